Background: an optimization exercise with open tools, aiming at small area, a short achievable clock period and few clock cycles. Do not read the settings as production practice.
At most, simulation tests tie the RTL to the original design; equivalence was not proved.
Order is by start time. A run may have started before the one above it ended, and the first run may already hold edits.
The series may have gaps, and a smaller design here may also do less where the tests do not look.
Only the layout flow was run in runs 1 to 4; the RTL was not checked for function there.
Power and IR drop assume default switching activity.

===== flow/run.sh =====
#!/bin/bash
# synth_recipe.tcl (not shown) runs the flow's synth.tcl, then flattens the netlist and writes it again
# the make line also repeats each setting of config.mk as NAME=value (left out here)
make -C /OpenROAD-flow-scripts/flow DESIGN_CONFIG=/design/flow/config.mk WORK_HOME=/design/flow/orfs CLKGATE_MAP_FILE= SYNTH_SCRIPT=/design/flow/synth_recipe.tcl finish

===== flow/config.mk =====
export PLATFORM = sky130hd
export DESIGN_NAME = gemm_accelerator_top_nxnxn
export DESIGN_NICKNAME = gemm_accelerator_top_nxnxn
export VERILOG_FILES = /design/flow/design.v
export SDC_FILE = /design/flow/constraint.sdc
export NUM_CORES = 4
export LEC_CHECK = 0
export CAP_MARGIN = 20
export CORE_MARGIN = 2
export CORE_UTILIZATION = 40
export SLEW_MARGIN = 20

===== flow/constraint.sdc =====
create_clock -name core_clock -period 10.0 [get_ports {clk_i}]
set_input_delay 2.0000 -clock core_clock [delete_from_list [all_inputs] [get_ports {clk_i}]]
set_output_delay 2.0000 -clock core_clock [all_outputs]
set_load 0.01 [all_outputs]

===== flow/design.v =====
module ceiling_counter #(
  parameter int Width      = 8,
  parameter int HasCeiling = 1
) (
  input  logic             clk_i,
  input  logic             rst_ni,        
  input  logic             tick_i,
  input  logic             clear_i,       
  input  logic [Width-1:0] ceiling_i,
  output logic [Width-1:0] count_o,
  output logic             last_value_o
);
  always_ff @(posedge clk_i or negedge rst_ni) begin
    if (!rst_ni) begin
      count_o <= '0;
    end else if (clear_i) begin
      count_o <= '0;
    end else if (tick_i) begin
      if (HasCeiling) begin
        if (count_o < (ceiling_i - 1'b1))
          count_o <= count_o + 1'b1;
        else count_o <= '0;
      end else begin
        count_o <= count_o + 1'b1;
      end
    end
  end
  always_comb begin
    if (HasCeiling) begin
      last_value_o = (count_o == (ceiling_i - 1'b1)) && tick_i;
    end else begin
      last_value_o = (&count_o) && tick_i;
    end
  end
endmodule
module register_chain #(
  parameter int Depth     = 3,
  parameter int DataWidth = 8
)(
  input  logic                     clk_i,
  input  logic                     rst_ni,
  input  logic [DataWidth-1:0]     data_in_i,
  output logic [DataWidth-1:0]     data_out_o
);
  logic [DataWidth-1:0] registers [0:Depth-1];
  always_ff @(posedge clk_i or negedge rst_ni) begin
    if (!rst_ni) begin
      for (int i = 0; i < Depth; i++) begin
        registers[i] <= '0;
      end
    end else begin
      registers[0] <= data_in_i;
      for (int i = 1; i < Depth; i++) begin
        registers[i] <= registers[i-1];
      end
    end
  end
  assign data_out_o = registers[Depth-1];
endmodule
module general_mac_pe #(
  parameter int unsigned InDataWidth  = 8,
  parameter int unsigned NumInputs    = 1,
  parameter int unsigned OutDataWidth = 32
)(
  input  logic clk_i,
  input  logic rst_ni,
  input  logic signed [NumInputs-1:0][InDataWidth-1:0] a_i,
  input  logic signed [NumInputs-1:0][InDataWidth-1:0] b_i,
  input  logic a_valid_i,
  input  logic b_valid_i,
  input  logic [1:0] acc_mux_sel,
  input  logic signed [OutDataWidth-1:0] acc_north,
  input  logic signed [OutDataWidth-1:0] acc_west,
  output logic signed [NumInputs-1:0][InDataWidth-1:0] a_o_east,
  output logic signed [NumInputs-1:0][InDataWidth-1:0] b_o_south,
  output logic signed [OutDataWidth-1:0] acc_east,
  output logic signed [OutDataWidth-1:0] acc_south
);
  logic acc_valid;
  logic signed [NumInputs-1:0][InDataWidth-1:0] regA, regB;
  logic signed [OutDataWidth-1:0] mult_result;
  logic signed [OutDataWidth-1:0] acc_mux_in, c_o, accumulation_result;
  logic [1:0] reg_mux_sel;
  logic acc_clr_i;
  assign acc_south = c_o;
  assign acc_east  = c_o;
  assign a_o_east  = regA;
  assign b_o_south = regB;
  always_ff @(posedge clk_i or negedge rst_ni) begin
    if (!rst_ni) begin
      regA <= '0;
      regB <= '0;
    end else begin
      if(a_valid_i)
        regA <= a_i;
      else
        regA <= '0;
      if(b_valid_i)
        regB <= b_i;
      else
        regB <= '0;
    end
  end
  always_comb begin
    mult_result = '0;
    for (int i = 0; i < NumInputs; i++) begin
      mult_result += $signed(regA[i]) * $signed(regB[i]);
    end
  end
  always_comb begin
    accumulation_result = mult_result + c_o;
  end
  always_ff @(posedge clk_i or negedge rst_ni) begin
    if (!rst_ni) begin
      c_o <= '0;
    end else if (acc_valid) begin
      c_o <= acc_mux_in;
    end else if (acc_clr_i) begin
      c_o <= '0;
    end else begin
      c_o <= c_o;
    end
  end
  always_comb begin
    case (acc_mux_sel)
      2'b00: begin 
        acc_mux_in = accumulation_result;  
        acc_clr_i  =  0;
        acc_valid  =  1;
      end
      2'b01: begin
        acc_mux_in = acc_north;  
        acc_clr_i  =  0;
        acc_valid  =  1;
      end
      2'b10: begin
        acc_mux_in = acc_west;   
        acc_clr_i  =  0;
        acc_valid  =  1;
      end
      2'b11: begin
        acc_mux_in = '0;         
        acc_clr_i  =  1;         
        acc_valid  =  0;
      end
      default: begin
        acc_mux_in = '0;
        acc_clr_i  =  0;         
        acc_valid  =  0;
      end
    endcase
  end
endmodule
module gemm_systolic_array_top #(
  parameter int unsigned numInputs = 4,
  parameter int unsigned dataWidth_I = 8,
  parameter int unsigned dataWidth_O = 32
) (
  input  logic                            clk_i,
  input  logic                            rst_ni,
  input  logic                            valid_data,
  input  logic signed [numInputs-1:0][dataWidth_I-1:0] sram_a_rdata_i,
  input  logic signed [numInputs-1:0][dataWidth_I-1:0] sram_b_rdata_i,  
  input  logic        [1:0]               acc_mux_sel,
  output logic signed [numInputs-1:0][dataWidth_O-1:0] sram_c_wdata_o,
  output logic                            done_o
);
  genvar m, k, n, connect_iter;
  logic busy;
  logic signed [4-1:0][4-1:0][dataWidth_I-1:0]  a_i;
  logic signed [4-1:0][4-1:0][dataWidth_I-1:0]  b_i;
  logic signed [4-1:0][4-1:0][dataWidth_I-1:0]  a_o_east;
  logic signed [4-1:0][4-1:0][dataWidth_I-1:0]  b_o_south;
  logic signed [4-1:0][4-1:0][dataWidth_O-1:0] acc_north;  
  logic signed [4-1:0][4-1:0][dataWidth_O-1:0] acc_west;   
  logic signed [4-1:0][4-1:0][dataWidth_O-1:0] acc_east;   
  logic signed [4-1:0][4-1:0][dataWidth_O-1:0] acc_south;  
  logic [1:0] reg_mux_sel;
  assign reg_mux_sel = acc_mux_sel;
  always_comb begin
    for (int i = 0; i < numInputs; i++) begin
      if(reg_mux_sel == 2'b01)
          sram_c_wdata_o[i] = acc_south[4-1][i];
      else if (reg_mux_sel == 2'b10)
          sram_c_wdata_o[i] = acc_east[i][4-1];
      else begin 
        sram_c_wdata_o[i] = '0;
      end
    end
  end
  logic [dataWidth_O-1:0] dbg_out_c_1;
  logic [dataWidth_O-1:0] dbg_out_c_2;
  logic [dataWidth_O-1:0] dbg_out_c_3;
  logic [dataWidth_O-1:0] dbg_out_c_4;
  assign dbg_out_c_1 = sram_c_wdata_o[0];
  assign dbg_out_c_2 = sram_c_wdata_o[1];
  assign dbg_out_c_3 = sram_c_wdata_o[2];
  assign dbg_out_c_4 = sram_c_wdata_o[3];
  for(connect_iter = 0; connect_iter < 4; connect_iter++) begin : connect_a_b
    for(n = 0; n < 4; n++) begin : connect_a
      if (connect_iter == 0) begin
        assign b_i[connect_iter][n] = sram_b_rdata_i[n];  
      end else begin
        assign b_i[connect_iter][n] = b_o_south[connect_iter-1][n];  
      end
    end
    for(m = 0; m < 4; m++) begin : connect_b
      if (connect_iter == 0) begin
        assign a_i[m][connect_iter] = sram_a_rdata_i[m];  
      end else begin
        assign a_i[m][connect_iter] = a_o_east[m][connect_iter-1];  
      end
    end
  end
  for(connect_iter = 0; connect_iter < 4; connect_iter++) begin : connect_acc
    for(n = 0; n < 4; n++) begin : connect_acc_north
      if (connect_iter == 0) begin
        assign acc_north[connect_iter][n] = acc_south[0][n];  
      end else begin
        assign acc_north[connect_iter][n] = acc_south[connect_iter-1][n];  
      end
    end
    for(m = 0; m < 4; m++) begin : connect_acc_east
      if (connect_iter == 0) begin
        assign acc_west[m][connect_iter] = acc_east[0][m];  
      end else begin
        assign acc_west[m][connect_iter] = acc_east[m][connect_iter-1];  
      end
    end
  end
  for (m = 0; m < 4; m++) begin : gem_mac_pe_m
    for (n = 0; n < 4; n++) begin : gem_mac_pe_n
        general_mac_pe #(
        .InDataWidth  ( dataWidth_I            ),
        .NumInputs    ( 1                      ),
        .OutDataWidth ( dataWidth_O           )
      ) i_mac_pe (
        .clk_i        ( clk_i                  ),
        .rst_ni       ( rst_ni                 ),
        .a_i          ( a_i[m][n]              ),
        .b_i          ( b_i[m][n]              ),
        .a_valid_i    ( valid_data             ),
        .b_valid_i    ( valid_data             ),
        .acc_north    ( acc_north[m][n]        ),
        .acc_mux_sel  ( reg_mux_sel            ),
        .acc_west     ( acc_west[m][n]         ),
        .a_o_east     ( a_o_east[m][n]         ),
        .b_o_south    ( b_o_south[m][n]        ),
        .acc_east     ( acc_east[m][n]         ),
        .acc_south    ( acc_south[m][n]        )
      );
    end
  end
endmodule
module gemm_accelerator_top_nxnxn #(
  parameter int unsigned InDataWidth      = 8,
  parameter int unsigned OutDataWidth     = 32,
  parameter int unsigned AddrWidth        = 16,
  parameter int unsigned SizeAddrWidth    = 8,
  parameter int unsigned NumKernels       = 2,
  parameter int unsigned NumParallelLanes = 4
) (
  input  logic                            clk_i,
  input  logic                            rst_ni,
  input  logic                            start_i,
  output logic                            done_o,
  input  logic        [SizeAddrWidth-1:0] M_size_i,
  input  logic        [SizeAddrWidth-1:0] K_size_i,
  input  logic        [SizeAddrWidth-1:0] N_size_i,
  output logic        [    AddrWidth-1:0] sram_a_addr_o,
  output logic        [    AddrWidth-1:0] sram_b_addr_o,
  output logic        [    AddrWidth-1:0] sram_c_addr_o,
  input  logic signed [InDataWidth*NumParallelLanes-1:0]              sram_a_rdata_i, 
  input  logic signed [InDataWidth*NumKernels*NumParallelLanes-1:0]   sram_b_rdata_i,
  output logic signed [OutDataWidth*NumKernels*NumParallelLanes-1:0]  sram_c_wdata_o,
  output logic                            sram_c_we_o
);
  logic signed [NumParallelLanes-1:0][InDataWidth-1:0]  sram_a_unpacked;  
  logic signed [NumKernels-1:0][NumParallelLanes-1:0][InDataWidth-1:0]  sram_b_packed;
  logic signed [NumKernels-1:0][NumParallelLanes-1:0][OutDataWidth-1:0] sram_c_packed;
  always_comb begin
    for (int n = 0; n < NumParallelLanes; n++) begin
      sram_a_unpacked[n] = sram_a_rdata_i[(n + 1)*InDataWidth-1 -: InDataWidth];
    end
  end
  always_comb begin
    for (int k = 0; k < NumKernels; k++) begin
      for (int n = 0; n < NumParallelLanes; n++) begin
        sram_b_packed[k][n] = sram_b_rdata_i[((k*NumParallelLanes) + n + 1)*InDataWidth-1 -: InDataWidth];
      end
    end
  end
  always_comb begin
    for (int k = 0; k < NumKernels; k++) begin
      for (int n = 0; n < NumParallelLanes; n++) begin
        sram_c_wdata_o[((k*NumParallelLanes) + n + 1)*OutDataWidth-1 -: OutDataWidth] = sram_c_packed[k][n];
      end
    end
  end
  logic tick_k, tick_n, tick_m;
  logic done_k, done_n, done_m;
  logic [SizeAddrWidth-1:0] count_k, count_n, count_m;
  ceiling_counter #(
    .Width      ( SizeAddrWidth ),
    .HasCeiling ( 1 )
  ) i_cnt_k (
    .clk_i      ( clk_i ),
    .rst_ni     ( rst_ni ),
    .clear_i    ( start_i ),
    .tick_i     ( tick_k ),
    .ceiling_i  ( K_size_i ), 
    .count_o    ( count_k ),
    .last_value_o ( done_k )
  );
  ceiling_counter #(
    .Width      ( SizeAddrWidth ),
    .HasCeiling ( 1 )
  ) i_cnt_n (
    .clk_i      ( clk_i ),
    .rst_ni     ( rst_ni ),
    .clear_i    ( start_i ),
    .tick_i     ( done_k ),  
    .ceiling_i  ( N_size_i>>$clog2(NumParallelLanes*NumKernels) ),  
    .count_o    ( count_n ),
    .last_value_o ( done_n )
  );
  logic done_last;
  ceiling_counter #(
    .Width      ( SizeAddrWidth ),
    .HasCeiling ( 1 )
  ) i_cnt_m (
    .clk_i      ( clk_i ),
    .rst_ni     ( rst_ni ),
    .clear_i    ( start_i ),
    .tick_i     ( done_n ),
    .ceiling_i  ( M_size_i>>2 ),  
    .count_o    ( count_m ),
    .last_value_o ( done_last )  
  );
  typedef enum logic [2:0] {
    IDLE,
    START_KERNELS,
    K_FILL,
    K_FLOOD,
    K_FLUSH,
    K_FLOOD_LAST,
    K_FLUSH_LAST,
    DONE
  } state_t;
  state_t current_state, next_state;
  logic   start_kernels_comb;  
  logic   all_kernels_done;    
  logic signed [NumParallelLanes-1:0][InDataWidth-1:0]  skewed_data_a;  
  logic signed [NumKernels-1:0][NumParallelLanes-1:0][InDataWidth-1:0]  skewed_data_b;
  logic signed [NumParallelLanes-1:0][InDataWidth-1:0] a_data;
  logic signed [NumKernels-1:0][NumParallelLanes-1:0][InDataWidth-1:0] b_data;
  assign a_data = (current_state == K_FILL) ? sram_a_unpacked : '0;
  genvar i, j;
  generate
    for (i = 0; i < NumParallelLanes; i++) begin : gen_skew_a
      if ( i == 0 ) begin
        assign skewed_data_a[0] = a_data[0];
      end else begin
        register_chain #(
          .Depth    (i),
          .DataWidth(InDataWidth)
        ) i_reg_chain_a (
          .clk_i      ( clk_i ),
          .rst_ni     ( rst_ni ),
          .data_in_i  ( a_data[i] ),
          .data_out_o ( skewed_data_a[i] )
        );
      end
    end
  endgenerate
  logic        [1:0]               control_pe;
  logic                             valid_data;
  logic        [NumKernels-1:0]     sub_done;
  logic        [NumKernels-1:0]     all_weights_sent;
  logic        [NumKernels-1:0]     done_pe;
  generate
    for (i = 0; i < NumKernels; i++) begin : gen_kernels
      assign b_data[i] = (current_state == K_FILL) ? sram_b_packed[i] : '0;
      for (j = 0; j < NumParallelLanes; j++) begin : gen_lanes
        if ( j == 0 ) begin
          assign skewed_data_b[i][0] = b_data[i][0];
        end else begin
          register_chain #(
            .Depth    (j),
            .DataWidth(InDataWidth)
          ) i_reg_chain_b (
            .clk_i      ( clk_i ),
            .rst_ni     ( rst_ni ),
            .data_in_i  ( b_data[i][j] ),
            .data_out_o ( skewed_data_b[i][j] )
          );
        end
      end
      gemm_systolic_array_top #(
        .numInputs      ( NumParallelLanes ),
        .dataWidth_I    ( InDataWidth      ),
        .dataWidth_O    ( OutDataWidth     )
      ) i_systolic_array (
        .clk_i          ( clk_i            ),
        .rst_ni         ( rst_ni           ),
        .valid_data     ( valid_data       ),
        .acc_mux_sel    ( control_pe       ),  
        .sram_a_rdata_i ( skewed_data_a    ),
        .sram_b_rdata_i ( skewed_data_b[i]    ),
        .sram_c_wdata_o ( sram_c_packed[i]   ),
        .done_o         ( done_pe[i]          )
      );  
    end
  endgenerate
  logic [2:0] wait_flooding;
  logic [1:0] wait_flushing;  logic [1:0] offset_c_sram;
  assign offset_c_sram = wait_flushing; 
  always_ff @(posedge clk_i or negedge rst_ni) begin
    if (!rst_ni) current_state <= IDLE;
    else         current_state <= next_state;
  end
  always_comb begin
    next_state = current_state;
    case (current_state)
      IDLE:begin
        if (start_i) next_state = START_KERNELS;
      end 
      START_KERNELS: begin
          next_state = K_FILL;
      end
      K_FILL: begin
        if (done_last) next_state = K_FLOOD_LAST;  
        else begin
          if (done_k) next_state = K_FLOOD;  
        end
      end
      K_FLOOD: begin
        if (wait_flooding >= 3'd6) next_state = K_FLUSH;
      end
      K_FLUSH: begin
        if (wait_flushing == 0) next_state = START_KERNELS;
      end
      K_FLOOD_LAST: begin
        if (wait_flooding >= 3'd6) next_state = K_FLUSH_LAST;
      end
      K_FLUSH_LAST: begin
        if (wait_flushing == 0) next_state = DONE;
      end
      DONE: begin
        next_state = IDLE;
      end
      default: 
        next_state = IDLE;
    endcase
  end
  always_comb begin
    valid_data  = 1'b0;
    done_o      = 1'b0;
    control_pe  = 2'b11;  
    sram_c_we_o = 1'b0; 
    tick_k      = 1'b0;
    case (current_state)
      IDLE: begin
        control_pe = 2'b11;  
      end
      START_KERNELS: begin
        control_pe = 2'b11;  
      end
      K_FILL: begin
        tick_k = 1'b1;
        valid_data = 1'b1;
        control_pe = 2'b00;  
      end
      K_FLOOD, K_FLOOD_LAST: begin
        valid_data = 1'b1;
        control_pe = 2'b00;  
      end
      K_FLUSH, K_FLUSH_LAST: begin
        valid_data = 1'b0;
        control_pe = 2'b01;  
        sram_c_we_o = 1'b1;  
      end
      DONE: begin
        done_o = 1'b1;
        control_pe = 2'b11;  
      end
      default:
        control_pe = 2'b11;  
    endcase
  end
  logic [SizeAddrWidth-1:0] reg_count_n, reg_count_m;
  always_ff @(posedge clk_i or negedge rst_ni) begin
    if (!rst_ni) begin
      wait_flooding <= '0;
      wait_flushing <= 2'd3;
      reg_count_n <= '0;
      reg_count_m <= '0;
    end else begin
      if (current_state == K_FILL) begin
          reg_count_n <= count_n;
          reg_count_m <= count_m;
      end 
      if ((current_state == K_FLOOD) || (current_state == K_FLOOD_LAST)) begin
          wait_flooding <= wait_flooding + 1;
      end else begin
          wait_flooding <= '0;
      end
      if ((current_state == K_FLUSH) || (current_state == K_FLUSH_LAST)) begin
          wait_flushing <= wait_flushing - 1;
      end else begin
          wait_flushing <= 2'd3;
      end
    end
  end
  always_comb begin
    sram_a_addr_o = count_m + count_k*(M_size_i>>2); 
    sram_b_addr_o = count_n + count_k*(N_size_i>>$clog2(NumParallelLanes*NumKernels)); 
    sram_c_addr_o = (reg_count_n) + reg_count_m*((N_size_i>>$clog2(NumParallelLanes*NumKernels))<<2) + offset_c_sram*(N_size_i>>$clog2(NumParallelLanes*NumKernels));
  end
endmodule

==> results of run 1 <==
==> how the worst max path moves through the flow <==
stage	startpoint	endpoint	slack [ns]	cells past startpoint
after global placement	M_size_i[2]	sram_a_addr_o[14]	0.50	18
after CTS	M_size_i[2]	sram_a_addr_o[14]	0.51	18
after detailed placement	M_size_i[2]	sram_a_addr_o[14]	0.55	18
final	M_size_i[2]	sram_a_addr_o[14]	0.56	18
after global routing	M_size_i[2]	sram_a_addr_o[14]	0.19	18
after floorplan	N_size_i[5]	sram_c_addr_o[14]	1.47	19
==> per-stage QoR <==
stage | hold slack (ns) | setup WS (ns) | power [mW] | instances
floorplan | 0.331 | 1.47 | 32.6 | 22800
global placement | 0.333 | 0.498 | 44.7 | 30400
detailed placement | 0.335 | 0.552 | 45.2 | 30400
CTS | 0.313 | 0.513 | 54.3 | 30800
global route | 0.326 | 0.192 | 58.7 | 30800
finish | 0.329 | 0.560 | 54.2 | 30800
==> layout by cell type (no fill, tap or decap), types with 499 or more instances in the layout <==
master / count
o21ai_0: 751
ha_1: 2365
nand2_1: 1510
fa_1: 4436
nor2_1: 935
a21oi_1: 794
xnor2_1: 645
and2_1: 1510
inv_1: 3227
dfrtp_1: 1598
a221oi_1: 499
==> power by group through the flow <==
stage	registers (mW)	clock network (mW)	logic, mW
global placement	11.8	0	32.8
floorplan	10.1	0	22.6
detailed placement	11.9	0	33.3
CTS	11.8	8.80	33.7
global route	12.1	9.02	37.5
finish	11.9	8.61	33.7
==> logic make-up after synthesis <==
logic type	synth area share
other cells	0.0000158
fa+ha+maj	0.499
flops	0.169
compound gates	0.125
xor+xnor	0.0382
mux	0.00220
simple gates	0.102
buf+inv	0.0650
==> layout make-up <==
type                            instances  share of cell area
Multi-Input combinational cell      17100               0.706
Clock inverter                         96             0.00547
Inverter                             3262              0.0475
Sequential cell                      1600               0.155
Tap cell                             7837              0.0380
Timing Repair Buffer                  626              0.0239
Clock buffer                          291              0.0237
Antenna cell                           38            0.000368
==> layer usage <==
layer / vias up / share of wire / track usage
li1: 75100 / - / -
met4: 40 / 0.031 / 0.0654
met5: - / 0.00089 / 0.00387
met1: 88100 / 0.43 / 0.326
met3: 1030 / 0.084 / 0.0581
met2: 5271 / 0.46 / 0.379
==> worst max-delay path: cells and delay by family <==
family | cells | cell delay (ns)
and+or+nand+nor | 2 | 0.37
xor gates and xnor gates | 1 | 0.15
adders and majority gates | 5 | 2.30
AOI/OAI and AO/OA | 6 | 1.30
buffers and inverters | 4 | 1.32
==> run_results.csv, run 1 <==
group,metric,value,unit
run_status,outcome,"finished clean",
global_route,gr-usage-all-layers,0.239,
floorplanning,dieWidth,775,um
setup_path,r2r_slack,2.10,ns
clock_network,post_cts_buffers,0,
synth,synth_top_cell_area_share,0.374,
global_route,antenna_found_initial,69,
cells_and_area,fillers,56200,
routing,wl_per_cell,22.8,um
clock_network,clk_pin_slew,0.06,ns
placed_design,dpl-instance-area,250000,um^2
synth,synth-async-reset-ratio,1.00,
sta,fmax,106,MHz
clock_network,ctsResizeCount,0,
clock_network,clock_path_buffers,4,
synth,synth_seq_area_share,0.169,
placed_design,portBuffers,420,
cells_and_area,area_growth,8.69,%
clock_network,root_buffer,"clkbuf_16",
min_path,min_path_cells,0,
synth,synth_most_common_cell,"fa_1",
power_and_ir_drop,clockPowerShare,0.159,
power_and_ir_drop,p_switching,28.6,mW
cells_and_area,fin_area,258000,um^2
placed_design,dp_hpwl,574000,um
synth,synth_area_leaders,"fa_1 37%, dfrtp_1 17%, ha_1 12%, inv_1 5.1%, and2_1 4.1%",
setup_path,r2r_cells,20,
floorplanning,start_util,0.401,
global_route,grt_start_max_net_pins,189,
synth,ys_ff_latch,1600,
clock_network,clock_sinks,1600,
setup_path,cp-start-kind,"input pin",
sta,max_slew.worst_pin.slew,1.22,ns
sta,period_minus_slack,9.44,ns
floorplanning,rows,283,
setup_path,critPathArrivalTime,7.44,ns
sta,finalSetupViolCount,0,
routing,viasPerCell,5.50,
routing,detail-route-antenna-nets,0,
power_and_ir_drop,p_sw_frac,0.527,
clock_network,clock_latency,1.00,ns
global_route,grt_pass1_wl,1110000,um
cells_and_area,nets,29700,
sta,hold_violations,0,
setup_path,crit_top_cell,"fa_1",
sta,rsz0062_at_grt,"no",
setup_path,path_max_fanout,10,
power_and_ir_drop,combPwrFrac,0.622,
routing,drc_errors,0,
synth,synth-warning-count,10,
synth,syn_avg_cell_area,10.4,um^2
routing,totalWireLength,703000,um
synth,yosys_most_used_dff,"dfrtp_1",
setup_path,cp_slowest_cell,"clkdlybuf4s50_1",
synth,syn-cell-area,237000,um^2
cells_and_area,register_area,40000,um^2
sta,final.setup.tns,0,ns
synth,yosys.area.top_type,"fa_1",
power_and_ir_drop,cellLeakagePower,135,nW
synth,synth.distinct_cells,90,
sta,post-route-period-util,0.944,
floorplanning,core,593000,um^2
min_path,hold_class,"flip-flop to flip-flop",
clock_network,ctsHoldBuffers,0,
setup_path,cp-end-kind,"output pin",
global_route,gr-total-overflow,0,
setup_path,crit_required,8.00,ns
setup_path,path_cells,"clkdlybuf4s50_1 -> and2_1 -> fa_1 -> inv_1 -> fa_1 -> fa_1 -> inv_1 -> fa_1 -> ha_1 -> a21oi_1 -> nor2b_1 -> o21ai_0 -> a21oi_1 -> o41ai_1 -> o21bai_1 -> a21oi_1 -> xnor2_1 -> clkdlybuf4s50_1",
sta,skew,0.0764,ns
power_and_ir_drop,seqPwrFrac,0.219,
power_and_ir_drop,power.density,210,nW/um^2
synth,synth_edf_count,0,
cells_and_area,finish.utilization,0.435,
synth,synth_common_cells,"4,436 x fa_1, 3,227 x inv_1, 2,369 x ha_1, 1,598 x dfrtp_1, 1,542 x and2_1",
power_and_ir_drop,ir_drop,0.000534,V
setup_path,crit_type,"input pin to output pin",
clock_network,cts_tree,"yes",
floorplanning,fp.dieH,775,um
clock_network,numCtsBuffers,214,
routing,vias,170000,
placed_design,gp_congestion,0.897,
floorplanning,pin_count,429,
power_and_ir_drop,internal_power,25.6,mW
floorplanning,die_area,600000,um^2
clock_network,ctsHtreeMaxLevel,4,
synth,synthCells,22800,
sta,slew_headroom,0.164,
cells_and_area,multi_input_area,182000,um^2
routing,drt-initial-drc-count,11100,
routing,dr.pass1.iters,6,
sta,maxSlewViolCount,0,
global_route,grt_pass1_vias,187000,
setup_path,critPathMaxStageDelay,0.64,ns
job,drv_cap,0,
cells_and_area,drive_gt1_frac,0.0302,
==> inputs of run 2 (changes only) <==
==> flow/design.v (replaced) <==
module ceiling_counter #(
  parameter int Width      = 8,
  parameter int HasCeiling = 1
) (
  input  logic             clk_i,
  input  logic             rst_ni,        
  input  logic             tick_i,
  input  logic             clear_i,       
  input  logic [Width-1:0] ceiling_i,
  output logic [Width-1:0] count_o,
  output logic             last_value_o
);
  always_ff @(posedge clk_i or negedge rst_ni) begin
    if (!rst_ni) begin
      count_o <= '0;
    end else if (clear_i) begin
      count_o <= '0;
    end else if (tick_i) begin
      if (HasCeiling) begin
        if (count_o < (ceiling_i - 1'b1))
          count_o <= count_o + 1'b1;
        else count_o <= '0;
      end else begin
        count_o <= count_o + 1'b1;
      end
    end
  end
  always_comb begin
    if (HasCeiling) begin
      last_value_o = (count_o == (ceiling_i - 1'b1)) && tick_i;
    end else begin
      last_value_o = (&count_o) && tick_i;
    end
  end
endmodule
module register_chain #(
  parameter int Depth     = 3,
  parameter int DataWidth = 8
)(
  input  logic                     clk_i,
  input  logic                     rst_ni,
  input  logic [DataWidth-1:0]     data_in_i,
  output logic [DataWidth-1:0]     data_out_o
);
  logic [DataWidth-1:0] registers [0:Depth-1];
  always_ff @(posedge clk_i or negedge rst_ni) begin
    if (!rst_ni) begin
      for (int i = 0; i < Depth; i++) begin
        registers[i] <= '0;
      end
    end else begin
      registers[0] <= data_in_i;
      for (int i = 1; i < Depth; i++) begin
        registers[i] <= registers[i-1];
      end
    end
  end
  assign data_out_o = registers[Depth-1];
endmodule
module general_mac_pe #(
  parameter int unsigned AccWidth = 23
) (
  input  logic                clk_i,
  input  logic [3:0]          a_one_i,   
  input  logic [3:0]          a_two_i,
  input  logic [3:0]          a_neg_i,
  input  logic [7:0]          b_i,
  input  logic                clr_i,
  output logic [AccWidth-1:0] acc_s_o,
  output logic [AccWidth-1:0] acc_c_o
);
  logic [AccWidth-1:0] acc_s_q, acc_c_q, acc_sg, acc_cg, row0, row1;
  assign acc_sg = clr_i ? '0 : acc_s_q;
  assign acc_cg = clr_i ? '0 : acc_c_q;
  logic s1, c2, s3, c4, s5, c6, s7, c8, s9, c10, s11, c12, s13, c14, s15, c16, s17, c18, s19, c20, s21, c22, s23, c24, s25, c26, s27, c28, s29, c30, s31, c32, s33, c34, s35, c36, s37, c38, s39, c40, s41, c42, s43, c44, s45, c46, s47, c48, s49, c50, s51, c52, s53, c54, s55, c56, s57, c58, s59, c60, s61, c62, s63, c64, s65, c66, s67, c68, s69, c70, s71, c72, s73, c74, s75, c76, s77, c78, s79, c80, s81, c82, s83, c84, s85, c86, s87, c88, s89, c90, s91, c92, s93, c94, s95, c96, s97, c98, s99, c100, s101, c102, s103, c104, s105, c106, s107, c108, s109, c110, s111, c112, s113, c114, s115, c116, s117, c118, s119, c120, s121, c122, s123, c124, s125, c126, s127, c128, s129, c130, s131, c132, s133, c134, s135, c136, s137, c138, s139, c140;
  assign s1 = a_neg_i[3] ^ acc_sg[6];
  assign c2 = a_neg_i[3] & acc_sg[6];
  assign s3 = acc_sg[7] ^ acc_cg[7];
  assign c4 = acc_sg[7] & acc_cg[7];
  assign s5 = 1'b1 ^ acc_sg[8] ^ acc_cg[8];
  assign c6 = (1'b1 & acc_sg[8]) | (1'b1 & acc_cg[8]) | (acc_sg[8] & acc_cg[8]);
  assign s7 = 1'b1 ^ acc_sg[9];
  assign c8 = 1'b1 & acc_sg[9];
  assign s9 = a_neg_i[1] ^ acc_sg[2];
  assign c10 = a_neg_i[1] & acc_sg[2];
  assign s11 = acc_sg[3] ^ acc_cg[3];
  assign c12 = acc_sg[3] & acc_cg[3];
  assign s13 = a_neg_i[2] ^ acc_sg[4] ^ acc_cg[4];
  assign c14 = (a_neg_i[2] & acc_sg[4]) | (a_neg_i[2] & acc_cg[4]) | (acc_sg[4] & acc_cg[4]);
  assign s15 = (((a_one_i[0] & b_i[4]) | (a_two_i[0] & b_i[3])) ^ a_neg_i[0]) ^ (((a_one_i[1] & b_i[2]) | (a_two_i[1] & b_i[1])) ^ a_neg_i[1]);
  assign c16 = (((a_one_i[0] & b_i[4]) | (a_two_i[0] & b_i[3])) ^ a_neg_i[0]) & (((a_one_i[1] & b_i[2]) | (a_two_i[1] & b_i[1])) ^ a_neg_i[1]);
  assign s17 = acc_sg[5] ^ acc_cg[5] ^ (((a_one_i[0] & b_i[5]) | (a_two_i[0] & b_i[4])) ^ a_neg_i[0]);
  assign c18 = (acc_sg[5] & acc_cg[5]) | (acc_sg[5] & (((a_one_i[0] & b_i[5]) | (a_two_i[0] & b_i[4])) ^ a_neg_i[0])) | (acc_cg[5] & (((a_one_i[0] & b_i[5]) | (a_two_i[0] & b_i[4])) ^ a_neg_i[0]));
  assign s19 = (((a_one_i[1] & b_i[3]) | (a_two_i[1] & b_i[2])) ^ a_neg_i[1]) ^ (((a_one_i[2] & b_i[1]) | (a_two_i[2] & b_i[0])) ^ a_neg_i[2]);
  assign c20 = (((a_one_i[1] & b_i[3]) | (a_two_i[1] & b_i[2])) ^ a_neg_i[1]) & (((a_one_i[2] & b_i[1]) | (a_two_i[2] & b_i[0])) ^ a_neg_i[2]);
  assign s21 = acc_cg[6] ^ (((a_one_i[0] & b_i[6]) | (a_two_i[0] & b_i[5])) ^ a_neg_i[0]) ^ (((a_one_i[1] & b_i[4]) | (a_two_i[1] & b_i[3])) ^ a_neg_i[1]);
  assign c22 = (acc_cg[6] & (((a_one_i[0] & b_i[6]) | (a_two_i[0] & b_i[5])) ^ a_neg_i[0])) | (acc_cg[6] & (((a_one_i[1] & b_i[4]) | (a_two_i[1] & b_i[3])) ^ a_neg_i[1])) | ((((a_one_i[0] & b_i[6]) | (a_two_i[0] & b_i[5])) ^ a_neg_i[0]) & (((a_one_i[1] & b_i[4]) | (a_two_i[1] & b_i[3])) ^ a_neg_i[1]));
  assign s23 = (((a_one_i[2] & b_i[2]) | (a_two_i[2] & b_i[1])) ^ a_neg_i[2]) ^ ((a_one_i[3] & b_i[0]) ^ a_neg_i[3]) ^ s1;
  assign c24 = ((((a_one_i[2] & b_i[2]) | (a_two_i[2] & b_i[1])) ^ a_neg_i[2]) & ((a_one_i[3] & b_i[0]) ^ a_neg_i[3])) | ((((a_one_i[2] & b_i[2]) | (a_two_i[2] & b_i[1])) ^ a_neg_i[2]) & s1) | (((a_one_i[3] & b_i[0]) ^ a_neg_i[3]) & s1);
  assign s25 = (((a_one_i[0] & b_i[7]) | (a_two_i[0] & b_i[6])) ^ a_neg_i[0]) ^ (((a_one_i[1] & b_i[5]) | (a_two_i[1] & b_i[4])) ^ a_neg_i[1]) ^ (((a_one_i[2] & b_i[3]) | (a_two_i[2] & b_i[2])) ^ a_neg_i[2]);
  assign c26 = ((((a_one_i[0] & b_i[7]) | (a_two_i[0] & b_i[6])) ^ a_neg_i[0]) & (((a_one_i[1] & b_i[5]) | (a_two_i[1] & b_i[4])) ^ a_neg_i[1])) | ((((a_one_i[0] & b_i[7]) | (a_two_i[0] & b_i[6])) ^ a_neg_i[0]) & (((a_one_i[2] & b_i[3]) | (a_two_i[2] & b_i[2])) ^ a_neg_i[2])) | ((((a_one_i[1] & b_i[5]) | (a_two_i[1] & b_i[4])) ^ a_neg_i[1]) & (((a_one_i[2] & b_i[3]) | (a_two_i[2] & b_i[2])) ^ a_neg_i[2]));
  assign s27 = (((a_one_i[3] & b_i[1]) | (a_two_i[3] & b_i[0])) ^ a_neg_i[3]) ^ s3 ^ c2;
  assign c28 = ((((a_one_i[3] & b_i[1]) | (a_two_i[3] & b_i[0])) ^ a_neg_i[3]) & s3) | ((((a_one_i[3] & b_i[1]) | (a_two_i[3] & b_i[0])) ^ a_neg_i[3]) & c2) | (s3 & c2);
  assign s29 = ~(((a_one_i[0] | a_two_i[0]) & b_i[7]) ^ a_neg_i[0]) ^ (((a_one_i[1] & b_i[6]) | (a_two_i[1] & b_i[5])) ^ a_neg_i[1]) ^ (((a_one_i[2] & b_i[4]) | (a_two_i[2] & b_i[3])) ^ a_neg_i[2]);
  assign c30 = (~(((a_one_i[0] | a_two_i[0]) & b_i[7]) ^ a_neg_i[0]) & (((a_one_i[1] & b_i[6]) | (a_two_i[1] & b_i[5])) ^ a_neg_i[1])) | (~(((a_one_i[0] | a_two_i[0]) & b_i[7]) ^ a_neg_i[0]) & (((a_one_i[2] & b_i[4]) | (a_two_i[2] & b_i[3])) ^ a_neg_i[2])) | ((((a_one_i[1] & b_i[6]) | (a_two_i[1] & b_i[5])) ^ a_neg_i[1]) & (((a_one_i[2] & b_i[4]) | (a_two_i[2] & b_i[3])) ^ a_neg_i[2]));
  assign s31 = (((a_one_i[3] & b_i[2]) | (a_two_i[3] & b_i[1])) ^ a_neg_i[3]) ^ c4 ^ s5;
  assign c32 = ((((a_one_i[3] & b_i[2]) | (a_two_i[3] & b_i[1])) ^ a_neg_i[3]) & c4) | ((((a_one_i[3] & b_i[2]) | (a_two_i[3] & b_i[1])) ^ a_neg_i[3]) & s5) | (c4 & s5);
  assign s33 = acc_cg[9] ^ (((a_one_i[1] & b_i[7]) | (a_two_i[1] & b_i[6])) ^ a_neg_i[1]) ^ (((a_one_i[2] & b_i[5]) | (a_two_i[2] & b_i[4])) ^ a_neg_i[2]);
  assign c34 = (acc_cg[9] & (((a_one_i[1] & b_i[7]) | (a_two_i[1] & b_i[6])) ^ a_neg_i[1])) | (acc_cg[9] & (((a_one_i[2] & b_i[5]) | (a_two_i[2] & b_i[4])) ^ a_neg_i[2])) | ((((a_one_i[1] & b_i[7]) | (a_two_i[1] & b_i[6])) ^ a_neg_i[1]) & (((a_one_i[2] & b_i[5]) | (a_two_i[2] & b_i[4])) ^ a_neg_i[2]));
  assign s35 = (((a_one_i[3] & b_i[3]) | (a_two_i[3] & b_i[2])) ^ a_neg_i[3]) ^ s7 ^ c6;
  assign c36 = ((((a_one_i[3] & b_i[3]) | (a_two_i[3] & b_i[2])) ^ a_neg_i[3]) & s7) | ((((a_one_i[3] & b_i[3]) | (a_two_i[3] & b_i[2])) ^ a_neg_i[3]) & c6) | (s7 & c6);
  assign s37 = acc_sg[10] ^ acc_cg[10] ^ ~(((a_one_i[1] | a_two_i[1]) & b_i[7]) ^ a_neg_i[1]);
  assign c38 = (acc_sg[10] & acc_cg[10]) | (acc_sg[10] & ~(((a_one_i[1] | a_two_i[1]) & b_i[7]) ^ a_neg_i[1])) | (acc_cg[10] & ~(((a_one_i[1] | a_two_i[1]) & b_i[7]) ^ a_neg_i[1]));
  assign s39 = (((a_one_i[2] & b_i[6]) | (a_two_i[2] & b_i[5])) ^ a_neg_i[2]) ^ (((a_one_i[3] & b_i[4]) | (a_two_i[3] & b_i[3])) ^ a_neg_i[3]) ^ c8;
  assign c40 = ((((a_one_i[2] & b_i[6]) | (a_two_i[2] & b_i[5])) ^ a_neg_i[2]) & (((a_one_i[3] & b_i[4]) | (a_two_i[3] & b_i[3])) ^ a_neg_i[3])) | ((((a_one_i[2] & b_i[6]) | (a_two_i[2] & b_i[5])) ^ a_neg_i[2]) & c8) | ((((a_one_i[3] & b_i[4]) | (a_two_i[3] & b_i[3])) ^ a_neg_i[3]) & c8);
  assign s41 = 1'b1 ^ acc_sg[11] ^ acc_cg[11];
  assign c42 = (1'b1 & acc_sg[11]) | (1'b1 & acc_cg[11]) | (acc_sg[11] & acc_cg[11]);
  assign s43 = (((a_one_i[2] & b_i[7]) | (a_two_i[2] & b_i[6])) ^ a_neg_i[2]) ^ (((a_one_i[3] & b_i[5]) | (a_two_i[3] & b_i[4])) ^ a_neg_i[3]);
  assign c44 = (((a_one_i[2] & b_i[7]) | (a_two_i[2] & b_i[6])) ^ a_neg_i[2]) & (((a_one_i[3] & b_i[5]) | (a_two_i[3] & b_i[4])) ^ a_neg_i[3]);
  assign s45 = acc_sg[12] ^ acc_cg[12] ^ ~(((a_one_i[2] | a_two_i[2]) & b_i[7]) ^ a_neg_i[2]);
  assign c46 = (acc_sg[12] & acc_cg[12]) | (acc_sg[12] & ~(((a_one_i[2] | a_two_i[2]) & b_i[7]) ^ a_neg_i[2])) | (acc_cg[12] & ~(((a_one_i[2] | a_two_i[2]) & b_i[7]) ^ a_neg_i[2]));
  assign s47 = 1'b1 ^ acc_sg[13];
  assign c48 = 1'b1 & acc_sg[13];
  assign s49 = a_neg_i[0] ^ acc_sg[0];
  assign c50 = a_neg_i[0] & acc_sg[0];
  assign s51 = acc_sg[1] ^ acc_cg[1];
  assign c52 = acc_sg[1] & acc_cg[1];
  assign s53 = acc_cg[2] ^ (((a_one_i[0] & b_i[2]) | (a_two_i[0] & b_i[1])) ^ a_neg_i[0]) ^ ((a_one_i[1] & b_i[0]) ^ a_neg_i[1]);
  assign c54 = (acc_cg[2] & (((a_one_i[0] & b_i[2]) | (a_two_i[0] & b_i[1])) ^ a_neg_i[0])) | (acc_cg[2] & ((a_one_i[1] & b_i[0]) ^ a_neg_i[1])) | ((((a_one_i[0] & b_i[2]) | (a_two_i[0] & b_i[1])) ^ a_neg_i[0]) & ((a_one_i[1] & b_i[0]) ^ a_neg_i[1]));
  assign s55 = (((a_one_i[0] & b_i[3]) | (a_two_i[0] & b_i[2])) ^ a_neg_i[0]) ^ (((a_one_i[1] & b_i[1]) | (a_two_i[1] & b_i[0])) ^ a_neg_i[1]) ^ s11;
  assign c56 = ((((a_one_i[0] & b_i[3]) | (a_two_i[0] & b_i[2])) ^ a_neg_i[0]) & (((a_one_i[1] & b_i[1]) | (a_two_i[1] & b_i[0])) ^ a_neg_i[1])) | ((((a_one_i[0] & b_i[3]) | (a_two_i[0] & b_i[2])) ^ a_neg_i[0]) & s11) | ((((a_one_i[1] & b_i[1]) | (a_two_i[1] & b_i[0])) ^ a_neg_i[1]) & s11);
  assign s57 = ((a_one_i[2] & b_i[0]) ^ a_neg_i[2]) ^ c12 ^ s15;
  assign c58 = (((a_one_i[2] & b_i[0]) ^ a_neg_i[2]) & c12) | (((a_one_i[2] & b_i[0]) ^ a_neg_i[2]) & s15) | (c12 & s15);
  assign s59 = s19 ^ c14 ^ c16;
  assign c60 = (s19 & c14) | (s19 & c16) | (c14 & c16);
  assign s61 = c20 ^ c18 ^ s21;
  assign c62 = (c20 & c18) | (c20 & s21) | (c18 & s21);
  assign s63 = c22 ^ s25 ^ c24;
  assign c64 = (c22 & s25) | (c22 & c24) | (s25 & c24);
  assign s65 = c26 ^ s29 ^ c28;
  assign c66 = (c26 & s29) | (c26 & c28) | (s29 & c28);
  assign s67 = c30 ^ s33 ^ s35;
  assign c68 = (c30 & s33) | (c30 & s35) | (s33 & s35);
  assign s69 = c34 ^ s37 ^ s39;
  assign c70 = (c34 & s37) | (c34 & s39) | (s37 & s39);
  assign s71 = s43 ^ s41 ^ c38;
  assign c72 = (s43 & s41) | (s43 & c38) | (s41 & c38);
  assign s73 = (((a_one_i[3] & b_i[6]) | (a_two_i[3] & b_i[5])) ^ a_neg_i[3]) ^ c42 ^ c44;
  assign c74 = ((((a_one_i[3] & b_i[6]) | (a_two_i[3] & b_i[5])) ^ a_neg_i[3]) & c42) | ((((a_one_i[3] & b_i[6]) | (a_two_i[3] & b_i[5])) ^ a_neg_i[3]) & c44) | (c42 & c44);
  assign s75 = acc_cg[13] ^ (((a_one_i[3] & b_i[7]) | (a_two_i[3] & b_i[6])) ^ a_neg_i[3]) ^ s47;
  assign c76 = (acc_cg[13] & (((a_one_i[3] & b_i[7]) | (a_two_i[3] & b_i[6])) ^ a_neg_i[3])) | (acc_cg[13] & s47) | ((((a_one_i[3] & b_i[7]) | (a_two_i[3] & b_i[6])) ^ a_neg_i[3]) & s47);
  assign s77 = acc_sg[14] ^ acc_cg[14] ^ ~(((a_one_i[3] | a_two_i[3]) & b_i[7]) ^ a_neg_i[3]);
  assign c78 = (acc_sg[14] & acc_cg[14]) | (acc_sg[14] & ~(((a_one_i[3] | a_two_i[3]) & b_i[7]) ^ a_neg_i[3])) | (acc_cg[14] & ~(((a_one_i[3] | a_two_i[3]) & b_i[7]) ^ a_neg_i[3]));
  assign s79 = 1'b1 ^ acc_sg[15];
  assign c80 = 1'b1 & acc_sg[15];
  assign s81 = 1'b1 ^ acc_sg[16];
  assign c82 = 1'b1 & acc_sg[16];
  assign s83 = 1'b1 ^ acc_sg[17];
  assign c84 = 1'b1 & acc_sg[17];
  assign s85 = 1'b1 ^ acc_sg[18];
  assign c86 = 1'b1 & acc_sg[18];
  assign s87 = 1'b1 ^ acc_sg[19];
  assign c88 = 1'b1 & acc_sg[19];
  assign s89 = 1'b1 ^ acc_sg[20];
  assign c90 = 1'b1 & acc_sg[20];
  assign s91 = 1'b1 ^ acc_sg[21];
  assign c92 = 1'b1 & acc_sg[21];
  assign s93 = 1'b1 ^ acc_sg[22];
  assign c94 = 1'b1 & acc_sg[22];
  assign s95 = acc_cg[0] ^ ((a_one_i[0] & b_i[0]) ^ a_neg_i[0]);
  assign c96 = acc_cg[0] & ((a_one_i[0] & b_i[0]) ^ a_neg_i[0]);
  assign s97 = (((a_one_i[0] & b_i[1]) | (a_two_i[0] & b_i[0])) ^ a_neg_i[0]) ^ s51 ^ c50;
  assign c98 = ((((a_one_i[0] & b_i[1]) | (a_two_i[0] & b_i[0])) ^ a_neg_i[0]) & s51) | ((((a_one_i[0] & b_i[1]) | (a_two_i[0] & b_i[0])) ^ a_neg_i[0]) & c50) | (s51 & c50);
  assign s99 = s9 ^ c52 ^ s53;
  assign c100 = (s9 & c52) | (s9 & s53) | (c52 & s53);
  assign s101 = c10 ^ c54 ^ s55;
  assign c102 = (c10 & c54) | (c10 & s55) | (c54 & s55);
  assign s103 = s13 ^ c56 ^ s57;
  assign c104 = (s13 & c56) | (s13 & s57) | (c56 & s57);
  assign s105 = s17 ^ c58 ^ s59;
  assign c106 = (s17 & c58) | (s17 & s59) | (c58 & s59);
  assign s107 = s23 ^ c60 ^ s61;
  assign c108 = (s23 & c60) | (s23 & s61) | (c60 & s61);
  assign s109 = s27 ^ c62 ^ s63;
  assign c110 = (s27 & c62) | (s27 & s63) | (c62 & s63);
  assign s111 = s31 ^ c64 ^ s65;
  assign c112 = (s31 & c64) | (s31 & s65) | (c64 & s65);
  assign s113 = c32 ^ c66 ^ s67;
  assign c114 = (c32 & c66) | (c32 & s67) | (c66 & s67);
  assign s115 = c36 ^ s69 ^ c68;
  assign c116 = (c36 & s69) | (c36 & c68) | (s69 & c68);
  assign s117 = c40 ^ s71 ^ c70;
  assign c118 = (c40 & s71) | (c40 & c70) | (s71 & c70);
  assign s119 = s45 ^ s73 ^ c72;
  assign c120 = (s45 & s73) | (s45 & c72) | (s73 & c72);
  assign s121 = c46 ^ s75 ^ c74;
  assign c122 = (c46 & s75) | (c46 & c74) | (s75 & c74);
  assign s123 = c48 ^ s77 ^ c76;
  assign c124 = (c48 & s77) | (c48 & c76) | (s77 & c76);
  assign s125 = acc_cg[15] ^ s79 ^ c78;
  assign c126 = (acc_cg[15] & s79) | (acc_cg[15] & c78) | (s79 & c78);
  assign s127 = acc_cg[16] ^ s81 ^ c80;
  assign c128 = (acc_cg[16] & s81) | (acc_cg[16] & c80) | (s81 & c80);
  assign s129 = acc_cg[17] ^ s83 ^ c82;
  assign c130 = (acc_cg[17] & s83) | (acc_cg[17] & c82) | (s83 & c82);
  assign s131 = acc_cg[18] ^ s85 ^ c84;
  assign c132 = (acc_cg[18] & s85) | (acc_cg[18] & c84) | (s85 & c84);
  assign s133 = acc_cg[19] ^ s87 ^ c86;
  assign c134 = (acc_cg[19] & s87) | (acc_cg[19] & c86) | (s87 & c86);
  assign s135 = acc_cg[20] ^ s89 ^ c88;
  assign c136 = (acc_cg[20] & s89) | (acc_cg[20] & c88) | (s89 & c88);
  assign s137 = acc_cg[21] ^ s91 ^ c90;
  assign c138 = (acc_cg[21] & s91) | (acc_cg[21] & c90) | (s91 & c90);
  assign s139 = acc_cg[22] ^ s93 ^ c92;
  assign c140 = (acc_cg[22] & s93) | (acc_cg[22] & c92) | (s93 & c92);
  assign row0 = {s139, s137, s135, s133, s131, s129, s127, s125, s123, s121, s119, s117, s115, s113, s111, s109, s107, s105, s103, s101, s99, s97, s49};
  assign row1 = {c138, c136, c134, c132, c130, c128, c126, c124, c122, c120, c118, c116, c114, c112, c110, c108, c106, c104, c102, c100, c98, c96, s95};
  always_ff @(posedge clk_i) begin
    acc_s_q <= row0;
    acc_c_q <= row1;
  end
  assign acc_s_o = acc_s_q;
  assign acc_c_o = acc_c_q;
endmodule
module gemm_systolic_array_top #(
  parameter int unsigned NumRows     = 4,
  parameter int unsigned NumCols     = 8,
  parameter int unsigned InDataWidth = 8,
  parameter int unsigned AccWidth    = 23
) (
  input  logic                                        clk_i,
  input  logic [NumRows-1:0][3:0]                     a_one_i,   
  input  logic [NumRows-1:0][3:0]                     a_two_i,
  input  logic [NumRows-1:0][3:0]                     a_neg_i,
  input  logic [NumCols-1:0][InDataWidth-1:0]         b_i,
  input  logic                                        clr_i,
  output logic [NumRows-1:0][NumCols-1:0][AccWidth-1:0] acc_s_o,
  output logic [NumRows-1:0][NumCols-1:0][AccWidth-1:0] acc_c_o
);
  for (genvar r = 0; r < NumRows; r++) begin : gen_row
    for (genvar c = 0; c < NumCols; c++) begin : gen_col
      general_mac_pe #(
        .AccWidth ( AccWidth )
      ) i_pe (
        .clk_i ( clk_i       ),
        .a_one_i ( a_one_i[r] ),
        .a_two_i ( a_two_i[r] ),
        .a_neg_i ( a_neg_i[r] ),
        .b_i   ( b_i[c]      ),
        .clr_i ( clr_i       ),
        .acc_s_o ( acc_s_o[r][c] ),
        .acc_c_o ( acc_c_o[r][c] )
      );
    end
  end
endmodule
module gemm_accelerator_top_nxnxn #(
  parameter int unsigned InDataWidth      = 8,
  parameter int unsigned OutDataWidth     = 32,
  parameter int unsigned AddrWidth        = 16,
  parameter int unsigned SizeAddrWidth    = 8,
  parameter int unsigned NumKernels       = 2,
  parameter int unsigned NumParallelLanes = 4
) (
  input  logic                            clk_i,
  input  logic                            rst_ni,
  input  logic                            start_i,
  output logic                            done_o,
  input  logic        [SizeAddrWidth-1:0] M_size_i,
  input  logic        [SizeAddrWidth-1:0] K_size_i,
  input  logic        [SizeAddrWidth-1:0] N_size_i,
  output logic        [    AddrWidth-1:0] sram_a_addr_o,
  output logic        [    AddrWidth-1:0] sram_b_addr_o,
  output logic        [    AddrWidth-1:0] sram_c_addr_o,
  input  logic signed [InDataWidth*NumParallelLanes-1:0]              sram_a_rdata_i,
  input  logic signed [InDataWidth*NumKernels*NumParallelLanes-1:0]   sram_b_rdata_i,
  output logic signed [OutDataWidth*NumKernels*NumParallelLanes-1:0]  sram_c_wdata_o,
  output logic                            sram_c_we_o
);
  localparam int unsigned NumRows  = NumParallelLanes;
  localparam int unsigned NumCols  = NumKernels * NumParallelLanes;
  localparam int unsigned AccWidth = 23;
  localparam int unsigned AW_A     = 14;   
  localparam int unsigned AW_B     = 13;   
  localparam int unsigned AW_C     = 13;   
  logic [5:0] mq_q;    
  logic [4:0] nq_q;    
  logic [7:0] k_q;
  always_ff @(posedge clk_i) begin
    mq_q <= M_size_i[7:2];
    nq_q <= N_size_i[7:3];
    k_q  <= K_size_i;
  end
  logic            issuing_q;    
  logic [1:0]      gap_q;        
  logic [7:0]      kc_q;         
  logic [5:0]      mb_q;         
  logic [4:0]      nb_q;         
  logic [AW_A-1:0] a_addr_q;
  logic [AW_B-1:0] b_addr_q;
  logic iv, ifirst, ilast, tile_wrap, op_last;
  logic [5:0] mb_inc;
  logic [4:0] nb_inc;
  assign mb_inc    = mb_q + 6'd1;
  assign nb_inc    = nb_q + 5'd1;
  assign iv        = issuing_q && (gap_q == 2'd0);
  assign ilast     = iv && (kc_q == 8'd1);
  assign tile_wrap = (nb_inc == nq_q);
  assign op_last   = tile_wrap && (mb_inc == mq_q);
  logic first_q;   
  assign ifirst = iv && first_q;
  always_ff @(posedge clk_i or negedge rst_ni) begin
    if (!rst_ni) begin
      issuing_q <= 1'b0;
      gap_q     <= 2'd0;
      first_q   <= 1'b0;
    end else begin
      if (start_i) begin
        issuing_q <= 1'b1;
        gap_q     <= 2'd0;
        first_q   <= 1'b1;
      end else if (issuing_q) begin
        if (gap_q != 2'd0) gap_q <= gap_q - 2'd1;
        else if (ilast) begin
          gap_q   <= 2'd3;
          first_q <= 1'b1;
          if (op_last) issuing_q <= 1'b0;
        end else begin
          first_q <= 1'b0;
        end
      end
    end
  end
  always_ff @(posedge clk_i) begin
    if (start_i) begin
      kc_q     <= K_size_i;
      mb_q     <= '0;
      nb_q     <= '0;
      a_addr_q <= '0;
      b_addr_q <= '0;
    end else if (iv) begin
      if (ilast) begin
        kc_q <= k_q;
        if (tile_wrap) begin
          nb_q     <= '0;
          mb_q     <= mb_inc;
          a_addr_q <= AW_A'(mb_inc);
          b_addr_q <= '0;
        end else begin
          nb_q     <= nb_inc;
          a_addr_q <= AW_A'(mb_q);
          b_addr_q <= AW_B'(nb_inc);
        end
      end else begin
        kc_q     <= kc_q - 8'd1;
        a_addr_q <= a_addr_q + AW_A'(mq_q);
        b_addr_q <= b_addr_q + AW_B'(nq_q);
      end
    end
  end
  assign sram_a_addr_o = AddrWidth'(a_addr_q);
  assign sram_b_addr_o = AddrWidth'(b_addr_q);
  logic [NumRows-1:0][3:0] a_one, a_two, a_neg;
  always_comb begin
    for (int r = 0; r < NumRows; r++) begin
      for (int i = 0; i < 4; i++) begin
        logic x2, x1, x0;
        x2 = sram_a_rdata_i[8*r + 2*i + 1];
        x1 = sram_a_rdata_i[8*r + 2*i];
        x0 = (i == 0) ? 1'b0 : sram_a_rdata_i[8*r + 2*i - 1];
        a_one[r][i] = iv & (x1 ^ x0);
        a_two[r][i] = iv & ((x2 & ~x1 & ~x0) | (~x2 & x1 & x0));
        a_neg[r][i] = iv & x2;
      end
    end
  end
  logic [NumRows-1:0][3:0] op_one_q, op_two_q, op_neg_q;
  logic [NumCols-1:0][InDataWidth-1:0] op_b_q;
  always_ff @(posedge clk_i) begin
    op_one_q <= a_one;
    op_two_q <= a_two;
    op_neg_q <= a_neg;
    op_b_q   <= sram_b_rdata_i;
  end
  logic f1_q, l1_q, w1_q, e1_q;
  logic f2_q, l2_q, w2_q, e2_q;
  always_ff @(posedge clk_i or negedge rst_ni) begin
    if (!rst_ni) begin
      f1_q <= 1'b0; l1_q <= 1'b0; w1_q <= 1'b0; e1_q <= 1'b0;
      f2_q <= 1'b0; l2_q <= 1'b0; w2_q <= 1'b0; e2_q <= 1'b0;
    end else begin
      f1_q <= ifirst;
      l1_q <= ilast;
      w1_q <= ilast && tile_wrap;
      e1_q <= ilast && op_last;
      f2_q <= f1_q;
      l2_q <= l1_q;
      w2_q <= w1_q;
      e2_q <= e1_q;
    end
  end
  logic [NumRows-1:0][NumCols-1:0][AccWidth-1:0] acc_s, acc_c;
  gemm_systolic_array_top #(
    .NumRows     ( NumRows     ),
    .NumCols     ( NumCols     ),
    .InDataWidth ( InDataWidth ),
    .AccWidth    ( AccWidth    )
  ) i_array (
    .clk_i   ( clk_i  ),
    .a_one_i ( op_one_q ),
    .a_two_i ( op_two_q ),
    .a_neg_i ( op_neg_q ),
    .b_i     ( op_b_q ),
    .clr_i   ( f1_q   ),
    .acc_s_o ( acc_s  ),
    .acc_c_o ( acc_c  )
  );
  logic            cap_q;
  logic [1:0]      row_q;
  logic            cwrap_q, cend_q;
  logic            we_q;
  logic [1:0]      wrow_q;
  logic            wrap_q, end_q;
  logic [AW_C-1:0] c_addr_q, c_base_q;
  logic [NumCols-1:0][AccWidth-1:0] wd_q;
  always_ff @(posedge clk_i or negedge rst_ni) begin
    if (!rst_ni) begin
      cap_q   <= 1'b0;
      row_q   <= 2'd0;
      cwrap_q <= 1'b0;
      cend_q  <= 1'b0;
      we_q    <= 1'b0;
      wrow_q  <= 2'd0;
      wrap_q  <= 1'b0;
      end_q   <= 1'b0;
    end else begin
      if (l1_q) begin
        cap_q   <= 1'b1;
        row_q   <= 2'd0;
        cwrap_q <= w1_q;
        cend_q  <= e1_q;
      end else if (cap_q) begin
        row_q <= row_q + 2'd1;
        if (row_q == 2'd3) begin
          cap_q  <= 1'b0;
          cend_q <= 1'b0;
        end
      end
      we_q   <= cap_q;
      wrow_q <= row_q;
      wrap_q <= cwrap_q;
      end_q  <= cend_q;
    end
  end
  logic [NumRows-1:0] rsel_q;
  always_ff @(posedge clk_i) begin
    if (l1_q)       rsel_q <= 4'b0001;
    else if (cap_q) rsel_q <= {rsel_q[2:0], 1'b0};
  end
  logic [NumCols-1:0][AccWidth-1:0] s_row, c_row;
  always_comb begin
    s_row = '0;
    c_row = '0;
    for (int r = 0; r < NumRows; r++) begin
      s_row |= acc_s[r] & {(NumCols*AccWidth){rsel_q[r]}};
      c_row |= acc_c[r] & {(NumCols*AccWidth){rsel_q[r]}};
    end
  end
  always_ff @(posedge clk_i) begin
    for (int c = 0; c < NumCols; c++) begin
      wd_q[c] <= s_row[c] + c_row[c];
    end
  end
  always_ff @(posedge clk_i) begin
    if (start_i) begin
      c_addr_q <= '0;
      c_base_q <= '0;
    end else if (we_q) begin
      if (wrow_q == 2'd3) begin
        if (wrap_q) begin
          c_addr_q <= c_addr_q + AW_C'(1);
          c_base_q <= c_addr_q + AW_C'(1);
        end else begin
          c_addr_q <= c_base_q + AW_C'(1);
          c_base_q <= c_base_q + AW_C'(1);
        end
      end else begin
        c_addr_q <= c_addr_q + AW_C'(nq_q);
      end
    end
  end
  assign sram_c_we_o   = we_q;
  assign sram_c_addr_o = AddrWidth'(c_addr_q);
  assign done_o        = we_q && end_q && (wrow_q == 2'd3);
  always_comb begin
    for (int c = 0; c < NumCols; c++) begin
      sram_c_wdata_o[c*OutDataWidth +: OutDataWidth] =
        OutDataWidth'($signed(wd_q[c]));
    end
  end
endmodule
--- a/flow/config.mk
+++ b/flow/config.mk
@@ -9,3 +9,4 @@
 export CORE_MARGIN = 2
-export CORE_UTILIZATION = 40
+export CORE_UTILIZATION = 60
+export PLACE_DENSITY = 0.7
 export SLEW_MARGIN = 20
==> run_results.csv, run 2 <==
group,metric,value,unit
global_route,antenna_found_initial,8,
floorplanning,rows,170,
placed_design,gp_congestion,0.884,
placed_design,placed_cells,15500,
clock_network,numCtsBuffers,206,
min_path,hold_class,"flip-flop to flip-flop",
setup_path,cp-start-kind,"flip-flop",
sta,final.setup.tns,0,ns
clock_network,clock_sinks,1881,
setup_path,cp-end-kind,"flip-flop",
sta,period_minus_slack,5.13,ns
floorplanning,fp.dieH,469,um
clock_network,ctsHoldBuffers,0,
clock_network,clock_path_buffers,3,
global_route,grt_pass1_wl,578000,um
synth,synth.distinct_cells,92,
cells_and_area,final_common_cell,"dfxtp_1",
setup_path,reg2reg_from,"rsel_q[2]$_SDFFE_PP0P_",
clock_network,ctsResizeCount,0,
clock_network,cts_tree,"yes",
min_path,hold_end,"end_q$_DFF_PN0_",
cells_and_area,area_growth,9.27,%
floorplanning,die_area,220000,um^2
synth,synth-warning-count,2,
synth,synth_edf_count,8,
min_path,min_path_cells,0,
setup_path,r2r_slack,4.87,ns
global_route,gr-total-overflow,0,
sta,hold_violations,0,
sta,slew_headroom,0.0682,
synth,syn-cell-area,130000,um^2
synth,syn_avg_cell_area,9.89,um^2
cells_and_area,register_area,38000,um^2
job,drv_cap,0,
placed_design,dp_hpwl,243000,um
sta,maxSlewViolCount,0,
global_route,grt_pass1_vias,99300,
global_route,grt_start_max_net_pins,255,
sta,finalSetupViolCount,0,
synth,synth_top_cell_area_share,0.286,
setup_path,path_max_fanout,80,
cells_and_area,most-common-layout-cells,"1,772 x dfxtp_1, 1,699 x inv_1, 1,601 x a22oi_1",
clock_network,clk_pin_slew,0.06,ns
setup_path,critPathArrivalTime,5.92,ns
routing,drc_errors,0,
cells_and_area,fillers,17000,
routing,detail-route-antenna-nets,0,
global_route,gr-usage-all-layers,0.341,
placed_design,portBuffers,415,
sta,rsz0062_at_grt,"no",
synth,synthCells,13100,
clock_network,clock_latency,0.89,ns
floorplanning,dieWidth,469,um
sta,skew,0.0405,ns
synth,yosys_most_used_dff,"dfxtp_1",
min_path,hp-start,"cend_q$_DFFE_PN0P_",
clock_network,post_cts_buffers,0,
setup_path,rr_endpoint,"wd_q[137]$_DFF_P_",
cells_and_area,nets,15100,
sta,fmax,195,MHz
sta,max_slew.worst_pin.slew,1.40,ns
synth,synth_seq_area_share,0.292,
synth,synth-async-reset-ratio,0.00957,
cells_and_area,multi_input_area,81400,um^2
floorplanning,start_util,0.604,
routing,wl_per_cell,23.4,um
cells_and_area,largest_registers,"i_array.gen_row.gen_col.i_pe.acc_c_q (736), i_array.gen_row.gen_col.i_pe.acc_s_q (736), wd_q (184)",
synth,yosys.area.top_type,"dfxtp_1",
cells_and_area,final_cells,15900,
clock_network,ctsHtreeMaxLevel,4,
routing,dr.pass1.iters,8,
routing,totalWireLength,372000,um
cells_and_area,drive_gt1_frac,0.0468,
sta,post-route-period-util,0.513,
routing,drt-initial-drc-count,8374,
setup_path,r2r_cells,12,
synth,synth_common_cells,"1,855 x dfxtp_1, 1,699 x inv_1, 1,601 x a22oi_1, 1,515 x fa_1, 1,112 x xnor2_1",
synth,synth_most_common_cell,"dfxtp_1",
routing,vias,94000,
floorplanning,core,215000,um^2
run_status,outcome,"finished clean",
routing,viasPerCell,5.91,
setup_path,crit_type,"flip-flop to flip-flop",
synth,ys_ff_latch,1881,
setup_path,crit_required,10.79,ns
clock_network,root_buffer,"clkbuf_16",
floorplanning,pin_count,429,
synth,synth_area_leaders,"dfxtp_1 29%, fa_1 23%, a22oi_1 9.3%, xnor2_1 7.5%, ha_1 5.6%",
[run 2: cell types whose count changed after synthesis, moves of 766 or more]
cell / change
a22oi_1: +1440
and2_1: -1533
dfrtp_1: -1580
dfxtp_1: +1855
fa_1: -2921
ha_1: -1786
inv_1: -1528
nor2_1: -766
[run 2: worst max-delay path by stage]
stage,startpoint,to,slack [ns],cells after the start
2_1_floorplan,rsel_q[2]$_SDFFE_PP0P_,wd_q[112]$_DFF_P_,6.29,17
3_3_place_gp,rsel_q[2]$_SDFFE_PP0P_,wd_q[137]$_DFF_P_,5.09,12
3_5_place_dp,rsel_q[2]$_SDFFE_PP0P_,wd_q[137]$_DFF_P_,5.06,12
4_1_cts,rsel_q[2]$_SDFFE_PP0P_,wd_q[137]$_DFF_P_,4.99,12
5_1_grt,rsel_q[2]$_SDFFE_PP0P_,wd_q[137]$_DFF_P_,4.73,12
6_report,rsel_q[2]$_SDFFE_PP0P_,wd_q[137]$_DFF_P_,4.87,12
[run 2: logic make-up after synthesis]
kind of cell,synth area share
xor+xnor,0.0971
mux,0.00197
simple gates,0.112
flops,0.292
other cells,0.0000289
buf+inv,0.0809
fa+ha+maj,0.290
compound gates,0.127
[run 2: metal layers]
layer  global-route usage  share of wire  vias up
met5                    0       0.000038        -
met4                0.153          0.049        2
met3               0.0792          0.098      897
met2                0.536           0.46     4391
met1                0.448           0.40    47100
li1                     -              -    41600
[run 2: metrics by stage]
step	hold slack, ns	utilization	worst slack [ns]	cell area, um^2
2_1_floorplan	0.348	-	6.29	130000
3_3_place_gp	0.364	0.626	5.09	135000
3_5_place_dp	0.365	0.626	5.06	135000
4_1_cts	0.384	0.660	4.99	142000
5_1_grt	0.392	0.660	4.73	142000
6_report	0.381	0.660	4.87	142000
[run 2: worst max-delay path: stages (launching register included)]
cell and delay [ns]:
dfxtp_4 0.78, buf_4 0.69, buf_4 0.95, a22oi_1 0.25
nand2_1 0.14, ha_1 0.34, and3_1 0.27, o211ai_1 0.09
o21ba_2 0.25, o41ai_4 0.50, nand2_2 0.13, a311oi_2 0.39
xnor2_1 0.15
[run 2: cell type report]
type / count / area share
clock inverters: 92 / 0.00847
well taps: 2838 / 0.0251
multi-input cells: 8532 / 0.574
repair buffers: 542 / 0.0367
clock buffers: 294 / 0.0418
inverters: 1704 / 0.0451
flip-flops and latches: 1881 / 0.268
diodes: 7 / 0.000124
Power of run 2 is not shown: the default activity estimate is doubtful for this run.
==> inputs of run 3 (changes only) <==
==> flow/design.v (replaced) <==
module ceiling_counter #(
  parameter int Width      = 8,
  parameter int HasCeiling = 1
) (
  input  logic             clk_i,
  input  logic             rst_ni,        
  input  logic             tick_i,
  input  logic             clear_i,       
  input  logic [Width-1:0] ceiling_i,
  output logic [Width-1:0] count_o,
  output logic             last_value_o
);
  always_ff @(posedge clk_i or negedge rst_ni) begin
    if (!rst_ni) begin
      count_o <= '0;
    end else if (clear_i) begin
      count_o <= '0;
    end else if (tick_i) begin
      if (HasCeiling) begin
        if (count_o < (ceiling_i - 1'b1))
          count_o <= count_o + 1'b1;
        else count_o <= '0;
      end else begin
        count_o <= count_o + 1'b1;
      end
    end
  end
  always_comb begin
    if (HasCeiling) begin
      last_value_o = (count_o == (ceiling_i - 1'b1)) && tick_i;
    end else begin
      last_value_o = (&count_o) && tick_i;
    end
  end
endmodule
module register_chain #(
  parameter int Depth     = 3,
  parameter int DataWidth = 8
)(
  input  logic                     clk_i,
  input  logic                     rst_ni,
  input  logic [DataWidth-1:0]     data_in_i,
  output logic [DataWidth-1:0]     data_out_o
);
  logic [DataWidth-1:0] registers [0:Depth-1];
  always_ff @(posedge clk_i or negedge rst_ni) begin
    if (!rst_ni) begin
      for (int i = 0; i < Depth; i++) begin
        registers[i] <= '0;
      end
    end else begin
      registers[0] <= data_in_i;
      for (int i = 1; i < Depth; i++) begin
        registers[i] <= registers[i-1];
      end
    end
  end
  assign data_out_o = registers[Depth-1];
endmodule
module general_mac_pe #(
  parameter int unsigned AccWidth = 23
) (
  input  logic                clk_i,
  input  logic [3:0]          a_one_i,   
  input  logic [3:0]          a_two_i,
  input  logic [3:0]          a_neg_i,
  input  logic [7:0]          b_i,
  input  logic                clr_i,
  output logic [AccWidth-1:0] acc_o,    
  output logic [AccWidth-1:0] cy_o       
);
  logic [AccWidth-1:0] acc_q, acc_g, row0, row1, acc_d;
  logic [11:1] cy_q, cy_g, cy_d;
  assign acc_g = clr_i ? '0 : acc_q;
  assign cy_g  = clr_i ? '0 : cy_q;
  logic s1, c2, s3, c4, s5, c6, s7, c8, s9, c10, s11, c12, s13, c14, s15, c16, s17, c18, s19, c20, s21, c22, s23, c24, s25, c26, s27, c28, s29, c30, s31, c32, s33, c34, s35, c36, s37, c38, s39, c40, s41, c42, s43, c44, s45, c46, s47, c48, s49, c50, s51, c52, s53, c54, s55, c56, s57, c58, s59, c60, s61, c62, s63, c64, s65, c66, s67, c68, s69, c70, s71, c72, s73, c74, s75, c76, s77, c78, s79, c80, s81, c82, s83, c84, s85, c86, s87, c88, s89, c90, s91, c92, s93, c94;
  assign s1 = a_neg_i[2] ^ acc_g[4];
  assign c2 = a_neg_i[2] & acc_g[4];
  assign s3 = acc_g[5] ^ (((a_one_i[0] & b_i[5]) | (a_two_i[0] & b_i[4])) ^ a_neg_i[0]);
  assign c4 = acc_g[5] & (((a_one_i[0] & b_i[5]) | (a_two_i[0] & b_i[4])) ^ a_neg_i[0]);
  assign s5 = a_neg_i[3] ^ acc_g[6] ^ (((a_one_i[0] & b_i[6]) | (a_two_i[0] & b_i[5])) ^ a_neg_i[0]);
  assign c6 = (a_neg_i[3] & acc_g[6]) | (a_neg_i[3] & (((a_one_i[0] & b_i[6]) | (a_two_i[0] & b_i[5])) ^ a_neg_i[0])) | (acc_g[6] & (((a_one_i[0] & b_i[6]) | (a_two_i[0] & b_i[5])) ^ a_neg_i[0]));
  assign s7 = (((a_one_i[1] & b_i[4]) | (a_two_i[1] & b_i[3])) ^ a_neg_i[1]) ^ (((a_one_i[2] & b_i[2]) | (a_two_i[2] & b_i[1])) ^ a_neg_i[2]);
  assign c8 = (((a_one_i[1] & b_i[4]) | (a_two_i[1] & b_i[3])) ^ a_neg_i[1]) & (((a_one_i[2] & b_i[2]) | (a_two_i[2] & b_i[1])) ^ a_neg_i[2]);
  assign s9 = acc_g[7] ^ (((a_one_i[0] & b_i[7]) | (a_two_i[0] & b_i[6])) ^ a_neg_i[0]) ^ (((a_one_i[1] & b_i[5]) | (a_two_i[1] & b_i[4])) ^ a_neg_i[1]);
  assign c10 = (acc_g[7] & (((a_one_i[0] & b_i[7]) | (a_two_i[0] & b_i[6])) ^ a_neg_i[0])) | (acc_g[7] & (((a_one_i[1] & b_i[5]) | (a_two_i[1] & b_i[4])) ^ a_neg_i[1])) | ((((a_one_i[0] & b_i[7]) | (a_two_i[0] & b_i[6])) ^ a_neg_i[0]) & (((a_one_i[1] & b_i[5]) | (a_two_i[1] & b_i[4])) ^ a_neg_i[1]));
  assign s11 = (((a_one_i[2] & b_i[3]) | (a_two_i[2] & b_i[2])) ^ a_neg_i[2]) ^ (((a_one_i[3] & b_i[1]) | (a_two_i[3] & b_i[0])) ^ a_neg_i[3]);
  assign c12 = (((a_one_i[2] & b_i[3]) | (a_two_i[2] & b_i[2])) ^ a_neg_i[2]) & (((a_one_i[3] & b_i[1]) | (a_two_i[3] & b_i[0])) ^ a_neg_i[3]);
  assign s13 = 1'b1 ^ acc_g[8] ^ ~(((a_one_i[0] | a_two_i[0]) & b_i[7]) ^ a_neg_i[0]);
  assign c14 = (1'b1 & acc_g[8]) | (1'b1 & ~(((a_one_i[0] | a_two_i[0]) & b_i[7]) ^ a_neg_i[0])) | (acc_g[8] & ~(((a_one_i[0] | a_two_i[0]) & b_i[7]) ^ a_neg_i[0]));
  assign s15 = (((a_one_i[1] & b_i[6]) | (a_two_i[1] & b_i[5])) ^ a_neg_i[1]) ^ (((a_one_i[2] & b_i[4]) | (a_two_i[2] & b_i[3])) ^ a_neg_i[2]) ^ (((a_one_i[3] & b_i[2]) | (a_two_i[3] & b_i[1])) ^ a_neg_i[3]);
  assign c16 = ((((a_one_i[1] & b_i[6]) | (a_two_i[1] & b_i[5])) ^ a_neg_i[1]) & (((a_one_i[2] & b_i[4]) | (a_two_i[2] & b_i[3])) ^ a_neg_i[2])) | ((((a_one_i[1] & b_i[6]) | (a_two_i[1] & b_i[5])) ^ a_neg_i[1]) & (((a_one_i[3] & b_i[2]) | (a_two_i[3] & b_i[1])) ^ a_neg_i[3])) | ((((a_one_i[2] & b_i[4]) | (a_two_i[2] & b_i[3])) ^ a_neg_i[2]) & (((a_one_i[3] & b_i[2]) | (a_two_i[3] & b_i[1])) ^ a_neg_i[3]));
  assign s17 = 1'b1 ^ acc_g[9] ^ (((a_one_i[1] & b_i[7]) | (a_two_i[1] & b_i[6])) ^ a_neg_i[1]);
  assign c18 = (1'b1 & acc_g[9]) | (1'b1 & (((a_one_i[1] & b_i[7]) | (a_two_i[1] & b_i[6])) ^ a_neg_i[1])) | (acc_g[9] & (((a_one_i[1] & b_i[7]) | (a_two_i[1] & b_i[6])) ^ a_neg_i[1]));
  assign s19 = (((a_one_i[2] & b_i[5]) | (a_two_i[2] & b_i[4])) ^ a_neg_i[2]) ^ (((a_one_i[3] & b_i[3]) | (a_two_i[3] & b_i[2])) ^ a_neg_i[3]);
  assign c20 = (((a_one_i[2] & b_i[5]) | (a_two_i[2] & b_i[4])) ^ a_neg_i[2]) & (((a_one_i[3] & b_i[3]) | (a_two_i[3] & b_i[2])) ^ a_neg_i[3]);
  assign s21 = acc_g[10] ^ ~(((a_one_i[1] | a_two_i[1]) & b_i[7]) ^ a_neg_i[1]) ^ (((a_one_i[2] & b_i[6]) | (a_two_i[2] & b_i[5])) ^ a_neg_i[2]);
  assign c22 = (acc_g[10] & ~(((a_one_i[1] | a_two_i[1]) & b_i[7]) ^ a_neg_i[1])) | (acc_g[10] & (((a_one_i[2] & b_i[6]) | (a_two_i[2] & b_i[5])) ^ a_neg_i[2])) | (~(((a_one_i[1] | a_two_i[1]) & b_i[7]) ^ a_neg_i[1]) & (((a_one_i[2] & b_i[6]) | (a_two_i[2] & b_i[5])) ^ a_neg_i[2]));
  assign s23 = 1'b1 ^ acc_g[11];
  assign c24 = 1'b1 & acc_g[11];
  assign s25 = a_neg_i[1] ^ acc_g[2];
  assign c26 = a_neg_i[1] & acc_g[2];
  assign s27 = acc_g[3] ^ (((a_one_i[0] & b_i[3]) | (a_two_i[0] & b_i[2])) ^ a_neg_i[0]);
  assign c28 = acc_g[3] & (((a_one_i[0] & b_i[3]) | (a_two_i[0] & b_i[2])) ^ a_neg_i[0]);
  assign s29 = (((a_one_i[0] & b_i[4]) | (a_two_i[0] & b_i[3])) ^ a_neg_i[0]) ^ (((a_one_i[1] & b_i[2]) | (a_two_i[1] & b_i[1])) ^ a_neg_i[1]) ^ ((a_one_i[2] & b_i[0]) ^ a_neg_i[2]);
  assign c30 = ((((a_one_i[0] & b_i[4]) | (a_two_i[0] & b_i[3])) ^ a_neg_i[0]) & (((a_one_i[1] & b_i[2]) | (a_two_i[1] & b_i[1])) ^ a_neg_i[1])) | ((((a_one_i[0] & b_i[4]) | (a_two_i[0] & b_i[3])) ^ a_neg_i[0]) & ((a_one_i[2] & b_i[0]) ^ a_neg_i[2])) | ((((a_one_i[1] & b_i[2]) | (a_two_i[1] & b_i[1])) ^ a_neg_i[1]) & ((a_one_i[2] & b_i[0]) ^ a_neg_i[2]));
  assign s31 = (((a_one_i[1] & b_i[3]) | (a_two_i[1] & b_i[2])) ^ a_neg_i[1]) ^ (((a_one_i[2] & b_i[1]) | (a_two_i[2] & b_i[0])) ^ a_neg_i[2]) ^ c2;
  assign c32 = ((((a_one_i[1] & b_i[3]) | (a_two_i[1] & b_i[2])) ^ a_neg_i[1]) & (((a_one_i[2] & b_i[1]) | (a_two_i[2] & b_i[0])) ^ a_neg_i[2])) | ((((a_one_i[1] & b_i[3]) | (a_two_i[1] & b_i[2])) ^ a_neg_i[1]) & c2) | ((((a_one_i[2] & b_i[1]) | (a_two_i[2] & b_i[0])) ^ a_neg_i[2]) & c2);
  assign s33 = ((a_one_i[3] & b_i[0]) ^ a_neg_i[3]) ^ s7 ^ c4;
  assign c34 = (((a_one_i[3] & b_i[0]) ^ a_neg_i[3]) & s7) | (((a_one_i[3] & b_i[0]) ^ a_neg_i[3]) & c4) | (s7 & c4);
  assign s35 = s11 ^ c8 ^ c6;
  assign c36 = (s11 & c8) | (s11 & c6) | (c8 & c6);
  assign s37 = c12 ^ c10 ^ s13;
  assign c38 = (c12 & c10) | (c12 & s13) | (c10 & s13);
  assign s39 = s19 ^ c14 ^ c16;
  assign c40 = (s19 & c14) | (s19 & c16) | (c14 & c16);
  assign s41 = (((a_one_i[3] & b_i[4]) | (a_two_i[3] & b_i[3])) ^ a_neg_i[3]) ^ c20 ^ c18;
  assign c42 = ((((a_one_i[3] & b_i[4]) | (a_two_i[3] & b_i[3])) ^ a_neg_i[3]) & c20) | ((((a_one_i[3] & b_i[4]) | (a_two_i[3] & b_i[3])) ^ a_neg_i[3]) & c18) | (c20 & c18);
  assign s43 = (((a_one_i[2] & b_i[7]) | (a_two_i[2] & b_i[6])) ^ a_neg_i[2]) ^ (((a_one_i[3] & b_i[5]) | (a_two_i[3] & b_i[4])) ^ a_neg_i[3]) ^ s23;
  assign c44 = ((((a_one_i[2] & b_i[7]) | (a_two_i[2] & b_i[6])) ^ a_neg_i[2]) & (((a_one_i[3] & b_i[5]) | (a_two_i[3] & b_i[4])) ^ a_neg_i[3])) | ((((a_one_i[2] & b_i[7]) | (a_two_i[2] & b_i[6])) ^ a_neg_i[2]) & s23) | ((((a_one_i[3] & b_i[5]) | (a_two_i[3] & b_i[4])) ^ a_neg_i[3]) & s23);
  assign s45 = acc_g[12] ^ ~(((a_one_i[2] | a_two_i[2]) & b_i[7]) ^ a_neg_i[2]) ^ (((a_one_i[3] & b_i[6]) | (a_two_i[3] & b_i[5])) ^ a_neg_i[3]);
  assign c46 = (acc_g[12] & ~(((a_one_i[2] | a_two_i[2]) & b_i[7]) ^ a_neg_i[2])) | (acc_g[12] & (((a_one_i[3] & b_i[6]) | (a_two_i[3] & b_i[5])) ^ a_neg_i[3])) | (~(((a_one_i[2] | a_two_i[2]) & b_i[7]) ^ a_neg_i[2]) & (((a_one_i[3] & b_i[6]) | (a_two_i[3] & b_i[5])) ^ a_neg_i[3]));
  assign s47 = 1'b1 ^ acc_g[13];
  assign c48 = 1'b1 & acc_g[13];
  assign s49 = a_neg_i[0] ^ acc_g[0];
  assign c50 = a_neg_i[0] & acc_g[0];
  assign s51 = acc_g[1] ^ (((a_one_i[0] & b_i[1]) | (a_two_i[0] & b_i[0])) ^ a_neg_i[0]);
  assign c52 = acc_g[1] & (((a_one_i[0] & b_i[1]) | (a_two_i[0] & b_i[0])) ^ a_neg_i[0]);
  assign s53 = (((a_one_i[0] & b_i[2]) | (a_two_i[0] & b_i[1])) ^ a_neg_i[0]) ^ ((a_one_i[1] & b_i[0]) ^ a_neg_i[1]) ^ s25;
  assign c54 = ((((a_one_i[0] & b_i[2]) | (a_two_i[0] & b_i[1])) ^ a_neg_i[0]) & ((a_one_i[1] & b_i[0]) ^ a_neg_i[1])) | ((((a_one_i[0] & b_i[2]) | (a_two_i[0] & b_i[1])) ^ a_neg_i[0]) & s25) | (((a_one_i[1] & b_i[0]) ^ a_neg_i[1]) & s25);
  assign s55 = (((a_one_i[1] & b_i[1]) | (a_two_i[1] & b_i[0])) ^ a_neg_i[1]) ^ c26 ^ s27;
  assign c56 = ((((a_one_i[1] & b_i[1]) | (a_two_i[1] & b_i[0])) ^ a_neg_i[1]) & c26) | ((((a_one_i[1] & b_i[1]) | (a_two_i[1] & b_i[0])) ^ a_neg_i[1]) & s27) | (c26 & s27);
  assign s57 = s1 ^ c28 ^ s29;
  assign c58 = (s1 & c28) | (s1 & s29) | (c28 & s29);
  assign s59 = s3 ^ c30 ^ s31;
  assign c60 = (s3 & c30) | (s3 & s31) | (c30 & s31);
  assign s61 = s5 ^ c32 ^ s33;
  assign c62 = (s5 & c32) | (s5 & s33) | (c32 & s33);
  assign s63 = s9 ^ c34 ^ s35;
  assign c64 = (s9 & c34) | (s9 & s35) | (c34 & s35);
  assign s65 = s15 ^ c36 ^ s37;
  assign c66 = (s15 & c36) | (s15 & s37) | (c36 & s37);
  assign s67 = s17 ^ s39 ^ c38;
  assign c68 = (s17 & s39) | (s17 & c38) | (s39 & c38);
  assign s69 = s21 ^ c40 ^ s41;
  assign c70 = (s21 & c40) | (s21 & s41) | (c40 & s41);
  assign s71 = c22 ^ s43 ^ c42;
  assign c72 = (c22 & s43) | (c22 & c42) | (s43 & c42);
  assign s73 = c24 ^ s45 ^ c44;
  assign c74 = (c24 & s45) | (c24 & c44) | (s45 & c44);
  assign s75 = (((a_one_i[3] & b_i[7]) | (a_two_i[3] & b_i[6])) ^ a_neg_i[3]) ^ s47 ^ c46;
  assign c76 = ((((a_one_i[3] & b_i[7]) | (a_two_i[3] & b_i[6])) ^ a_neg_i[3]) & s47) | ((((a_one_i[3] & b_i[7]) | (a_two_i[3] & b_i[6])) ^ a_neg_i[3]) & c46) | (s47 & c46);
  assign s77 = acc_g[14] ^ ~(((a_one_i[3] | a_two_i[3]) & b_i[7]) ^ a_neg_i[3]) ^ c48;
  assign c78 = (acc_g[14] & ~(((a_one_i[3] | a_two_i[3]) & b_i[7]) ^ a_neg_i[3])) | (acc_g[14] & c48) | (~(((a_one_i[3] | a_two_i[3]) & b_i[7]) ^ a_neg_i[3]) & c48);
  assign s79 = 1'b1 ^ acc_g[15];
  assign c80 = 1'b1 & acc_g[15];
  assign s81 = 1'b1 ^ acc_g[16];
  assign c82 = 1'b1 & acc_g[16];
  assign s83 = 1'b1 ^ acc_g[17];
  assign c84 = 1'b1 & acc_g[17];
  assign s85 = 1'b1 ^ acc_g[18];
  assign c86 = 1'b1 & acc_g[18];
  assign s87 = 1'b1 ^ acc_g[19];
  assign c88 = 1'b1 & acc_g[19];
  assign s89 = 1'b1 ^ acc_g[20];
  assign c90 = 1'b1 & acc_g[20];
  assign s91 = 1'b1 ^ acc_g[21];
  assign c92 = 1'b1 & acc_g[21];
  assign s93 = 1'b1 ^ acc_g[22];
  assign c94 = 1'b1 & acc_g[22];
  assign row0 = {s93, s91, s89, s87, s85, s83, s81, s79, s77, s75, s73, s71, s69, s67, s65, s63, s61, s59, s57, s55, s53, s51, ((a_one_i[0] & b_i[0]) ^ a_neg_i[0])};
  assign row1 = {c92, c90, c88, c86, c84, c82, c80, c78, c76, c74, c72, c70, c68, c66, c64, c62, c60, c58, c56, c54, c52, c50, s49};
  logic k0, k2, k4, k6, k8, k10, k12, k14, k16, k18, k20;
  assign acc_d[0] = row0[0] ^ row1[0];
  assign k0 = (row0[0] & row1[0]);
  assign acc_d[1] = row0[1] ^ row1[1] ^ k0;
  assign cy_d[1] = ((row0[1] & row1[1]) | (row0[1] & k0) | (row1[1] & k0));
  assign acc_d[2] = row0[2] ^ row1[2] ^ cy_g[1];
  assign k2 = ((row0[2] & row1[2]) | (row0[2] & cy_g[1]) | (row1[2] & cy_g[1]));
  assign acc_d[3] = row0[3] ^ row1[3] ^ k2;
  assign cy_d[2] = ((row0[3] & row1[3]) | (row0[3] & k2) | (row1[3] & k2));
  assign acc_d[4] = row0[4] ^ row1[4] ^ cy_g[2];
  assign k4 = ((row0[4] & row1[4]) | (row0[4] & cy_g[2]) | (row1[4] & cy_g[2]));
  assign acc_d[5] = row0[5] ^ row1[5] ^ k4;
  assign cy_d[3] = ((row0[5] & row1[5]) | (row0[5] & k4) | (row1[5] & k4));
  assign acc_d[6] = row0[6] ^ row1[6] ^ cy_g[3];
  assign k6 = ((row0[6] & row1[6]) | (row0[6] & cy_g[3]) | (row1[6] & cy_g[3]));
  assign acc_d[7] = row0[7] ^ row1[7] ^ k6;
  assign cy_d[4] = ((row0[7] & row1[7]) | (row0[7] & k6) | (row1[7] & k6));
  assign acc_d[8] = row0[8] ^ row1[8] ^ cy_g[4];
  assign k8 = ((row0[8] & row1[8]) | (row0[8] & cy_g[4]) | (row1[8] & cy_g[4]));
  assign acc_d[9] = row0[9] ^ row1[9] ^ k8;
  assign cy_d[5] = ((row0[9] & row1[9]) | (row0[9] & k8) | (row1[9] & k8));
  assign acc_d[10] = row0[10] ^ row1[10] ^ cy_g[5];
  assign k10 = ((row0[10] & row1[10]) | (row0[10] & cy_g[5]) | (row1[10] & cy_g[5]));
  assign acc_d[11] = row0[11] ^ row1[11] ^ k10;
  assign cy_d[6] = ((row0[11] & row1[11]) | (row0[11] & k10) | (row1[11] & k10));
  assign acc_d[12] = row0[12] ^ row1[12] ^ cy_g[6];
  assign k12 = ((row0[12] & row1[12]) | (row0[12] & cy_g[6]) | (row1[12] & cy_g[6]));
  assign acc_d[13] = row0[13] ^ row1[13] ^ k12;
  assign cy_d[7] = ((row0[13] & row1[13]) | (row0[13] & k12) | (row1[13] & k12));
  assign acc_d[14] = row0[14] ^ row1[14] ^ cy_g[7];
  assign k14 = ((row0[14] & row1[14]) | (row0[14] & cy_g[7]) | (row1[14] & cy_g[7]));
  assign acc_d[15] = row0[15] ^ row1[15] ^ k14;
  assign cy_d[8] = ((row0[15] & row1[15]) | (row0[15] & k14) | (row1[15] & k14));
  assign acc_d[16] = row0[16] ^ row1[16] ^ cy_g[8];
  assign k16 = ((row0[16] & row1[16]) | (row0[16] & cy_g[8]) | (row1[16] & cy_g[8]));
  assign acc_d[17] = row0[17] ^ row1[17] ^ k16;
  assign cy_d[9] = ((row0[17] & row1[17]) | (row0[17] & k16) | (row1[17] & k16));
  assign acc_d[18] = row0[18] ^ row1[18] ^ cy_g[9];
  assign k18 = ((row0[18] & row1[18]) | (row0[18] & cy_g[9]) | (row1[18] & cy_g[9]));
  assign acc_d[19] = row0[19] ^ row1[19] ^ k18;
  assign cy_d[10] = ((row0[19] & row1[19]) | (row0[19] & k18) | (row1[19] & k18));
  assign acc_d[20] = row0[20] ^ row1[20] ^ cy_g[10];
  assign k20 = ((row0[20] & row1[20]) | (row0[20] & cy_g[10]) | (row1[20] & cy_g[10]));
  assign acc_d[21] = row0[21] ^ row1[21] ^ k20;
  assign cy_d[11] = ((row0[21] & row1[21]) | (row0[21] & k20) | (row1[21] & k20));
  assign acc_d[22] = row0[22] ^ row1[22] ^ cy_g[11];
  always_ff @(posedge clk_i) begin
    acc_q <= acc_d;
    cy_q  <= cy_d;
  end
  assign acc_o = acc_q;
  always_comb begin
    cy_o = '0;
    for (int j = 1; j < 12; j++) cy_o[2*j] = cy_q[j];
  end
endmodule
module gemm_systolic_array_top #(
  parameter int unsigned NumRows     = 4,
  parameter int unsigned NumCols     = 8,
  parameter int unsigned InDataWidth = 8,
  parameter int unsigned AccWidth    = 23
) (
  input  logic                                          clk_i,
  input  logic [NumRows-1:0][3:0]                       a_one_i,
  input  logic [NumRows-1:0][3:0]                       a_two_i,
  input  logic [NumRows-1:0][3:0]                       a_neg_i,
  input  logic [NumCols-1:0][InDataWidth-1:0]           b_i,
  input  logic [NumRows-1:0]                            clr_i,
  output logic [NumRows-1:0][NumCols-1:0][AccWidth-1:0] acc_o,
  output logic [NumRows-1:0][NumCols-1:0][AccWidth-1:0] cy_o
);
  for (genvar r = 0; r < NumRows; r++) begin : gen_row
    for (genvar c = 0; c < NumCols; c++) begin : gen_col
      general_mac_pe #(
        .AccWidth ( AccWidth )
      ) i_pe (
        .clk_i   ( clk_i       ),
        .a_one_i ( a_one_i[r]  ),
        .a_two_i ( a_two_i[r]  ),
        .a_neg_i ( a_neg_i[r]  ),
        .b_i     ( b_i[c]      ),
        .clr_i   ( clr_i[r]    ),
        .acc_o   ( acc_o[r][c] ),
        .cy_o    ( cy_o[r][c]  )
      );
    end
  end
endmodule
module gemm_accelerator_top_nxnxn #(
  parameter int unsigned InDataWidth      = 8,
  parameter int unsigned OutDataWidth     = 32,
  parameter int unsigned AddrWidth        = 16,
  parameter int unsigned SizeAddrWidth    = 8,
  parameter int unsigned NumKernels       = 2,
  parameter int unsigned NumParallelLanes = 4
) (
  input  logic                            clk_i,
  input  logic                            rst_ni,
  input  logic                            start_i,
  output logic                            done_o,
  input  logic        [SizeAddrWidth-1:0] M_size_i,
  input  logic        [SizeAddrWidth-1:0] K_size_i,
  input  logic        [SizeAddrWidth-1:0] N_size_i,
  output logic        [    AddrWidth-1:0] sram_a_addr_o,
  output logic        [    AddrWidth-1:0] sram_b_addr_o,
  output logic        [    AddrWidth-1:0] sram_c_addr_o,
  input  logic signed [InDataWidth*NumParallelLanes-1:0]              sram_a_rdata_i,
  input  logic signed [InDataWidth*NumKernels*NumParallelLanes-1:0]   sram_b_rdata_i,
  output logic signed [OutDataWidth*NumKernels*NumParallelLanes-1:0]  sram_c_wdata_o,
  output logic                            sram_c_we_o
);
  localparam int unsigned NumRows  = NumParallelLanes;
  localparam int unsigned NumCols  = NumKernels * NumParallelLanes;
  localparam int unsigned AccWidth = 23;
  localparam int unsigned AW_A     = 14;   
  localparam int unsigned AW_B     = 13;   
  localparam int unsigned AW_C     = 13;   
  logic [5:0] mq_q;    
  logic [4:0] nq_q;    
  logic [7:0] k_q;
  always_ff @(posedge clk_i) begin
    mq_q <= M_size_i[7:2];
    nq_q <= N_size_i[7:3];
    k_q  <= K_size_i;
  end
  logic            issuing_q;    
  logic [1:0]      gap_q;        
  logic [7:0]      kc_q;         
  logic [5:0]      mb_q;         
  logic [4:0]      nb_q;         
  logic [AW_A-1:0] a_addr_q;
  logic [AW_B-1:0] b_addr_q;
  logic iv, ilast, tile_wrap, op_last;
  logic [5:0] mb_inc;
  logic [4:0] nb_inc;
  assign mb_inc    = mb_q + 6'd1;
  assign nb_inc    = nb_q + 5'd1;
  assign iv        = issuing_q && (gap_q == 2'd0);
  assign ilast     = iv && (kc_q == 8'd1);
  assign tile_wrap = (nb_inc == nq_q);
  assign op_last   = tile_wrap && (mb_inc == mq_q);
  always_ff @(posedge clk_i or negedge rst_ni) begin
    if (!rst_ni) begin
      issuing_q <= 1'b0;
      gap_q     <= 2'd0;
    end else begin
      if (start_i) begin
        issuing_q <= 1'b1;
        gap_q     <= 2'd0;
      end else if (issuing_q) begin
        if (gap_q != 2'd0) gap_q <= gap_q - 2'd1;
        else if (ilast) begin
          gap_q <= 2'd3;
          if (op_last) issuing_q <= 1'b0;
        end
      end
    end
  end
  always_ff @(posedge clk_i) begin
    if (start_i) begin
      kc_q     <= K_size_i;
      mb_q     <= '0;
      nb_q     <= '0;
      a_addr_q <= '0;
      b_addr_q <= '0;
    end else if (iv) begin
      if (ilast) begin
        kc_q <= k_q;
        if (tile_wrap) begin
          nb_q     <= '0;
          mb_q     <= mb_inc;
          a_addr_q <= AW_A'(mb_inc);
          b_addr_q <= '0;
        end else begin
          nb_q     <= nb_inc;
          a_addr_q <= AW_A'(mb_q);
          b_addr_q <= AW_B'(nb_inc);
        end
      end else begin
        kc_q     <= kc_q - 8'd1;
        a_addr_q <= a_addr_q + AW_A'(mq_q);
        b_addr_q <= b_addr_q + AW_B'(nq_q);
      end
    end
  end
  assign sram_a_addr_o = AddrWidth'(a_addr_q);
  assign sram_b_addr_o = AddrWidth'(b_addr_q);
  logic [NumRows-1:0][3:0] a_one, a_two, a_neg;
  always_comb begin
    for (int r = 0; r < NumRows; r++) begin
      for (int i = 0; i < 4; i++) begin
        logic x2, x1, x0;
        x2 = sram_a_rdata_i[8*r + 2*i + 1];
        x1 = sram_a_rdata_i[8*r + 2*i];
        x0 = (i == 0) ? 1'b0 : sram_a_rdata_i[8*r + 2*i - 1];
        a_one[r][i] = iv & (x1 ^ x0);
        a_two[r][i] = iv & ((x2 & ~x1 & ~x0) | (~x2 & x1 & x0));
        a_neg[r][i] = iv & x2;
      end
    end
  end
  logic [NumRows-1:0][3:0] op_one_q, op_two_q, op_neg_q;
  logic [NumCols-1:0][InDataWidth-1:0] op_b_q;
  always_ff @(posedge clk_i) begin
    op_one_q <= a_one;
    op_two_q <= a_two;
    op_neg_q <= a_neg;
    op_b_q   <= sram_b_rdata_i;
  end
  logic l1_q, w1_q, e1_q;
  always_ff @(posedge clk_i or negedge rst_ni) begin
    if (!rst_ni) begin
      l1_q <= 1'b0;
      w1_q <= 1'b0;
      e1_q <= 1'b0;
    end else begin
      l1_q <= ilast;
      w1_q <= ilast && tile_wrap;
      e1_q <= ilast && op_last;
    end
  end
  logic [NumRows-1:0] rsel_q;    
  logic [1:0]         row_q;
  logic               cap_q, cwrap_q, cend_q;
  logic               we_q, wlast_q, wrap_q, done_q;
  logic [AW_C-1:0]    c_addr_q, c_base_q;
  always_ff @(posedge clk_i or negedge rst_ni) begin
    if (!rst_ni) begin
      rsel_q  <= '0;
      row_q   <= 2'd0;
      cap_q   <= 1'b0;
      cwrap_q <= 1'b0;
      cend_q  <= 1'b0;
      we_q    <= 1'b0;
      wlast_q <= 1'b0;
      wrap_q  <= 1'b0;
      done_q  <= 1'b0;
    end else begin
      if (start_i) begin
        rsel_q <= '1;
      end else if (l1_q) begin
        rsel_q <= 4'b0001;
      end else if (cap_q) begin
        rsel_q <= {rsel_q[2:0], 1'b0};
      end else begin
        rsel_q <= '0;
      end
      if (l1_q) begin
        cap_q   <= 1'b1;
        row_q   <= 2'd0;
        cwrap_q <= w1_q;
        cend_q  <= e1_q;
      end else if (cap_q) begin
        row_q <= row_q + 2'd1;
        if (row_q == 2'd3) cap_q <= 1'b0;
      end
      we_q    <= cap_q;
      wlast_q <= cap_q && (row_q == 2'd3);
      wrap_q  <= cwrap_q;
      done_q  <= cap_q && (row_q == 2'd3) && cend_q;
    end
  end
  logic [NumRows-1:0][NumCols-1:0][AccWidth-1:0] acc, cy;
  gemm_systolic_array_top #(
    .NumRows     ( NumRows     ),
    .NumCols     ( NumCols     ),
    .InDataWidth ( InDataWidth ),
    .AccWidth    ( AccWidth    )
  ) i_array (
    .clk_i   ( clk_i    ),
    .a_one_i ( op_one_q ),
    .a_two_i ( op_two_q ),
    .a_neg_i ( op_neg_q ),
    .b_i     ( op_b_q   ),
    .clr_i   ( rsel_q   ),
    .acc_o   ( acc      ),
    .cy_o    ( cy       )
  );
  logic [NumRows-1:0] msel_q;
  always_ff @(posedge clk_i) begin
    if (l1_q)       msel_q <= 4'b0001;
    else if (cap_q) msel_q <= {msel_q[2:0], 1'b0};
  end
  logic [NumCols-1:0][AccWidth-1:0] acc_row, cy_row;
  always_comb begin
    acc_row = '0;
    cy_row  = '0;
    for (int r = 0; r < NumRows; r++) begin
      acc_row |= acc[r] & {(NumCols*AccWidth){msel_q[r]}};
      cy_row  |= cy[r]  & {(NumCols*AccWidth){msel_q[r]}};
    end
  end
  logic [NumCols-1:0][AccWidth-1:0] wd_q;
  always_ff @(posedge clk_i) begin
    for (int c = 0; c < NumCols; c++) begin
      wd_q[c] <= acc_row[c] + cy_row[c];
    end
  end
  always_ff @(posedge clk_i) begin
    if (start_i) begin
      c_addr_q <= '0;
      c_base_q <= '0;
    end else if (we_q) begin
      if (wlast_q) begin
        if (wrap_q) begin
          c_addr_q <= c_addr_q + AW_C'(1);
          c_base_q <= c_addr_q + AW_C'(1);
        end else begin
          c_addr_q <= c_base_q + AW_C'(1);
          c_base_q <= c_base_q + AW_C'(1);
        end
      end else begin
        c_addr_q <= c_addr_q + AW_C'(nq_q);
      end
    end
  end
  assign sram_c_we_o   = we_q;
  assign sram_c_addr_o = AddrWidth'(c_addr_q);
  assign done_o        = done_q;
  always_comb begin
    for (int c = 0; c < NumCols; c++) begin
      sram_c_wdata_o[c*OutDataWidth +: OutDataWidth] =
        OutDataWidth'($signed(wd_q[c]));
    end
  end
endmodule
==> run_results.csv, run 3 <==
group,metric,value,unit
global_route,gr-total-overflow,0,
synth,ys_ff_latch,1498,
setup_path,r2r_cells,9,
synth,synth_seq_area_share,0.262,
sta,slew_headroom,0.125,
setup_path,critPathArrivalTime,5.86,ns
synth,synth-async-reset-ratio,0.0127,
setup_path,reg2reg_from,"op_two_q[6]$_DFF_P_",
floorplanning,start_util,0.605,
global_route,antenna_found_initial,31,
sta,max_slew.worst_pin.slew,1.31,ns
job,drv_cap,0,
synth,synth_edf_count,8,
global_route,grt_pass1_wl,540000,um
clock_network,ctsHtreeMaxLevel,4,
synth,yosys_most_used_dff,"dfxtp_1",
setup_path,crit_top_cell,"fa_1",
routing,detail-route-antenna-nets,0,
synth,syn_avg_cell_area,9.81,um^2
sta,final.setup.tns,0,ns
routing,vias,84400,
routing,drt-initial-drc-count,7447,
cells_and_area,fillers,15200,
routing,wl_per_cell,24.4,um
setup_path,rr_endpoint,"i_array.gen_row[1].gen_col[5].i_pe.acc_q[13]$_DFF_P_",
clock_network,numCtsBuffers,174,
cells_and_area,largest_registers,"i_array.gen_row.gen_col.i_pe.acc_q (736), i_array.gen_row.gen_col.i_pe.cy_q (352), wd_q (184)",
cells_and_area,final_cells,14300,
setup_path,crit_path_start,"op_two_q[6]$_DFF_P_",
clock_network,clock_sinks,1498,
placed_design,dp_hpwl,237000,um
sta,finalSetupViolCount,0,
clock_network,post_cts_buffers,0,
floorplanning,core,190000,um^2
clock_network,root_buffer,"clkbuf_16",
setup_path,r2r_slack,4.83,ns
routing,dr.pass1.iters,8,
setup_path,crit_required,10.70,ns
cells_and_area,largest_reg_flops,736,
synth,synth.distinct_cells,85,
synth,synth_top_cell_area_share,0.262,
cells_and_area,most-common-layout-cells,"1,881 x inv_1, 1,507 x fa_1, 1,398 x dfxtp_1",
synth,synth_area_leaders,"fa_1 26%, dfxtp_1 26%, a22oi_1 9.1%, xnor2_1 6.3%, inv_1 6.1%",
setup_path,cp_slowest_cell,"dfxtp_2",
global_route,gr-usage-all-layers,0.359,
floorplanning,dieWidth,442,um
setup_path,path_max_fanout,29,
clock_network,cts_tree,"yes",
global_route,grt_pass1_vias,91500,
sta,rsz0062_at_grt,"no",
cells_and_area,nets,13700,
sta,post-route-period-util,0.517,
synth,syn-cell-area,115000,um^2
setup_path,path_cells,"buf_4 -> or2_2 -> nand2_1 -> xnor2_1 -> fa_1 -> inv_1 -> fa_1 -> fa_1 -> fa_1",
global_route,grt_start_max_net_pins,166,
synth,yosys.area.top_type,"fa_1",
cells_and_area,area_growth,9.35,%
floorplanning,pin_count,429,
min_path,hp-start,"cwrap_q$_DFFE_PN0P_",
floorplanning,die_area,195000,um^2
sta,period_minus_slack,5.17,ns
clock_network,clock_path_buffers,3,
sta,fmax,194,MHz
sta,maxSlewViolCount,0,
cells_and_area,final_common_cell,"inv_1",
setup_path,cp-end-kind,"flip-flop",
synth,synth-warning-count,2,
routing,totalWireLength,347000,um
min_path,hold_class,"flip-flop to flip-flop",
floorplanning,rows,160,
floorplanning,fp.dieH,442,um
clock_network,clk_pin_slew,0.06,ns
cells_and_area,drive_gt1_frac,0.0472,
sta,hold_violations,0,
setup_path,crit_end,"i_array.gen_row[1].gen_col[5].i_pe.acc_q[13]$_DFF_P_",
placed_design,placed_cells,13900,
placed_design,portBuffers,415,
placed_design,gp_congestion,0.898,
synth,synth_most_common_cell,"inv_1",
clock_network,ctsResizeCount,0,
clock_network,clock_latency,0.85,ns
cells_and_area,largest_register,"i_array.gen_row.gen_col.i_pe.acc_q",
synth,synth_common_cells,"1,881 x inv_1, 1,507 x fa_1, 1,471 x dfxtp_1, 1,387 x a22oi_1, 822 x xnor2_1",
setup_path,crit_type,"flip-flop to flip-flop",
run_status,outcome,"finished clean",
routing,drc_errors,0,
setup_path,critPathMaxStageDelay,1.20,ns
sta,skew,0.0551,ns
setup_path,cp-start-kind,"flip-flop",
synth,synthCells,11700,
clock_network,ctsHoldBuffers,0,
routing,viasPerCell,5.92,
-- run 3: area by class of cell --
class	count	area [um^2]	share of cell area
Clock inverter	68	741	0.00589
Tap cell	2511	3140	0.0250
Clock buffer	250	5000	0.0398
Inverter	1884	7070	0.0562
Timing Repair Buffer	565	5350	0.0426
Sequential cell	1498	30300	0.241
Antenna cell	34	85.1	0.000677
Multi-Input combinational cell	7441	74000	0.588
-- run 3: worst max-delay path: cells and delay by family, from the launching register on --
family	cells	cell delay [ns]
DFF	1	1.20
xor gates and xnor gates	1	0.20
buffers and inverters	2	0.65
adders and majority gates	4	1.99
and+or+nand+nor	2	0.92
-- run 3: stage by stage --
| step | hold WS, ns | util | cell area, um^2 | worst slack [ns] |
|---|---|---|---|---|
| CTS | 0.375 | 0.661 | 126000 | 4.96 |
| finish | 0.375 | 0.661 | 126000 | 4.83 |
| global placement | 0.360 | 0.630 | 120000 | 5.07 |
| floorplan | 0.350 | - | 115000 | 6.17 |
| detailed placement | 0.363 | 0.630 | 120000 | 5.00 |
| global route | 0.384 | 0.661 | 126000 | 4.88 |
-- run 3: cell families after synthesis --
kind of cell               Yosys count  share of synthesized area
buffers and inverters             2786                     0.0944
and+or+nand+nor                   2093                     0.0960
adders and majority gates         2002                      0.316
AOI/OAI and AO/OA                 1869                      0.118
DFF                               1498                      0.262
xor gates and xnor gates          1445                      0.110
muxes                               24                    0.00215
other                                1                  0.0000326
-- run 3: per-layer routing --
metal	vias to the layer above	part of all wire	global-route usage
li1	36600	-	-
met1	42500	0.38	0.448
met2	4140	0.46	0.573
met3	1010	0.093	0.0797
met4	38	0.069	0.216
met5	-	0.00076	0
-- run 3: worst min-delay path by stage --
stage,cells after the start,endpoint,slack [ns]
2_1_floorplan,0,wrap_q$_DFF_PN0_,0.35
3_3_place_gp,0,wrap_q$_DFF_PN0_,0.36
3_5_place_dp,0,wrap_q$_DFF_PN0_,0.36
4_1_cts,0,wrap_q$_DFF_PN0_,0.37
5_1_grt,0,wrap_q$_DFF_PN0_,0.38
6_report,0,wrap_q$_DFF_PN0_,0.37
Power of run 3 is not shown: default switching activity piles up to over one toggle a cycle in this logic, so the estimate is an artifact.
==> inputs of run 4 (changes only) <==
==> flow/flow/run.sh (new file) <==
#!/bin/bash
# The standard layout (standard.sh, unchanged synthesis and steps),
# with repair_timing asked for more setup slack than the clock needs, so that
# it also buffers and sizes paths that already meet the 10 ns clock.
set -euo pipefail
bash standard.sh SETUP_SLACK_MARGIN=6.5 finish > run_standard.log 2>&1
==> flow/standard.sh (new file) <==
#!/bin/bash
# synth_recipe.tcl (not shown) runs the flow's synth.tcl, then flattens the netlist and writes it again
# the make line also repeats each setting of config.mk as NAME=value (left out here)
make -C /OpenROAD-flow-scripts/flow DESIGN_CONFIG=/design/flow/config.mk WORK_HOME=/design/flow/orfs CLKGATE_MAP_FILE= SYNTH_SCRIPT=/design/flow/synth_recipe.tcl "${@:-finish}"
--- a/flow/config.mk
+++ b/flow/config.mk
@@ -7,3 +7,3 @@
 export LEC_CHECK = 0
-export CAP_MARGIN = 20
+export CAP_MARGIN = 50
 export CORE_MARGIN = 2
@@ -11,2 +11,2 @@
 export PLACE_DENSITY = 0.7
-export SLEW_MARGIN = 20
+export SLEW_MARGIN = 70
removed: flow/run.sh
==> run_results.csv, run 4 <==
group,metric,value,unit
routing,wl_per_cell,28.6,um
sta,finalSetupViolCount,0,
cells_and_area,drive_gt1_frac,0.171,
clock_network,clock_latency,0.91,ns
floorplanning,die_area,195000,um^2
sta,post-route-period-util,0.376,
synth,syn-cell-area,115000,um^2
placed_design,gp_congestion,0.910,
setup_path,crit_required,10.78,ns
sta,max_slew.worst_pin.slew,0.739,ns
global_route,grt_pass1_vias,97000,
job,drv_cap,0,
min_path,hold_end,"wrap_q$_DFF_PN0_",
synth,synth_common_cells,"1,881 x inv_1, 1,507 x fa_1, 1,471 x dfxtp_1, 1,387 x a22oi_1, 822 x xnor2_1",
clock_network,clk_pin_slew,0.06,ns
global_route,gr-usage-all-layers,0.419,
setup_path,reg2reg_from,"msel_q[1]$_SDFFE_PP0P_",
routing,viasPerCell,6.21,
synth,yosys_most_used_dff,"dfxtp_1",
cells_and_area,largest_registers,"i_array.gen_row.gen_col.i_pe.acc_q (736), i_array.gen_row.gen_col.i_pe.cy_q (352), wd_q (184)",
sta,skew,0.0931,ns
clock_network,clock_sinks,1498,
routing,vias,92700,
floorplanning,dieWidth,442,um
routing,totalWireLength,428000,um
sta,final.setup.tns,0,ns
synth,synth_most_common_cell,"inv_1",
synth,synth-async-reset-ratio,0.0127,
placed_design,dp_hpwl,252000,um
sta,hold_violations,0,
clock_network,clock_path_buffers,3,
cells_and_area,most-common-layout-cells,"1,826 x inv_1, 1,330 x dfxtp_1, 1,286 x fa_1",
floorplanning,rows,160,
clock_network,cts_tree,"yes",
synth,synth.distinct_cells,85,
min_path,min_path_cells,0,
cells_and_area,largest_register,"i_array.gen_row.gen_col.i_pe.acc_q",
synth,synth_area_leaders,"fa_1 26%, dfxtp_1 26%, a22oi_1 9.1%, xnor2_1 6.3%, inv_1 6.1%",
synth,yosys.area.top_type,"fa_1",
cells_and_area,final_common_cell,"inv_1",
global_route,grt_pass1_wl,612000,um
sta,maxSlewViolCount,0,
floorplanning,core,190000,um^2
clock_network,ctsHoldBuffers,0,
synth,ys_ff_latch,1498,
sta,rsz0062_at_grt,"yes",
setup_path,r2r_cells,16,
placed_design,portBuffers,415,
cells_and_area,nets,14400,
clock_network,numCtsBuffers,175,
cells_and_area,area_growth,22.9,%
floorplanning,fp.dieH,442,um
synth,synth_seq_area_share,0.262,
routing,drc_errors,0,
synth,synthCells,11700,
min_path,hp-start,"cwrap_q$_DFFE_PN0P_",
sta,slew_headroom,0.507,
setup_path,rr_endpoint,"wd_q[158]$_DFF_P_",
sta,period_minus_slack,3.76,ns
routing,drt-initial-drc-count,11200,
setup_path,path_max_fanout,39,
routing,dr.pass1.iters,9,
run_status,outcome,"finished clean",
sta,fmax,266,MHz
floorplanning,pin_count,429,
cells_and_area,fillers,12600,
setup_path,critPathArrivalTime,4.54,ns
setup_path,r2r_slack,6.24,ns
routing,detail-route-antenna-nets,0,
global_route,gr-total-overflow,0,
global_route,grt_start_max_net_pins,60,
cells_and_area,largest_reg_flops,736,
clock_network,ctsHtreeMaxLevel,4,
setup_path,cp-start-kind,"flip-flop",
floorplanning,start_util,0.605,
synth,synth-warning-count,2,
setup_path,crit_type,"flip-flop to flip-flop",
clock_network,root_buffer,"clkbuf_16",
min_path,hold_class,"flip-flop to flip-flop",
synth,syn_avg_cell_area,9.81,um^2
synth,synth_edf_count,8,
synth,synth_top_cell_area_share,0.262,
global_route,antenna_found_initial,44,
setup_path,cp-end-kind,"flip-flop",
==> run 4: cell types whose count changed in the layout (fill, tap and decap cells not counted), sizes merged, moves of 2 or more <==
cell	change
buf	+632
clkdlybuf4s50	-305
dlygate4sd2	+110
clkdlybuf4s15	+102
clkbuf	+62
bufbuf	+61
diode	+17
clkinv	+4
dlymetal6s2s	+3
clkdlybuf4s18	+2
==> run 4: cells by family after synthesis <==
group / after synthesis / synth area share
adders and majority gates: 2002 / 0.316
xor gates and xnor gates: 1445 / 0.110
buffers and inverters: 2786 / 0.0944
muxes: 24 / 0.00215
other: 1 / 0.0000326
and+or+nand+nor: 2093 / 0.0960
AOI/OAI and AO/OA: 1869 / 0.118
DFF: 1498 / 0.262
==> run 4: worst max-delay path by stage <==
stage / startpoint / to / slack (ns)
after floorplan: msel_q[1]$_SDFFE_PP0P_ / wd_q[22]$_DFF_P_ / 6.47
after global placement: msel_q[2]$_SDFFE_PP0P_ / wd_q[181]$_DFF_P_ / 4.68
after detailed placement: op_neg_q[5]$_DFF_P_ / i_array.gen_row[1].gen_col[2].i_pe.acc_q[9]$_DFF_P_ / 5.80
after CTS: rsel_q[0]$_DFF_PN0_ / i_array.gen_row[0].gen_col[6].i_pe.acc_q[9]$_DFF_P_ / 6.38
after global routing: msel_q[2]$_SDFFE_PP0P_ / wd_q[180]$_DFF_P_ / 6.22
final: msel_q[1]$_SDFFE_PP0P_ / wd_q[158]$_DFF_P_ / 6.24
==> run 4: metrics by stage <==
stage / area (um^2) / instances / utilization / setup WS (ns) / hold slack (ns)
final: 141000 / 14900 / 0.743 / 6.24 / 0.332
after detailed placement: 124000 / 14100 / 0.654 / 5.80 / 0.360
after global routing: 141000 / 14900 / 0.743 / 6.22 / 0.360
after floorplan: 115000 / 11700 / - / 6.47 / 0.350
after global placement: 120000 / 13900 / 0.630 / 4.68 / 0.367
after CTS: 137000 / 14700 / 0.719 / 6.38 / 0.356
==> run 4: final cells by class <==
class | instances | area [um^2] | share of cell area
multi-input cells | 7441 | 77000 | 0.545
clock buffers | 257 | 5100 | 0.0361
clock inverters | 70 | 774 | 0.00548
diodes | 51 | 128 | 0.000903
flip-flops and latches | 1498 | 30600 | 0.217
well taps | 2511 | 3140 | 0.0222
inverters | 1884 | 7080 | 0.0501
repair buffers | 1226 | 17500 | 0.124
==> run 4: timing repair <==
| item | in CTS | in global routing |
|---|---|---|
| pin swaps | 111 | 309 |
| cloned | 76 | 28 |
| buffers inserted | 236 | 138 |
| setup endpoints to repair | 611 | 324 |
| resized for setup | 1231 | 598 |
==> run 4: routing by layer <==
| layer | GRT usage | vias up | part of all wire |
|---|---|---|---|
| met1 | 0.496 | 46000 | 0.34 |
| met2 | 0.625 | 6459 | 0.42 |
| met5 | 0 | - | 0.00062 |
| li1 | - | 38100 | - |
| met3 | 0.149 | 2093 | 0.14 |
| met4 | 0.315 | 30 | 0.099 |
==> run 4: worst max-delay path, cell delays in order (launching register included) <==
cell	delay [ns]
dfxtp_4	0.42
buf_8	0.16
buf_12	0.17
buf_16	0.20
buf_16	0.19
a22oi_1	0.20
nand2_1	0.12
ha_4	0.31
clkinvlp_4	0.15
a211oi_4	0.25
buf_6	0.19
o22ai_1	0.10
buf_2	0.19
o31ai_4	0.35
a31oi_4	0.16
a21oi_2	0.18
xor2_2	0.19
Power of run 4 is not shown: the default activity estimate is doubtful for this run.
==> inputs of run 5 (changes only) <==
--- a/flow/design.v
+++ b/flow/design.v
@@ -76,14 +76,14 @@
   logic s1, c2, s3, c4, s5, c6, s7, c8, s9, c10, s11, c12, s13, c14, s15, c16, s17, c18, s19, c20, s21, c22, s23, c24, s25, c26, s27, c28, s29, c30, s31, c32, s33, c34, s35, c36, s37, c38, s39, c40, s41, c42, s43, c44, s45, c46, s47, c48, s49, c50, s51, c52, s53, c54, s55, c56, s57, c58, s59, c60, s61, c62, s63, c64, s65, c66, s67, c68, s69, c70, s71, c72, s73, c74, s75, c76, s77, c78, s79, c80, s81, c82, s83, c84, s85, c86, s87, c88, s89, c90, s91, c92, s93, c94;
-  assign s1 = a_neg_i[2] ^ acc_g[4];
-  assign c2 = a_neg_i[2] & acc_g[4];
-  assign s3 = acc_g[5] ^ (((a_one_i[0] & b_i[5]) | (a_two_i[0] & b_i[4])) ^ a_neg_i[0]);
-  assign c4 = acc_g[5] & (((a_one_i[0] & b_i[5]) | (a_two_i[0] & b_i[4])) ^ a_neg_i[0]);
-  assign s5 = a_neg_i[3] ^ acc_g[6] ^ (((a_one_i[0] & b_i[6]) | (a_two_i[0] & b_i[5])) ^ a_neg_i[0]);
-  assign c6 = (a_neg_i[3] & acc_g[6]) | (a_neg_i[3] & (((a_one_i[0] & b_i[6]) | (a_two_i[0] & b_i[5])) ^ a_neg_i[0])) | (acc_g[6] & (((a_one_i[0] & b_i[6]) | (a_two_i[0] & b_i[5])) ^ a_neg_i[0]));
+  assign s1 = acc_g[4] ^ a_neg_i[2];
+  assign c2 = acc_g[4] & a_neg_i[2];
+  assign s3 = acc_g[5] ^ cy_g[3] ^ (((a_one_i[0] & b_i[5]) | (a_two_i[0] & b_i[4])) ^ a_neg_i[0]);
+  assign c4 = (acc_g[5] & cy_g[3]) | (acc_g[5] & (((a_one_i[0] & b_i[5]) | (a_two_i[0] & b_i[4])) ^ a_neg_i[0])) | (cy_g[3] & (((a_one_i[0] & b_i[5]) | (a_two_i[0] & b_i[4])) ^ a_neg_i[0]));
+  assign s5 = acc_g[6] ^ a_neg_i[3] ^ (((a_one_i[0] & b_i[6]) | (a_two_i[0] & b_i[5])) ^ a_neg_i[0]);
+  assign c6 = (acc_g[6] & a_neg_i[3]) | (acc_g[6] & (((a_one_i[0] & b_i[6]) | (a_two_i[0] & b_i[5])) ^ a_neg_i[0])) | (a_neg_i[3] & (((a_one_i[0] & b_i[6]) | (a_two_i[0] & b_i[5])) ^ a_neg_i[0]));
   assign s7 = (((a_one_i[1] & b_i[4]) | (a_two_i[1] & b_i[3])) ^ a_neg_i[1]) ^ (((a_one_i[2] & b_i[2]) | (a_two_i[2] & b_i[1])) ^ a_neg_i[2]);
   assign c8 = (((a_one_i[1] & b_i[4]) | (a_two_i[1] & b_i[3])) ^ a_neg_i[1]) & (((a_one_i[2] & b_i[2]) | (a_two_i[2] & b_i[1])) ^ a_neg_i[2]);
-  assign s9 = acc_g[7] ^ (((a_one_i[0] & b_i[7]) | (a_two_i[0] & b_i[6])) ^ a_neg_i[0]) ^ (((a_one_i[1] & b_i[5]) | (a_two_i[1] & b_i[4])) ^ a_neg_i[1]);
-  assign c10 = (acc_g[7] & (((a_one_i[0] & b_i[7]) | (a_two_i[0] & b_i[6])) ^ a_neg_i[0])) | (acc_g[7] & (((a_one_i[1] & b_i[5]) | (a_two_i[1] & b_i[4])) ^ a_neg_i[1])) | ((((a_one_i[0] & b_i[7]) | (a_two_i[0] & b_i[6])) ^ a_neg_i[0]) & (((a_one_i[1] & b_i[5]) | (a_two_i[1] & b_i[4])) ^ a_neg_i[1]));
-  assign s11 = (((a_one_i[2] & b_i[3]) | (a_two_i[2] & b_i[2])) ^ a_neg_i[2]) ^ (((a_one_i[3] & b_i[1]) | (a_two_i[3] & b_i[0])) ^ a_neg_i[3]);
-  assign c12 = (((a_one_i[2] & b_i[3]) | (a_two_i[2] & b_i[2])) ^ a_neg_i[2]) & (((a_one_i[3] & b_i[1]) | (a_two_i[3] & b_i[0])) ^ a_neg_i[3]);
+  assign s9 = acc_g[7] ^ cy_g[4] ^ (((a_one_i[0] & b_i[7]) | (a_two_i[0] & b_i[6])) ^ a_neg_i[0]);
+  assign c10 = (acc_g[7] & cy_g[4]) | (acc_g[7] & (((a_one_i[0] & b_i[7]) | (a_two_i[0] & b_i[6])) ^ a_neg_i[0])) | (cy_g[4] & (((a_one_i[0] & b_i[7]) | (a_two_i[0] & b_i[6])) ^ a_neg_i[0]));
+  assign s11 = (((a_one_i[1] & b_i[5]) | (a_two_i[1] & b_i[4])) ^ a_neg_i[1]) ^ (((a_one_i[2] & b_i[3]) | (a_two_i[2] & b_i[2])) ^ a_neg_i[2]) ^ (((a_one_i[3] & b_i[1]) | (a_two_i[3] & b_i[0])) ^ a_neg_i[3]);
+  assign c12 = ((((a_one_i[1] & b_i[5]) | (a_two_i[1] & b_i[4])) ^ a_neg_i[1]) & (((a_one_i[2] & b_i[3]) | (a_two_i[2] & b_i[2])) ^ a_neg_i[2])) | ((((a_one_i[1] & b_i[5]) | (a_two_i[1] & b_i[4])) ^ a_neg_i[1]) & (((a_one_i[3] & b_i[1]) | (a_two_i[3] & b_i[0])) ^ a_neg_i[3])) | ((((a_one_i[2] & b_i[3]) | (a_two_i[2] & b_i[2])) ^ a_neg_i[2]) & (((a_one_i[3] & b_i[1]) | (a_two_i[3] & b_i[0])) ^ a_neg_i[3]));
   assign s13 = 1'b1 ^ acc_g[8] ^ ~(((a_one_i[0] | a_two_i[0]) & b_i[7]) ^ a_neg_i[0]);
@@ -92,54 +92,54 @@
   assign c16 = ((((a_one_i[1] & b_i[6]) | (a_two_i[1] & b_i[5])) ^ a_neg_i[1]) & (((a_one_i[2] & b_i[4]) | (a_two_i[2] & b_i[3])) ^ a_neg_i[2])) | ((((a_one_i[1] & b_i[6]) | (a_two_i[1] & b_i[5])) ^ a_neg_i[1]) & (((a_one_i[3] & b_i[2]) | (a_two_i[3] & b_i[1])) ^ a_neg_i[3])) | ((((a_one_i[2] & b_i[4]) | (a_two_i[2] & b_i[3])) ^ a_neg_i[2]) & (((a_one_i[3] & b_i[2]) | (a_two_i[3] & b_i[1])) ^ a_neg_i[3]));
-  assign s17 = 1'b1 ^ acc_g[9] ^ (((a_one_i[1] & b_i[7]) | (a_two_i[1] & b_i[6])) ^ a_neg_i[1]);
-  assign c18 = (1'b1 & acc_g[9]) | (1'b1 & (((a_one_i[1] & b_i[7]) | (a_two_i[1] & b_i[6])) ^ a_neg_i[1])) | (acc_g[9] & (((a_one_i[1] & b_i[7]) | (a_two_i[1] & b_i[6])) ^ a_neg_i[1]));
-  assign s19 = (((a_one_i[2] & b_i[5]) | (a_two_i[2] & b_i[4])) ^ a_neg_i[2]) ^ (((a_one_i[3] & b_i[3]) | (a_two_i[3] & b_i[2])) ^ a_neg_i[3]);
-  assign c20 = (((a_one_i[2] & b_i[5]) | (a_two_i[2] & b_i[4])) ^ a_neg_i[2]) & (((a_one_i[3] & b_i[3]) | (a_two_i[3] & b_i[2])) ^ a_neg_i[3]);
+  assign s17 = 1'b1 ^ acc_g[9] ^ cy_g[5];
+  assign c18 = (1'b1 & acc_g[9]) | (1'b1 & cy_g[5]) | (acc_g[9] & cy_g[5]);
+  assign s19 = (((a_one_i[1] & b_i[7]) | (a_two_i[1] & b_i[6])) ^ a_neg_i[1]) ^ (((a_one_i[2] & b_i[5]) | (a_two_i[2] & b_i[4])) ^ a_neg_i[2]) ^ (((a_one_i[3] & b_i[3]) | (a_two_i[3] & b_i[2])) ^ a_neg_i[3]);
+  assign c20 = ((((a_one_i[1] & b_i[7]) | (a_two_i[1] & b_i[6])) ^ a_neg_i[1]) & (((a_one_i[2] & b_i[5]) | (a_two_i[2] & b_i[4])) ^ a_neg_i[2])) | ((((a_one_i[1] & b_i[7]) | (a_two_i[1] & b_i[6])) ^ a_neg_i[1]) & (((a_one_i[3] & b_i[3]) | (a_two_i[3] & b_i[2])) ^ a_neg_i[3])) | ((((a_one_i[2] & b_i[5]) | (a_two_i[2] & b_i[4])) ^ a_neg_i[2]) & (((a_one_i[3] & b_i[3]) | (a_two_i[3] & b_i[2])) ^ a_neg_i[3]));
   assign s21 = acc_g[10] ^ ~(((a_one_i[1] | a_two_i[1]) & b_i[7]) ^ a_neg_i[1]) ^ (((a_one_i[2] & b_i[6]) | (a_two_i[2] & b_i[5])) ^ a_neg_i[2]);
   assign c22 = (acc_g[10] & ~(((a_one_i[1] | a_two_i[1]) & b_i[7]) ^ a_neg_i[1])) | (acc_g[10] & (((a_one_i[2] & b_i[6]) | (a_two_i[2] & b_i[5])) ^ a_neg_i[2])) | (~(((a_one_i[1] | a_two_i[1]) & b_i[7]) ^ a_neg_i[1]) & (((a_one_i[2] & b_i[6]) | (a_two_i[2] & b_i[5])) ^ a_neg_i[2]));
-  assign s23 = 1'b1 ^ acc_g[11];
-  assign c24 = 1'b1 & acc_g[11];
-  assign s25 = a_neg_i[1] ^ acc_g[2];
-  assign c26 = a_neg_i[1] & acc_g[2];
-  assign s27 = acc_g[3] ^ (((a_one_i[0] & b_i[3]) | (a_two_i[0] & b_i[2])) ^ a_neg_i[0]);
-  assign c28 = acc_g[3] & (((a_one_i[0] & b_i[3]) | (a_two_i[0] & b_i[2])) ^ a_neg_i[0]);
-  assign s29 = (((a_one_i[0] & b_i[4]) | (a_two_i[0] & b_i[3])) ^ a_neg_i[0]) ^ (((a_one_i[1] & b_i[2]) | (a_two_i[1] & b_i[1])) ^ a_neg_i[1]) ^ ((a_one_i[2] & b_i[0]) ^ a_neg_i[2]);
-  assign c30 = ((((a_one_i[0] & b_i[4]) | (a_two_i[0] & b_i[3])) ^ a_neg_i[0]) & (((a_one_i[1] & b_i[2]) | (a_two_i[1] & b_i[1])) ^ a_neg_i[1])) | ((((a_one_i[0] & b_i[4]) | (a_two_i[0] & b_i[3])) ^ a_neg_i[0]) & ((a_one_i[2] & b_i[0]) ^ a_neg_i[2])) | ((((a_one_i[1] & b_i[2]) | (a_two_i[1] & b_i[1])) ^ a_neg_i[1]) & ((a_one_i[2] & b_i[0]) ^ a_neg_i[2]));
-  assign s31 = (((a_one_i[1] & b_i[3]) | (a_two_i[1] & b_i[2])) ^ a_neg_i[1]) ^ (((a_one_i[2] & b_i[1]) | (a_two_i[2] & b_i[0])) ^ a_neg_i[2]) ^ c2;
-  assign c32 = ((((a_one_i[1] & b_i[3]) | (a_two_i[1] & b_i[2])) ^ a_neg_i[1]) & (((a_one_i[2] & b_i[1]) | (a_two_i[2] & b_i[0])) ^ a_neg_i[2])) | ((((a_one_i[1] & b_i[3]) | (a_two_i[1] & b_i[2])) ^ a_neg_i[1]) & c2) | ((((a_one_i[2] & b_i[1]) | (a_two_i[2] & b_i[0])) ^ a_neg_i[2]) & c2);
+  assign s23 = 1'b1 ^ acc_g[11] ^ cy_g[6];
+  assign c24 = (1'b1 & acc_g[11]) | (1'b1 & cy_g[6]) | (acc_g[11] & cy_g[6]);
+  assign s25 = acc_g[2] ^ a_neg_i[1];
+  assign c26 = acc_g[2] & a_neg_i[1];
+  assign s27 = acc_g[3] ^ cy_g[2] ^ (((a_one_i[0] & b_i[3]) | (a_two_i[0] & b_i[2])) ^ a_neg_i[0]);
+  assign c28 = (acc_g[3] & cy_g[2]) | (acc_g[3] & (((a_one_i[0] & b_i[3]) | (a_two_i[0] & b_i[2])) ^ a_neg_i[0])) | (cy_g[2] & (((a_one_i[0] & b_i[3]) | (a_two_i[0] & b_i[2])) ^ a_neg_i[0]));
+  assign s29 = s1 ^ (((a_one_i[0] & b_i[4]) | (a_two_i[0] & b_i[3])) ^ a_neg_i[0]) ^ (((a_one_i[1] & b_i[2]) | (a_two_i[1] & b_i[1])) ^ a_neg_i[1]);
+  assign c30 = (s1 & (((a_one_i[0] & b_i[4]) | (a_two_i[0] & b_i[3])) ^ a_neg_i[0])) | (s1 & (((a_one_i[1] & b_i[2]) | (a_two_i[1] & b_i[1])) ^ a_neg_i[1])) | ((((a_one_i[0] & b_i[4]) | (a_two_i[0] & b_i[3])) ^ a_neg_i[0]) & (((a_one_i[1] & b_i[2]) | (a_two_i[1] & b_i[1])) ^ a_neg_i[1]));
+  assign s31 = c2 ^ (((a_one_i[1] & b_i[3]) | (a_two_i[1] & b_i[2])) ^ a_neg_i[1]) ^ (((a_one_i[2] & b_i[1]) | (a_two_i[2] & b_i[0])) ^ a_neg_i[2]);
+  assign c32 = (c2 & (((a_one_i[1] & b_i[3]) | (a_two_i[1] & b_i[2])) ^ a_neg_i[1])) | (c2 & (((a_one_i[2] & b_i[1]) | (a_two_i[2] & b_i[0])) ^ a_neg_i[2])) | ((((a_one_i[1] & b_i[3]) | (a_two_i[1] & b_i[2])) ^ a_neg_i[1]) & (((a_one_i[2] & b_i[1]) | (a_two_i[2] & b_i[0])) ^ a_neg_i[2]));
   assign s33 = ((a_one_i[3] & b_i[0]) ^ a_neg_i[3]) ^ s7 ^ c4;
   assign c34 = (((a_one_i[3] & b_i[0]) ^ a_neg_i[3]) & s7) | (((a_one_i[3] & b_i[0]) ^ a_neg_i[3]) & c4) | (s7 & c4);
-  assign s35 = s11 ^ c8 ^ c6;
-  assign c36 = (s11 & c8) | (s11 & c6) | (c8 & c6);
-  assign s37 = c12 ^ c10 ^ s13;
-  assign c38 = (c12 & c10) | (c12 & s13) | (c10 & s13);
-  assign s39 = s19 ^ c14 ^ c16;
-  assign c40 = (s19 & c14) | (s19 & c16) | (c14 & c16);
-  assign s41 = (((a_one_i[3] & b_i[4]) | (a_two_i[3] & b_i[3])) ^ a_neg_i[3]) ^ c20 ^ c18;
-  assign c42 = ((((a_one_i[3] & b_i[4]) | (a_two_i[3] & b_i[3])) ^ a_neg_i[3]) & c20) | ((((a_one_i[3] & b_i[4]) | (a_two_i[3] & b_i[3])) ^ a_neg_i[3]) & c18) | (c20 & c18);
-  assign s43 = (((a_one_i[2] & b_i[7]) | (a_two_i[2] & b_i[6])) ^ a_neg_i[2]) ^ (((a_one_i[3] & b_i[5]) | (a_two_i[3] & b_i[4])) ^ a_neg_i[3]) ^ s23;
-  assign c44 = ((((a_one_i[2] & b_i[7]) | (a_two_i[2] & b_i[6])) ^ a_neg_i[2]) & (((a_one_i[3] & b_i[5]) | (a_two_i[3] & b_i[4])) ^ a_neg_i[3])) | ((((a_one_i[2] & b_i[7]) | (a_two_i[2] & b_i[6])) ^ a_neg_i[2]) & s23) | ((((a_one_i[3] & b_i[5]) | (a_two_i[3] & b_i[4])) ^ a_neg_i[3]) & s23);
-  assign s45 = acc_g[12] ^ ~(((a_one_i[2] | a_two_i[2]) & b_i[7]) ^ a_neg_i[2]) ^ (((a_one_i[3] & b_i[6]) | (a_two_i[3] & b_i[5])) ^ a_neg_i[3]);
-  assign c46 = (acc_g[12] & ~(((a_one_i[2] | a_two_i[2]) & b_i[7]) ^ a_neg_i[2])) | (acc_g[12] & (((a_one_i[3] & b_i[6]) | (a_two_i[3] & b_i[5])) ^ a_neg_i[3])) | (~(((a_one_i[2] | a_two_i[2]) & b_i[7]) ^ a_neg_i[2]) & (((a_one_i[3] & b_i[6]) | (a_two_i[3] & b_i[5])) ^ a_neg_i[3]));
-  assign s47 = 1'b1 ^ acc_g[13];
-  assign c48 = 1'b1 & acc_g[13];
-  assign s49 = a_neg_i[0] ^ acc_g[0];
-  assign c50 = a_neg_i[0] & acc_g[0];
-  assign s51 = acc_g[1] ^ (((a_one_i[0] & b_i[1]) | (a_two_i[0] & b_i[0])) ^ a_neg_i[0]);
-  assign c52 = acc_g[1] & (((a_one_i[0] & b_i[1]) | (a_two_i[0] & b_i[0])) ^ a_neg_i[0]);
-  assign s53 = (((a_one_i[0] & b_i[2]) | (a_two_i[0] & b_i[1])) ^ a_neg_i[0]) ^ ((a_one_i[1] & b_i[0]) ^ a_neg_i[1]) ^ s25;
-  assign c54 = ((((a_one_i[0] & b_i[2]) | (a_two_i[0] & b_i[1])) ^ a_neg_i[0]) & ((a_one_i[1] & b_i[0]) ^ a_neg_i[1])) | ((((a_one_i[0] & b_i[2]) | (a_two_i[0] & b_i[1])) ^ a_neg_i[0]) & s25) | (((a_one_i[1] & b_i[0]) ^ a_neg_i[1]) & s25);
-  assign s55 = (((a_one_i[1] & b_i[1]) | (a_two_i[1] & b_i[0])) ^ a_neg_i[1]) ^ c26 ^ s27;
-  assign c56 = ((((a_one_i[1] & b_i[1]) | (a_two_i[1] & b_i[0])) ^ a_neg_i[1]) & c26) | ((((a_one_i[1] & b_i[1]) | (a_two_i[1] & b_i[0])) ^ a_neg_i[1]) & s27) | (c26 & s27);
-  assign s57 = s1 ^ c28 ^ s29;
-  assign c58 = (s1 & c28) | (s1 & s29) | (c28 & s29);
-  assign s59 = s3 ^ c30 ^ s31;
-  assign c60 = (s3 & c30) | (s3 & s31) | (c30 & s31);
-  assign s61 = s5 ^ c32 ^ s33;
-  assign c62 = (s5 & c32) | (s5 & s33) | (c32 & s33);
-  assign s63 = s9 ^ c34 ^ s35;
-  assign c64 = (s9 & c34) | (s9 & s35) | (c34 & s35);
+  assign s35 = c8 ^ c6 ^ s9;
+  assign c36 = (c8 & c6) | (c8 & s9) | (c6 & s9);
+  assign s37 = c10 ^ c12 ^ s13;
+  assign c38 = (c10 & c12) | (c10 & s13) | (c12 & s13);
+  assign s39 = s17 ^ c14 ^ c16;
+  assign c40 = (s17 & c14) | (s17 & c16) | (c14 & c16);
+  assign s41 = c18 ^ (((a_one_i[3] & b_i[4]) | (a_two_i[3] & b_i[3])) ^ a_neg_i[3]) ^ c20;
+  assign c42 = (c18 & (((a_one_i[3] & b_i[4]) | (a_two_i[3] & b_i[3])) ^ a_neg_i[3])) | (c18 & c20) | ((((a_one_i[3] & b_i[4]) | (a_two_i[3] & b_i[3])) ^ a_neg_i[3]) & c20);
+  assign s43 = s23 ^ (((a_one_i[2] & b_i[7]) | (a_two_i[2] & b_i[6])) ^ a_neg_i[2]) ^ (((a_one_i[3] & b_i[5]) | (a_two_i[3] & b_i[4])) ^ a_neg_i[3]);
+  assign c44 = (s23 & (((a_one_i[2] & b_i[7]) | (a_two_i[2] & b_i[6])) ^ a_neg_i[2])) | (s23 & (((a_one_i[3] & b_i[5]) | (a_two_i[3] & b_i[4])) ^ a_neg_i[3])) | ((((a_one_i[2] & b_i[7]) | (a_two_i[2] & b_i[6])) ^ a_neg_i[2]) & (((a_one_i[3] & b_i[5]) | (a_two_i[3] & b_i[4])) ^ a_neg_i[3]));
+  assign s45 = acc_g[12] ^ c24 ^ ~(((a_one_i[2] | a_two_i[2]) & b_i[7]) ^ a_neg_i[2]);
+  assign c46 = (acc_g[12] & c24) | (acc_g[12] & ~(((a_one_i[2] | a_two_i[2]) & b_i[7]) ^ a_neg_i[2])) | (c24 & ~(((a_one_i[2] | a_two_i[2]) & b_i[7]) ^ a_neg_i[2]));
+  assign s47 = 1'b1 ^ acc_g[13] ^ cy_g[7];
+  assign c48 = (1'b1 & acc_g[13]) | (1'b1 & cy_g[7]) | (acc_g[13] & cy_g[7]);
+  assign s49 = acc_g[0] ^ a_neg_i[0];
+  assign c50 = acc_g[0] & a_neg_i[0];
+  assign s51 = acc_g[1] ^ cy_g[1] ^ (((a_one_i[0] & b_i[1]) | (a_two_i[0] & b_i[0])) ^ a_neg_i[0]);
+  assign c52 = (acc_g[1] & cy_g[1]) | (acc_g[1] & (((a_one_i[0] & b_i[1]) | (a_two_i[0] & b_i[0])) ^ a_neg_i[0])) | (cy_g[1] & (((a_one_i[0] & b_i[1]) | (a_two_i[0] & b_i[0])) ^ a_neg_i[0]));
+  assign s53 = s25 ^ (((a_one_i[0] & b_i[2]) | (a_two_i[0] & b_i[1])) ^ a_neg_i[0]) ^ ((a_one_i[1] & b_i[0]) ^ a_neg_i[1]);
+  assign c54 = (s25 & (((a_one_i[0] & b_i[2]) | (a_two_i[0] & b_i[1])) ^ a_neg_i[0])) | (s25 & ((a_one_i[1] & b_i[0]) ^ a_neg_i[1])) | ((((a_one_i[0] & b_i[2]) | (a_two_i[0] & b_i[1])) ^ a_neg_i[0]) & ((a_one_i[1] & b_i[0]) ^ a_neg_i[1]));
+  assign s55 = c26 ^ (((a_one_i[1] & b_i[1]) | (a_two_i[1] & b_i[0])) ^ a_neg_i[1]) ^ s27;
+  assign c56 = (c26 & (((a_one_i[1] & b_i[1]) | (a_two_i[1] & b_i[0])) ^ a_neg_i[1])) | (c26 & s27) | ((((a_one_i[1] & b_i[1]) | (a_two_i[1] & b_i[0])) ^ a_neg_i[1]) & s27);
+  assign s57 = ((a_one_i[2] & b_i[0]) ^ a_neg_i[2]) ^ c28 ^ s29;
+  assign c58 = (((a_one_i[2] & b_i[0]) ^ a_neg_i[2]) & c28) | (((a_one_i[2] & b_i[0]) ^ a_neg_i[2]) & s29) | (c28 & s29);
+  assign s59 = c30 ^ s3 ^ s31;
+  assign c60 = (c30 & s3) | (c30 & s31) | (s3 & s31);
+  assign s61 = c32 ^ s5 ^ s33;
+  assign c62 = (c32 & s5) | (c32 & s33) | (s5 & s33);
+  assign s63 = s11 ^ c34 ^ s35;
+  assign c64 = (s11 & c34) | (s11 & s35) | (c34 & s35);
   assign s65 = s15 ^ c36 ^ s37;
   assign c66 = (s15 & c36) | (s15 & s37) | (c36 & s37);
-  assign s67 = s17 ^ s39 ^ c38;
-  assign c68 = (s17 & s39) | (s17 & c38) | (s39 & c38);
+  assign s67 = s19 ^ s39 ^ c38;
+  assign c68 = (s19 & s39) | (s19 & c38) | (s39 & c38);
   assign s69 = s21 ^ c40 ^ s41;
@@ -148,22 +148,22 @@
   assign c72 = (c22 & s43) | (c22 & c42) | (s43 & c42);
-  assign s73 = c24 ^ s45 ^ c44;
-  assign c74 = (c24 & s45) | (c24 & c44) | (s45 & c44);
-  assign s75 = (((a_one_i[3] & b_i[7]) | (a_two_i[3] & b_i[6])) ^ a_neg_i[3]) ^ s47 ^ c46;
-  assign c76 = ((((a_one_i[3] & b_i[7]) | (a_two_i[3] & b_i[6])) ^ a_neg_i[3]) & s47) | ((((a_one_i[3] & b_i[7]) | (a_two_i[3] & b_i[6])) ^ a_neg_i[3]) & c46) | (s47 & c46);
-  assign s77 = acc_g[14] ^ ~(((a_one_i[3] | a_two_i[3]) & b_i[7]) ^ a_neg_i[3]) ^ c48;
-  assign c78 = (acc_g[14] & ~(((a_one_i[3] | a_two_i[3]) & b_i[7]) ^ a_neg_i[3])) | (acc_g[14] & c48) | (~(((a_one_i[3] | a_two_i[3]) & b_i[7]) ^ a_neg_i[3]) & c48);
-  assign s79 = 1'b1 ^ acc_g[15];
-  assign c80 = 1'b1 & acc_g[15];
+  assign s73 = (((a_one_i[3] & b_i[6]) | (a_two_i[3] & b_i[5])) ^ a_neg_i[3]) ^ c44 ^ s45;
+  assign c74 = ((((a_one_i[3] & b_i[6]) | (a_two_i[3] & b_i[5])) ^ a_neg_i[3]) & c44) | ((((a_one_i[3] & b_i[6]) | (a_two_i[3] & b_i[5])) ^ a_neg_i[3]) & s45) | (c44 & s45);
+  assign s75 = s47 ^ (((a_one_i[3] & b_i[7]) | (a_two_i[3] & b_i[6])) ^ a_neg_i[3]) ^ c46;
+  assign c76 = (s47 & (((a_one_i[3] & b_i[7]) | (a_two_i[3] & b_i[6])) ^ a_neg_i[3])) | (s47 & c46) | ((((a_one_i[3] & b_i[7]) | (a_two_i[3] & b_i[6])) ^ a_neg_i[3]) & c46);
+  assign s77 = acc_g[14] ^ c48 ^ ~(((a_one_i[3] | a_two_i[3]) & b_i[7]) ^ a_neg_i[3]);
+  assign c78 = (acc_g[14] & c48) | (acc_g[14] & ~(((a_one_i[3] | a_two_i[3]) & b_i[7]) ^ a_neg_i[3])) | (c48 & ~(((a_one_i[3] | a_two_i[3]) & b_i[7]) ^ a_neg_i[3]));
+  assign s79 = 1'b1 ^ acc_g[15] ^ cy_g[8];
+  assign c80 = (1'b1 & acc_g[15]) | (1'b1 & cy_g[8]) | (acc_g[15] & cy_g[8]);
   assign s81 = 1'b1 ^ acc_g[16];
   assign c82 = 1'b1 & acc_g[16];
-  assign s83 = 1'b1 ^ acc_g[17];
-  assign c84 = 1'b1 & acc_g[17];
+  assign s83 = 1'b1 ^ acc_g[17] ^ cy_g[9];
+  assign c84 = (1'b1 & acc_g[17]) | (1'b1 & cy_g[9]) | (acc_g[17] & cy_g[9]);
   assign s85 = 1'b1 ^ acc_g[18];
   assign c86 = 1'b1 & acc_g[18];
-  assign s87 = 1'b1 ^ acc_g[19];
-  assign c88 = 1'b1 & acc_g[19];
+  assign s87 = 1'b1 ^ acc_g[19] ^ cy_g[10];
+  assign c88 = (1'b1 & acc_g[19]) | (1'b1 & cy_g[10]) | (acc_g[19] & cy_g[10]);
   assign s89 = 1'b1 ^ acc_g[20];
   assign c90 = 1'b1 & acc_g[20];
-  assign s91 = 1'b1 ^ acc_g[21];
-  assign c92 = 1'b1 & acc_g[21];
+  assign s91 = 1'b1 ^ acc_g[21] ^ cy_g[11];
+  assign c92 = (1'b1 & acc_g[21]) | (1'b1 & cy_g[11]) | (acc_g[21] & cy_g[11]);
   assign s93 = 1'b1 ^ acc_g[22];
@@ -172,48 +172,48 @@
   assign row1 = {c92, c90, c88, c86, c84, c82, c80, c78, c76, c74, c72, c70, c68, c66, c64, c62, c60, c58, c56, c54, c52, c50, s49};
-  logic k0, k2, k4, k6, k8, k10, k12, k14, k16, k18, k20;
+  logic k1, k3, k5, k7, k9, k11, k13, k15, k17, k19, k21;
   assign acc_d[0] = row0[0] ^ row1[0];
-  assign k0 = (row0[0] & row1[0]);
-  assign acc_d[1] = row0[1] ^ row1[1] ^ k0;
-  assign cy_d[1] = ((row0[1] & row1[1]) | (row0[1] & k0) | (row1[1] & k0));
-  assign acc_d[2] = row0[2] ^ row1[2] ^ cy_g[1];
-  assign k2 = ((row0[2] & row1[2]) | (row0[2] & cy_g[1]) | (row1[2] & cy_g[1]));
-  assign acc_d[3] = row0[3] ^ row1[3] ^ k2;
-  assign cy_d[2] = ((row0[3] & row1[3]) | (row0[3] & k2) | (row1[3] & k2));
-  assign acc_d[4] = row0[4] ^ row1[4] ^ cy_g[2];
-  assign k4 = ((row0[4] & row1[4]) | (row0[4] & cy_g[2]) | (row1[4] & cy_g[2]));
-  assign acc_d[5] = row0[5] ^ row1[5] ^ k4;
-  assign cy_d[3] = ((row0[5] & row1[5]) | (row0[5] & k4) | (row1[5] & k4));
-  assign acc_d[6] = row0[6] ^ row1[6] ^ cy_g[3];
-  assign k6 = ((row0[6] & row1[6]) | (row0[6] & cy_g[3]) | (row1[6] & cy_g[3]));
-  assign acc_d[7] = row0[7] ^ row1[7] ^ k6;
-  assign cy_d[4] = ((row0[7] & row1[7]) | (row0[7] & k6) | (row1[7] & k6));
-  assign acc_d[8] = row0[8] ^ row1[8] ^ cy_g[4];
-  assign k8 = ((row0[8] & row1[8]) | (row0[8] & cy_g[4]) | (row1[8] & cy_g[4]));
-  assign acc_d[9] = row0[9] ^ row1[9] ^ k8;
-  assign cy_d[5] = ((row0[9] & row1[9]) | (row0[9] & k8) | (row1[9] & k8));
-  assign acc_d[10] = row0[10] ^ row1[10] ^ cy_g[5];
-  assign k10 = ((row0[10] & row1[10]) | (row0[10] & cy_g[5]) | (row1[10] & cy_g[5]));
-  assign acc_d[11] = row0[11] ^ row1[11] ^ k10;
-  assign cy_d[6] = ((row0[11] & row1[11]) | (row0[11] & k10) | (row1[11] & k10));
-  assign acc_d[12] = row0[12] ^ row1[12] ^ cy_g[6];
-  assign k12 = ((row0[12] & row1[12]) | (row0[12] & cy_g[6]) | (row1[12] & cy_g[6]));
-  assign acc_d[13] = row0[13] ^ row1[13] ^ k12;
-  assign cy_d[7] = ((row0[13] & row1[13]) | (row0[13] & k12) | (row1[13] & k12));
-  assign acc_d[14] = row0[14] ^ row1[14] ^ cy_g[7];
-  assign k14 = ((row0[14] & row1[14]) | (row0[14] & cy_g[7]) | (row1[14] & cy_g[7]));
-  assign acc_d[15] = row0[15] ^ row1[15] ^ k14;
-  assign cy_d[8] = ((row0[15] & row1[15]) | (row0[15] & k14) | (row1[15] & k14));
-  assign acc_d[16] = row0[16] ^ row1[16] ^ cy_g[8];
-  assign k16 = ((row0[16] & row1[16]) | (row0[16] & cy_g[8]) | (row1[16] & cy_g[8]));
-  assign acc_d[17] = row0[17] ^ row1[17] ^ k16;
-  assign cy_d[9] = ((row0[17] & row1[17]) | (row0[17] & k16) | (row1[17] & k16));
-  assign acc_d[18] = row0[18] ^ row1[18] ^ cy_g[9];
-  assign k18 = ((row0[18] & row1[18]) | (row0[18] & cy_g[9]) | (row1[18] & cy_g[9]));
-  assign acc_d[19] = row0[19] ^ row1[19] ^ k18;
-  assign cy_d[10] = ((row0[19] & row1[19]) | (row0[19] & k18) | (row1[19] & k18));
-  assign acc_d[20] = row0[20] ^ row1[20] ^ cy_g[10];
-  assign k20 = ((row0[20] & row1[20]) | (row0[20] & cy_g[10]) | (row1[20] & cy_g[10]));
-  assign acc_d[21] = row0[21] ^ row1[21] ^ k20;
-  assign cy_d[11] = ((row0[21] & row1[21]) | (row0[21] & k20) | (row1[21] & k20));
-  assign acc_d[22] = row0[22] ^ row1[22] ^ cy_g[11];
+  assign cy_d[1] = (row0[0] & row1[0]);
+  assign acc_d[1] = row0[1] ^ row1[1];
+  assign k1 = (row0[1] & row1[1]);
+  assign acc_d[2] = row0[2] ^ row1[2] ^ k1;
+  assign cy_d[2] = ((row0[2] & row1[2]) | (row0[2] & k1) | (row1[2] & k1));
+  assign acc_d[3] = row0[3] ^ row1[3];
+  assign k3 = (row0[3] & row1[3]);
+  assign acc_d[4] = row0[4] ^ row1[4] ^ k3;
+  assign cy_d[3] = ((row0[4] & row1[4]) | (row0[4] & k3) | (row1[4] & k3));
+  assign acc_d[5] = row0[5] ^ row1[5];
+  assign k5 = (row0[5] & row1[5]);
+  assign acc_d[6] = row0[6] ^ row1[6] ^ k5;
+  assign cy_d[4] = ((row0[6] & row1[6]) | (row0[6] & k5) | (row1[6] & k5));
+  assign acc_d[7] = row0[7] ^ row1[7];
+  assign k7 = (row0[7] & row1[7]);
+  assign acc_d[8] = row0[8] ^ row1[8] ^ k7;
+  assign cy_d[5] = ((row0[8] & row1[8]) | (row0[8] & k7) | (row1[8] & k7));
+  assign acc_d[9] = row0[9] ^ row1[9];
+  assign k9 = (row0[9] & row1[9]);
+  assign acc_d[10] = row0[10] ^ row1[10] ^ k9;
+  assign cy_d[6] = ((row0[10] & row1[10]) | (row0[10] & k9) | (row1[10] & k9));
+  assign acc_d[11] = row0[11] ^ row1[11];
+  assign k11 = (row0[11] & row1[11]);
+  assign acc_d[12] = row0[12] ^ row1[12] ^ k11;
+  assign cy_d[7] = ((row0[12] & row1[12]) | (row0[12] & k11) | (row1[12] & k11));
+  assign acc_d[13] = row0[13] ^ row1[13];
+  assign k13 = (row0[13] & row1[13]);
+  assign acc_d[14] = row0[14] ^ row1[14] ^ k13;
+  assign cy_d[8] = ((row0[14] & row1[14]) | (row0[14] & k13) | (row1[14] & k13));
+  assign acc_d[15] = row0[15] ^ row1[15];
+  assign k15 = (row0[15] & row1[15]);
+  assign acc_d[16] = row0[16] ^ row1[16] ^ k15;
+  assign cy_d[9] = ((row0[16] & row1[16]) | (row0[16] & k15) | (row1[16] & k15));
+  assign acc_d[17] = row0[17] ^ row1[17];
+  assign k17 = (row0[17] & row1[17]);
+  assign acc_d[18] = row0[18] ^ row1[18] ^ k17;
+  assign cy_d[10] = ((row0[18] & row1[18]) | (row0[18] & k17) | (row1[18] & k17));
+  assign acc_d[19] = row0[19] ^ row1[19];
+  assign k19 = (row0[19] & row1[19]);
+  assign acc_d[20] = row0[20] ^ row1[20] ^ k19;
+  assign cy_d[11] = ((row0[20] & row1[20]) | (row0[20] & k19) | (row1[20] & k19));
+  assign acc_d[21] = row0[21] ^ row1[21];
+  assign k21 = (row0[21] & row1[21]);
+  assign acc_d[22] = row0[22] ^ row1[22] ^ k21;
   always_ff @(posedge clk_i) begin
@@ -225,3 +225,13 @@
     cy_o = '0;
-    for (int j = 1; j < 12; j++) cy_o[2*j] = cy_q[j];
+    cy_o[1] = cy_q[1];
+    cy_o[3] = cy_q[2];
+    cy_o[5] = cy_q[3];
+    cy_o[7] = cy_q[4];
+    cy_o[9] = cy_q[5];
+    cy_o[11] = cy_q[6];
+    cy_o[13] = cy_q[7];
+    cy_o[15] = cy_q[8];
+    cy_o[17] = cy_q[9];
+    cy_o[19] = cy_q[10];
+    cy_o[21] = cy_q[11];
   end
==> run_results.csv, run 5 <==
group,metric,value,unit
sta,hold_violations,0,
synth,synth.distinct_cells,82,
clock_network,clock_path_buffers,3,
cells_and_area,area_growth,20.1,%
sta,finalSetupViolCount,0,
synth,synth_most_common_cell,"dfxtp_1",
synth,syn_avg_cell_area,10.0,um^2
cells_and_area,most-common-layout-cells,"1,403 x a22oi_1, 1,351 x inv_1, 1,339 x dfxtp_1",
placed_design,dp_hpwl,251000,um
setup_path,crit_required,10.76,ns
placed_design,dpl-instance-area,124000,um^2
routing,viasPerCell,6.24,
cells_and_area,fin_area,138000,um^2
placed_design,portBuffers,415,
routing,met1_length,145000,um
setup_path,r2r_cells,13,
sta,max_slew.worst_pin.slew,0.577,ns
clock_network,clock_latency,0.88,ns
sta,post-route-period-util,0.367,
setup_path,crit_type,"flip-flop to flip-flop",
synth,synthCells,11500,
routing,drt-initial-drc-count,10900,
routing,vias,90800,
cells_and_area,largest_register,"i_array.gen_row.gen_col.i_pe.acc_q",
routing,top_layer,"met5",
setup_path,reg2reg_from,"rsel_q[1]$_DFF_PN0_",
setup_path,path_cells,"buf_12 -> buf_12 -> buf_16 -> buf_16 -> buf_16 -> buf_16 -> nand2b_4 -> fa_2 -> fa_1 -> inv_1 -> fa_1 -> ha_2 -> fa_1",
setup_path,critPathMaxStageDelay,0.57,ns
synth,synth_area_leaders,"dfxtp_1 26%, fa_1 23%, ha_1 9.7%, a22oi_1 9.3%, xnor2_1 8.1%",
sta,skew,0.0487,ns
routing,totalWireLength,409000,um
clock_network,numCtsBuffers,172,
synth,synth_seq_area_share,0.263,
floorplanning,rows,160,
run_status,outcome,"finished clean",
floorplanning,dieWidth,441,um
global_route,antenna_found_initial,38,
synth,synth_common_cells,"1,471 x dfxtp_1, 1,426 x a22oi_1, 1,365 x inv_1, 1,315 x fa_1, 1,061 x xnor2_1",
cells_and_area,largest_reg_flops,736,
synth,synth-async-reset-ratio,0.0127,
clock_network,cts_tree,"yes",
clock_network,ctsHtreeMaxLevel,4,
clock_network,clk_pin_slew,0.06,ns
sta,final.setup.tns,0,ns
global_route,gr-total-overflow,0,
global_route,gr-usage-all-layers,0.395,
setup_path,cp-end-kind,"flip-flop",
min_path,hold_class,"flip-flop to flip-flop",
floorplanning,start_util,0.604,
global_route,grt_pass1_vias,93800,
sta,fmax,273,MHz
floorplanning,die_area,195000,um^2
setup_path,rr_endpoint,"i_array.gen_row[1].gen_col[1].i_pe.acc_q[8]$_DFF_P_",
synth,yosys.area.top_type,"dfxtp_1",
routing,wl_per_cell,28.1,um
routing,wl_met2,173000,um
sta,period_minus_slack,3.67,ns
routing,drc_errors,0,
clock_network,root_buffer,"clkbuf_16",
routing,dr_wl_met3,55800,um
routing,detail-route-antenna-nets,0,
sta,slew_headroom,0.614,
floorplanning,fp.dieH,441,um
setup_path,path_max_fanout,5,
setup_path,crit_path_start,"rsel_q[1]$_DFF_PN0_",
synth,ys_ff_latch,1498,
synth,synth-warning-count,2,
global_route,grt_pass1_wl,577000,um
cells_and_area,drive_gt1_frac,0.139,
setup_path,crit_end,"i_array.gen_row[1].gen_col[1].i_pe.acc_q[8]$_DFF_P_",
clock_network,clock_sinks,1498,
synth,syn-cell-area,115000,um^2
synth,synth_edf_count,8,
sta,maxSlewViolCount,0,
cells_and_area,largest_registers,"i_array.gen_row.gen_col.i_pe.acc_q (736), i_array.gen_row.gen_col.i_pe.cy_q (352), wd_q (184)",
cells_and_area,nets,14200,
floorplanning,core,190000,um^2
floorplanning,pin_count,429,
job,drv_cap,0,
placed_design,gp_congestion,0.913,
sta,rsz0062_at_grt,"yes",
cells_and_area,final_common_cell,"a22oi_1",
setup_path,critPathArrivalTime,4.43,ns
synth,synth_top_cell_area_share,0.257,
routing,dr.pass1.iters,7,
setup_path,r2r_slack,6.33,ns
synth,yosys_most_used_dff,"dfxtp_1",
global_route,grt_start_max_net_pins,71,
setup_path,cp-start-kind,"flip-flop",
setup_path,cp_slowest_cell,"fa_2",
setup_path,crit_top_cell,"buf_16",
-- run 5: changes by cell type after synthesis, moves of 39 or more --
cell / before / now
a22oi_1: 1387 / 1426
fa_1: 1507 / 1315
ha_1: 495 / 887
inv_1: 1881 / 1365
nand2_1: 642 / 698
nand2b_1: 516 / 746
nor2b_1: 559 / 366
xnor2_1: 822 / 1061
xor2_1: 620 / 364
-- run 5: critical path, delay by kind of cell (launching register included) --
family | cells | cell delay, ns
adder cells (fa/ha/maj) | 5 | 2.04
flip-flops | 1 | 0.50
buffers and inverters | 7 | 0.88
AND/OR/NAND/NOR | 1 | 0.14
-- run 5: cell families after synthesis --
family | after synthesis | synth area share
muxes | 26 | 0.00232
other | 1 | 0.0000327
and+or+nand+nor | 2173 | 0.0999
xor gates and xnor gates | 1428 | 0.109
adders and majority gates | 2202 | 0.326
AOI/OAI and AO/OA | 1865 | 0.121
buffers and inverters | 2280 | 0.0783
DFF | 1498 | 0.263
-- run 5: stage by stage --
step | setup slack [ns] | std cells | hold WS, ns | utilization
2_1_floorplan | 6.43 | 11500 | 0.350 | -
3_3_place_gp | 4.82 | 13700 | 0.368 | 0.629
3_5_place_dp | 5.74 | 13800 | 0.374 | 0.650
4_1_cts | 6.31 | 14300 | 0.401 | 0.702
5_1_grt | 6.27 | 14500 | 0.406 | 0.725
6_report | 6.33 | 14500 | 0.398 | 0.725
-- run 5: worst min path at each step --
| stage | endpoint | cells past startpoint | start | slack (ns) |
|---|---|---|---|---|
| after floorplan | wrap_q$_DFF_PN0_ | 0 | cwrap_q$_DFFE_PN0P_ | 0.35 |
| after global placement | wrap_q$_DFF_PN0_ | 0 | cwrap_q$_DFFE_PN0P_ | 0.37 |
| after detailed placement | wrap_q$_DFF_PN0_ | 0 | cwrap_q$_DFFE_PN0P_ | 0.37 |
| after CTS | wrap_q$_DFF_PN0_ | 0 | cwrap_q$_DFFE_PN0P_ | 0.40 |
| after global routing | wrap_q$_DFF_PN0_ | 0 | cwrap_q$_DFFE_PN0P_ | 0.41 |
| final | wrap_q$_DFF_PN0_ | 0 | cwrap_q$_DFFE_PN0P_ | 0.40 |
-- run 5: layout make-up --
class	count	area, um^2
Antenna cell	45	113
Clock buffer	238	4940
Clock inverter	79	1100
Fill cell	13200	52200
Inverter	1370	5190
Multi-Input combinational cell	7702	77400
Sequential cell	1498	30600
Tap cell	2511	3140
Timing Repair Buffer	1097	15200
Timing Repair inverter	1	8.76
-- run 5: repair_timing --
item / 4_1_cts / 5_1_grt
cloned: 47 / 44
setup buffers: 136 / 136
endpoints found under the hold margin: 0 / 0
hold buffers: 0 / 0
pin swaps: 55 / 140
setup endpoints to repair: 580 / 260
resized for setup: 1058 / 364
-- run 5: metal layers --
layer	vias up	track usage
met2	6247	0.594
li1	38000	-
met3	1687	0.123
met4	38	0.256
met5	-	0
met1	44800	0.492
Testbench counts for the RTL of run 5, summed over its fixed seeds: cycles 201,873.
Power of run 5 is not shown: the default activity estimate is doubtful for this run.
==> inputs of run 6 (changes only) <==
==> flow/flow/run.sh (replaced) <==
#!/bin/bash
# The standard layout (standard.sh, unchanged synthesis and steps),
# with repair_timing asked for more setup slack than the clock needs, so that
# it also buffers and sizes paths that already meet the 10 ns clock, and with
# small port buffers (repair_timing upsizes those on critical paths).
set -euo pipefail
bash standard.sh SETUP_SLACK_MARGIN=6.5 'BUFFER_PORTS_ARGS=-buffer_cell sky130_fd_sc_hd__buf_2' finish > run_standard.log 2>&1
--- a/flow/config.mk
+++ b/flow/config.mk
@@ -7,6 +7,7 @@
 export LEC_CHECK = 0
-export CAP_MARGIN = 50
+export CAP_MARGIN = 20
 export CORE_MARGIN = 2
-export CORE_UTILIZATION = 60
-export PLACE_DENSITY = 0.7
-export SLEW_MARGIN = 70
+export CORE_UTILIZATION = 55
+export CTS_BUF_LIST = sky130_fd_sc_hd__clkbuf_4 sky130_fd_sc_hd__clkbuf_8
+export PLACE_DENSITY = 0.65
+export SLEW_MARGIN = 20
==> run_results.csv, run 6 <==
group,metric,value,unit
clock_network,numCtsBuffers,298,
setup_path,crit_buf_inv,1,
placed_design,place_ws,5.12,ns
setup_path,crit_path_start,"we_q$_DFF_PN0_",
setup_path,crit_required,8.00,ns
cells_and_area,fin_area,132000,um^2
setup_path,reg2reg_from,"op_neg_q[11]$_DFF_P_",
routing,dr.pass1.iters,7,
synth,synth_area_leaders,"dfxtp_1 26%, fa_1 23%, ha_1 9.7%, a22oi_1 9.3%, xnor2_1 8.1%",
synth,synth.distinct_cells,82,
synth,synth_seq_area_share,0.263,
global_route,gr-total-overflow,0,
sta,max_slew.worst_pin.slew,0.932,ns
synth,yosys.area.top_type,"dfxtp_1",
global_route,grt_pass1_wl,577000,um
global_route,grt_start_max_net_pins,88,
cells_and_area,register_area,30700,um^2
sta,slew_headroom,0.379,
clock_network,ctsHoldBuffers,0,
clock_network,root_buffer,"clkbuf_8",
clock_network,clock_path_buffers,4,
global_route,grt_pass1_vias,91600,
synth,yosys_most_used_dff,"dfxtp_1",
cells_and_area,final_common_cell,"a22oi_1",
sta,final.setup.tns,0,ns
setup_path,cp-end-kind,"output pin",
routing,detail-route-antenna-nets,0,
floorplanning,core,207000,um^2
setup_path,path_max_fanout,2,
synth,synth-warning-count,2,
floorplanning,start_util,0.553,
setup_path,cp_slowest_cell,"dfrtp_4",
placed_design,gp_congestion,0.898,
cells_and_area,largest_register,"i_array.gen_row.gen_col.i_pe.acc_q",
sta,period_minus_slack,3.72,ns
min_path,hp-start,"cwrap_q$_DFFE_PN0P_",
floorplanning,rows,167,
setup_path,critPathArrivalTime,1.72,ns
routing,viasPerCell,6.01,
setup_path,r2r_slack,6.46,ns
setup_path,critPathMaxStageDelay,0.51,ns
cells_and_area,area_growth,15.1,%
synth,synth-async-reset-ratio,0.0127,
sta,fmax,269,MHz
sta,finalSetupViolCount,0,
setup_path,crit_type,"flip-flop to output pin",
clock_network,cts_tree,"yes",
global_route,antenna_found_initial,42,
setup_path,path_cells,"buf_6",
synth,syn-cell-area,115000,um^2
job,drv_cap,0,
run_status,outcome,"finished clean",
cells_and_area,nets,14100,
sta,worst_slack,6.28,ns
floorplanning,die_area,212000,um^2
placed_design,dp_hpwl,233000,um
min_path,hold_class,"flip-flop to flip-flop",
synth,syn_avg_cell_area,10.0,um^2
cells_and_area,multi_input_area,76100,um^2
routing,drt-initial-drc-count,9918,
cells_and_area,largest_registers,"i_array.gen_row.gen_col.i_pe.acc_q (736), i_array.gen_row.gen_col.i_pe.cy_q (352), wd_q (184)",
sta,maxSlewViolCount,0,
routing,vias,88900,
routing,wl_per_cell,27.2,um
sta,post-route-period-util,0.372,
synth,synth_edf_count,8,
cells_and_area,drive_gt1_frac,0.149,
sta,rsz0062_at_grt,"yes",
synth,synth_top_cell_area_share,0.257,
synth,synthCells,11500,
floorplanning,dieWidth,461,um
cells_and_area,largest_reg_flops,736,
synth,synth_common_cells,"1,471 x dfxtp_1, 1,426 x a22oi_1, 1,365 x inv_1, 1,315 x fa_1, 1,061 x xnor2_1",
sta,skew,0.0867,ns
routing,totalWireLength,402000,um
clock_network,clock_sinks,1498,
placed_design,dpl-instance-area,118000,um^2
setup_path,cp-start-kind,"flip-flop",
synth,ys_ff_latch,1498,
floorplanning,fp.dieH,461,um
placed_design,portBuffers,415,
cells_and_area,most-common-layout-cells,"1,412 x a22oi_1, 1,364 x inv_1, 1,307 x fa_1",
global_route,gr-usage-all-layers,0.364,
routing,drc_errors,0,
floorplanning,pin_count,429,
sta,hold_violations,0,
setup_path,crit_family,"flip-flops",
clock_network,ctsHtreeMaxLevel,5,
clock_network,clk_pin_slew,0.06,ns
cells_and_area,fillers,16700,
clock_network,clock_latency,1.12,ns
synth,synth_most_common_cell,"dfxtp_1",
[run 6: cell types whose count changed in the layout (fill, tap and decap cells not counted), moves of 66 or more]
cell and delta:
clkdlybuf4s15_2 -74, clkbuf_16 -192, clkbuf_8 +332, dfxtp_1 -103
dfxtp_2 +111, fa_1 +66, dlygate4sd2_1 -105, fa_2 -66
buf_6 +139, clkbuf_4 +78, buf_2 +150, clkdlybuf4s50_1 -112
buf_16 -91
[run 6: worst reg2reg max path: cells and delay by family (launching register included)]
kind | cells | cell delay [ns]
xor gates and xnor gates | 1 | 0.39
DFF | 1 | 0.55
buffers and inverters | 3 | 0.46
adders and majority gates | 5 | 2.01
[run 6: cells by family after synthesis]
kind of cell	count (synthesis)	share of synthesized area
compound gates	1865	0.121
xor+xnor	1428	0.109
fa+ha+maj	2202	0.326
buf+inv	2280	0.0783
flops	1498	0.263
mux	26	0.00232
other cells	1	0.0000327
simple gates	2173	0.0999
[run 6: worst paths after layout]
check                                                                  endpoint  cells after the start
setup / recovery                                                    sram_c_we_o                      1
hold / removal                                                 wrap_q$_DFF_PN0_                      0
setup reg to reg           i_array.gen_row[2].gen_col[2].i_pe.acc_q[12]$_DFF_P_                      9
hold reg to reg                                                wrap_q$_DFF_PN0_                      0
max in group asynchronous                                        we_q$_DFF_PN0_                      1
min in group asynchronous                                   rsel_q[2]$_DFF_PN0_                      1
[run 6: final cells by class]
class                           instances  share of cell area
Inverter                             1370              0.0394
Antenna cell                           42            0.000796
Clock buffer                          445              0.0427
Tap cell                             2788              0.0264
Multi-Input combinational cell       7702               0.577
Clock inverter                         51             0.00342
Timing Repair Buffer                  896              0.0781
Sequential cell                      1498               0.232
[run 6: metrics by stage]
step | utilization | hold slack, ns | instances
after floorplan | - | 0.350 | 11500
after detailed placement | 0.568 | 0.390 | 13900
after CTS | 0.624 | 0.377 | 14600
final | 0.637 | 0.380 | 14800
after global placement | 0.568 | 0.375 | 13900
after global routing | 0.637 | 0.394 | 14800
[run 6: repair_timing]
| action | in CTS | in global routing |
|---|---|---|
| setup endpoints to repair | 1021 | 475 |
| pin swaps | 13 | 29 |
| buffers inserted | 196 | 88 |
| resized for setup | 640 | 241 |
| cloned | 25 | 26 |
[run 6: metal layers]
layer | up-vias | routed length (um) | global-route usage
li1 | 37800 | - | -
met1 | 44000 | 150000 | 0.470
met2 | 5740 | 169000 | 0.539
met3 | 1286 | 54300 | 0.114
met4 | 28 | 28800 | 0.210
met5 | - | 284 | 0
Power of run 6 is not shown: the default activity estimate is doubtful for this run.
==> inputs of run 7 (changes only) <==
==> flow/flow/run.sh (replaced) <==
#!/bin/bash
# The standard layout (standard.sh, unchanged synthesis and steps),
# with repair_timing asked for more setup slack than the clock needs, so that
# it also buffers and sizes paths that already meet the 10 ns clock.
set -euo pipefail
bash standard.sh SETUP_SLACK_MARGIN=6.5 finish > run_standard.log 2>&1
--- a/flow/config.mk
+++ b/flow/config.mk
@@ -10,3 +10,2 @@
 export CORE_UTILIZATION = 55
-export CTS_BUF_LIST = sky130_fd_sc_hd__clkbuf_4 sky130_fd_sc_hd__clkbuf_8
 export PLACE_DENSITY = 0.65
==> run_results.csv, run 7 <==
group,metric,value,unit
clock_network,root_buffer,"clkbuf_16",
clock_network,cts_tree,"yes",
placed_design,place_ws,5.48,ns
sta,fmax,280,MHz
synth,ys_ff_latch,1498,
sta,hold_violations,0,
sta,maxSlewViolCount,0,
sta,hold_ws,0.400,ns
setup_path,rr_endpoint,"i_array.gen_row[1].gen_col[7].i_pe.acc_q[8]$_DFF_P_",
clock_network,clk_pin_slew,0.06,ns
routing,detail-route-antenna-nets,0,
synth,synthCells,11500,
synth,syn_avg_cell_area,10.0,um^2
floorplanning,start_util,0.553,
floorplanning,pin_count,429,
clock_network,ctsHtreeMaxLevel,4,
global_route,gr-total-overflow,0,
setup_path,cp-end-kind,"output pin",
clock_network,clock_path_buffers,3,
synth,synth-warning-count,2,
setup_path,crit_required,8.00,ns
cells_and_area,fillers,16800,
routing,dr.pass1.iters,7,
setup_path,critPathArrivalTime,1.57,ns
routing,vias,87300,
routing,totalWireLength,392000,um
cells_and_area,area_growth,14.6,%
cells_and_area,nets,13900,
floorplanning,die_area,212000,um^2
setup_path,crit_end,"sram_c_wdata_o[221]",
sta,post-route-period-util,0.357,
global_route,antenna_found_initial,28,
sta,slew_headroom,0.218,
clock_network,clock_latency,0.89,ns
cells_and_area,drive_gt1_frac,0.0972,
clock_network,clock_sinks,1498,
setup_path,crit_path_start,"wd_q[160]$_DFF_P_",
routing,viasPerCell,6.01,
cells_and_area,final_common_cell,"a22oi_1",
synth,syn-cell-area,115000,um^2
cells_and_area,largest_register,"i_array.gen_row.gen_col.i_pe.acc_q",
cells_and_area,largest_registers,"i_array.gen_row.gen_col.i_pe.acc_q (736), i_array.gen_row.gen_col.i_pe.cy_q (352), wd_q (184)",
placed_design,portBuffers,415,
run_status,outcome,"finished clean",
placed_design,dp_hpwl,235000,um
floorplanning,core,207000,um^2
cells_and_area,most-common-layout-cells,"1,408 x a22oi_1, 1,364 x inv_1, 1,332 x dfxtp_1",
routing,wl_per_cell,27.0,um
sta,worst_slack,6.43,ns
global_route,gr-usage-all-layers,0.361,
min_path,min_path_cells,0,
setup_path,reg2reg_from,"rsel_q[1]$_DFF_PN0_",
synth,synth.distinct_cells,82,
setup_path,cp-start-kind,"flip-flop",
cells_and_area,largest_reg_flops,736,
synth,synth_most_common_cell,"dfxtp_1",
synth,synth_area_leaders,"dfxtp_1 26%, fa_1 23%, ha_1 9.7%, a22oi_1 9.3%, xnor2_1 8.1%",
sta,skew,0.0564,ns
global_route,grt_start_max_net_pins,89,
synth,yosys_most_used_dff,"dfxtp_1",
sta,period_minus_slack,3.57,ns
synth,synth_seq_area_share,0.263,
setup_path,crit_type,"flip-flop to output pin",
synth,yosys.area.top_type,"dfxtp_1",
floorplanning,rows,167,
cells_and_area,finish.utilization,0.634,
synth,synth-async-reset-ratio,0.0127,
sta,finalSetupViolCount,0,
synth,synth_common_cells,"1,471 x dfxtp_1, 1,426 x a22oi_1, 1,365 x inv_1, 1,315 x fa_1, 1,061 x xnor2_1",
floorplanning,dieWidth,461,um
sta,max_slew.worst_pin.slew,1.17,ns
setup_path,path_max_fanout,4,
placed_design,gp_congestion,0.887,
sta,final.setup.tns,0,ns
synth,synth_edf_count,8,
floorplanning,fp.dieH,461,um
setup_path,r2r_slack,6.51,ns
synth,synth_top_cell_area_share,0.257,
global_route,grt_pass1_wl,573000,um
global_route,grt_pass1_vias,91200,
clock_network,numCtsBuffers,177,
sta,rsz0062_at_grt,"yes",
routing,drc_errors,0,
setup_path,r2r_cells,9,
job,drv_cap,0,
min_path,hold_class,"flip-flop to flip-flop",
routing,drt-initial-drc-count,9500,
run 7: cell counts after synthesis:
No cell type changed its count.
run 7: area by class of cell:
class,count,area (um^2),area share
tap,2788,3490,0.0265
multi-input combinational,7702,75900,0.578
inverter,1370,5170,0.0393
sequential,1498,30600,0.233
timing repair buffer,828,10200,0.0773
clock inverter,67,838,0.00638
clock buffer,258,5210,0.0396
antenna,20,50.0,0.000381
run 7: critical path: stages (launching register included):
cell,delay [ns]
dfxtp_4,0.35
buf_12,0.13
buf_6,0.11
buf_6,0.11
run 7: worst min path at each step:
| stage | end | from |
|---|---|---|
| 2_1_floorplan | wrap_q$_DFF_PN0_ | cwrap_q$_DFFE_PN0P_ |
| 3_3_place_gp | wrap_q$_DFF_PN0_ | cwrap_q$_DFFE_PN0P_ |
| 3_5_place_dp | wrap_q$_DFF_PN0_ | cwrap_q$_DFFE_PN0P_ |
| 4_1_cts | wrap_q$_DFF_PN0_ | cwrap_q$_DFFE_PN0P_ |
| 5_1_grt | wrap_q$_DFF_PN0_ | cwrap_q$_DFFE_PN0P_ |
| 6_report | wrap_q$_DFF_PN0_ | cwrap_q$_DFFE_PN0P_ |
run 7: routing by layer:
metal	wire length [um]	global-route usage	share of wire
met2	166000	0.541	0.42
met4	26100	0.190	0.067
met5	352	0.000459	0.00090
met1	150000	0.472	0.38
met3	49300	0.102	0.13
run 7: logic make-up (layout without fill, tap and decap cells):
kind of cell             count (synthesis)  count (layout)  synth area share
AO/OA/AOI/OAI                         1865            1865             0.121
other                                    1              28         0.0000327
XOR/XNOR                              1428            1428             0.109
buffers and inverters                 2280            2523            0.0783
adder cells (fa/ha/maj)               2202            2202             0.326
AND/OR/NAND/NOR                       2173            2173            0.0999
multiplexers                            26              26           0.00232
flip-flops                            1498            1498             0.263
run 7: metrics by stage:
stage                     area [um^2]  cells
after floorplan                115000  11500
after global placement         120000  13900
after detailed placement       120000  13900
after CTS                      130000  14400
after global routing           131000  14500
final                          131000  14500
run 7: what timing repair did:
action | 4_1_cts | 5_1_grt
hold buffers | 0 | 0
buffers inserted | 155 | 73
gates resized for setup | 1233 | 155
cloned | 14 | 19
setup endpoints to repair | 1012 | 199
pin swaps | 7 | 16
Power of run 7 is not shown: the default activity estimate is doubtful for this run.
==> inputs of run 8 (changes only) <==
--- a/flow/config.mk
+++ b/flow/config.mk
@@ -10,2 +10,4 @@
 export CORE_UTILIZATION = 55
+export CTS_CLUSTER_DIAMETER = 100
+export CTS_CLUSTER_SIZE = 20
 export PLACE_DENSITY = 0.65
==> run_results.csv, run 8 <==
group,metric,value,unit
run_status,outcome,"finished clean",
sta,maxSlewViolCount,0,
clock_network,clock_path_buffers,3,
setup_path,path_cells,"buf_16 -> nand2b_1 -> fa_1 -> fa_1 -> inv_1 -> fa_1 -> ha_1 -> fa_1",
synth,yosys.area.top_type,"dfxtp_1",
setup_path,cp_slowest_cell,"dfrtp_4",
sta,fmax,283,MHz
sta,period_minus_slack,3.53,ns
setup_path,cp-end-kind,"flip-flop",
cells_and_area,fillers,17300,
routing,vias,86100,
synth,synth-async-reset-ratio,0.0127,
synth,synth_seq_area_share,0.263,
placed_design,place_ws,5.48,ns
cells_and_area,largest_reg_flops,736,
setup_path,crit_path_start,"rsel_q[2]$_DFF_PN0_",
cells_and_area,area_growth,11.2,%
synth,synthCells,11500,
cells_and_area,multi_input_area,75900,um^2
placed_design,dp_hpwl,235000,um
floorplanning,core,207000,um^2
setup_path,r2r_cells,8,
floorplanning,pin_count,429,
routing,detail-route-antenna-nets,0,
cells_and_area,drive_gt1_frac,0.0692,
cells_and_area,nets,13800,
cells_and_area,fin_area,128000,um^2
setup_path,r2r_slack,6.47,ns
placed_design,dpl-instance-area,120000,um^2
setup_path,cp-start-kind,"flip-flop",
cells_and_area,final_common_cell,"a22oi_1",
routing,dr.pass1.iters,6,
routing,viasPerCell,6.01,
sta,hold_violations,0,
setup_path,reg2reg_from,"rsel_q[2]$_DFF_PN0_",
job,drv_cap,0,
global_route,gr-usage-all-layers,0.353,
synth,synth_common_cells,"1,471 x dfxtp_1, 1,426 x a22oi_1, 1,365 x inv_1, 1,315 x fa_1, 1,061 x xnor2_1",
synth,synth-warning-count,2,
sta,rsz0062_at_grt,"yes",
floorplanning,start_util,0.553,
routing,drc_errors,0,
synth,synth_area_leaders,"dfxtp_1 26%, fa_1 23%, ha_1 9.7%, a22oi_1 9.3%, xnor2_1 8.1%",
synth,ys_ff_latch,1498,
floorplanning,dieWidth,461,um
placed_design,gp_congestion,0.887,
clock_network,numCtsBuffers,92,
synth,syn-cell-area,115000,um^2
cells_and_area,largest_register,"i_array.gen_row.gen_col.i_pe.acc_q",
global_route,grt_pass1_wl,563000,um
sta,finalSetupViolCount,0,
min_path,hold_class,"flip-flop to flip-flop",
global_route,antenna_found_initial,32,
setup_path,path_max_fanout,74,
synth,synth_top_cell_area_share,0.257,
clock_network,clk_pin_slew,0.10,ns
clock_network,root_buffer,"clkbuf_16",
synth,synth.distinct_cells,82,
floorplanning,die_area,212000,um^2
routing,drt-initial-drc-count,9550,
clock_network,clock_latency,0.82,ns
clock_network,clock_sinks,1498,
floorplanning,fp.dieH,461,um
floorplanning,rows,167,
synth,yosys_most_used_dff,"dfxtp_1",
sta,max_slew.worst_pin.slew,1.15,ns
global_route,grt_start_max_net_pins,89,
setup_path,crit_end,"i_array.gen_row[2].gen_col[7].i_pe.acc_q[8]$_DFF_P_",
global_route,gr-total-overflow,0,
placed_design,portBuffers,415,
routing,wl_per_cell,27.1,um
sta,worst_slack,6.47,ns
sta,skew,0.0642,ns
cells_and_area,most-common-layout-cells,"1,414 x a22oi_1, 1,365 x inv_1, 1,350 x dfxtp_1",
min_path,hp-start,"cwrap_q$_DFFE_PN0P_",
cells_and_area,largest_registers,"i_array.gen_row.gen_col.i_pe.acc_q (736), i_array.gen_row.gen_col.i_pe.cy_q (352), wd_q (184)",
synth,syn_avg_cell_area,10.0,um^2
routing,totalWireLength,388000,um
sta,final.setup.tns,0,ns
setup_path,crit_required,10.70,ns
clock_network,ctsHtreeMaxLevel,3,
setup_path,critPathArrivalTime,4.24,ns
synth,synth_edf_count,8,
setup_path,crit_top_cell,"fa_1",
setup_path,rr_endpoint,"i_array.gen_row[2].gen_col[7].i_pe.acc_q[8]$_DFF_P_",
sta,post-route-period-util,0.353,
global_route,grt_pass1_vias,89400,
synth,synth_most_common_cell,"dfxtp_1",
sta,slew_headroom,0.234,
setup_path,critPathMaxStageDelay,0.57,ns
setup_path,crit_type,"flip-flop to flip-flop",
cells_and_area,register_area,30500,um^2
clock_network,cts_tree,"yes",
run 8: worst min path at each step:
| stage | to | slack, ns | depth (start not counted) |
|---|---|---|---|
| finish | wrap_q$_DFF_PN0_ | 0.40 | 0 |
| global route | wrap_q$_DFF_PN0_ | 0.42 | 0 |
| CTS | wrap_q$_DFF_PN0_ | 0.40 | 0 |
| detailed placement | wrap_q$_DFF_PN0_ | 0.38 | 0 |
| global placement | wrap_q$_DFF_PN0_ | 0.36 | 0 |
| floorplan | wrap_q$_DFF_PN0_ | 0.35 | 0 |
run 8: per-layer routing:
layer	vias up	track usage	part of all wire
li1	37100	-	-
met4	20	0.178	0.066
met2	4931	0.533	0.43
met1	43100	0.470	0.39
met5	-	0.000459	0.00045
met3	1031	0.0895	0.12
run 8: kinds of logic (layout without fill, tap and decap cells):
kind of cell | after synthesis | after routing | synth area share
xor gates and xnor gates | 1428 | 1428 | 0.109
muxes | 26 | 26 | 0.00232
adders and majority gates | 2202 | 2202 | 0.326
buffers and inverters | 2280 | 2312 | 0.0783
other | 1 | 31 | 0.0000327
AOI/OAI and AO/OA | 1865 | 1865 | 0.121
and+or+nand+nor | 2173 | 2173 | 0.0999
DFF | 1498 | 1498 | 0.263
run 8: cell type report:
type | count | share of cell area
Inverter | 1370 | 0.0405
Antenna cell | 23 | 0.000451
Sequential cell | 1498 | 0.239
Clock buffer | 116 | 0.0196
Clock inverter | 23 | 0.00206
Multi-Input combinational cell | 7702 | 0.595
Timing Repair Buffer | 803 | 0.0753
Tap cell | 2788 | 0.0274
run 8: critical path: cells and delay by family, from the launching register on:
kind,cells,cell delay (ns)
fa+ha+maj,5,2.14
flops,1,0.57
simple gates,1,0.30
buf+inv,2,0.25
run 8: stage by stage:
stage | hold slack, ns | util | std cells
after floorplan | 0.350 | - | 11500
after global placement | 0.361 | 0.578 | 13900
after detailed placement | 0.382 | 0.578 | 13900
after CTS | 0.400 | 0.605 | 14200
after global routing | 0.415 | 0.615 | 14300
final | 0.398 | 0.615 | 14300
run 8: repair_timing:
item,4_1_cts,5_1_grt
hold buffers,0,0
pin swaps,4,16
endpoints found under the hold margin,0,0
gates resized for setup,740,149
setup endpoints to repair,1009,202
setup buffers,106,97
gates cloned,9,24
Power of run 8 is not shown: the default activity estimate is doubtful for this run.

static timing again, ports no longer ideal:
How much do the figures lean on ideal ports? The routed layouts below were timed once more, with nothing changed but the port constraints.
Step 1 (the two cells are an assumption about what drives the block):
set clk [get_ports {clk_i}]
set_driving_cell -lib_cell sky130_fd_sc_hd__clkbuf_16 $clk
set_driving_cell -lib_cell sky130_fd_sc_hd__buf_2 [delete_from_list [all_inputs] $clk]
Step 2 adds t to the input delays and takes it off the output delays; t is the mean of the earliest and latest rising clock arrival at the registers after step 1. Input paths then give back, and output paths get back, about the clock's delay inside the block.
a / b / c = ideal / step 1 / step 2; a / b = the first two.
run | shift t [ns] | setup WS [ns] | worst hold slack (ns) | worst register clock-pin slew, ns | worst slew at a driven data input, ns
run 1 | 1.093 | 0.560 / 0.534 / 0.534 | 0.329 / 0.329 / 0.329 | 0.07 / 0.07 | 0.14
run 2 | 0.966 | 4.872 / 4.872 / 4.872 | 0.381 / 0.381 / 0.381 | 0.07 / 0.07 | 0.06
run 3 | 0.922 | 4.834 / 4.834 / 4.834 | 0.375 / 0.375 / 0.375 | 0.07 / 0.07 | 0.09
run 4 | 0.967 | 6.242 / 6.242 / 6.242 | 0.332 / 0.332 / 0.332 | 0.07 / 0.07 | 0.10
run 5 | 0.952 | 6.331 / 6.331 / 6.331 | 0.398 / 0.398 / 0.398 | 0.07 / 0.07 | 0.09
run 6 | 1.163 | 6.282 / 6.188 / 6.269 | 0.380 / 0.380 / 0.380 | 0.07 / 0.07 | 0.15
run 7 | 0.951 | 6.429 / 6.335 / 6.235 | 0.400 / 0.400 / 0.400 | 0.07 / 0.07 | 0.06
run 8 | 0.878 | 6.465 / 6.452 / 6.233 | 0.398 / 0.398 / 0.398 | 0.10 / 0.10 | 0.06
After both steps setup and hold are still met in every run listed. The setup slack of run 8, which loses most, moves by -0.013 ns with the drivers and by -0.232 ns with both steps.
